Source: an optimization exercise on an open RTL-to-GDS flow (aim: small area). Production flows keep margins and buffers that such runs may drop. Only simulation tests tie the RTL to the original design; equivalence was not proved. The runs stand in the order in which they began. Some may have run side by side, so a run need not build on the results above it, and the first need not be the original design. The series may have gaps, and a smaller design here may also do less where the tests do not look. In runs 9 to 17 the design's own scripts or RTL, not TritonCTS, make the clock network. The clock input has no modelled driver; a real chip could not lean on it and would need a root buffer or a full tree.

`flow/config.mk`:
```
export PLATFORM = sky130hd
export DESIGN_NAME = pwm_microcontroller
export DESIGN_NICKNAME = pwm_microcontroller
export VERILOG_FILES = /design/flow/design.v
export SDC_FILE = /design/flow/constraint.sdc
export NUM_CORES = 4
export LEC_CHECK = 0
export CAP_MARGIN = 20
export CORE_MARGIN = 2
export CORE_UTILIZATION = 40
export SLEW_MARGIN = 20
```
`flow/constraint.sdc`:
```
create_clock -name core_clock -period 10.0 [get_ports {clk}]
set_input_delay 2.0000 -clock core_clock [delete_from_list [all_inputs] [get_ports {clk}]]
set_output_delay 2.0000 -clock core_clock [all_outputs]
set_load 0.01 [all_outputs]
```
`flow/design.v`:
```
module pwm_microcontroller(
    input clk,            
    input rst,            
    input RX,             
    output TX,            
    output pwm0,          
    output pwm1           
);
    parameter PWM_BITS = 8;
    parameter PWM_FREQ = 1000;           
    parameter PWM_PERIOD = CLK_FREQ / PWM_FREQ;  
    parameter BAUD_RATE = 115200;
    parameter CLK_FREQ = 12000000;
    parameter BAUD_COUNT = CLK_FREQ / BAUD_RATE;
    reg [PWM_BITS-1:0] pwm0_duty;
    reg [PWM_BITS-1:0] pwm1_duty;
    reg [15:0] pwm_counter;   
    reg [7:0] rx_data;
    reg rx_valid;
    reg [2:0] rx_state;
    reg [15:0] baud_counter;
    reg [2:0] bit_counter;
    reg rx_sync1, rx_sync2;
    reg tx_busy;
    reg tx_start;
    reg [7:0] tx_data;
    reg [3:0] tx_bit_counter;
    reg [15:0] tx_baud_counter;
    reg tx_reg;
    assign TX = tx_reg;
    reg [7:0] instr;
    reg [7:0] data;
    reg waiting_for_data;
    always @(posedge clk) begin
        if (rst) begin
            rx_sync1 <= 1'b1;
            rx_sync2 <= 1'b1;
        end else begin
            rx_sync1 <= RX;
            rx_sync2 <= rx_sync1;
        end
    end
    always @(posedge clk) begin
        if (rst) begin
            rx_data <= 8'h00;
            rx_valid <= 1'b0;
            rx_state <= 3'b000;
            baud_counter <= 16'h0000;
            bit_counter <= 3'b000;
        end else begin
        rx_valid <= 1'b0;
        case (rx_state)
            3'b000: begin  
                if (rx_sync2 == 1'b0) begin
                    rx_state <= 3'b001;
                    baud_counter <= 16'h0000;
                    bit_counter <= 3'b000;
                end
            end
            3'b001: begin  
                if (baud_counter >= (BAUD_COUNT >> 1)) begin
                    if (rx_sync2 == 1'b0) begin
                        rx_state <= 3'b010;
                        baud_counter <= 16'h0000;
                    end else begin
                        rx_state <= 3'b000;
                    end
                end else begin
                    baud_counter <= baud_counter + 16'h0001;
                end
            end
            3'b010: begin  
                if (baud_counter >= BAUD_COUNT) begin
                    rx_data[bit_counter] <= rx_sync2;
                    baud_counter <= 16'h0000;
                    bit_counter <= bit_counter + 3'b001;
                    if (bit_counter == 3'b111) begin
                        rx_state <= 3'b100;
                    end
                end else begin
                    baud_counter <= baud_counter + 16'h0001;
                end
            end
            3'b100: begin  
                if (baud_counter >= BAUD_COUNT) begin
                    if (rx_sync2 == 1'b1) begin
                        rx_valid <= 1'b1;
                    end
                    rx_state <= 3'b000;
                    baud_counter <= 16'h0000;
                end else begin
                    baud_counter <= baud_counter + 16'h0001;
                end
            end
            default: begin
                rx_state <= 3'b000;
                baud_counter <= 16'h0000;
            end
        endcase
        end
    end
    always @(posedge clk) begin
        if (rst) begin
            pwm0_duty <= 0;
            pwm1_duty <= 0;
            tx_data <= 8'h00;
            tx_start <= 0;
            instr <= 0;
            data <= 0;
            waiting_for_data <= 0;
        end else
        if (rx_valid) begin
            if (!waiting_for_data) begin
                instr <= rx_data;
                if (rx_data == 8'h01 || rx_data == 8'h02) begin
                    waiting_for_data <= 1;
                end else if (rx_data == 8'hFF) begin
                    pwm0_duty <= 0;
                    pwm1_duty <= 0;
                    tx_data <= 8'hAA;  
                    tx_start <= 1;
                end
            end else begin
                data <= rx_data;
                if (instr == 8'h01) pwm0_duty <= rx_data;
                else if (instr == 8'h02) pwm1_duty <= rx_data;
                tx_data <= 8'h55;  
                tx_start <= 1;
                waiting_for_data <= 0;
            end
        end else begin
            tx_start <= 0;
        end
    end
    always @(posedge clk) begin
        if (rst) begin
            tx_busy <= 0;
            tx_bit_counter <= 0;
            tx_baud_counter <= 0;
            tx_reg <= 1'b1;
        end else begin
        if (tx_start && !tx_busy) begin
            tx_busy <= 1;
            tx_bit_counter <= 0;
            tx_baud_counter <= 0;
        end
        if (tx_busy) begin
            if (tx_baud_counter == 0) begin
                case (tx_bit_counter)
                    0: tx_reg <= 1'b0;  
                    1: tx_reg <= tx_data[0];
                    2: tx_reg <= tx_data[1];
                    3: tx_reg <= tx_data[2];
                    4: tx_reg <= tx_data[3];
                    5: tx_reg <= tx_data[4];
                    6: tx_reg <= tx_data[5];
                    7: tx_reg <= tx_data[6];
                    8: tx_reg <= tx_data[7];
                    9: tx_reg <= 1'b1;  
                    default: begin
                        tx_reg <= 1'b1;
                        tx_busy <= 0;
                        tx_bit_counter <= 0;
                    end
                endcase
                tx_bit_counter <= tx_bit_counter + 1;
            end
            tx_baud_counter <= (tx_baud_counter == BAUD_COUNT-1) ? 0 : tx_baud_counter + 1;
        end
        end
    end
    always @(posedge clk) begin
        if (rst) pwm_counter <= 0;
        else if (pwm_counter == PWM_PERIOD-1) pwm_counter <= 0;
        else pwm_counter <= pwm_counter + 1;
    end
    assign pwm0 = (pwm_counter < ((pwm0_duty * PWM_PERIOD) >> 8)) ? 1'b0 : 1'b1;
    assign pwm1 = (pwm_counter < ((pwm1_duty * PWM_PERIOD) >> 8)) ? 1'b0 : 1'b1;
endmodule
```
`flow/run.sh`:
```
#!/bin/bash
# synth_recipe.tcl (not shown) runs the flow's synth.tcl, then flattens the netlist and writes it again
# the make line also repeats each setting of config.mk as NAME=value (left out here)
make -C /OpenROAD-flow-scripts/flow DESIGN_CONFIG=/design/flow/config.mk WORK_HOME=/design/flow/orfs CLKGATE_MAP_FILE= SYNTH_SCRIPT=/design/flow/synth_recipe.tcl finish
```
==> flow_summary_export.csv, run 1 <==
group,metric,value,unit
status,status,"no timing/DRC/antenna violations",
yosys,synth_area_leaders,"dfxtp_1 (23%), ha_1 (17%), fa_1 (12%), inv_1 (5.8%), nor2_1 (3.9%)",
global_route,gr-total-overflow,0,
floorplan,coreArea,21000,um^2
min_path,whs_endpoint,"rx_sync2",
finish,multiInputGateArea,5870,um^2
yosys,synthAdderAreaFrac,28.8,%
clock_network,cts_inserted_buffers,9,
global_route,grt_pass1_vias,6088,
flow_run,maxCapViolations,0,
min_path,holdPathStages,1,
worst_setup_path,setup.worst_path.end_class,"primary output",
floorplan,std_cell_rows,53,
finish,regArea,1980,um^2
worst_setup_path,r2r-start,"tx_baud_counter[3]",
finish,layout_commonest_cell,"inv_1",
sta,fin_crit_sh,82.6,%
yosys,synth_top_area_cell,"dfxtp_1",
global_route,grt_max_degree,39,
routing,viasPerCell,5.13,
floorplan,die_w,150,um
clock_network,cts_buffer_depth,2,
routing,wl_per_cell,13.8,um
yosys,ys_ff_latch,99,
placed_design,gp_congestion,0.791,
clock_network,cts_tree,"yes",
finish,syn_to_final_growth,6.91,%
yosys,synth_ff_type,"dfxtp_1",
min_path,min-delay-start,"rx_sync1",
routing,final_antenna_net_count,0,
clock_network,cts_sinks,99,
worst_setup_path,path_max_fanout,5,
worst_setup_path,r2r_setup_slack,7.70,ns
yosys,yosysUniqueCellTypes,73,
yosys,synth-simple-area-share,17.4,%
finish,drive_gt1_share,4.30,%
sta,final_hold_viol_count,0,
yosys,synthesis.area,8490,um^2
worst_setup_path,critPathArrivalTime,6.26,ns
floorplan,die-area,22400,um^2
min_path,min_path_type,"reg -> reg",
sta,max_freq,0.121,GHz
sta,drv_slew,0,
finish,fin_nets,1118,
floorplan,pin_count,6,
yosys,synth-compound-area-share,14.5,%
sta,setup_viol,0,
yosys,synth_cells,957,
sta,tightest_slew,0.678,ns
routing,totalWireLength,16.9,mm
finish,antennaDiodeCount,0,
worst_setup_path,crit_slowest_cell,"fa_1",
clock_network,insertion_delay,0.35,ns
clock_network,post-cts-setup-buffers,0,
worst_setup_path,path_cells,"inv_1, fa_1, fa_1, inv_1, fa_1, inv_1, fa_1, inv_1, ha_1, and3_1, a221o_1, a221oi_1, xor2_1, ha_1, a21o_1, a21o_1, a21o_1, a21o_1, a221o_1, clkdlybuf4s50_1",
global_route,grt_usage,15.8,%
finish,top_regs,"baud_counter x16, pwm_counter x16, tx_baud_counter x16",
yosys,synthMuxAreaShare,3.70,%
worst_setup_path,critical_path_class,"reg -> out",
global_route,grt_pass1_wl,29.1,mm
clock_network,path_clk_slew,0.08,ns
sta,relSlewSlack,54.6,%
sta,rsz0062_at_grt,"no",
yosys,synth_top_family_by_area,"adder cells",
yosys,synth_nets,1126,
clock_network,htree_num_levels,3,
global_route,antenna_found_initial,0,
routing,dr.pass1.iters,4,
yosys,yosys_warnings,1,
yosys,ys_seq_area_share,23.3,%
clock_network,cts_hold_buf,0,
worst_setup_path,slowest_delay,0.55,ns
yosys,syn_avg_cell_area,8.87,um^2
yosys,synthXorXnorAreaFrac,4.74,%
clock_network,cts_root_buf,"clkbuf_16",
worst_setup_path,crit_required,8.00,ns
worst_setup_path,cp-start-kind,"flip-flop",
floorplan,die_y,150,um
placed_design,hpwl,13.3,mm
finish,most-common-layout-cells,"inv_1 (132), ha_1 (117), dfxtp_1 (99)",
sta,timing.setup.tns,0,ns
routing,drt_iter0_markers,276,
floorplan,initial_core_util,40.5,%
sta,finalCriticalPeriod,8.26,ns
worst_setup_path,rr_worst_depth,5,
clock_network,post_cts_resized,0,
sta,finClkSkew,0.0119,ns
routing,drc,0,
yosys,synth_edf_count,0,
yosys,async_reset_ff_share,0,%
worst_setup_path,crit_start,"pwm0_duty[5]",
routing,vias,6308,
finish,fillers,2098,
yosys,synth_top_area_share,23.3,%
placed_design,portBuffers,5,
worst_setup_path,reg2reg_to,"tx_baud_counter[13]",
==> layer usage <==
layer	global-route usage, %	wire length, um	up-vias
met5	0	0	-
met4	2.83	116	0
li1	-	-	3299
met2	26.4	7810	31
met3	2.65	313	8
met1	21.9	8690	2970
==> critical path: cells and delay by family (launching register included) <==
family,cells,cell delay (ns)
AOI/OAI and AO/OA,7,1.76
xor gates and xnor gates,1,0.18
adders and majority gates,6,2.56
buffers and inverters,5,0.73
DFF,1,0.43
and+or+nand+nor,1,0.22
==> cell usage after synthesis, drive strengths merged, types with 22 or more instances <==
library cell / count
xnor2: 24
xor2: 22
nand3: 22
and2: 22
ha: 117
nand2: 42
a21oi: 52
nor2: 90
fa: 49
mux2i: 28
inv: 132
dfxtp: 99
==> kinds of logic (layout without fill, tap and decap cells) <==
family	Yosys count	after routing
compound gates	169	169
fa+ha+maj	166	166
flops	99	99
xor+xnor	46	46
mux	31	31
buf+inv	159	156
simple gates	287	287
==> per-stage QoR <==
stage | instance area [um^2] | util, % | instances | hold slack, ns | setup slack, ns
final | 9080 | 43.3 | 1229 | 0.414 | 1.74
after CTS | 9070 | 43.3 | 1228 | 0.419 | 1.71
after global placement | 8750 | 41.8 | 1212 | 0.397 | 2.17
after detailed placement | 8750 | 41.8 | 1212 | 0.399 | 2.10
after global routing | 9080 | 43.3 | 1229 | 0.437 | 1.41
after floorplan | 8490 | - | 957 | 0.389 | 2.78
==> layout make-up <==
class                   instances  share of cell area, %
inverters                     133                   5.50
flip-flops and latches         99                   21.8
well taps                     275                   3.79
clock inverters                 6                  0.909
multi-input cells             699                   64.7
clock buffers                  10                   2.63
repair buffers                  7                  0.661
==> worst max path at each step <==
stage,slack (ns),endpoint,depth (start not counted)
2_1_floorplan,2.78,pwm0,19
3_3_place_gp,2.17,pwm0,20
3_5_place_dp,2.10,pwm0,20
4_1_cts,1.71,pwm0,20
5_1_grt,1.41,pwm0,20
6_report,1.74,pwm0,20
Power of run 1 is not shown: the default activity estimate is doubtful for this run.
==> run 2, diff against run 1 <==
==> flow/design.v (replaced) <==
module pwm_microcontroller(
    input  clk,
    input  rst,
    input  RX,
    output TX,
    output pwm0,
    output pwm1
);
    reg s1, s2;
    always @(posedge clk) begin
        s1 <= rst | RX;
        s2 <= rst | s1;
    end
    reg  [1:0] st;
    reg  [6:0] bd;        
    reg  [8:0] sr;        
    reg        rx_valid;
    wire idle  = ~st[1] & ~st[0];
    wire start = st[0];
    wire act   = st[1];
    wire term  = bd[6] & bd[5] & bd[3];    
    wire stopb = sr[0];
    always @(posedge clk) begin
        bd <= idle ? 7'd52 : (term ? 7'd0 : bd + 7'd1);
        if (start | (act & term & ~stopb))
            sr <= {act ? s2 : term, sr[8:1]};
        if (rst) begin
            st <= 2'b00;
            rx_valid <= 1'b0;
        end else begin
            rx_valid <= act & term & stopb & s2;
            if (idle) begin
                if (~s2) st <= 2'b01;
            end else if (start) begin
                if (term) st <= s2 ? 2'b00 : 2'b10;
            end else begin
                if (term & stopb) st <= 2'b00;
            end
        end
    end
    wire [7:0] rd = sr[8:1];
    reg       waiting, which, sel;
    reg [7:0] duty0, duty1;
    wire is_ff   = &rd;
    wire is_cmd  = (rd[7:2] == 6'd0) & (rd[1] ^ rd[0]);
    wire ack     = rx_valid & (waiting | is_ff);
    always @(posedge clk) begin
        if (rx_valid & ~waiting) which <= rd[1];
        if (ack) sel <= waiting;    
        if (rst) begin
            waiting <= 1'b0;
            duty0 <= 8'd0;
            duty1 <= 8'd0;
        end else if (rx_valid) begin
            if (~waiting) begin
                if (is_cmd) waiting <= 1'b1;
                else if (is_ff) begin
                    duty0 <= 8'd0;
                    duty1 <= 8'd0;
                end
            end else begin
                if (~which) duty0 <= rd;
                else duty1 <= rd;
                waiting <= 1'b0;
            end
        end
    end
    reg [3:0] bc;
    reg [6:0] tb;
    reg       txr;
    assign TX = txr;
    wire tidle = bc[3] & bc[1] & bc[0];          
    wire tterm = tb[6] & tb[5] & tb[2] & tb[1] & tb[0];  
    wire emit  = ~tidle & tterm;
    wire last  = (bc == 4'd10);
    wire bitv  = (bc == 4'd0) ? 1'b0 :
                 (bc[3] & (bc[1] | bc[0])) ? 1'b1 : ~(bc[0] ^ sel);
    wire sel_n = ack ? waiting : sel;
    always @(posedge clk) begin
        if (rst) begin
            bc  <= 4'd11;
            txr <= 1'b1;
        end else begin
            if (emit) begin
                txr <= (bc == 4'd0) ? 1'b0 :
                       (bc == 4'd9 || bc == 4'd10) ? 1'b1 : ~(bc[0] ^ sel);
                bc  <= bc + 4'd1;
            end
            if (ack & (tidle | (last & tterm))) bc <= 4'd0;
        end
        if (ack & (tidle | (last & tterm)))
            tb <= 7'd102;
        else
            tb <= tterm ? 7'd0 : tb + 7'd1;
    end
    reg [7:0] k;
    reg [5:0] r;
    wire rterm = r[5] & r[3] & r[2] & r[1];    
    always @(posedge clk) begin
        if (rst) begin
            k <= 8'd0;
            r <= 6'd1;
        end else if (rterm) begin
            k <= k + 8'd1;
            r <= {5'd0, &k[2:0]};
        end else begin
            r <= r + 6'd1;
        end
    end
    assign pwm0 = (duty0 <= k);
    assign pwm1 = (duty1 <= k);
endmodule
==> flow_summary_export.csv, run 2 <==
group,metric,value,unit
status,status,"no timing/DRC/antenna violations",
routing,drc,0,
yosys,synth_ff_type,"dfxtp_1",
global_route,grt_pass1_wl,9.86,mm
worst_setup_path,crit_family,"buffers and inverters",
clock_network,htree_num_levels,3,
floorplan,die_w,91.5,um
floorplan,die_y,91.5,um
yosys,yosys_warnings,1,
worst_setup_path,critPathArrivalTime,2.28,ns
min_path,holdPathStages,1,
clock_network,cts_inserted_buffers,9,
placed_design,gp_congestion,0.788,
flow_run,maxCapViolations,0,
yosys,syn_avg_cell_area,10.1,um^2
global_route,antenna_found_initial,0,
clock_network,insertion_delay,0.34,ns
worst_setup_path,setup.worst_path.end_class,"primary output",
global_route,gr-total-overflow,0,
sta,fin_crit_sh,42.8,%
placed_design,hpwl,3.97,mm
yosys,yosysUniqueCellTypes,54,
placed_design,portBuffers,5,
worst_setup_path,cp_num_cells,7,
sta,finClkSkew,0.00620,ns
sta,timing.setup.tns,0,ns
worst_setup_path,path_cells,"inv_1, ha_1, nor2b_1, o21ai_0, a21boi_0, o31ai_1, clkdlybuf4s50_1",
finish,regMostFlops,"sr",
worst_setup_path,cp.buffers_inverters,2,
yosys,ys_ff_latch,66,
worst_setup_path,critical_path_class,"reg -> out",
min_path,min-delay-start,"s1",
floorplan,initial_core_util,41.8,%
routing,viasPerCell,5.19,
yosys,synth_nets,332,
finish,largest_reg_flops,9,
clock_network,post_cts_resized,0,
worst_setup_path,crit_required,8.00,ns
yosys,synth_cells,303,
sta,setup_viol,0,
routing,vias,2152,
yosys,synthTopCellsByCount,"dfxtp_1 (55), ha_1 (26), nor2_1 (24)",
clock_network,cts_buffer_depth,2,
routing,wl_per_cell,13.5,um
clock_network,cts_sinks,66,
routing,final_antenna_net_count,0,
clock_network,cts_hold_buf,0,
floorplan,std_cell_rows,31,
worst_setup_path,crit_slowest_cell,"clkdlybuf4s50_1",
finish,most-common-layout-cells,"dfxtp_1 (55), ha_1 (26), nor2_1 (24)",
clock_network,post-cts-setup-buffers,0,
sta,finalCriticalPeriod,4.28,ns
sta,tightest_slew,0.679,ns
yosys,synthesis.area,3060,um^2
clock_network,path_clk_slew,0.07,ns
sta,final_hold_viol_count,0,
global_route,grt_max_degree,33,
routing,totalWireLength,5.61,mm
yosys,synth_top_area_cell,"dfxtp_1",
worst_setup_path,rr_worst_depth,5,
routing,dr.pass1.iters,4,
yosys,synth_area_leaders,"dfxtp_1 (36%), edfxtp_1 (11%), ha_1 (11%), xnor2_1 (3.4%), a22o_1 (3.1%)",
sta,drv_slew,0,
yosys,async_reset_ff_share,0,%
finish,antennaDiodeCount,0,
sta,relSlewSlack,54.4,%
sta,rsz0062_at_grt,"no",
worst_setup_path,path_max_fanout,6,
worst_setup_path,crit_start,"k[1]",
global_route,grt_usage,14.8,%
floorplan,die-area,8370,um^2
routing,drt_iter0_markers,66,
sta,max_freq,0.234,GHz
worst_setup_path,cp-start-kind,"flip-flop",
yosys,synth.most_common_cell,"dfxtp_1",
worst_setup_path,r2r-start,"sr[2]",
yosys,ys_seq_area_share,46.7,%
clock_network,cts_root_buf,"clkbuf_8",
global_route,grt_pass1_vias,2084,
floorplan,pin_count,6,
finish,fin_nets,340,
yosys,synth_edf_count,11,
finish,syn_to_final_growth,11.1,%
clock_network,cts_tree,"yes",
floorplan,coreArea,7330,um^2
worst_setup_path,slowest_delay,0.57,ns
finish,layout_commonest_cell,"dfxtp_1",
yosys,synth_top_area_share,35.9,%
min_path,min_path_type,"reg -> reg",
finish,drive_gt1_share,8.54,%
==> run 2: final timing paths <==
| path | endpoint | slack [ns] |
|---|---|---|
| worst min-delay path | s2 | 0.42 |
| worst min register to register | s2 | 0.42 |
| worst max-delay path | pwm1 | 5.72 |
| worst max register to register | duty1[2] | 8.22 |
==> run 2: area by class of cell <==
class / count / area [um^2]
fillers: 698 / 3930
clock buffers: 15 / 198
inverters: 16 / 60.1
flip-flops and latches: 66 / 1430
repair buffers: 6 / 57.6
multi-input cells: 212 / 1530
well taps: 99 / 124
clock inverters: 1 / 5.00
==> run 2: cells by family after synthesis <==
| logic type | Yosys count | synth area share, % |
|---|---|---|
| compound gates | 64 | 14.8 |
| mux | 1 | 0.327 |
| xor+xnor | 17 | 4.86 |
| fa+ha+maj | 26 | 10.6 |
| simple gates | 104 | 19.3 |
| flops | 66 | 46.7 |
| buf+inv | 25 | 3.39 |
==> run 2: worst register-to-register path, stage by stage, from the launching register on <==
cell      delay (ns)
edfxtp_1        0.50
ha_1            0.24
nand4b_1        0.12
o21ai_0         0.08
a21oi_1         0.54
a22o_1          0.25
==> run 2: through the flow <==
stage / instance area (um^2) / utilization, % / setup slack [ns] / hold WS, ns / instances
floorplan: 3060 / - / 6.62 / 0.389 / 303
global placement: 3200 / 43.7 / 6.10 / 0.401 / 399
detailed placement: 3200 / 43.7 / 6.07 / 0.411 / 399
CTS: 3400 / 46.4 / 5.69 / 0.427 / 415
global route: 3400 / 46.4 / 5.59 / 0.455 / 415
finish: 3400 / 46.4 / 5.72 / 0.422 / 415
==> run 2: layer usage <==
layer,track usage [%],share of wire [%],vias up,routed length (um)
met5,0,0,-,0
met4,6.94,2.5,0,141
li1,-,-,1114,-
met3,4.23,3.3,12,187
met1,20.0,51,993,2880
met2,21.7,43,33,2390
Power of run 2 is not shown: the default activity estimate is doubtful for this run.
==> run 3, diff against run 2 <==
--- a/flow/config.mk
+++ b/flow/config.mk
@@ -8,4 +8,6 @@
 export CAP_MARGIN = 20
 export CORE_MARGIN = 2
 export CORE_UTILIZATION = 40
+export CTS_CLUSTER_DIAMETER = 500
+export CTS_CLUSTER_SIZE = 100
 export SLEW_MARGIN = 20
==> flow_summary_export.csv, run 3 <==
group,metric,value,unit
clock_network,post-cts-setup-buffers,0,
placed_design,portBuffers,5,
sta,final_hold_viol_count,0,
sta,finalCriticalPeriod,4.28,ns
floorplan,initial_core_util,41.8,%
yosys,synth_edf_count,11,
sta,fin_crit_sh,42.8,%
min_path,min-delay-start,"s1",
worst_setup_path,reg2reg_to,"duty1[2]",
finish,stdcell_count,415,
worst_setup_path,path_max_fanout,6,
yosys,synth_top_area_cell,"dfxtp_1",
global_route,grt_max_degree,33,
worst_setup_path,cp-start-kind,"flip-flop",
routing,drc,0,
global_route,gr-total-overflow,0,
finish,syn_to_final_growth,11.1,%
yosys,yosysUniqueCellTypes,54,
global_route,antenna_found_initial,0,
sta,rsz0062_at_grt,"no",
routing,wl_per_cell,13.5,um
floorplan,pin_count,6,
finish,regMostFlops,"sr",
min_path,holdPathStages,1,
clock_network,insertion_delay,0.34,ns
sta,relSlewSlack,54.4,%
floorplan,std_cell_rows,31,
yosys,synthesis.area,3060,um^2
min_path,whs_endpoint,"s2",
routing,vias,2152,
yosys,synth_ff_type,"dfxtp_1",
flow_run,maxCapViolations,0,
yosys,synth_cells,303,
yosys,ys_ff_latch,66,
yosys,async_reset_ff_share,0,%
finish,largest_reg_flops,9,
sta,max_freq,0.234,GHz
clock_network,cts_hold_buf,0,
yosys,ys_seq_area_share,46.7,%
yosys,yosys_warnings,1,
clock_network,cts_sinks,66,
sta,tightest_slew,0.679,ns
sta,finClkSkew,0.00620,ns
finish,fin_nets,340,
finish,drive_gt1_share,8.54,%
clock_network,path_clk_slew,0.07,ns
clock_network,cts_root_buf,"clkbuf_8",
floorplan,die_y,91.5,um
finish,layout_commonest_cell,"dfxtp_1",
routing,drt_iter0_markers,66,
worst_setup_path,setup.worst_path.end_class,"primary output",
clock_network,htree_num_levels,3,
status,status,"no timing/DRC/antenna violations",
yosys,synth.most_common_cell,"dfxtp_1",
placed_design,placedCellCount,399,
finish,most-common-layout-cells,"dfxtp_1 (55), ha_1 (26), nor2_1 (24)",
clock_network,cts_tree,"yes",
global_route,grt_usage,14.8,%
placed_design,hpwl,3.97,mm
finish,fillers,698,
sta,timing.setup.tns,0,ns
worst_setup_path,r2r-start,"sr[2]",
finish,antennaDiodeCount,0,
yosys,synthTopCellsByCount,"dfxtp_1 (55), ha_1 (26), nor2_1 (24)",
clock_network,cts_buffer_depth,2,
floorplan,coreArea,7330,um^2
floorplan,die_w,91.5,um
placed_design,gp_congestion,0.788,
clock_network,cts_inserted_buffers,9,
yosys,synth_nets,332,
yosys,synth_top_area_share,35.9,%
sta,drv_slew,0,
global_route,grt_pass1_vias,2084,
worst_setup_path,rr_worst_depth,5,
finish,fin_util,46.4,%
worst_setup_path,critPathArrivalTime,2.28,ns
worst_setup_path,critical_path_class,"reg -> out",
clock_network,post_cts_resized,0,
routing,dr.pass1.iters,4,
routing,final_antenna_net_count,0,
yosys,syn_avg_cell_area,10.1,um^2
routing,totalWireLength,5.61,mm
routing,viasPerCell,5.19,
worst_setup_path,crit_required,8.00,ns
floorplan,die-area,8370,um^2
sta,setup_viol,0,
worst_setup_path,r2r_setup_slack,8.22,ns
global_route,grt_pass1_wl,9.86,mm
yosys,synth_area_leaders,"dfxtp_1 (36%), edfxtp_1 (11%), ha_1 (11%), xnor2_1 (3.4%), a22o_1 (3.1%)",
min_path,min_path_type,"reg -> reg",
==> run 3: cell counts in the layout (fill, tap and decap cells not counted) <==
No cell type changed its count.
==> run 3: layout make-up <==
cell class                      instances  area [um^2]  area share (%)
Multi-Input combinational cell        212         1530            44.9
Sequential cell                        66         1430            42.1
Clock buffer                           15          198            5.81
Tap cell                               99          124            3.64
Inverter                               16         60.1            1.76
Timing Repair Buffer                    6         57.6            1.69
Clock inverter                          1         5.00           0.147
==> run 3: per-layer routing <==
metal | vias to the layer above | part of all wire (%) | GRT usage, %
li1 | 1114 | - | -
met1 | 993 | 51 | 20.0
met2 | 33 | 43 | 21.7
met3 | 12 | 3.3 | 4.23
met4 | 0 | 2.5 | 6.94
met5 | - | 0 | 0
==> run 3: through the flow <==
| step | area (um^2) | setup WS (ns) | hold slack [ns] |
|---|---|---|---|
| floorplan | 3060 | 6.62 | 0.389 |
| global placement | 3200 | 6.10 | 0.401 |
| detailed placement | 3200 | 6.07 | 0.411 |
| CTS | 3400 | 5.69 | 0.427 |
| global route | 3400 | 5.59 | 0.455 |
| finish | 3400 | 5.72 | 0.422 |
==> run 3: worst max-delay path, cell delays in order, from the launching register on <==
cell and delay (ns):
dfxtp_1 0.42, inv_1 0.10, ha_1 0.30, nor2b_1 0.13, o21ai_0 0.13, a21boi_0 0.11
o31ai_1 0.20, clkdlybuf4s50_1 0.57
==> run 3: cells by family (layout without fill, tap and decap cells) <==
logic type,Yosys count,after routing,synth area share [%]
compound gates,64,64,14.8
xor+xnor,17,17,4.86
fa+ha+maj,26,26,10.6
buf+inv,25,38,3.39
flops,66,66,46.7
mux,1,1,0.327
simple gates,104,104,19.3
==> run 3: worst max-delay path by stage <==
stage	to	startpoint
floorplan	pwm1	k[1]
global placement	pwm1	k[1]
detailed placement	pwm1	k[1]
CTS	pwm1	k[1]
global route	pwm1	k[1]
finish	pwm1	k[1]
Power of run 3 is not shown: the default activity estimate is doubtful for this run.
==> run 4, diff against run 3 <==
--- a/flow/config.mk
+++ b/flow/config.mk
@@ -8,6 +8,7 @@
 export CAP_MARGIN = 20
 export CORE_MARGIN = 2
 export CORE_UTILIZATION = 40
+export CTS_BUF_LIST = sky130_fd_sc_hd__clkbuf_4
 export CTS_CLUSTER_DIAMETER = 500
 export CTS_CLUSTER_SIZE = 100
 export SLEW_MARGIN = 20
==> flow_summary_export.csv, run 4 <==
group,metric,value,unit
yosys,synth_cells,303,
finish,stdcell_count,415,
clock_network,post-cts-setup-buffers,0,
finish,antennaDiodeCount,0,
placed_design,portBuffers,5,
yosys,synthMuxAreaShare,0.327,%
clock_network,insertion_delay,0.39,ns
routing,viasPerCell,5.22,
yosys,synthTopCellsByCount,"dfxtp_1 (55), ha_1 (26), nor2_1 (24)",
finish,largest_reg_flops,9,
floorplan,coreArea,7330,um^2
finish,most-common-layout-cells,"dfxtp_1 (55), ha_1 (26), nor2_1 (24)",
yosys,synth_nets,332,
routing,drt_iter0_markers,62,
yosys,synthXorXnorAreaFrac,4.86,%
floorplan,die_y,91.5,um
clock_network,cts_root_buf,"clkbuf_4",
clock_network,cts_inserted_buffers,9,
finish,regMostFlops,"sr",
flow_run,maxCapViolations,0,
yosys,synthesis.area,3060,um^2
floorplan,die-area,8370,um^2
finish,fillers,707,
sta,setup_viol,0,
floorplan,std_cell_rows,31,
yosys,synthAdderAreaFrac,10.6,%
placed_design,hpwl,3.97,mm
worst_setup_path,crit_start,"k[1]",
global_route,grt_pass1_wl,9.84,mm
yosys,async_reset_ff_share,0,%
worst_setup_path,critical_path_class,"reg -> out",
finish,fin_nets,340,
sta,fin_crit_sh,43.5,%
sta,tightest_slew,0.685,ns
sta,relSlewSlack,54.0,%
yosys,synth-compound-area-share,14.8,%
global_route,grt_max_degree,33,
global_route,grt_usage,14.7,%
yosys,synth_area_leaders,"dfxtp_1 (36%), edfxtp_1 (11%), ha_1 (11%), xnor2_1 (3.4%), a22o_1 (3.1%)",
status,status,"no timing/DRC/antenna violations",
clock_network,htree_num_levels,3,
global_route,top_usage_layer,"met2",
sta,worst_slack,5.65,ns
clock_network,cts_hold_buf,0,
sta,drv_slew,0,
min_path,min_path_type,"reg -> reg",
sta,timing.setup.tns,0,ns
worst_setup_path,critPathArrivalTime,2.35,ns
sta,rsz0062_at_grt,"no",
clock_network,cts_buffer_depth,2,
global_route,gr-total-overflow,0,
worst_setup_path,r2r_setup_slack,8.19,ns
worst_setup_path,setup.worst_path.end_class,"primary output",
routing,vias,2166,
placed_design,gp_congestion,0.788,
worst_setup_path,r2r-start,"sr[2]",
sta,final_hold_viol_count,0,
floorplan,pin_count,6,
yosys,ys_ff_latch,66,
worst_setup_path,rr_worst_depth,5,
yosys,yosys_warnings,1,
sta,finClkSkew,0.0125,ns
worst_setup_path,crit_required,8.00,ns
global_route,grt_use_met3,3.98,%
global_route,grt_use_met1,19.8,%
placed_design,placedCellCount,399,
yosys,synth_top_family_by_area,"simple AND/OR/NAND/NOR gates",
yosys,yosysUniqueCellTypes,54,
finish,regArea,1430,um^2
yosys,synth_top_area_share,35.9,%
yosys,synth_edf_count,11,
routing,totalWireLength,5.57,mm
routing,drc,0,
sta,finalCriticalPeriod,4.35,ns
global_route,grt_util_met2,21.8,%
sta,max_freq,0.230,GHz
yosys,synth_ff_type,"dfxtp_1",
floorplan,initial_core_util,41.8,%
worst_setup_path,cp-endpoint,"pwm1",
clock_network,post_cts_resized,0,
yosys,synth_top_area_cell,"dfxtp_1",
worst_setup_path,cp-start-kind,"flip-flop",
floorplan,die_w,91.5,um
placed_design,place_ws,6.07,ns
worst_setup_path,reg2reg_to,"duty1[2]",
clock_network,path_clk_slew,0.11,ns
yosys,syn_avg_cell_area,10.1,um^2
global_route,antenna_found_initial,0,
yosys,ys_seq_area_share,46.7,%
finish,syn_to_final_growth,8.70,%
routing,final_antenna_net_count,0,
finish,layout_commonest_cell,"dfxtp_1",
worst_setup_path,path_max_fanout,6,
clock_network,cts_tree,"yes",
finish,drive_gt1_share,8.23,%
finish,multiInputGateArea,1530,um^2
clock_network,cts_sinks,66,
global_route,grt_pass1_vias,2069,
yosys,synth.most_common_cell,"dfxtp_1",
routing,dr.pass1.iters,4,
routing,wl_per_cell,13.4,um
yosys,synth-simple-area-share,19.3,%
run 4: per-layer routing:
metal,share of wire (%),vias up
met5,0,-
met4,1.7,0
met3,2.1,6
met2,44,24
met1,52,1017
li1,-,1119
run 4: metrics by stage:
step	cell area (um^2)	hold WS [ns]	utilization, %
6_report	3330	0.432	45.4
5_1_grt	3330	0.468	45.4
4_1_cts	3330	0.443	45.4
3_5_place_dp	3200	0.411	43.7
3_3_place_gp	3200	0.401	43.7
2_1_floorplan	3060	0.389	-
run 4: kinds of logic (layout without fill, tap and decap cells):
kind of cell,Yosys count,after routing
simple gates,104,104
buf+inv,25,38
fa+ha+maj,26,26
mux,1,1
compound gates,64,64
xor+xnor,17,17
flops,66,66
run 4: layout make-up:
cell class | count | area share [%]
Clock buffer | 11 | 2.48
Clock inverter | 5 | 1.39
Inverter | 16 | 1.80
Multi-Input combinational cell | 212 | 45.9
Sequential cell | 66 | 43.0
Tap cell | 99 | 3.72
Timing Repair Buffer | 6 | 1.73
run 4: how the worst min path moves through the flow:
stage                     to  cells past startpoint  start  slack, ns
after floorplan           s2                      1     s1       0.39
after global placement    s2                      1     s1       0.40
after detailed placement  s2                      1     s1       0.41
after CTS                 s2                      1     s1       0.44
after global routing      s2                      1     s1       0.47
final                     s2                      1     s1       0.43
run 4: critical path, stage by stage, from the launching register on:
cell and delay [ns]:
dfxtp_1 0.43, inv_1 0.10, ha_1 0.30, nor2b_1 0.13, o21ai_0 0.13, a21boi_0 0.11
o31ai_1 0.20, clkdlybuf4s50_1 0.57
Power of run 4 is not shown: the default activity estimate is doubtful for this run.
==> run 5, diff against run 4 <==
==> flow/flow/run.sh (new file) <==
#!/bin/bash
# Standard layout with smaller port buffers and a clock tree without dummy loads.
set -euo pipefail
export BUFFER_PORTS_ARGS="-buffer_cell sky130_fd_sc_hd__buf_1"
export CTS_ARGS="-sink_clustering_enable -repair_clock_nets -dont_use_dummy_load -buf_list sky130_fd_sc_hd__clkbuf_4 -sink_clustering_size 100 -sink_clustering_max_diameter 500"
bash standard.sh > standard.log 2>&1
==> flow/standard.sh (new file) <==
#!/bin/bash
# synth_recipe.tcl (not shown) runs the flow's synth.tcl, then flattens the netlist and writes it again
# the make line also repeats each setting of config.mk as NAME=value (left out here)
make -C /OpenROAD-flow-scripts/flow DESIGN_CONFIG=/design/flow/config.mk WORK_HOME=/design/flow/orfs CLKGATE_MAP_FILE= SYNTH_SCRIPT=/design/flow/synth_recipe.tcl "${@:-finish}"
--- a/flow/config.mk
+++ b/flow/config.mk
@@ -8,7 +8,4 @@
 export CAP_MARGIN = 20
 export CORE_MARGIN = 2
 export CORE_UTILIZATION = 40
-export CTS_BUF_LIST = sky130_fd_sc_hd__clkbuf_4
-export CTS_CLUSTER_DIAMETER = 500
-export CTS_CLUSTER_SIZE = 100
 export SLEW_MARGIN = 20
removed: flow/run.sh
==> flow_summary_export.csv, run 5 <==
group,metric,value,unit
status,status,"no timing/DRC/antenna violations",
routing,dr.pass1.iters,4,
yosys,synthTopCellsByCount,"dfxtp_1 (55), ha_1 (26), nor2_1 (24)",
worst_setup_path,crit_required,8.00,ns
yosys,synth_top_area_share,35.9,%
placed_design,portBuffers,5,
clock_network,cts_hold_buf,0,
yosys,synth_top_area_cell,"dfxtp_1",
yosys,synth_cells,303,
yosys,synth-compound-area-share,14.8,%
routing,totalWireLength,5.42,mm
yosys,synthesis.area,3060,um^2
routing,drc,0,
floorplan,die_w,91.5,um
sta,final_hold_viol_count,0,
yosys,synth_area_leaders,"dfxtp_1 (36%), edfxtp_1 (11%), ha_1 (11%), xnor2_1 (3.4%), a22o_1 (3.1%)",
floorplan,die-area,8370,um^2
sta,rsz0062_at_grt,"no",
worst_setup_path,slowest_delay,0.34,ns
clock_network,post_cts_resized,0,
worst_setup_path,crit_slowest_cell,"dfxtp_1",
routing,viasPerCell,5.25,
routing,final_antenna_net_count,0,
yosys,yosysUniqueCellTypes,54,
global_route,grt_max_degree,33,
routing,drt_iter0_markers,69,
finish,regArea,1430,um^2
finish,most-common-layout-cells,"dfxtp_1 (55), ha_1 (26), nor2_1 (24)",
sta,setup_viol,0,
global_route,antenna_found_initial,0,
yosys,synthAdderAreaFrac,10.6,%
global_route,grt_pass1_wl,9.55,mm
finish,regMostFlops,"sr",
clock_network,cts_sinks,66,
clock_network,cts_inserted_buffers,9,
placed_design,gp_congestion,0.813,
clock_network,post-cts-setup-buffers,0,
clock_network,insertion_delay,0.40,ns
clock_network,cts_root_buf,"clkbuf_4",
floorplan,pin_count,6,
sta,finalCriticalPeriod,3.93,ns
routing,wl_per_cell,13.3,um
sta,tightest_slew,0.700,ns
yosys,async_reset_ff_share,0,%
worst_setup_path,path_max_fanout,3,
yosys,synth_top_family_by_area,"simple AND/OR/NAND/NOR gates",
yosys,yosys_warnings,1,
global_route,grt_usage,14.4,%
floorplan,coreArea,7330,um^2
finish,layout_commonest_cell,"dfxtp_1",
yosys,ys_seq_area_share,46.7,%
yosys,ys_ff_latch,66,
sta,finClkSkew,0.0268,ns
placed_design,hpwl,3.86,mm
min_path,min_path_type,"reg -> reg",
finish,drive_gt1_share,7.12,%
finish,multiInputGateArea,1530,um^2
sta,fin_crit_sh,39.3,%
worst_setup_path,setup.worst_path.end_class,"primary output",
routing,vias,2141,
finish,fillers,718,
clock_network,cts_tree,"yes",
floorplan,initial_core_util,41.8,%
sta,max_freq,0.254,GHz
finish,largest_reg_flops,9,
finish,syn_to_final_growth,5.68,%
floorplan,std_cell_rows,31,
yosys,synthMuxAreaShare,0.327,%
floorplan,die_y,91.5,um
global_route,grt_pass1_vias,2070,
yosys,synth_edf_count,11,
clock_network,htree_num_levels,3,
clock_network,cts_buffer_depth,2,
yosys,synth.most_common_cell,"dfxtp_1",
yosys,syn_avg_cell_area,10.1,um^2
worst_setup_path,cp-start-kind,"flip-flop",
global_route,gr-total-overflow,0,
worst_setup_path,critPathArrivalTime,1.93,ns
sta,drv_slew,0,
sta,timing.setup.tns,0,ns
worst_setup_path,critical_path_class,"reg -> out",
flow_run,maxCapViolations,0,
yosys,synthXorXnorAreaFrac,4.86,%
sta,relSlewSlack,53.2,%
finish,antennaDiodeCount,0,
yosys,synth_nets,332,
worst_setup_path,path_cells,"inv_1, ha_1, a21o_1, a21oi_1, a21boi_0, o31ai_1, buf_1",
finish,fin_nets,340,
yosys,synth-simple-area-share,19.3,%
clock_network,path_clk_slew,0.09,ns
yosys,synth_ff_type,"dfxtp_1",
## run 5: changes by cell type in the layout (fill, tap and decap cells not counted)
cell             before  now
clkinv_1              3    0
clkinv_2              1    0
clkbuf_4             11    9
clkdlybuf4s50_1       5    0
buf_1                 0    5
bufinv_16             1    0
## run 5: path summary, 6_finish.rpt
path         startpoint       end  slack [ns]  cells after the start
min reg2reg          s1        s2        0.41                      1
min                  s1        s2        0.41                      1
max                k[3]      pwm1        6.07                      7
max reg2reg       sr[2]  duty1[4]        8.23                      5
## run 5: cell families after synthesis
logic type               after synthesis
AND/OR/NAND/NOR                      104
buffers and inverters                 25
multiplexers                           1
adder cells (fa/ha/maj)               26
AO/OA/AOI/OAI                         64
flip-flops                            66
XOR/XNOR                              17
## run 5: cell type report
cell class                      instances  area share, %
Tap cell                               99           3.83
Inverter                               16           1.86
Timing Repair Buffer                    6          0.812
Sequential cell                        66           44.2
Clock buffer                            9           2.09
Multi-Input combinational cell        212           47.2
## run 5: per-layer routing
metal	track usage [%]	wire (um)
met1	19.9	2930
met2	21.2	2260
met3	3.49	124
met4	6.44	97
met5	0	0
## run 5: critical path, delay by kind of cell (launching register included)
kind,cells,cell delay [ns]
buffers and inverters,2,0.25
adder cells (fa/ha/maj),1,0.29
AO/OA/AOI/OAI,4,0.65
flip-flops,1,0.34
## run 5: metrics by stage
stage	instances	cell area (um^2)	hold slack, ns	utilization (%)	worst slack [ns]
detailed placement	399	3170	0.399	43.2	6.46
global placement	399	3170	0.394	43.2	6.51
finish	408	3240	0.415	44.2	6.07
global route	408	3240	0.438	44.2	5.84
CTS	408	3240	0.418	44.2	6.04
floorplan	303	3060	0.389	-	6.62
Power of run 5 is not shown: the default activity estimate is doubtful for this run.
==> run 6, diff against run 5 <==
==> flow/design.v (replaced) <==
module pwm_microcontroller(
    input  clk,
    input  rst,
    input  RX,
    output TX,
    output pwm0,
    output pwm1
);
    reg s1, s2;
    always @(posedge clk) begin
        s1 <= rst | RX;
        s2 <= rst | s1;
    end
    reg  [1:0] st;
    reg  [6:0] bd;
    reg  [8:0] sr;
    wire idle     = ~(st[1] ^ st[0]);
    wire start    = ~st[1] & st[0];
    wire act      = st[1] & ~st[0];
    wire rx_valid = st[1] & st[0];
    wire term     = ~bd[0] & bd[1] & ~bd[2] & bd[3] & bd[5];    
    wire stopb    = sr[0];
    always @(posedge clk) begin
        bd <= idle ? 7'b0010101 : (term ? 7'b0100101 : {bd[5:0], (bd[0] ^ bd[6])});
        if (start | (act & term & ~stopb))
            sr <= {act ? s2 : term, sr[8:1]};
        if (rst)
            st <= 2'b00;
        else if (idle)
            st <= {1'b0, ~s2};
        else if (term) begin
            if (start) st <= {~s2, 1'b0};
            else if (stopb) st <= {s2, s2};
        end
    end
    wire [7:0] rd = sr[8:1];
    reg       waiting, which, sel;
    reg [7:0] duty0, duty1;
    wire is_ff  = &rd;
    wire is_cmd = (rd[7:2] == 6'd0) & (rd[1] ^ rd[0]);
    wire ack    = rx_valid & (waiting | is_ff);
    wire ld0    = rst | (rx_valid & (waiting ? ~which : is_ff));
    wire ld1    = rst | (rx_valid & (waiting ?  which : is_ff));
    wire [7:0] dval = rd & {8{waiting & ~rst}};
    always @(posedge clk) begin
        if (rx_valid & ~waiting) which <= rd[1];
        if (ack) sel <= waiting;    
        if (ld0) duty0 <= dval;
        if (ld1) duty1 <= dval;
        if (rst)
            waiting <= 1'b0;
        else if (rx_valid)
            waiting <= ~waiting & is_cmd;
    end
    reg [3:0] bc;
    reg [6:0] tb;
    reg       txr;
    assign TX = txr;
    wire tidle = bc[3] & bc[1] & bc[0];
    wire last  = bc[3] & bc[1] & ~bc[0];
    wire tterm = ~tb[1] & tb[2] & ~tb[3] & tb[4] & tb[6];    
    wire emit  = ~tidle & tterm;
    wire go    = ack & (tidle | (last & tterm));
    always @(posedge clk) begin
        if (rst) begin
            bc  <= 4'd11;
            txr <= 1'b1;
        end else if (go) begin
            bc  <= 4'd0;
            if (emit) txr <= 1'b1;
        end else if (emit) begin
            bc  <= bc + 4'd1;
            txr <= (bc == 4'd0) ? 1'b0 : (bc[3] & (bc[1] | bc[0])) ? 1'b1 : ~(bc[0] ^ sel);
        end
        tb <= go ? 7'b1111010 : (tterm ? 7'b0010110 : {tb[5:0], (tb[0] ^ tb[6])});
    end
    reg [7:0] k;
    reg [5:0] r;
    wire rterm = ~r[0] & ~r[2] & ~r[4] & ~r[5];    
    always @(posedge clk) begin
        if (rst) begin
            k <= 8'd0;
            r <= 6'b001111;
        end else if (rterm) begin
            k <= k + 8'd1;
            r <= (&k[2:0]) ? 6'b001111 : 6'b000111;
        end else begin
            r <= {r[4:0], (r[0] ^ r[5])};
        end
    end
    function le8(input [7:0] d, input [7:0] q);
        integer i;
        begin
            le8 = 1'b1;
            for (i = 0; i < 8; i = i + 1)
                le8 = (q[i] & ~d[i]) | ((q[i] | ~d[i]) & le8);
        end
    endfunction
    assign pwm0 = le8(duty0, k);
    assign pwm1 = le8(duty1, k);
endmodule
==> flow/flow/run.sh (replaced) <==
#!/bin/bash
# Own layout flow: the standard synthesis, then the combinational logic
# re-mapped by ABC for area (registers untouched), then the standard ORFS
# layout with small port buffers and a clock tree without dummy loads.
set -euo pipefail
here=$(pwd)
R=$here/orfs/results/$FLOW_PLATFORM/pwm_microcontroller/base
YOSYS=${YOSYS_EXE:-$FLOW_HOME/../tools/install/yosys/bin/yosys}

export BUFFER_PORTS_ARGS="-buffer_cell sky130_fd_sc_hd__buf_1"
export CTS_ARGS="-sink_clustering_enable -repair_clock_nets -dont_use_dummy_load -buf_list sky130_fd_sc_hd__clkbuf_4 -sink_clustering_size 100 -sink_clustering_max_diameter 500"

bash standard.sh synth > $here/standard_synth.log 2>&1

cp $R/1_2_yosys.v $here/1_2_yosys_standard.v
LIB=$FLOW_HOME/platforms/$FLOW_PLATFORM/lib/sky130_fd_sc_hd__tt_025C_1v80.lib \
NETLIST_IN=$here/1_2_yosys_standard.v NETLIST_OUT=$R/1_2_yosys.v \
ABC_SCRIPT=$here/flow/area.abc \
  $YOSYS -c $here/flow/reabc.tcl > $here/reabc.log 2>&1
rm -f $R/1_synth.odb $R/1_synth.sdc

bash standard.sh finish > $here/standard_finish.log 2>&1
==> flow/flow/area.abc (new file) <==
strash
balance
rewrite
refactor
balance
rewrite
rewrite -z
balance
refactor -z
rewrite -z
balance
dch -f
amap
topo
==> flow/flow/reabc.tcl (new file) <==
# Re-map the combinational logic of the standard synthesis netlist for area.
# Sequential and tie cells stay as they are, with their instance names.
yosys -import
set lib $::env(LIB)
read_liberty -ignore_miss_func -ignore_miss_dir -setattr liberty_cell $lib
read_verilog $::env(NETLIST_IN)
hierarchy -top $::env(FLOW_TOP)
setattr -mod -set keep_hierarchy 1 sky130_fd_sc_hd__*df* sky130_fd_sc_hd__conb_1
flatten
opt_clean -purge
set dont_use {}
foreach c {sky130_fd_sc_hd__probe_p_8 sky130_fd_sc_hd__probec_p_8 sky130_fd_sc_hd__lpflow_*} {
  lappend dont_use -dont_use $c
}
abc -liberty $lib -script $::env(ABC_SCRIPT) {*}$dont_use $::env(FLOW_TOP)
opt_clean -purge
read_liberty -lib -overwrite -ignore_miss_dir -setattr liberty_cell $lib
hierarchy -top $::env(FLOW_TOP)
splitnets
opt_clean -purge
hilomap -singleton -hicell sky130_fd_sc_hd__conb_1 HI -locell sky130_fd_sc_hd__conb_1 LO
insbuf -buf sky130_fd_sc_hd__buf_4 A X
check -assert -mapped
stat -liberty $lib
write_verilog -noattr -nohex -nodec $::env(NETLIST_OUT)
==> flow_summary_export.csv, run 6 <==
group,metric,value,unit
placed_design,hpwl,2.90,mm
placed_design,place_ws,6.14,ns
sta,setup_viol,0,
yosys,yosys_warnings,1,
finish,regMostFlops,"sr",
sta,timing.setup.tns,0,ns
sta,final_hold_viol_count,0,
clock_network,post-cts-setup-buffers,0,
routing,viasPerCell,5.11,
worst_setup_path,path_max_fanout,6,
clock_network,cts_tree,"yes",
clock_network,cts_hold_buf,0,
yosys,synth_cells,243,
clock_network,post_cts_resized,0,
finish,most-common-layout-cells,"nor2_1 (45), dfxtp_1 (38), clkinv_1 (33)",
global_route,grt_max_degree,21,
worst_setup_path,setup.worst_path.end_class,"primary output",
floorplan,pin_count,6,
floorplan,std_cell_rows,28,
yosys,synth_nets,246,
floorplan,die_w,82.4,um
finish,fin_nets,264,
sta,finClkSkew,0.0241,ns
sta,rsz0062_at_grt,"no",
global_route,grt_usage,14.2,%
sta,finalCriticalPeriod,4.03,ns
floorplan,die-area,6790,um^2
routing,wl_per_cell,12.1,um
yosys,syn_avg_cell_area,10.1,um^2
worst_setup_path,critical_path_class,"reg -> out",
placed_design,portBuffers,5,
clock_network,cts_buffer_depth,2,
floorplan,die_y,82.4,um
sta,worst_slack,5.97,ns
routing,totalWireLength,4.03,mm
finish,antennaDiodeCount,0,
global_route,antenna_found_initial,0,
global_route,gr-total-overflow,0,
finish,drive_gt1_share,4.25,%
clock_network,cts_sinks,65,
clock_network,cts_root_buf,"clkbuf_4",
status,status,"no timing/DRC/antenna violations",
finish,largest_reg_flops,9,
flow_run,maxCapViolations,0,
clock_network,cts_inserted_buffers,9,
finish,fillers,577,
sta,drv_slew,0,
worst_setup_path,cp-start-kind,"flip-flop",
floorplan,coreArea,5920,um^2
routing,vias,1706,
global_route,grt_pass1_wl,7.04,mm
sta,max_freq,0.248,GHz
sta,fin_crit_sh,40.3,%
finish,layout_commonest_cell,"nor2_1",
routing,drt_iter0_markers,117,
sta,relSlewSlack,42.5,%
worst_setup_path,critPathArrivalTime,2.03,ns
worst_setup_path,crit_required,8.00,ns
sta,tightest_slew,0.862,ns
global_route,grt_pass1_vias,1593,
routing,final_antenna_net_count,0,
yosys,synthesis.area,2460,um^2
routing,dr.pass1.iters,4,
floorplan,initial_core_util,41.5,%
placed_design,gp_congestion,0.847,
clock_network,path_clk_slew,0.10,ns
min_path,min_path_type,"reg -> reg",
clock_network,insertion_delay,0.40,ns
clock_network,htree_num_levels,3,
finish,syn_to_final_growth,7.94,%
routing,drc,0,
[run 6: metal layers]
metal  track usage, %  share of wire (%)
met1             18.2                 52
met2             20.2                 43
met3             5.87                3.8
met4             8.00                1.8
met5                0                  0
[run 6: area by class of cell]
class	count	area [um^2]	area share (%)
sequential	65	1570	59.2
timing repair buffer	7	33.8	1.27
clock buffer	9	67.6	2.55
inverter	33	124	4.67
multi-input combinational	145	762	28.7
tap	75	93.8	3.54
[run 6: final timing paths]
check	startpoint	to	slack (ns)	depth (start not counted)
hold / removal	s1	s2	0.41	1
setup reg to reg	sr[2]	duty0[3]	7.87	6
hold reg to reg	s1	s2	0.41	1
setup / recovery	k[1]	pwm1	5.97	9
[run 6: per-stage QoR]
stage | cells | util, % | hold WS, ns | cell area [um^2]
after global placement | 325 | 43.7 | 0.388 | 2580
after global routing | 334 | 44.8 | 0.428 | 2650
final | 334 | 44.8 | 0.408 | 2650
after floorplan | 243 | - | 0.384 | 2460
after CTS | 334 | 44.8 | 0.418 | 2650
after detailed placement | 325 | 43.7 | 0.398 | 2580
[run 6: worst max-delay path, stage by stage (launching register included)]
cell and delay [ns]:
dfxtp_1 0.34, clkinv_1 0.15, a22oi_1 0.22, nor3_1 0.07, a221oi_1 0.21, nor3_1 0.09
a221oi_1 0.22, nor4_1 0.08, nor2_1 0.09, buf_1 0.15
Power of run 6 is not shown: the default activity estimate is doubtful for this run.
==> run 7, diff against run 6 <==
--- a/flow/flow/run.sh
+++ b/flow/flow/run.sh
@@ -13,9 +13,10 @@
 bash standard.sh synth > $here/standard_synth.log 2>&1
 
 cp $R/1_2_yosys.v $here/1_2_yosys_standard.v
+mkdir -p $here/reabc
 LIB=$FLOW_HOME/platforms/$FLOW_PLATFORM/lib/sky130_fd_sc_hd__tt_025C_1v80.lib \
 NETLIST_IN=$here/1_2_yosys_standard.v NETLIST_OUT=$R/1_2_yosys.v \
-ABC_SCRIPT=$here/flow/area.abc \
+ABC_DIR=$here/flow/abc STAT_DIR=$here/reabc \
   $YOSYS -c $here/flow/reabc.tcl > $here/reabc.log 2>&1
 rm -f $R/1_synth.odb $R/1_synth.sdc
 
==> flow/flow/abc/s1.abc (new file) <==
strash
balance
rewrite
refactor
balance
rewrite
rewrite -z
balance
refactor -z
rewrite -z
balance
dch -f
amap
topo
==> flow/flow/abc/s12.abc (new file) <==
strash
balance
rewrite
refactor
balance
rewrite
rewrite -z
balance
refactor -z
rewrite -z
balance
&get -n
&st
&dch -f
&nf -a -p
&put
topo
==> flow/flow/abc/s2.abc (new file) <==
strash
balance
rewrite
refactor
balance
rewrite
rewrite -z
balance
refactor -z
rewrite -z
balance
balance
rewrite
refactor
balance
rewrite
rewrite -z
balance
refactor -z
rewrite -z
balance
dch -f
amap
topo
==> flow/flow/abc/s5.abc (new file) <==
strash
dch -f
amap
topo
==> flow/flow/abc/s7.abc (new file) <==
strash
ifraig
scorr
dc2
dretime
strash
&get -n
&dch -f
&nf -a
&put
topo
==> flow/flow/abc/s8.abc (new file) <==
strash
balance
rewrite
refactor
balance
rewrite
rewrite -z
balance
refactor -z
rewrite -z
balance
dch -f
amap
strash
dch -f
amap
topo
==> flow/flow/abc/s9.abc (new file) <==
strash
balance
rewrite
refactor
balance
rewrite
rewrite -z
balance
refactor -z
rewrite -z
balance
dc2
dch -f
amap
topo
==> flow/flow/reabc.tcl (replaced) <==
# Re-map the combinational logic of the standard synthesis netlist for area.
# Sequential and tie cells stay as they are, with their instance names.
# Several ABC scripts are tried; the smallest result is kept.
yosys -import
set lib $::env(LIB)
set top $::env(FLOW_TOP)
read_liberty -ignore_miss_func -ignore_miss_dir -setattr liberty_cell $lib
read_verilog $::env(NETLIST_IN)
hierarchy -top $top
setattr -mod -set keep_hierarchy 1 sky130_fd_sc_hd__*df* sky130_fd_sc_hd__conb_1
flatten
opt_clean -purge
design -save base
set dont_use {}
foreach c {sky130_fd_sc_hd__probe_p_8 sky130_fd_sc_hd__probec_p_8 sky130_fd_sc_hd__lpflow_*} {
  lappend dont_use -dont_use $c
}
set best_area 1e18
set best_script ""
foreach s [lsort [glob $::env(ABC_DIR)/*.abc]] {
  design -load base
  abc -liberty $lib -script $s {*}$dont_use $top
  opt_clean -purge
  set f $::env(STAT_DIR)/[file tail [file rootname $s]].stat
  tee -q -o $f stat -liberty $lib $top
  set fh [open $f]; set txt [read $fh]; close $fh
  if {[regexp {Chip area for module[^:]*:\s*([0-9.]+)} $txt -> area]} {
    puts "ABC script [file tail $s]: area $area"
    if {$area < $best_area} {
      set best_area $area
      set best_script $s
      design -save best
    }
  }
}
puts "best ABC script: [file tail $best_script] ($best_area)"
design -load best
read_liberty -lib -overwrite -ignore_miss_dir -setattr liberty_cell $lib
hierarchy -top $top
splitnets
opt_clean -purge
hilomap -singleton -hicell sky130_fd_sc_hd__conb_1 HI -locell sky130_fd_sc_hd__conb_1 LO
insbuf -buf sky130_fd_sc_hd__buf_4 A X
check -assert -mapped
stat -liberty $lib
write_verilog -noattr -nohex -nodec $::env(NETLIST_OUT)
--- a/flow/config.mk
+++ b/flow/config.mk
@@ -7,5 +7,6 @@
 export LEC_CHECK = 0
 export CAP_MARGIN = 20
 export CORE_MARGIN = 2
-export CORE_UTILIZATION = 40
+export CORE_UTILIZATION = 70
+export PLACE_DENSITY = 0.8
 export SLEW_MARGIN = 20
removed: flow/flow/area.abc
==> flow_summary_export.csv, run 7 <==
group,metric,value,unit
finish,multiInputGateArea,748,um^2
placed_design,portBuffers,5,
global_route,grt_pass1_wl,7.07,mm
clock_network,cts_tree,"yes",
sta,rsz0062_at_grt,"no",
finish,fillers,225,
routing,viasPerCell,5.85,
global_route,grt_usage,23.9,%
sta,drv_slew,0,
floorplan,pin_count,6,
finish,stdcell_count,298,
worst_setup_path,crit_start,"k[1]",
finish,regArea,1570,um^2
sta,finalCriticalPeriod,4.22,ns
finish,regMostFlops,"sr",
status,status,"no timing/DRC/antenna violations",
worst_setup_path,crit_slowest_cell,"dfxtp_1",
clock_network,cts_buffer_depth,2,
worst_setup_path,critical_path_class,"reg -> out",
clock_network,htree_num_levels,3,
sta,tightest_slew,0.876,ns
finish,most-common-layout-cells,"dfxtp_1 (38), clkinv_1 (34), nor2_1 (34)",
min_path,min-delay-start,"bd[5]",
clock_network,cts_inserted_buffers,9,
clock_network,cts_root_buf,"clkbuf_4",
yosys,synth_cells,237,
floorplan,die_w,63.1,um
sta,final_hold_viol_count,0,
floorplan,std_cell_rows,21,
worst_setup_path,slowest_delay,0.35,ns
yosys,synth_nets,240,
yosys,syn_avg_cell_area,10.3,um^2
clock_network,insertion_delay,0.39,ns
routing,totalWireLength,4.03,mm
global_route,antenna_found_initial,0,
global_route,gr-total-overflow,0,
flow_run,maxCapViolations,0,
finish,antennaDiodeCount,0,
routing,drc,0,
global_route,grt_pass1_vias,1650,
routing,dr.pass1.iters,4,
sta,max_freq,0.237,GHz
yosys,synthesis.area,2450,um^2
placed_design,placedCellCount,289,
worst_setup_path,r2r-start,"r[0]",
finish,layout_commonest_cell,"dfxtp_1",
worst_setup_path,r2r_setup_slack,7.91,ns
clock_network,path_clk_slew,0.09,ns
min_path,min_path_type,"reg -> reg",
placed_design,gp_congestion,0.757,
routing,drt_iter0_markers,122,
clock_network,post_cts_resized,0,
global_route,grt_max_degree,20,
finish,syn_to_final_growth,6.19,%
worst_setup_path,path_cells,"clkinv_1, nor2_1, nor3b_1, a221oi_1, nor2_1, a221oi_1, o21ai_0, o221a_1, o32ai_1, buf_1",
sta,relSlewSlack,41.6,%
placed_design,hpwl,2.94,mm
clock_network,post-cts-setup-buffers,0,
finish,largest_reg_flops,9,
floorplan,coreArea,3340,um^2
worst_setup_path,cp-start-kind,"flip-flop",
worst_setup_path,setup.worst_path.end_class,"primary output",
sta,setup_viol,0,
floorplan,die_y,63.1,um
sta,timing.setup.tns,0,ns
floorplan,initial_core_util,73.3,%
routing,vias,1744,
routing,wl_per_cell,13.5,um
sta,fin_crit_sh,42.2,%
clock_network,cts_hold_buf,0,
finish,drive_gt1_share,3.97,%
worst_setup_path,critPathArrivalTime,2.22,ns
worst_setup_path,path_max_fanout,6,
floorplan,die-area,3990,um^2
yosys,yosys_warnings,1,
worst_setup_path,crit_required,8.00,ns
sta,finClkSkew,0.0210,ns
finish,fin_nets,257,
routing,final_antenna_net_count,0,
clock_network,cts_sinks,65,
## run 7: through the flow
stage | area (um^2) | setup WS, ns | hold slack [ns] | util, %
floorplan | 2450 | 6.40 | 0.390 | -
global placement | 2530 | 5.79 | 0.398 | 75.9
detailed placement | 2530 | 5.60 | 0.414 | 75.9
CTS | 2600 | 5.76 | 0.420 | 77.9
global route | 2600 | 5.54 | 0.441 | 77.9
finish | 2600 | 5.78 | 0.409 | 77.9
## run 7: critical path, delay by kind of cell (launching register included)
family          cells  cell delay [ns]
compound gates      5             0.87
flops               1             0.35
buf+inv             2             0.33
simple gates        3             0.27
## run 7: layer usage
metal / track usage, % / part of all wire, %
met1: 28.9 / 44
met2: 37.2 / 48
met3: 10.0 / 5.1
met4: 11.1 / 2.5
met5: 0 / 0
## run 7: worst paths after layout
check,end,cells past startpoint
worst max-delay path,pwm1,10
worst max register to register,k[7],11
worst min register to register,bd[6],2
worst min-delay path,bd[6],2
## run 7: layout make-up
type / count / area share [%]
clock buffers: 9 / 2.60
inverters: 34 / 4.91
multi-input cells: 138 / 28.8
flip-flops and latches: 65 / 60.5
well taps: 46 / 2.21
repair buffers: 6 / 1.01
Power of run 7 is not shown: the default activity estimate is doubtful for this run.
==> run 8, diff against run 7 <==
--- a/flow/design.v
+++ b/flow/design.v
@@ -35,43 +35,44 @@
     end
     wire [7:0] rd = sr[8:1];
     reg       waiting, which, sel;
-    reg [7:0] duty0, duty1;
+    reg [7:0] dn0, dn1;       
     wire is_ff  = &rd;
     wire is_cmd = (rd[7:2] == 6'd0) & (rd[1] ^ rd[0]);
     wire ack    = rx_valid & (waiting | is_ff);
     wire ld0    = rst | (rx_valid & (waiting ? ~which : is_ff));
     wire ld1    = rst | (rx_valid & (waiting ?  which : is_ff));
-    wire [7:0] dval = rd & {8{waiting & ~rst}};
+    wire [7:0] dnval = ~(rd & {8{waiting & ~rst}});
     always @(posedge clk) begin
         if (rx_valid & ~waiting) which <= rd[1];
         if (ack) sel <= waiting;    
-        if (ld0) duty0 <= dval;
-        if (ld1) duty1 <= dval;
+        if (ld0) dn0 <= dnval;
+        if (ld1) dn1 <= dnval;
         if (rst)
             waiting <= 1'b0;
         else if (rx_valid)
             waiting <= ~waiting & is_cmd;
     end
-    reg [3:0] bc;
+    reg [3:0] c;
     reg [6:0] tb;
     reg       txr;
     assign TX = txr;
-    wire tidle = bc[3] & bc[1] & bc[0];
-    wire last  = bc[3] & bc[1] & ~bc[0];
+    wire tidle = ~c[3] & ~c[2];             
+    wire last  = &c;                        
     wire tterm = ~tb[1] & tb[2] & ~tb[3] & tb[4] & tb[6];    
     wire emit  = ~tidle & tterm;
     wire go    = ack & (tidle | (last & tterm));
+    wire bitv  = (~c[3] & ~c[1]) ? 1'b0 : (c[3] & c[2] & c[1]) ? 1'b1 : (c[0] ^ sel);
     always @(posedge clk) begin
-        if (rst) begin
-            bc  <= 4'd11;
+        if (rst)
+            c <= 4'd0;
+        else if (go)
+            c <= 4'd5;
+        else if (emit)
+            c <= c + 4'd1;
+        if (rst)
             txr <= 1'b1;
-        end else if (go) begin
-            bc  <= 4'd0;
-            if (emit) txr <= 1'b1;
-        end else if (emit) begin
-            bc  <= bc + 4'd1;
-            txr <= (bc == 4'd0) ? 1'b0 : (bc[3] & (bc[1] | bc[0])) ? 1'b1 : ~(bc[0] ^ sel);
-        end
+        else if (emit)
+            txr <= bitv;
         tb <= go ? 7'b1111010 : (tterm ? 7'b0010110 : {tb[5:0], (tb[0] ^ tb[6])});
     end
     reg [7:0] k;
@@ -88,14 +89,14 @@
             r <= {r[4:0], (r[0] ^ r[5])};
         end
     end
-    function le8(input [7:0] d, input [7:0] q);
+    function le8(input [7:0] dn, input [7:0] q);
         integer i;
         begin
             le8 = 1'b1;
             for (i = 0; i < 8; i = i + 1)
-                le8 = (q[i] & ~d[i]) | ((q[i] | ~d[i]) & le8);
+                le8 = (q[i] & dn[i]) | ((q[i] | dn[i]) & le8);
         end
     endfunction
-    assign pwm0 = le8(duty0, k);
-    assign pwm1 = le8(duty1, k);
+    assign pwm0 = le8(dn0, k);
+    assign pwm1 = le8(dn1, k);
 endmodule
==> flow/flow/run.sh (replaced) <==
#!/bin/bash
# Own layout flow: the standard synthesis, then the combinational logic
# re-mapped by ABC for area (registers untouched; several ABC scripts are run
# and the smallest netlist is kept), then the standard ORFS layout with small
# port buffers and a clock tree without dummy loads.
set -euo pipefail
here=$(pwd)
R=$here/orfs/results/$FLOW_PLATFORM/pwm_microcontroller/base
YOSYS=${YOSYS_EXE:-$FLOW_HOME/../tools/install/yosys/bin/yosys}
LIB=$FLOW_HOME/platforms/$FLOW_PLATFORM/lib/sky130_fd_sc_hd__tt_025C_1v80.lib

export BUFFER_PORTS_ARGS="-buffer_cell sky130_fd_sc_hd__buf_1"
export CTS_ARGS="-sink_clustering_enable -repair_clock_nets -dont_use_dummy_load -buf_list sky130_fd_sc_hd__clkbuf_4 -sink_clustering_size 100 -sink_clustering_max_diameter 500"

bash standard.sh synth > $here/standard_synth.log 2>&1
cp $R/1_2_yosys.v $here/1_2_yosys_standard.v

# re-map with each ABC script, four at a time
mkdir -p $here/reabc
for s in $here/flow/abc/*.abc; do
  n=$(basename $s .abc)
  LIB=$LIB NETLIST_IN=$here/1_2_yosys_standard.v NETLIST_OUT=$here/reabc/$n.v \
  ABC_DIR=$here/flow/abc ABC_GLOB=$n.abc STAT_DIR=$here/reabc FLOW_TOP=$FLOW_TOP \
    timeout 900 $YOSYS -c $here/flow/reabc.tcl > $here/reabc/$n.log 2>&1 &
  while [ $(jobs -rp | wc -l) -ge 4 ]; do sleep 1; done
done
wait
best=""; best_area=""
for s in $here/flow/abc/*.abc; do
  n=$(basename $s .abc)
  a=$(grep "best ABC script" $here/reabc/$n.log | sed 's/.*(\(.*\))/\1/' || true)
  [ -n "$a" ] && [ -f $here/reabc/$n.v ] || continue
  echo "$n $a" >> $here/reabc/areas.txt
  if [ -z "$best" ] || awk "BEGIN{exit !($a < $best_area)}"; then best=$n; best_area=$a; fi
done
echo "best: $best $best_area" >> $here/reabc/areas.txt
cp $here/reabc/$best.v $R/1_2_yosys.v
rm -f $R/1_synth.odb $R/1_synth.sdc

bash standard.sh finish > $here/standard_finish.log 2>&1
==> flow/flow/abc/n0.abc (new file) <==
strash
&get -n
&deepsyn -T 30 -S 0
&put
strash
&get -n
&dch -f
&nf -a
&put
topo
==> flow/flow/abc/n1.abc (new file) <==
strash
&get -n
&deepsyn -T 30 -S 1
&put
strash
&get -n
&dch -f
&nf -a
&put
topo
==> flow/flow/abc/n2.abc (new file) <==
strash
&get -n
&deepsyn -T 30 -S 2
&put
strash
&get -n
&dch -f
&nf -a
&put
topo
==> flow/flow/abc/n3.abc (new file) <==
strash
&get -n
&deepsyn -T 30 -S 3
&put
strash
&get -n
&dch -f
&nf -a
&put
topo
--- a/flow/flow/reabc.tcl
+++ b/flow/flow/reabc.tcl
@@ -17,7 +17,7 @@
 }
 set best_area 1e18
 set best_script ""
-foreach s [lsort [glob $::env(ABC_DIR)/*.abc]] {
+foreach s [lsort [glob $::env(ABC_DIR)/$::env(ABC_GLOB)]] {
   design -load base
   abc -liberty $lib -script $s {*}$dont_use $top
   opt_clean -purge
==> flow_summary_export.csv, run 8 <==
group,metric,value,unit
routing,vias,1577,
routing,drt_iter0_markers,81,
floorplan,std_cell_rows,21,
clock_network,post_cts_resized,0,
worst_setup_path,r2r-start,"r[5]",
worst_setup_path,crit_slowest_cell,"edfxtp_1",
sta,tightest_slew,1.03,ns
clock_network,path_clk_slew,0.10,ns
yosys,synth_cells,209,
finish,drive_gt1_share,4.04,%
worst_setup_path,path_max_fanout,2,
worst_setup_path,reg2reg_to,"k[7]",
sta,timing.setup.tns,0,ns
floorplan,pin_count,6,
clock_network,htree_num_levels,3,
routing,final_antenna_net_count,0,
finish,syn_to_final_growth,6.07,%
placed_design,gp_congestion,0.825,
placed_design,portBuffers,5,
worst_setup_path,r2r_setup_slack,7.76,ns
sta,finalCriticalPeriod,3.86,ns
placed_design,placedCellCount,260,
routing,dr.pass1.iters,4,
clock_network,cts_tree,"yes",
sta,final_hold_viol_count,0,
routing,viasPerCell,5.86,
min_path,whs_endpoint,"r[2]",
worst_setup_path,critPathArrivalTime,1.86,ns
min_path,min-delay-start,"r[1]",
worst_setup_path,crit_family,"compound AO/OA/AOI/OAI gates",
finish,layout_commonest_cell,"dfxtp_1",
floorplan,coreArea,3280,um^2
clock_network,cts_sinks,65,
min_path,min_path_type,"reg -> reg",
finish,stdcell_count,269,
status,status,"no timing/DRC/antenna violations",
yosys,syn_avg_cell_area,11.3,um^2
yosys,synthesis.area,2370,um^2
yosys,yosys_warnings,1,
global_route,grt_pass1_wl,6.34,mm
sta,finClkSkew,0.0235,ns
routing,totalWireLength,3.62,mm
worst_setup_path,crit_required,8.00,ns
finish,antennaDiodeCount,0,
min_path,holdPathStages,1,
worst_setup_path,cp-start-kind,"flip-flop",
flow_run,maxCapViolations,0,
worst_setup_path,setup.worst_path.end_class,"primary output",
finish,regMostFlops,"sr",
placed_design,hpwl,2.55,mm
worst_setup_path,path_cells,"a22oi_1, o2bb2ai_1, a21oi_1, a221oi_1, a2bb2oi_1, o21ai_0, buf_1",
finish,most-common-layout-cells,"dfxtp_1 (38), nand2_1 (30), edfxtp_1 (27)",
worst_setup_path,rr_worst_depth,6,
sta,fin_crit_sh,38.6,%
sta,drv_slew,0,
global_route,gr-total-overflow,0,
floorplan,die-area,3870,um^2
global_route,antenna_found_initial,0,
global_route,grt_pass1_vias,1439,
sta,relSlewSlack,31.6,%
yosys,synth_nets,212,
finish,fin_nets,228,
floorplan,die_y,62.2,um
clock_network,post-cts-setup-buffers,0,
sta,setup_viol,0,
clock_network,insertion_delay,0.40,ns
clock_network,cts_buffer_depth,2,
clock_network,cts_root_buf,"clkbuf_4",
clock_network,cts_hold_buf,0,
routing,drc,0,
finish,largest_reg_flops,9,
global_route,grt_usage,21.4,%
floorplan,die_w,62.2,um
worst_setup_path,slowest_delay,0.40,ns
sta,max_freq,0.259,GHz
floorplan,initial_core_util,72.2,%
routing,wl_per_cell,13.4,um
worst_setup_path,cp.buffers_inverters,1,
clock_network,cts_inserted_buffers,9,
worst_setup_path,critical_path_class,"reg -> out",
global_route,grt_max_degree,26,
sta,rsz0062_at_grt,"no",
[run 8: per-layer routing]
metal | routed length (um) | vias up | share of wire (%) | track usage, %
met5 | 0 | - | 0 | 0
met4 | 84 | 0 | 2.3 | 10.3
met3 | 208 | 12 | 5.8 | 10.9
met2 | 1660 | 36 | 46 | 32.7
met1 | 1660 | 731 | 46 | 25.2
li1 | - | 798 | - | -
[run 8: per-stage QoR]
step | cell area, um^2 | hold slack (ns) | util (%) | setup slack (ns)
finish | 2510 | 0.413 | 76.5 | 6.14
global route | 2510 | 0.439 | 76.5 | 5.92
CTS | 2510 | 0.421 | 76.5 | 6.11
detailed placement | 2450 | 0.405 | 74.5 | 5.80
global placement | 2450 | 0.394 | 74.5 | 5.90
floorplan | 2370 | 0.390 | - | 6.75
[run 8: area by class of cell]
cell class                      count  area (um^2)
Clock buffer                        9         67.6
Fill cell                         228          771
Inverter                            2         7.51
Multi-Input combinational cell    142          791
Sequential cell                    65         1570
Tap cell                           46         57.6
Timing Repair Buffer                5         18.8
[run 8: worst max-delay path by stage]
| stage | start | to | depth (start not counted) |
|---|---|---|---|
| final | dn1[2] | pwm1 | 7 |
| after global routing | dn1[2] | pwm1 | 7 |
| after CTS | dn1[2] | pwm1 | 7 |
| after detailed placement | rst | dn0[6] | 3 |
| after global placement | rst | dn1[6] | 3 |
| after floorplan | k[2] | pwm1 | 6 |
Power of run 8 is not shown: the default activity estimate is doubtful for this run.
==> run 9, diff against run 8 <==
--- a/flow/flow/run.sh
+++ b/flow/flow/run.sh
@@ -2,7 +2,7 @@
 # Own layout flow: the standard synthesis, then the combinational logic
 # re-mapped by ABC for area (registers untouched; several ABC scripts are run
 # and the smallest netlist is kept), then the standard ORFS layout with small
-# port buffers and a clock tree without dummy loads.
+# port buffers and a one-level clock tree of three buffers (cts_hook.tcl).
 set -euo pipefail
 here=$(pwd)
 R=$here/orfs/results/$FLOW_PLATFORM/pwm_microcontroller/base
@@ -10,7 +10,9 @@
 LIB=$FLOW_HOME/platforms/$FLOW_PLATFORM/lib/sky130_fd_sc_hd__tt_025C_1v80.lib
 
 export BUFFER_PORTS_ARGS="-buffer_cell sky130_fd_sc_hd__buf_1"
-export CTS_ARGS="-sink_clustering_enable -repair_clock_nets -dont_use_dummy_load -buf_list sky130_fd_sc_hd__clkbuf_4 -sink_clustering_size 100 -sink_clustering_max_diameter 500"
+export PRE_CTS_TCL=$here/flow/cts_hook.tcl
+export MY_CTS_GROUPS=3
+export MY_CTS_BUF=sky130_fd_sc_hd__clkbuf_8
 
 bash standard.sh synth > $here/standard_synth.log 2>&1
 cp $R/1_2_yosys.v $here/1_2_yosys_standard.v
==> flow/flow/cts_hook.tcl (new file) <==
# PRE_CTS hook: build the clock tree here, with the clock port driving a few
# buffers placed at the centres of balanced clusters of register clock pins,
# and turn the TritonCTS call that follows into a no-op. The rest of the
# ORFS CTS step (legalisation, timing repair) runs as usual.
source [file join [file dirname [info script]] cts_tree.tcl]
my_cts $::env(MY_CTS_GROUPS) $::env(MY_CTS_BUF)
rename clock_tree_synthesis orfs_clock_tree_synthesis
proc clock_tree_synthesis {args} {
  puts "clock tree built by the flow's PRE_CTS hook; TritonCTS not run"
}
==> flow/flow/cts_tree.tcl (new file) <==
# Build a one-level clock tree: the clock port drives G buffers, each buffer
# drives the register clock pins of one cluster (k-means on pin positions).
proc my_cts {G master_name} {
  set block [ord::get_db_block]
  set db [ord::get_db]
  set master [$db findMaster $master_name]
  set clk [[$block findBTerm clk] getNet]
  set sinks {}
  foreach it [$clk getITerms] {
    set inst [$it getInst]
    set loc [$inst getLocation]
    set bb [$inst getBBox]
    lappend sinks [list $it [expr ([$bb xMin] + [$bb xMax]) / 2.0] [expr ([$bb yMin] + [$bb yMax]) / 2.0]]
  }
  set n [llength $sinks]
  # initial centres: sinks sorted by x, spread evenly
  set sorted [lsort -real -index 1 $sinks]
  set cx {}; set cy {}
  for {set g 0} {$g < $G} {incr g} {
    set s [lindex $sorted [expr int(($g + 0.5) * $n / $G)]]
    lappend cx [lindex $s 1]; lappend cy [lindex $s 2]
  }
  set cap [expr int(ceil(double($n) / $G))]
  for {set iter 0} {$iter < 30} {incr iter} {
    # balanced assignment: each sink to its nearest centre with room left
    set cnt [lrepeat $G 0]
    set pairs {}
    foreach s $sinks {
      set i [lsearch -exact $sinks $s]
      for {set g 0} {$g < $G} {incr g} {
        set d [expr abs([lindex $s 1] - [lindex $cx $g]) + abs([lindex $s 2] - [lindex $cy $g])]
        lappend pairs [list $d $i $g]
      }
    }
    set asg [lrepeat $n -1]
    foreach p [lsort -real -index 0 $pairs] {
      lassign $p d i g
      if {[lindex $asg $i] >= 0} continue
      if {[lindex $cnt $g] >= $cap} continue
      lset asg $i $g
      lset cnt $g [expr [lindex $cnt $g] + 1]
    }
    set sx [lrepeat $G 0.0]; set sy [lrepeat $G 0.0]
    for {set i 0} {$i < $n} {incr i} {
      set g [lindex $asg $i]
      lset sx $g [expr [lindex $sx $g] + [lindex [lindex $sinks $i] 1]]
      lset sy $g [expr [lindex $sy $g] + [lindex [lindex $sinks $i] 2]]
    }
    for {set g 0} {$g < $G} {incr g} {
      if {[lindex $cnt $g] > 0} {
        lset cx $g [expr [lindex $sx $g] / [lindex $cnt $g]]
        lset cy $g [expr [lindex $sy $g] / [lindex $cnt $g]]
      }
    }
  }
  for {set g 0} {$g < $G} {incr g} {
    set inst [odb::dbInst_create $block $master clkbuf_leaf_$g]
    set net [odb::dbNet_create $block clknet_leaf_$g]
    $net setSigType CLOCK
    [$inst findITerm A] connect $clk
    [$inst findITerm X] connect $net
    $inst setLocation [expr int([lindex $cx $g])] [expr int([lindex $cy $g])]
    $inst setPlacementStatus PLACED
    for {set i 0} {$i < $n} {incr i} {
      if {[lindex $asg $i] == $g} {
        set it [lindex [lindex $sinks $i] 0]
        $it disconnect
        $it connect $net
      }
    }
  }
  global_connect
}
==> flow_summary_export.csv, run 9 <==
group,metric,value,unit
sta,tightest_slew,1.01,ns
global_route,grt_max_degree,26,
worst_setup_path,cp-start-kind,"input pin",
sta,timing.hold.ws,0.430,ns
placed_design,gp_congestion,0.825,
yosys,synthesis.area,2370,um^2
routing,drc,0,
global_route,grt_pass1_wl,6.22,mm
sta,relSlewSlack,32.7,%
finish,fillers,228,
yosys,synth_cells,209,
global_route,gr-total-overflow,0,
floorplan,std_cell_rows,21,
worst_setup_path,setup.worst_path.end_class,"flip-flop",
clock_network,cts_hold_buf,0,
worst_setup_path,crit_required,9.82,ns
worst_setup_path,path_cells,"buf_1, nor2b_1, a21oi_1",
worst_setup_path,critical_path_class,"in -> reg",
floorplan,die-area,3870,um^2
worst_setup_path,crit_slowest_cell,"buf_1",
worst_setup_path,cp.buffers_inverters,1,
routing,vias,1535,
clock_network,path_clk_slew,0.12,ns
finish,most-common-layout-cells,"dfxtp_1 (38), nand2_1 (30), edfxtp_1 (27)",
sta,drv_slew,0,
worst_setup_path,path_max_fanout,25,
yosys,syn_avg_cell_area,11.3,um^2
sta,rsz0062_at_grt,"no",
sta,finalCriticalPeriod,3.97,ns
clock_network,insertion_delay,0.17,ns
floorplan,pin_count,6,
flow_run,maxCapViolations,0,
placed_design,portBuffers,5,
sta,finClkSkew,0.00703,ns
worst_setup_path,slowest_delay,0.73,ns
finish,layout_commonest_cell,"dfxtp_1",
sta,setup_viol,0,
global_route,grt_pass1_vias,1401,
routing,drt_iter0_markers,90,
floorplan,die_y,62.2,um
finish,regMostFlops,"sr",
placed_design,dpl-instance-area,2450,um^2
sta,fin_crit_sh,39.7,%
floorplan,die_w,62.2,um
global_route,antenna_found_initial,0,
routing,wl_per_cell,13.4,um
finish,fin_util,75.7,%
status,status,"no timing/DRC/antenna violations",
finish,fin_area,2490,um^2
floorplan,initial_core_util,72.2,%
clock_network,post-cts-setup-buffers,0,
yosys,yosys_warnings,1,
routing,totalWireLength,3.53,mm
finish,syn_to_final_growth,4.96,%
sta,timing.setup.tns,0,ns
clock_network,post_cts_resized,0,
global_route,grt_usage,19.0,%
sta,max_freq,0.252,GHz
min_path,min_path_type,"reg -> reg",
worst_setup_path,crit_family,"buffers and inverters",
worst_setup_path,critPathArrivalTime,3.79,ns
finish,antennaDiodeCount,0,
finish,fin_nets,222,
routing,viasPerCell,5.84,
finish,drive_gt1_share,1.38,%
finish,largest_reg_flops,9,
yosys,synth_nets,212,
routing,dr.pass1.iters,4,
routing,final_antenna_net_count,0,
placed_design,hpwl,2.55,mm
floorplan,coreArea,3280,um^2
sta,final_hold_viol_count,0,
-- run 9: per-layer routing --
metal | up-vias | GRT usage [%] | routed length (um)
li1 | 783 | - | -
met1 | 724 | 26.5 | 1700
met2 | 23 | 32.1 | 1660
met3 | 5 | 2.36 | 115
met4 | 0 | 4.72 | 49
met5 | - | 0 | 0
-- run 9: final timing paths --
path | slack, ns | start | end | depth (start not counted)
worst max register to register | 7.75 | r[4] | k[7] | 6
worst max-delay path | 6.03 | rst | dn0[3] | 3
worst min register to register | 0.43 | r[1] | r[2] | 1
worst min-delay path | 0.43 | r[1] | r[2] | 1
-- run 9: worst reg2reg max path, stage by stage, from the launching register on --
cell	delay (ns)
dfxtp_1	0.34
nor4_1	0.72
and3_1	0.36
and4_1	0.31
and3_1	0.21
xnor2_1	0.12
nor2_1	0.05
-- run 9: cell type report --
type | instances | area [um^2] | share of cell area, %
Buffer | 3 | 41.3 | 1.66
Inverter | 2 | 7.51 | 0.302
Multi-Input combinational cell | 142 | 791 | 31.8
Sequential cell | 65 | 1570 | 63.2
Tap cell | 46 | 57.6 | 2.31
Timing Repair Buffer | 5 | 18.8 | 0.755
-- run 9: per-stage QoR --
| step | std cells | setup WS (ns) |
|---|---|---|
| final | 263 | 6.03 |
| after global routing | 263 | 5.80 |
| after CTS | 263 | 5.80 |
| after detailed placement | 260 | 5.80 |
| after global placement | 260 | 5.90 |
| after floorplan | 209 | 6.75 |
Power of run 9 is not shown: the default activity estimate is doubtful for this run.
==> run 10, diff against run 9 <==
--- a/flow/design.v
+++ b/flow/design.v
@@ -6,11 +6,12 @@
     output pwm0,
     output pwm1
 );
-    reg s1, s2;
+    reg s1n, s2n;
     always @(posedge clk) begin
-        s1 <= rst | RX;
-        s2 <= rst | s1;
+        s1n <= ~(rst | RX);
+        s2n <= ~rst & s1n;
     end
+    wire s2 = ~s2n;
     reg  [1:0] st;
     reg  [6:0] bd;
     reg  [8:0] sr;
@@ -18,10 +19,10 @@
     wire start    = ~st[1] & st[0];
     wire act      = st[1] & ~st[0];
     wire rx_valid = st[1] & st[0];
-    wire term     = ~bd[0] & bd[1] & ~bd[2] & bd[3] & bd[5];    
+    wire term     = bd[0] & bd[1] & bd[2] & bd[5] & bd[6];    
     wire stopb    = sr[0];
     always @(posedge clk) begin
-        bd <= idle ? 7'b0010101 : (term ? 7'b0100101 : {bd[5:0], (bd[0] ^ bd[6])});
+        bd <= idle ? 7'b0000010 : (term ? 7'b0001010 : {bd[5:0], ~(bd[3] ^ bd[6])});
         if (start | (act & term & ~stopb))
             sr <= {act ? s2 : term, sr[8:1]};
         if (rst)
@@ -58,7 +59,7 @@
     assign TX = txr;
     wire tidle = ~c[3] & ~c[2];             
     wire last  = &c;                        
-    wire tterm = ~tb[1] & tb[2] & ~tb[3] & tb[4] & tb[6];    
+    wire tterm = tb[0] & tb[1] & tb[3] & tb[4] & tb[6];    
     wire emit  = ~tidle & tterm;
     wire go    = ack & (tidle | (last & tterm));
     wire bitv  = (~c[3] & ~c[1]) ? 1'b0 : (c[3] & c[2] & c[1]) ? 1'b1 : (c[0] ^ sel);
@@ -73,18 +74,18 @@
             txr <= 1'b1;
         else if (emit)
             txr <= bitv;
-        tb <= go ? 7'b1111010 : (tterm ? 7'b0010110 : {tb[5:0], (tb[0] ^ tb[6])});
+        tb <= go ? 7'b1101101 : (tterm ? 7'b1000101 : {tb[5:0], ~(tb[3] ^ tb[6])});
     end
     reg [7:0] k;
     reg [5:0] r;
-    wire rterm = ~r[0] & ~r[2] & ~r[4] & ~r[5];    
+    wire rterm = ~r[1] & ~r[2] & ~r[3] & ~r[5];    
     always @(posedge clk) begin
         if (rst) begin
             k <= 8'd0;
-            r <= 6'b001111;
+            r <= 6'b111110;
         end else if (rterm) begin
             k <= k + 8'd1;
-            r <= (&k[2:0]) ? 6'b001111 : 6'b000111;
+            r <= (&k[2:0]) ? 6'b111110 : 6'b111111;
         end else begin
             r <= {r[4:0], (r[0] ^ r[5])};
         end
--- a/flow/flow/run.sh
+++ b/flow/flow/run.sh
@@ -2,7 +2,7 @@
 # Own layout flow: the standard synthesis, then the combinational logic
 # re-mapped by ABC for area (registers untouched; several ABC scripts are run
 # and the smallest netlist is kept), then the standard ORFS layout with small
-# port buffers and a one-level clock tree of three buffers (cts_hook.tcl).
+# port buffers and a one-level clock tree of four buffers (cts_hook.tcl).
 set -euo pipefail
 here=$(pwd)
 R=$here/orfs/results/$FLOW_PLATFORM/pwm_microcontroller/base
@@ -11,8 +11,8 @@
 
 export BUFFER_PORTS_ARGS="-buffer_cell sky130_fd_sc_hd__buf_1"
 export PRE_CTS_TCL=$here/flow/cts_hook.tcl
-export MY_CTS_GROUPS=3
-export MY_CTS_BUF=sky130_fd_sc_hd__clkbuf_8
+export MY_CTS_GROUPS=4
+export MY_CTS_BUF=sky130_fd_sc_hd__buf_6
 
 bash standard.sh synth > $here/standard_synth.log 2>&1
 cp $R/1_2_yosys.v $here/1_2_yosys_standard.v
==> flow_summary_export.csv, run 10 <==
group,metric,value,unit
status,status,"no timing/DRC/antenna violations",
yosys,syn_avg_cell_area,12.0,um^2
yosys,synth_cells,196,
placed_design,portBuffers,5,
sta,drv_slew,0,
finish,fin_util,75.7,%
sta,timing.hold.ws,0.425,ns
global_route,antenna_found_initial,0,
sta,final_hold_viol_count,0,
clock_network,cts_hold_buf,0,
floorplan,die_w,61.9,um
finish,regArea,1570,um^2
routing,final_antenna_net_count,0,
floorplan,std_cell_rows,21,
routing,viasPerCell,5.86,
finish,most-common-layout-cells,"dfxtp_1 (38), edfxtp_1 (27), nand2_1 (18)",
clock_network,path_clk_slew,0.10,ns
routing,totalWireLength,3.43,mm
global_route,grt_pass1_wl,5.40,mm
worst_setup_path,setup.worst_path.end_class,"primary output",
routing,wl_per_cell,13.5,um
placed_design,hpwl,2.47,mm
finish,syn_to_final_growth,5.81,%
finish,largest_reg_flops,9,
worst_setup_path,path_max_fanout,7,
routing,vias,1482,
sta,max_freq,0.262,GHz
global_route,gr-total-overflow,0,
clock_network,insertion_delay,0.13,ns
sta,rsz0062_at_grt,"no",
sta,timing.setup.tns,0,ns
global_route,grt_pass1_vias,1251,
yosys,yosys_warnings,1,
clock_network,post-cts-setup-buffers,0,
finish,layout_commonest_cell,"dfxtp_1",
finish,regMostFlops,"sr",
worst_setup_path,critical_path_class,"reg -> out",
min_path,min_path_type,"reg -> reg",
floorplan,pin_count,6,
routing,drt_iter0_markers,111,
sta,setup_viol,0,
placed_design,gp_congestion,0.792,
sta,tightest_slew,0.884,ns
finish,fillers,227,
floorplan,coreArea,3280,um^2
global_route,grt_usage,18.5,%
finish,drive_gt1_share,2.90,%
routing,drc,0,
sta,finClkSkew,0.0123,ns
yosys,synthesis.area,2350,um^2
finish,fin_nets,212,
finish,multiInputGateArea,773,um^2
worst_setup_path,crit_required,8.00,ns
sta,finalCriticalPeriod,3.82,ns
routing,dr.pass1.iters,4,
worst_setup_path,cp-start-kind,"flip-flop",
floorplan,initial_core_util,71.5,%
sta,fin_crit_sh,38.2,%
yosys,synth_nets,199,
floorplan,die-area,3830,um^2
finish,antennaDiodeCount,0,
worst_setup_path,critPathArrivalTime,1.82,ns
flow_run,maxCapViolations,0,
floorplan,die_y,61.9,um
clock_network,post_cts_resized,0,
global_route,grt_max_degree,26,
sta,relSlewSlack,40.4,%
## run 10: layout make-up
type / instances / share of cell area [%]
Timing Repair Buffer: 7 / 1.36
Multi-Input combinational cell: 130 / 31.1
Sequential cell: 65 / 63.2
Inverter: 1 / 0.151
Tap cell: 46 / 2.32
Buffer: 4 / 1.81
## run 10: path summary, 6_finish.rpt
check             start     to  slack, ns  depth (start not counted)
hold / removal     r[4]   r[5]       0.43                          1
setup reg to reg   c[3]  tb[1]       8.02                          5
setup / recovery   k[1]   pwm1       6.18                          6
hold reg to reg    r[4]   r[5]       0.43                          1
## run 10: routing by layer
metal / track usage (%) / wire length [um]
met5: 0 / 0
met4: 2.74 / 55
met3: 1.86 / 88
met2: 33.8 / 1720
met1: 24.5 / 1560
## run 10: worst max-delay path, cell delays in order (launching register included)
cell and delay, ns:
dfxtp_1 0.38, a211oi_1 0.24, o21ai_0 0.13, a222oi_1 0.31
o21ai_0 0.15, maj3_1 0.36, buf_1 0.13
## run 10: through the flow
step,setup WS [ns],instances,area [um^2]
2_1_floorplan,6.58,196,2350
3_3_place_gp,6.38,249,2440
3_5_place_dp,6.34,249,2440
4_1_cts,6.34,253,2480
5_1_grt,6.03,253,2480
6_report,6.18,253,2480
Power of run 10 is not shown: the default activity estimate is doubtful for this run.
==> run 11, diff against run 10 <==
--- a/flow/config.mk
+++ b/flow/config.mk
@@ -8,5 +8,6 @@
 export CAP_MARGIN = 20
 export CORE_MARGIN = 2
 export CORE_UTILIZATION = 70
+export GPL_TIMING_DRIVEN = 0
 export PLACE_DENSITY = 0.8
 export SLEW_MARGIN = 20
==> flow_summary_export.csv, run 11 <==
group,metric,value,unit
status,status,"no timing/DRC/antenna violations",
sta,max_freq,0.249,GHz
worst_setup_path,critical_path_class,"in -> reg",
global_route,gr-total-overflow,0,
clock_network,path_clk_slew,0.09,ns
sta,drv_slew,0,
global_route,antenna_found_initial,0,
clock_network,cts_hold_buf,0,
floorplan,pin_count,6,
routing,wl_per_cell,13.6,um
finish,fillers,226,
clock_network,post_cts_resized,0,
sta,rsz0062_at_grt,"no",
routing,drt_iter0_markers,87,
yosys,synth_cells,196,
worst_setup_path,path_max_fanout,25,
flow_run,maxCapViolations,0,
clock_network,post-cts-setup-buffers,0,
yosys,yosys_warnings,1,
worst_setup_path,critPathArrivalTime,3.78,ns
finish,layout_commonest_cell,"dfxtp_1",
global_route,grt_usage,18.0,%
placed_design,hpwl,2.45,mm
yosys,syn_avg_cell_area,12.0,um^2
routing,met3_length,93,um
floorplan,die_y,61.9,um
finish,drive_gt1_share,2.44,%
yosys,synth_nets,199,
sta,fin_crit_sh,40.2,%
min_path,min_path_type,"reg -> reg",
routing,highest_layer,"met4",
routing,totalWireLength,3.41,mm
sta,timing.setup.tns,0,ns
worst_setup_path,slowest_delay,0.73,ns
sta,relSlewSlack,33.0,%
routing,vias,1479,
sta,finalCriticalPeriod,4.02,ns
sta,setup_viol,0,
sta,finClkSkew,0.00855,ns
finish,fin_nets,210,
floorplan,initial_core_util,71.5,%
routing,met1_length,1.60,mm
sta,tightest_slew,1.00,ns
worst_setup_path,cp-start-kind,"input pin",
finish,antennaDiodeCount,0,
floorplan,std_cell_rows,21,
clock_network,insertion_delay,0.13,ns
placed_design,gp_congestion,0.777,
finish,most-common-layout-cells,"dfxtp_1 (38), edfxtp_1 (27), nand2_1 (18)",
routing,final_antenna_net_count,0,
worst_setup_path,crit_required,9.77,ns
yosys,synthesis.area,2350,um^2
routing,dr.pass1.iters,4,
worst_setup_path,crit_slowest_cell,"buf_1",
finish,syn_to_final_growth,5.43,%
worst_setup_path,setup.worst_path.end_class,"flip-flop",
floorplan,die_w,61.9,um
placed_design,portBuffers,5,
sta,final_hold_viol_count,0,
routing,viasPerCell,5.89,
global_route,grt_pass1_wl,5.31,mm
finish,largest_reg_flops,9,
floorplan,coreArea,3280,um^2
routing,wl_met2,1.66,mm
floorplan,die-area,3830,um^2
finish,regMostFlops,"sr",
global_route,grt_max_degree,26,
routing,drc,0,
global_route,grt_pass1_vias,1264,
worst_setup_path,path_cells,"buf_1, nor2b_1, a21oi_1",
## run 11: critical path: cells and delay by family
family | cells | cell delay (ns)
compound gates | 1 | 0.69
buf+inv | 1 | 0.73
simple gates | 1 | 0.36
## run 11: layout make-up
class	instances	area, um^2	share of cell area [%]
inverters	1	3.75	0.152
multi-input cells	130	779	31.5
well taps	46	57.6	2.32
repair buffers	5	18.8	0.758
plain buffers	4	45.0	1.82
flip-flops and latches	65	1570	63.5
## run 11: path summary, 6_finish.rpt
kind	start	end	slack (ns)	depth (start not counted)
worst max-delay path	rst	dn1[0]	5.98	3
worst min-delay path	r[4]	r[5]	0.42	1
worst max register to register	r[5]	k[7]	7.99	5
worst min register to register	r[4]	r[5]	0.42	1
## run 11: routing by layer
layer,track usage (%),up-vias
met4,3.34,0
met5,0,-
met2,32.8,19
met1,23.9,705
met3,1.45,5
li1,-,750
## run 11: stage by stage
stage                     setup WS (ns)  area (um^2)  hold slack, ns  util [%]  std cells
after CTS                          5.85         2470           0.398      75.2        251
after global routing               5.78         2480           0.437      75.4        251
after global placement             5.90         2420           0.393      73.8        247
final                              5.98         2480           0.416      75.4        251
after detailed placement           5.85         2420           0.398      73.8        247
after floorplan                    6.58         2350           0.390         -        196
Power of run 11 is not shown: the default activity estimate is doubtful for this run.
==> run 12, diff against run 11 <==
--- a/flow/design.v
+++ b/flow/design.v
@@ -15,23 +15,23 @@
     reg  [1:0] st;
     reg  [6:0] bd;
     reg  [8:0] sr;
-    wire idle     = ~(st[1] ^ st[0]);
-    wire start    = ~st[1] & st[0];
-    wire act      = st[1] & ~st[0];
-    wire rx_valid = st[1] & st[0];
-    wire term     = bd[0] & bd[1] & bd[2] & bd[5] & bd[6];    
+    wire idle     = (st == 2'b00) | (st == 2'b10);
+    wire start    = (st == 2'b01);
+    wire act      = (st == 2'b11);
+    wire rx_valid = (st == 2'b10);
+    wire term     = ~bd[0] & bd[1] & ~bd[2] & ~bd[3] & ~bd[6];    
     wire stopb    = sr[0];
     always @(posedge clk) begin
-        bd <= idle ? 7'b0000010 : (term ? 7'b0001010 : {bd[5:0], ~(bd[3] ^ bd[6])});
+        bd <= idle ? 7'b1010101 : (term ? 7'b1000101 : {bd[5:0], (bd[3] ^ bd[6])});
         if (start | (act & term & ~stopb))
             sr <= {act ? s2 : term, sr[8:1]};
         if (rst)
             st <= 2'b00;
         else if (idle)
-            st <= {1'b0, ~s2};
+            st <= s2 ? 2'b00 : 2'b01;
         else if (term) begin
-            if (start) st <= {~s2, 1'b0};
-            else if (stopb) st <= {s2, s2};
+            if (start) st <= s2 ? 2'b00 : 2'b11;
+            else if (stopb) st <= s2 ? 2'b10 : 2'b00;
         end
     end
     wire [7:0] rd = sr[8:1];
@@ -57,19 +57,19 @@
     reg [6:0] tb;
     reg       txr;
     assign TX = txr;
-    wire tidle = ~c[3] & ~c[2];             
-    wire last  = &c;                        
+    wire tidle = (c == 4'd0);
+    wire last  = (c == 4'd1);
     wire tterm = tb[0] & tb[1] & tb[3] & tb[4] & tb[6];    
     wire emit  = ~tidle & tterm;
     wire go    = ack & (tidle | (last & tterm));
-    wire bitv  = (~c[3] & ~c[1]) ? 1'b0 : (c[3] & c[2] & c[1]) ? 1'b1 : (c[0] ^ sel);
+    wire bitv  = (c[3] & c[1] & c[0]) ? 1'b0 : (c[3] | c[2] | (c[1] & c[0])) ? (c[0] ^ sel) : 1'b1;
     always @(posedge clk) begin
         if (rst)
             c <= 4'd0;
         else if (go)
-            c <= 4'd5;
+            c <= 4'd11;
         else if (emit)
-            c <= c + 4'd1;
+            c <= c - 4'd1;
         if (rst)
             txr <= 1'b1;
         else if (emit)
@@ -78,14 +78,14 @@
     end
     reg [7:0] k;
     reg [5:0] r;
-    wire rterm = ~r[1] & ~r[2] & ~r[3] & ~r[5];    
+    wire rterm = ~r[0] & ~r[1] & ~r[3] & ~r[5];    
     always @(posedge clk) begin
         if (rst) begin
             k <= 8'd0;
-            r <= 6'b111110;
+            r <= 6'b011111;
         end else if (rterm) begin
             k <= k + 8'd1;
-            r <= (&k[2:0]) ? 6'b111110 : 6'b111111;
+            r <= (&k[2:0]) ? 6'b011111 : 6'b001111;
         end else begin
             r <= {r[4:0], (r[0] ^ r[5])};
         end
==> flow_summary_export.csv, run 12 <==
group,metric,value,unit
yosys,syn_avg_cell_area,11.7,um^2
floorplan,die-area,3800,um^2
worst_setup_path,path_cells,"buf_1, nor2b_1, a21oi_1",
routing,final_antenna_net_count,0,
finish,fin_util,78.8,%
sta,finClkSkew,0.0137,ns
routing,wl_per_cell,14.0,um
finish,fin_nets,213,
finish,most-common-layout-cells,"dfxtp_1 (38), edfxtp_1 (27), nand2_1 (23)",
finish,syn_to_final_growth,5.11,%
routing,drt_iter0_markers,113,
finish,largest_reg_flops,9,
worst_setup_path,crit_family,"compound AO/OA/AOI/OAI gates",
floorplan,initial_core_util,74.9,%
global_route,grt_max_degree,25,
sta,final_hold_viol_count,0,
yosys,synth_nets,202,
yosys,synth_cells,199,
global_route,grt_usage,20.8,%
routing,dr.pass1.iters,4,
yosys,yosys_warnings,1,
sta,finalCriticalPeriod,4.07,ns
sta,relSlewSlack,33.6,%
routing,totalWireLength,3.54,mm
global_route,grt_pass1_vias,1447,
global_route,gr-total-overflow,0,
worst_setup_path,cp_num_cells,3,
routing,vias,1515,
sta,max_freq,0.246,GHz
global_route,antenna_found_initial,0,
status,status,"no timing/DRC/antenna violations",
sta,timing.hold.ws,0.418,ns
worst_setup_path,reg2reg_to,"k[7]",
sta,tightest_slew,0.996,ns
min_path,min_path_type,"reg -> reg",
routing,viasPerCell,6.01,
floorplan,die_y,61.6,um
floorplan,std_cell_rows,20,
floorplan,die_w,61.6,um
global_route,grt_pass1_wl,6.07,mm
placed_design,gp_congestion,0.753,
finish,drive_gt1_share,1.92,%
finish,fin_area,2440,um^2
worst_setup_path,cp-start-kind,"input pin",
worst_setup_path,cp-endpoint,"dn0[6]",
finish,antennaDiodeCount,0,
sta,drv_slew,0,
clock_network,post-cts-setup-buffers,0,
worst_setup_path,crit_slowest_cell,"a21oi_1",
worst_setup_path,path_max_fanout,24,
floorplan,pin_count,6,
finish,regMostFlops,"sr",
worst_setup_path,slowest_delay,0.74,ns
clock_network,insertion_delay,0.13,ns
routing,drc,0,
worst_setup_path,critPathArrivalTime,3.83,ns
sta,timing.setup.tns,0,ns
clock_network,path_clk_slew,0.10,ns
finish,layout_commonest_cell,"dfxtp_1",
worst_setup_path,setup.worst_path.end_class,"flip-flop",
sta,rsz0062_at_grt,"no",
placed_design,portBuffers,5,
worst_setup_path,crit_required,9.76,ns
worst_setup_path,cp.buffers_inverters,1,
worst_setup_path,r2r_setup_slack,7.68,ns
sta,setup_viol,0,
worst_setup_path,rr_worst_depth,6,
worst_setup_path,r2r-start,"r[3]",
placed_design,hpwl,2.47,mm
placed_design,dpl-instance-area,2400,um^2
flow_run,maxCapViolations,0,
floorplan,coreArea,3100,um^2
sta,fin_crit_sh,40.7,%
worst_setup_path,critical_path_class,"in -> reg",
clock_network,cts_hold_buf,0,
worst_setup_path,crit_start,"rst",
yosys,synthesis.area,2320,um^2
clock_network,post_cts_resized,0,
[run 12: metal layers]
| layer | part of all wire [%] | track usage, % | up-vias | wire length (um) |
|---|---|---|---|---|
| li1 | - | - | 755 | - |
| met1 | 46 | 27.1 | 738 | 1620 |
| met2 | 51 | 39.2 | 18 | 1810 |
| met3 | 2.0 | 1.68 | 4 | 71 |
| met4 | 0.93 | 1.82 | 0 | 33 |
| met5 | 0 | 0 | - | 0 |
[run 12: area by class of cell]
| type | count | area (um^2) |
|---|---|---|
| multi-input cells | 130 | 738 |
| inverters | 4 | 15.0 |
| plain buffers | 4 | 45.0 |
| fillers | 210 | 659 |
| flip-flops and latches | 65 | 1570 |
| well taps | 44 | 55.1 |
| repair buffers | 5 | 18.8 |
[run 12: worst min-delay path by stage]
| stage | startpoint | end | slack (ns) | depth (start not counted) |
|---|---|---|---|---|
| detailed placement | r[2] | r[3] | 0.40 | 1 |
| global route | r[2] | r[3] | 0.45 | 1 |
| CTS | r[2] | r[3] | 0.40 | 1 |
| global placement | r[2] | r[3] | 0.40 | 1 |
| finish | r[2] | r[3] | 0.42 | 1 |
| floorplan | r[2] | r[3] | 0.39 | 1 |
[run 12: per-stage QoR]
stage	cells	setup WS, ns
6_report	252	5.93
5_1_grt	252	5.69
4_1_cts	252	5.75
3_5_place_dp	248	5.76
3_3_place_gp	248	5.84
2_1_floorplan	199	6.75
Power of run 12 is not shown: the default activity estimate is doubtful for this run.
==> run 13, diff against run 12 <==
--- a/flow/design.v
+++ b/flow/design.v
@@ -35,7 +35,7 @@
         end
     end
     wire [7:0] rd = sr[8:1];
-    reg       waiting, which, sel;
+    reg       waiting, which;
     reg [7:0] dn0, dn1;       
     wire is_ff  = &rd;
     wire is_cmd = (rd[7:2] == 6'd0) & (rd[1] ^ rd[0]);
@@ -44,8 +44,10 @@
     wire ld1    = rst | (rx_valid & (waiting ?  which : is_ff));
     wire [7:0] dnval = ~(rd & {8{waiting & ~rst}});
     always @(posedge clk) begin
-        if (rx_valid & ~waiting) which <= rd[1];
-        if (ack) sel <= waiting;    
+        if (rst)
+            which <= 1'b0;
+        else if (rx_valid)
+            which <= ~waiting & rd[1];
         if (ld0) dn0 <= dnval;
         if (ld1) dn1 <= dnval;
         if (rst)
@@ -55,14 +57,12 @@
     end
     reg [3:0] c;
     reg [6:0] tb;
-    reg       txr;
-    assign TX = txr;
-    wire tidle = (c == 4'd0);
-    wire last  = (c == 4'd1);
+    assign TX = which ? ((~c[0] & ~c[1]) | (~c[0] & ~c[3]) | (c[0] & c[1] & c[3]) | (~c[1] & ~c[2] & ~c[3])) : (c[0] | (~c[1] & ~c[2] & ~c[3]));
+    wire tidle = ~c[0] & ~c[1] & ~c[2] & ~c[3];
+    wire last  = c[0] & ~c[1] & ~c[2] & ~c[3];
     wire tterm = tb[0] & tb[1] & tb[3] & tb[4] & tb[6];    
     wire emit  = ~tidle & tterm;
     wire go    = ack & (tidle | (last & tterm));
-    wire bitv  = (c[3] & c[1] & c[0]) ? 1'b0 : (c[3] | c[2] | (c[1] & c[0])) ? (c[0] ^ sel) : 1'b1;
     always @(posedge clk) begin
         if (rst)
             c <= 4'd0;
@@ -70,10 +70,6 @@
             c <= 4'd11;
         else if (emit)
             c <= c - 4'd1;
-        if (rst)
-            txr <= 1'b1;
-        else if (emit)
-            txr <= bitv;
         tb <= go ? 7'b1101101 : (tterm ? 7'b1000101 : {tb[5:0], ~(tb[3] ^ tb[6])});
     end
     reg [7:0] k;
==> flow/flow/abc/da1.abc (new file) <==
strash
&get -n
&deepsyn -T 30 -S 1
&put
strash
&get -n
&dch -f
&nf -a -p -R 1000
&put
topo
==> flow/flow/abc/da2.abc (new file) <==
strash
&get -n
&deepsyn -T 30 -S 2
&put
strash
&get -n
&dch -f
&nf -a -p -R 1000
&put
topo
==> flow/flow/abc/da3.abc (new file) <==
strash
&get -n
&deepsyn -T 30 -S 3
&put
strash
&get -n
&dch -f
&nf -a -p -R 1000
&put
topo
==> flow/flow/abc/dp1.abc (new file) <==
strash
&get -n
&deepsyn -T 30 -S 1
&put
strash
&get -n
&dch -f
&nf -p -R 1000
&put
topo
==> flow/flow/abc/dp2.abc (new file) <==
strash
&get -n
&deepsyn -T 30 -S 2
&put
strash
&get -n
&dch -f
&nf -p -R 1000
&put
topo
==> flow/flow/abc/dp3.abc (new file) <==
strash
&get -n
&deepsyn -T 30 -S 3
&put
strash
&get -n
&dch -f
&nf -p -R 1000
&put
topo
==> flow/flow/abc/dp4.abc (new file) <==
strash
&get -n
&deepsyn -T 30 -S 4
&put
strash
&get -n
&dch -f
&nf -p -R 1000
&put
topo
==> flow/flow/abc/dp5.abc (new file) <==
strash
&get -n
&deepsyn -T 30 -S 5
&put
strash
&get -n
&dch -f
&nf -p -R 1000
&put
topo
==> flow/flow/abc/dp6.abc (new file) <==
strash
&get -n
&deepsyn -T 30 -S 6
&put
strash
&get -n
&dch -f
&nf -p -R 1000
&put
topo
==> flow/flow/abc/f1.abc (new file) <==
strash
balance
rewrite
refactor
balance
rewrite
rewrite -z
balance
refactor -z
rewrite -z
balance
&get -n
&st
&dch -f
&nf -p -R 1000
&put
topo
==> flow/flow/abc/f2.abc (new file) <==
strash
&get -n
&st
&synch2
&dch -f
&nf -a -p -R 1000
&put
topo
removed: flow/flow/abc/n0.abc
removed: flow/flow/abc/n1.abc
removed: flow/flow/abc/n2.abc
removed: flow/flow/abc/n3.abc
removed: flow/flow/abc/s1.abc
removed: flow/flow/abc/s12.abc
removed: flow/flow/abc/s2.abc
removed: flow/flow/abc/s5.abc
removed: flow/flow/abc/s7.abc
removed: flow/flow/abc/s8.abc
removed: flow/flow/abc/s9.abc
==> flow_summary_export.csv, run 13 <==
group,metric,value,unit
finish,regMostFlops,"sr",
sta,setup_viol,0,
placed_design,hpwl,2.42,mm
worst_setup_path,setup.worst_path.end_class,"flip-flop",
clock_network,insertion_delay,0.13,ns
routing,vias,1466,
sta,finalCriticalPeriod,4.06,ns
sta,tightest_slew,0.999,ns
sta,final_hold_viol_count,0,
floorplan,die-area,3700,um^2
flow_run,maxCapViolations,0,
global_route,grt_pass1_vias,1354,
sta,worst_slack,5.94,ns
placed_design,gp_congestion,0.779,
global_route,gr-total-overflow,0,
sta,drv_slew,0,
placed_design,place_ws,5.82,ns
sta,finClkSkew,0.00662,ns
clock_network,post_cts_resized,0,
finish,most-common-layout-cells,"dfxtp_1 (38), edfxtp_1 (25), nand2_1 (24)",
yosys,synth_nets,205,
status,status,"no timing/DRC/antenna violations",
routing,dr.pass1.iters,4,
routing,drt_iter0_markers,128,
worst_setup_path,path_max_fanout,25,
worst_setup_path,critical_path_class,"in -> reg",
floorplan,coreArea,3050,um^2
finish,syn_to_final_growth,5.26,%
placed_design,portBuffers,5,
sta,timing.setup.tns,0,ns
placed_design,dpl-instance-area,2330,um^2
sta,relSlewSlack,33.4,%
finish,drive_gt1_share,1.90,%
routing,drc,0,
min_path,holdPathStages,1,
routing,wl_per_cell,13.2,um
sta,rsz0062_at_grt,"no",
yosys,yosys_warnings,1,
yosys,synthesis.area,2260,um^2
routing,viasPerCell,5.75,
finish,multiInputGateArea,744,um^2
worst_setup_path,crit_required,9.76,ns
sta,max_freq,0.246,GHz
routing,totalWireLength,3.38,mm
global_route,grt_pass1_wl,5.56,mm
floorplan,die_w,60.8,um
finish,fin_util,77.9,%
worst_setup_path,cp-start-kind,"input pin",
yosys,synth_cells,202,
clock_network,cts_hold_buf,0,
floorplan,std_cell_rows,20,
finish,fillers,217,
global_route,grt_usage,19.3,%
floorplan,initial_core_util,74.0,%
global_route,antenna_found_initial,0,
global_route,grt_max_degree,26,
sta,fin_crit_sh,40.6,%
floorplan,pin_count,6,
finish,layout_commonest_cell,"dfxtp_1",
clock_network,post-cts-setup-buffers,0,
worst_setup_path,rr_worst_depth,8,
routing,final_antenna_net_count,0,
finish,fin_area,2380,um^2
floorplan,die_y,60.8,um
finish,fin_nets,216,
yosys,syn_avg_cell_area,11.2,um^2
finish,antennaDiodeCount,0,
min_path,min_path_type,"reg -> reg",
clock_network,path_clk_slew,0.09,ns
worst_setup_path,critPathArrivalTime,3.82,ns
finish,regArea,1510,um^2
finish,largest_reg_flops,9,
run 13: changes by cell type in the layout (fill, tap and decap cells not counted), sizes merged, moves of 2 or more:
cell,previous run,this run
nor2,9,19
and2,2,7
o21a,4,0
and3,7,4
clkinv,4,1
o21ai,7,10
o21bai,0,3
a22oi,3,5
edfxtp,27,25
nand3b,2,0
nor3,7,5
or2,1,3
xnor2,2,0
xor2,3,1
run 13: worst paths after layout:
| path | slack, ns | start | endpoint |
|---|---|---|---|
| setup / recovery | 5.94 | rst | dn1[7] |
| hold / removal | 0.43 | r[2] | r[3] |
| setup reg to reg | 7.45 | r[0] | k[7] |
| hold reg to reg | 0.43 | r[2] | r[3] |
run 13: cell type report:
class | instances | share of cell area [%]
flip-flops and latches | 63 | 63.5
multi-input cells | 138 | 31.3
well taps | 44 | 2.31
plain buffers | 4 | 1.89
repair buffers | 5 | 0.789
inverters | 1 | 0.158
run 13: stage by stage:
step	std cells	hold slack [ns]
2_1_floorplan	202	0.386
3_3_place_gp	251	0.397
3_5_place_dp	251	0.406
4_1_cts	255	0.408
5_1_grt	255	0.461
6_report	255	0.431
run 13: critical path: stages:
cell	delay, ns
buf_1	0.72
nor2b_1	0.37
a21oi_1	0.72
run 13: per-layer routing:
layer	global-route usage, %	vias up	share of wire, %
met5	0	-	0
met4	2.17	0	1.4
met3	2.13	4	3.8
met2	38.6	21	51
met1	22.8	684	44
li1	-	757	-
Power of run 13 is not shown: the default activity estimate is doubtful for this run.
==> run 14, diff against run 13 <==
--- a/flow/design.v
+++ b/flow/design.v
@@ -15,10 +15,10 @@
     reg  [1:0] st;
     reg  [6:0] bd;
     reg  [8:0] sr;
-    wire idle     = (st == 2'b00) | (st == 2'b10);
-    wire start    = (st == 2'b01);
-    wire act      = (st == 2'b11);
-    wire rx_valid = (st == 2'b10);
+    wire idle     = (st == 2'b01) | (st == 2'b11);
+    wire start    = (st == 2'b00);
+    wire act      = (st == 2'b10);
+    wire rx_valid = (st == 2'b11);
     wire term     = ~bd[0] & bd[1] & ~bd[2] & ~bd[3] & ~bd[6];    
     wire stopb    = sr[0];
     always @(posedge clk) begin
@@ -26,12 +26,12 @@
         if (start | (act & term & ~stopb))
             sr <= {act ? s2 : term, sr[8:1]};
         if (rst)
-            st <= 2'b00;
+            st <= 2'b01;
         else if (idle)
-            st <= s2 ? 2'b00 : 2'b01;
+            st <= s2 ? 2'b01 : 2'b00;
         else if (term) begin
-            if (start) st <= s2 ? 2'b00 : 2'b11;
-            else if (stopb) st <= s2 ? 2'b10 : 2'b00;
+            if (start) st <= s2 ? 2'b01 : 2'b10;
+            else if (stopb) st <= s2 ? 2'b11 : 2'b01;
         end
     end
     wire [7:0] rd = sr[8:1];
@@ -57,17 +57,16 @@
     end
     reg [3:0] c;
     reg [6:0] tb;
-    assign TX = which ? ((~c[0] & ~c[1]) | (~c[0] & ~c[3]) | (c[0] & c[1] & c[3]) | (~c[1] & ~c[2] & ~c[3])) : (c[0] | (~c[1] & ~c[2] & ~c[3]));
-    wire tidle = ~c[0] & ~c[1] & ~c[2] & ~c[3];
-    wire last  = c[0] & ~c[1] & ~c[2] & ~c[3];
+    assign TX = which ? ((~c[0] & ~c[1]) | (~c[0] & ~c[2]) | (~c[0] & ~c[3]) | (c[0] & c[1] & c[2] & c[3]) | (~c[1] & ~c[3])) : (c[0] | (~c[1] & ~c[3]));
+    wire tidle = ~c[0] & ~c[1] & ~c[3];
     wire tterm = tb[0] & tb[1] & tb[3] & tb[4] & tb[6];    
     wire emit  = ~tidle & tterm;
-    wire go    = ack & (tidle | (last & tterm));
+    wire go    = ack & (~c[0] | tterm);
     always @(posedge clk) begin
         if (rst)
-            c <= 4'd0;
+            c <= 4'd4;
         else if (go)
-            c <= 4'd11;
+            c <= 4'd15;
         else if (emit)
             c <= c - 4'd1;
         tb <= go ? 7'b1101101 : (tterm ? 7'b1000101 : {tb[5:0], ~(tb[3] ^ tb[6])});
--- a/flow/flow/run.sh
+++ b/flow/flow/run.sh
@@ -2,7 +2,7 @@
 # Own layout flow: the standard synthesis, then the combinational logic
 # re-mapped by ABC for area (registers untouched; several ABC scripts are run
 # and the smallest netlist is kept), then the standard ORFS layout with small
-# port buffers and a one-level clock tree of four buffers (cts_hook.tcl).
+# port buffers and a one-level clock tree of two buffers (cts_hook.tcl).
 set -euo pipefail
 here=$(pwd)
 R=$here/orfs/results/$FLOW_PLATFORM/pwm_microcontroller/base
@@ -11,8 +11,8 @@
 
 export BUFFER_PORTS_ARGS="-buffer_cell sky130_fd_sc_hd__buf_1"
 export PRE_CTS_TCL=$here/flow/cts_hook.tcl
-export MY_CTS_GROUPS=4
-export MY_CTS_BUF=sky130_fd_sc_hd__buf_6
+export MY_CTS_GROUPS=2
+export MY_CTS_BUF=sky130_fd_sc_hd__buf_12
 
 bash standard.sh synth > $here/standard_synth.log 2>&1
 cp $R/1_2_yosys.v $here/1_2_yosys_standard.v
==> flow_summary_export.csv, run 14 <==
group,metric,value,unit
finish,antennaDiodeCount,0,
yosys,synthesis.area,2250,um^2
global_route,grt_usage,21.1,%
min_path,min_path_type,"reg -> reg",
placed_design,gp_congestion,0.803,
worst_setup_path,crit_slowest_cell,"buf_1",
sta,timing.hold.ws,0.422,ns
sta,max_freq,0.245,GHz
worst_setup_path,critPathArrivalTime,3.86,ns
worst_setup_path,crit_start,"rst",
worst_setup_path,cp-endpoint,"dn0[0]",
finish,fin_util,77.3,%
status,status,"no timing/DRC/antenna violations",
global_route,grt_pass1_vias,1362,
worst_setup_path,critical_path_class,"in -> reg",
placed_design,hpwl,2.51,mm
yosys,syn_avg_cell_area,11.2,um^2
clock_network,path_clk_slew,0.11,ns
finish,largest_reg_flops,9,
routing,met3_length,81,um
worst_setup_path,crit_family,"buffers and inverters",
sta,tightest_slew,1.04,ns
yosys,synth_nets,203,
clock_network,insertion_delay,0.14,ns
floorplan,std_cell_rows,20,
clock_network,post-cts-setup-buffers,0,
global_route,grt_max_degree,33,
sta,finalCriticalPeriod,4.08,ns
yosys,synth_cells,200,
worst_setup_path,crit_required,9.78,ns
floorplan,initial_core_util,73.6,%
routing,dr.pass1.iters,4,
worst_setup_path,setup.worst_path.end_class,"flip-flop",
finish,drive_gt1_share,0.966,%
routing,totalWireLength,3.58,mm
floorplan,coreArea,3050,um^2
placed_design,portBuffers,5,
clock_network,post_cts_resized,0,
global_route,gr-total-overflow,0,
sta,timing.setup.tns,0,ns
sta,worst_slack,5.92,ns
finish,most-common-layout-cells,"dfxtp_1 (38), edfxtp_1 (25), nand2_1 (24)",
finish,layout_commonest_cell,"dfxtp_1",
global_route,grt_pass1_wl,5.93,mm
routing,drc,0,
worst_setup_path,path_max_fanout,25,
sta,setup_viol,0,
routing,final_antenna_net_count,0,
worst_setup_path,reg2reg_to,"k[7]",
sta,rsz0062_at_grt,"no",
global_route,antenna_found_initial,0,
sta,drv_slew,0,
finish,syn_to_final_growth,5.07,%
worst_setup_path,r2r-start,"r[0]",
routing,highest_layer,"met4",
worst_setup_path,cp-start-kind,"input pin",
placed_design,place_ws,5.77,ns
sta,fin_crit_sh,40.8,%
routing,met1_length,1.54,mm
worst_setup_path,cp.buffers_inverters,1,
sta,relSlewSlack,30.7,%
floorplan,die_y,60.6,um
finish,regMostFlops,"sr",
worst_setup_path,rr_worst_depth,7,
finish,fin_nets,212,
routing,wl_met2,1.88,mm
flow_run,maxCapViolations,0,
yosys,yosys_warnings,1,
routing,viasPerCell,5.85,
worst_setup_path,cp_num_cells,3,
routing,wl_per_cell,14.3,um
worst_setup_path,slowest_delay,0.75,ns
routing,drt_iter0_markers,98,
routing,vias,1468,
floorplan,die-area,3680,um^2
floorplan,pin_count,6,
floorplan,die_w,60.6,um
clock_network,cts_hold_buf,0,
sta,finClkSkew,0.00232,ns
sta,final_hold_viol_count,0,
worst_setup_path,path_cells,"buf_1, nor2b_1, a21oi_1",
worst_setup_path,r2r_setup_slack,7.47,ns
-- run 14: worst min path at each step --
stage,depth (start not counted),endpoint,startpoint
2_1_floorplan,1,bd[6],bd[5]
3_3_place_gp,1,r[3],r[2]
3_5_place_dp,1,r[3],r[2]
4_1_cts,1,r[3],r[2]
5_1_grt,1,r[3],r[2]
6_report,1,r[3],r[2]
-- run 14: final cells by class --
| cell class | instances | area [um^2] |
|---|---|---|
| sequential | 63 | 1510 |
| multi-input combinational | 135 | 727 |
| fill | 222 | 693 |
| tap | 44 | 55.1 |
| buffer | 2 | 40.0 |
| timing repair buffer | 5 | 18.8 |
| inverter | 2 | 7.51 |
-- run 14: per-stage QoR --
| stage | std cells | cell area, um^2 |
|---|---|---|
| 2_1_floorplan | 200 | 2250 |
| 3_3_place_gp | 249 | 2320 |
| 3_5_place_dp | 249 | 2320 |
| 4_1_cts | 251 | 2360 |
| 5_1_grt | 251 | 2360 |
| 6_report | 251 | 2360 |
-- run 14: worst register-to-register path: stages, from the launching register on --
cell and delay, ns:
dfxtp_1 0.35, nor4_1 0.83, and3_1 0.36, and3_1 0.22
and2_0 0.24, and3_1 0.23, xnor2_1 0.12, nor2_1 0.05
-- run 14: metal layers --
metal	vias up	track usage, %
li1	748	-
met1	691	26.2
met2	21	40.1
met5	-	0
met3	8	1.71
met4	0	4.66
Power of run 14 is not shown: the default activity estimate is doubtful for this run.
==> run 15, diff against run 14 <==
==> flow/flow/abc/da1.abc (replaced) <==
strash
&get -n
&deepsyn -T 45 -S 1
&put
strash
&get -n
&dch -f
&nf -a -p -R 1000
&put
topo
==> flow/flow/abc/da2.abc (replaced) <==
strash
&get -n
&deepsyn -T 45 -S 2
&put
strash
&get -n
&dch -f
&nf -a -p -R 1000
&put
topo
==> flow/flow/abc/da3.abc (replaced) <==
strash
&get -n
&deepsyn -T 45 -S 3
&put
strash
&get -n
&dch -f
&nf -a -p -R 1000
&put
topo
==> flow/flow/abc/da4.abc (new file) <==
strash
&get -n
&deepsyn -T 45 -S 4
&put
strash
&get -n
&dch -f
&nf -a -p -R 1000
&put
topo
==> flow/flow/abc/dp1.abc (replaced) <==
strash
&get -n
&deepsyn -T 45 -S 1
&put
strash
&get -n
&dch -f
&nf -p -R 1000
&put
topo
==> flow/flow/abc/dp2.abc (replaced) <==
strash
&get -n
&deepsyn -T 45 -S 2
&put
strash
&get -n
&dch -f
&nf -p -R 1000
&put
topo
==> flow/flow/abc/dp3.abc (replaced) <==
strash
&get -n
&deepsyn -T 45 -S 3
&put
strash
&get -n
&dch -f
&nf -p -R 1000
&put
topo
==> flow/flow/abc/dp4.abc (replaced) <==
strash
&get -n
&deepsyn -T 45 -S 4
&put
strash
&get -n
&dch -f
&nf -p -R 1000
&put
topo
==> flow/flow/abc/dp5.abc (replaced) <==
strash
&get -n
&deepsyn -T 45 -S 5
&put
strash
&get -n
&dch -f
&nf -p -R 1000
&put
topo
==> flow/flow/abc/dp6.abc (replaced) <==
strash
&get -n
&deepsyn -T 45 -S 6
&put
strash
&get -n
&dch -f
&nf -p -R 1000
&put
topo
==> flow/flow/abc/dp7.abc (new file) <==
strash
&get -n
&deepsyn -T 45 -S 7
&put
strash
&get -n
&dch -f
&nf -p -R 1000
&put
topo
==> flow/flow/abc/dp8.abc (new file) <==
strash
&get -n
&deepsyn -T 45 -S 8
&put
strash
&get -n
&dch -f
&nf -p -R 1000
&put
topo
==> flow_summary_export.csv, run 15 <==
group,metric,value,unit
sta,relSlewSlack,30.7,%
finish,syn_to_final_growth,5.07,%
floorplan,initial_core_util,73.6,%
sta,max_freq,0.245,GHz
finish,antennaDiodeCount,0,
worst_setup_path,crit_required,9.78,ns
sta,drv_slew,0,
finish,most-common-layout-cells,"dfxtp_1 (38), edfxtp_1 (25), nand2_1 (24)",
min_path,min_path_type,"reg -> reg",
floorplan,std_cell_rows,20,
yosys,yosys_warnings,1,
global_route,grt_max_degree,33,
finish,fin_nets,212,
finish,drive_gt1_share,0.966,%
global_route,grt_usage,21.1,%
placed_design,gp_congestion,0.803,
routing,drc,0,
routing,wl_met2,1.88,mm
sta,final_hold_viol_count,0,
floorplan,die-area,3680,um^2
routing,drt_iter0_markers,98,
global_route,grt_pass1_vias,1362,
global_route,gr-total-overflow,0,
yosys,synth_cells,200,
worst_setup_path,r2r_setup_slack,7.47,ns
routing,met3_length,81,um
sta,tightest_slew,1.04,ns
sta,fin_crit_sh,40.8,%
finish,fillers,222,
worst_setup_path,critPathArrivalTime,3.86,ns
floorplan,die_w,60.6,um
floorplan,pin_count,6,
global_route,grt_pass1_wl,5.93,mm
yosys,synth_nets,203,
clock_network,cts_hold_buf,0,
status,status,"no timing/DRC/antenna violations",
global_route,antenna_found_initial,0,
routing,dr.pass1.iters,4,
sta,setup_viol,0,
floorplan,die_y,60.6,um
placed_design,place_ws,5.77,ns
routing,viasPerCell,5.85,
placed_design,portBuffers,5,
routing,met1_length,1.54,mm
routing,totalWireLength,3.58,mm
worst_setup_path,setup.worst_path.end_class,"flip-flop",
sta,worst_slack,5.92,ns
clock_network,post_cts_resized,0,
sta,rsz0062_at_grt,"no",
routing,wl_per_cell,14.3,um
clock_network,path_clk_slew,0.11,ns
floorplan,coreArea,3050,um^2
flow_run,maxCapViolations,0,
placed_design,hpwl,2.51,mm
routing,vias,1468,
worst_setup_path,path_max_fanout,25,
clock_network,post-cts-setup-buffers,0,
sta,finClkSkew,0.00232,ns
routing,highest_layer,"met4",
clock_network,insertion_delay,0.14,ns
finish,regMostFlops,"sr",
yosys,synthesis.area,2250,um^2
worst_setup_path,cp-start-kind,"input pin",
yosys,syn_avg_cell_area,11.2,um^2
sta,finalCriticalPeriod,4.08,ns
finish,largest_reg_flops,9,
sta,timing.setup.tns,0,ns
routing,final_antenna_net_count,0,
worst_setup_path,critical_path_class,"in -> reg",
finish,layout_commonest_cell,"dfxtp_1",
[run 15: routing by layer]
layer	vias up	global-route usage [%]
li1	748	-
met1	691	26.2
met2	21	40.1
met3	8	1.71
met4	0	4.66
met5	-	0
[run 15: cell type report]
class	instances	area [um^2]	share of cell area (%)
sequential	63	1510	64.1
multi-input combinational	135	727	30.8
tap	44	55.1	2.33
buffer	2	40.0	1.70
timing repair buffer	5	18.8	0.795
inverter	2	7.51	0.318
[run 15: worst paths after layout]
kind	from	to	depth (start not counted)
hold / removal	r[2]	r[3]	1
setup reg to reg	r[0]	k[7]	7
hold reg to reg	r[2]	r[3]	1
setup / recovery	rst	dn0[0]	3
[run 15: metrics by stage]
| stage | hold WS (ns) | utilization [%] | instance area [um^2] | instances |
|---|---|---|---|---|
| after floorplan | 0.390 | - | 2250 | 200 |
| after global placement | 0.396 | 76.0 | 2320 | 249 |
| after detailed placement | 0.400 | 76.0 | 2320 | 249 |
| after CTS | 0.401 | 77.3 | 2360 | 251 |
| after global routing | 0.431 | 77.3 | 2360 | 251 |
| final | 0.422 | 77.3 | 2360 | 251 |
[run 15: worst max-delay path, cell delays in order]
cell     delay, ns
buf_1         0.75
nor2b_1       0.35
a21oi_1       0.75
Power of run 15 is not shown: the default activity estimate is doubtful for this run.
==> run 16, diff against run 15 <==
==> flow/flow/run.sh (replaced) <==
#!/bin/bash
# Own layout flow: the standard synthesis, then the combinational logic
# re-mapped by ABC for area (registers untouched): several ABC scripts are run
# on the netlist and the smallest result is kept, for a few rounds, each round
# starting from the previous round's best. Then the standard ORFS layout with
# small port buffers and a one-level clock tree of two buffers (cts_hook.tcl).
set -euo pipefail
here=$(pwd)
R=$here/orfs/results/$FLOW_PLATFORM/pwm_microcontroller/base
YOSYS=${YOSYS_EXE:-$FLOW_HOME/../tools/install/yosys/bin/yosys}
LIB=$FLOW_HOME/platforms/$FLOW_PLATFORM/lib/sky130_fd_sc_hd__tt_025C_1v80.lib
ROUNDS=3

export BUFFER_PORTS_ARGS="-buffer_cell sky130_fd_sc_hd__buf_1"
export PRE_CTS_TCL=$here/flow/cts_hook.tcl
export MY_CTS_GROUPS=2
export MY_CTS_BUF=sky130_fd_sc_hd__buf_12

bash standard.sh synth > $here/standard_synth.log 2>&1
cp $R/1_2_yosys.v $here/1_2_yosys_standard.v

# one round: re-map $1 with each ABC script, four at a time, into reabc/$2;
# prints the best netlist and its area
reabc_round() {
  local in=$1 d=$here/reabc/$2
  mkdir -p $d
  for s in $here/flow/abc/*.abc; do
    local n=$(basename $s .abc)
    LIB=$LIB NETLIST_IN=$in NETLIST_OUT=$d/$n.v \
    ABC_DIR=$here/flow/abc ABC_GLOB=$n.abc STAT_DIR=$d FLOW_TOP=$FLOW_TOP \
      timeout 900 $YOSYS -c $here/flow/reabc.tcl > $d/$n.log 2>&1 &
    while [ $(jobs -rp | wc -l) -ge 4 ]; do sleep 1; done
  done
  wait
  local best="" best_area=""
  for s in $here/flow/abc/*.abc; do
    local n=$(basename $s .abc) a
    a=$(grep "best ABC script" $d/$n.log | sed 's/.*(\(.*\))/\1/' || true)
    [ -n "$a" ] && [ -f $d/$n.v ] || continue
    echo "$n $a" >> $d/areas.txt
    if [ -z "$best" ] || awk "BEGIN{exit !($a < $best_area)}"; then best=$n; best_area=$a; fi
  done
  echo "$d/$best.v $best_area"
}

cur=$here/1_2_yosys_standard.v
cur_area=1e18
for r in $(seq 1 $ROUNDS); do
  read -r nv na < <(reabc_round $cur round$r)
  echo "round $r: $nv $na" >> $here/reabc/summary.txt
  if awk "BEGIN{exit !($na < $cur_area)}"; then cur=$nv; cur_area=$na; fi
done
echo "kept: $cur $cur_area" >> $here/reabc/summary.txt
cp $cur $R/1_2_yosys.v
rm -f $R/1_synth.odb $R/1_synth.sdc

bash standard.sh finish > $here/standard_finish.log 2>&1
==> flow_summary_export.csv, run 16 <==
group,metric,value,unit
worst_setup_path,cp-start-kind,"input pin",
routing,drc,0,
worst_setup_path,critPathArrivalTime,3.86,ns
min_path,min_path_type,"reg -> reg",
yosys,synthesis.area,2240,um^2
placed_design,hpwl,2.50,mm
floorplan,die-area,3660,um^2
finish,fillers,231,
finish,most-common-layout-cells,"dfxtp_1 (38), edfxtp_1 (25), nand2_1 (20)",
routing,final_antenna_net_count,0,
finish,antennaDiodeCount,0,
worst_setup_path,reg2reg_to,"k[7]",
sta,relSlewSlack,29.9,%
routing,dr.pass1.iters,4,
finish,regMostFlops,"sr",
sta,worst_slack,5.93,ns
routing,drt_iter0_markers,67,
yosys,synth_cells,196,
placed_design,gp_congestion,0.749,
floorplan,initial_core_util,73.2,%
worst_setup_path,rr_worst_depth,7,
worst_setup_path,setup.worst_path.end_class,"flip-flop",
finish,layout_commonest_cell,"dfxtp_1",
floorplan,pin_count,6,
sta,max_freq,0.246,GHz
placed_design,portBuffers,5,
sta,finClkSkew,0.00469,ns
worst_setup_path,critical_path_class,"in -> reg",
floorplan,die_w,60.5,um
global_route,gr-total-overflow,0,
min_path,holdPathStages,1,
global_route,grt_pass1_wl,6.04,mm
routing,vias,1503,
clock_network,cts_hold_buf,0,
finish,syn_to_final_growth,5.09,%
worst_setup_path,r2r-start,"r[5]",
yosys,syn_avg_cell_area,11.4,um^2
sta,tightest_slew,1.05,ns
sta,setup_viol,0,
yosys,yosys_warnings,1,
floorplan,die_y,60.5,um
global_route,antenna_found_initial,0,
placed_design,place_ws,5.80,ns
routing,viasPerCell,6.09,
finish,largest_reg_flops,9,
finish,fin_nets,208,
clock_network,post-cts-setup-buffers,0,
finish,drive_gt1_share,0.985,%
routing,totalWireLength,3.52,mm
worst_setup_path,r2r_setup_slack,7.48,ns
global_route,grt_usage,21.3,%
sta,timing.setup.tns,0,ns
flow_run,maxCapViolations,0,
floorplan,std_cell_rows,20,
worst_setup_path,slowest_delay,0.76,ns
sta,finalCriticalPeriod,4.07,ns
sta,final_hold_viol_count,0,
worst_setup_path,path_max_fanout,25,
sta,fin_crit_sh,40.7,%
worst_setup_path,crit_required,9.79,ns
sta,rsz0062_at_grt,"no",
status,status,"no timing/DRC/antenna violations",
floorplan,coreArea,3050,um^2
worst_setup_path,crit_slowest_cell,"buf_1",
sta,drv_slew,0,
global_route,grt_max_degree,33,
worst_setup_path,path_cells,"buf_1, nor2_1, a21oi_1",
clock_network,insertion_delay,0.14,ns
global_route,grt_pass1_vias,1399,
clock_network,post_cts_resized,0,
yosys,synth_nets,199,
min_path,whs_endpoint,"r[3]",
routing,wl_per_cell,14.3,um
min_path,min-delay-start,"r[2]",
clock_network,path_clk_slew,0.11,ns
run 16: worst max-delay path by stage:
stage                      start     end  slack (ns)
final                        rst  dn1[0]        5.93
after global routing         rst  dn1[2]        5.68
after CTS                    rst  dn1[7]        5.77
after detailed placement     rst  dn1[7]        5.80
after global placement       rst  dn1[7]        5.90
after floorplan           dn0[1]    pwm0        6.75
run 16: final cells by class:
class                   instances  area [um^2]  area share (%)
inverters                       3         11.3           0.479
repair buffers                  5         18.8           0.799
well taps                      44         55.1            2.34
plain buffers                   2         40.0            1.70
multi-input cells             130          713            30.4
flip-flops and latches         63         1510            64.3
run 16: metal layers:
layer  track usage [%]  wire [um]  up-vias  part of all wire, %
met2              38.5       1840       18                   52
met5                 0          0        -                    0
met3              1.92         60       10                  1.7
li1                  -          -      740                    -
met4              7.76         95        0                  2.7
met1              26.9       1520      735                   43
run 16: worst max-delay path: cells and delay by family:
| family | cells | cell delay, ns |
|---|---|---|
| buf+inv | 1 | 0.76 |
| compound gates | 1 | 0.73 |
| simple gates | 1 | 0.36 |
run 16: stage by stage:
step / hold slack [ns] / instance area, um^2 / cells / util, %
3_3_place_gp: 0.396 / 2310 / 245 / 75.7
6_report: 0.444 / 2350 / 247 / 77.0
4_1_cts: 0.414 / 2350 / 247 / 77.0
5_1_grt: 0.471 / 2350 / 247 / 77.0
3_5_place_dp: 0.406 / 2310 / 245 / 75.7
2_1_floorplan: 0.390 / 2240 / 196 / -
Power of run 16 is not shown: the default activity estimate is doubtful for this run.
==> run 17, diff against run 16 <==
--- a/flow/flow/run.sh
+++ b/flow/flow/run.sh
@@ -1,15 +1,15 @@
 #!/bin/bash
 # Own layout flow: the standard synthesis, then the combinational logic
 # re-mapped by ABC for area (registers untouched): several ABC scripts are run
-# on the netlist and the smallest result is kept, for a few rounds, each round
-# starting from the previous round's best. Then the standard ORFS layout with
+# on the netlist and the smallest result is kept, for up to six rounds, each
+# round starting from the previous round's best, until a round gains nothing. Then the standard ORFS layout with
 # small port buffers and a one-level clock tree of two buffers (cts_hook.tcl).
 set -euo pipefail
 here=$(pwd)
 R=$here/orfs/results/$FLOW_PLATFORM/pwm_microcontroller/base
 YOSYS=${YOSYS_EXE:-$FLOW_HOME/../tools/install/yosys/bin/yosys}
 LIB=$FLOW_HOME/platforms/$FLOW_PLATFORM/lib/sky130_fd_sc_hd__tt_025C_1v80.lib
-ROUNDS=3
+ROUNDS=6
 
 export BUFFER_PORTS_ARGS="-buffer_cell sky130_fd_sc_hd__buf_1"
 export PRE_CTS_TCL=$here/flow/cts_hook.tcl
@@ -48,7 +48,7 @@
 for r in $(seq 1 $ROUNDS); do
   read -r nv na < <(reabc_round $cur round$r)
   echo "round $r: $nv $na" >> $here/reabc/summary.txt
-  if awk "BEGIN{exit !($na < $cur_area)}"; then cur=$nv; cur_area=$na; fi
+  if awk "BEGIN{exit !($na < $cur_area)}"; then cur=$nv; cur_area=$na; else break; fi
 done
 echo "kept: $cur $cur_area" >> $here/reabc/summary.txt
 cp $cur $R/1_2_yosys.v
==> flow_summary_export.csv, run 17 <==
group,metric,value,unit
status,status,"no timing/DRC/antenna violations",
sta,finalCriticalPeriod,4.07,ns
global_route,grt_pass1_wl,6.04,mm
placed_design,hpwl,2.50,mm
sta,setup_viol,0,
sta,final_hold_viol_count,0,
finish,syn_to_final_growth,5.09,%
clock_network,post-cts-setup-buffers,0,
worst_setup_path,r2r-start,"r[5]",
routing,dr.pass1.iters,4,
worst_setup_path,setup.worst_path.end_class,"flip-flop",
worst_setup_path,path_max_fanout,25,
min_path,holdPathStages,1,
worst_setup_path,critical_path_class,"in -> reg",
finish,antennaDiodeCount,0,
worst_setup_path,path_cells,"buf_1, nor2_1, a21oi_1",
yosys,synth_cells,196,
global_route,gr-total-overflow,0,
clock_network,insertion_delay,0.14,ns
worst_setup_path,critPathArrivalTime,3.86,ns
clock_network,post_cts_resized,0,
yosys,synth_nets,199,
routing,drt_iter0_markers,67,
finish,most-common-layout-cells,"dfxtp_1 (38), edfxtp_1 (25), nand2_1 (20)",
yosys,yosys_warnings,1,
placed_design,portBuffers,5,
floorplan,die_y,60.5,um
global_route,grt_pass1_vias,1399,
sta,fin_crit_sh,40.7,%
global_route,antenna_found_initial,0,
sta,rsz0062_at_grt,"no",
worst_setup_path,rr_worst_depth,7,
yosys,syn_avg_cell_area,11.4,um^2
worst_setup_path,reg2reg_to,"k[7]",
placed_design,gp_congestion,0.749,
worst_setup_path,crit_start,"rst",
sta,max_freq,0.246,GHz
finish,regMostFlops,"sr",
worst_setup_path,slowest_delay,0.76,ns
clock_network,cts_hold_buf,0,
min_path,min_path_type,"reg -> reg",
floorplan,std_cell_rows,20,
global_route,grt_max_degree,33,
routing,vias,1503,
sta,relSlewSlack,29.9,%
routing,totalWireLength,3.52,mm
worst_setup_path,crit_required,9.79,ns
worst_setup_path,crit_slowest_cell,"buf_1",
flow_run,maxCapViolations,0,
sta,tightest_slew,1.05,ns
floorplan,coreArea,3050,um^2
worst_setup_path,cp-start-kind,"input pin",
routing,wl_per_cell,14.3,um
sta,drv_slew,0,
finish,largest_reg_flops,9,
floorplan,initial_core_util,73.2,%
routing,final_antenna_net_count,0,
finish,layout_commonest_cell,"dfxtp_1",
global_route,grt_usage,21.3,%
clock_network,path_clk_slew,0.11,ns
finish,drive_gt1_share,0.985,%
worst_setup_path,cp-endpoint,"dn1[0]",
sta,timing.setup.tns,0,ns
floorplan,die_w,60.5,um
routing,drc,0,
floorplan,pin_count,6,
floorplan,die-area,3660,um^2
worst_setup_path,r2r_setup_slack,7.48,ns
routing,viasPerCell,6.09,
yosys,synthesis.area,2240,um^2
sta,finClkSkew,0.00469,ns
finish,fin_nets,208,
-- run 17: worst max-delay path, delay by kind of cell --
| kind | cells | cell delay (ns) |
|---|---|---|
| compound gates | 1 | 0.73 |
| buf+inv | 1 | 0.76 |
| simple gates | 1 | 0.36 |
-- run 17: final cells by class --
| cell class | instances | area [um^2] |
|---|---|---|
| timing repair buffer | 5 | 18.8 |
| tap | 44 | 55.1 |
| sequential | 63 | 1510 |
| multi-input combinational | 130 | 713 |
| fill | 231 | 703 |
| inverter | 3 | 11.3 |
| buffer | 2 | 40.0 |
-- run 17: metal layers --
| layer | global-route usage [%] | part of all wire [%] | routed length, um |
|---|---|---|---|
| met3 | 1.92 | 1.7 | 60 |
| met4 | 7.76 | 2.7 | 95 |
| met1 | 26.9 | 43 | 1520 |
| met5 | 0 | 0 | 0 |
| met2 | 38.5 | 52 | 1840 |
-- run 17: worst min path at each step --
stage | start | endpoint
after floorplan | bd[5] | bd[6]
after global placement | r[2] | r[3]
after detailed placement | tb[5] | tb[6]
after CTS | r[2] | r[3]
after global routing | tb[5] | tb[6]
final | r[2] | r[3]
-- run 17: metrics by stage --
| step | std cells | utilization [%] | hold WS, ns | setup WS (ns) | cell area, um^2 |
|---|---|---|---|---|---|
| floorplan | 196 | - | 0.390 | 6.75 | 2240 |
| global placement | 245 | 75.7 | 0.396 | 5.90 | 2310 |
| detailed placement | 245 | 75.7 | 0.406 | 5.80 | 2310 |
| CTS | 247 | 77.0 | 0.414 | 5.77 | 2350 |
| global route | 247 | 77.0 | 0.471 | 5.68 | 2350 |
| finish | 247 | 77.0 | 0.444 | 5.93 | 2350 |
Power of run 17 is not shown: the default activity estimate is doubtful for this run.

[what the ideal ports hide]
The flow's constraints put no driver on any port. The routed layouts listed below were extracted and timed again, unchanged, in two steps. Step 1 assumes that a clkbuf_16 drives the clock port and a buf_2 every other input. Step 2 adds t to the input delays and takes it off the output delays; t is the mean of the earliest and latest rising clock arrival at the registers after step 1. Input paths then give back, and output paths get back, about the clock's delay inside the block. a / b / c = ideal ports / drivers / drivers and shift; a / b = the first two.
run | t, ns | setup WS [ns] | worst hold slack (ns) | worst setup path at the end | cell pins on the clock port's net
run 1 | 0.394 | 1.740 / 1.693 / 2.087 | 0.414 / 0.414 / 0.414 | register to output | 1
run 2 | 0.364 | 5.721 / 5.691 / 6.055 | 0.422 / 0.422 / 0.422 | register to output | 1
run 3 | 0.364 | 5.721 / 5.691 / 6.055 | 0.422 / 0.422 / 0.422 | register to output | 1
run 4 | 0.411 | 5.651 / 5.623 / 6.034 | 0.432 / 0.432 / 0.432 | register to output | 1
run 5 | 0.413 | 6.066 / 6.039 / 6.453 | 0.415 / 0.415 / 0.415 | register to output | 1
run 6 | 0.415 | 5.973 / 5.945 / 6.127 | 0.408 / 0.408 / 0.408 | input to register | 1
run 7 | 0.411 | 5.780 / 5.754 / 5.561 | 0.409 / 0.409 / 0.409 | input to register | 1
run 8 | 0.409 | 6.145 / 6.121 / 5.813 | 0.413 / 0.413 / 0.413 | input to register | 1
run 9 | 0.213 | 6.027 / 6.044 / 5.831 | 0.430 / 0.430 / 0.430 | input to register | 3
run 10 | 0.182 | 6.180 / 6.123 / 6.305 | 0.425 / 0.425 / 0.425 | register to output | 4
run 11 | 0.182 | 5.984 / 6.012 / 5.830 | 0.416 / 0.416 / 0.416 | input to register | 4
run 12 | 0.175 | 5.930 / 5.954 / 5.779 | 0.418 / 0.418 / 0.418 | input to register | 4
run 13 | 0.183 | 5.940 / 5.971 / 5.788 | 0.431 / 0.431 / 0.431 | input to register | 4
run 14 | 0.184 | 5.923 / 5.940 / 5.756 | 0.422 / 0.422 / 0.422 | input to register | 2
run 15 | 0.184 | 5.923 / 5.940 / 5.756 | 0.422 / 0.422 / 0.422 | input to register | 2
run 16 | 0.193 | 5.929 / 5.949 / 5.756 | 0.444 / 0.444 / 0.444 | input to register | 2
run 17 | 0.193 | 5.929 / 5.949 / 5.756 | 0.444 / 0.444 / 0.444 | input to register | 2
After both steps setup and hold are still met in every run listed. For run 8, which loses most, drivers alone change the setup slack by -0.024 ns; drivers and shift together by -0.332 ns.
